This is an optimization exercise on Yosys and OpenROAD, whose aim is small area, a short achievable clock period and few clock cycles, not a production implementation.
At most, simulation tests tie the RTL to the original design; equivalence was not proved.
Runs are listed by start time; runs that overlapped did not see each other's results, and the first one shown may already differ from the original design.
The series may have gaps, and a smaller design here may also do less where the tests do not look.
The RTL of runs 3 to 8 was laid out without a check of its function.
Power and IR drop assume default switching activity.

--- flow/run.sh ---
#!/bin/bash
# synth_recipe.tcl (not shown) runs the flow's synth.tcl, then flattens the netlist and writes it again
# the make line also repeats each setting of config.mk as NAME=value (left out here)
make -C /OpenROAD-flow-scripts/flow DESIGN_CONFIG=/design/flow/config.mk WORK_HOME=/design/flow/orfs CLKGATE_MAP_FILE= SYNTH_SCRIPT=/design/flow/synth_recipe.tcl finish
--- flow/config.mk ---
export PLATFORM = sky130hd
export DESIGN_NAME = procMonoc
export DESIGN_NICKNAME = procMonoc
export VERILOG_FILES = /design/flow/design.v
export SDC_FILE = /design/flow/constraint.sdc
export NUM_CORES = 4
export LEC_CHECK = 0
export CAP_MARGIN = 20
export CORE_MARGIN = 2
export CORE_UTILIZATION = 35
export SETUP_SLACK_MARGIN = 0.3
export SLEW_MARGIN = 20
--- flow/constraint.sdc ---
create_clock -name core_clock -period 12.5 [get_ports {clk}]
set_input_delay 2.5000 -clock core_clock [delete_from_list [all_inputs] [get_ports {clk}]]
set_output_delay 2.5000 -clock core_clock [all_outputs]
set_load 0.01 [all_outputs]
--- flow/design.v ---
module ALU(ASrc, BSrc, aluOp, alures);
  input logic [31:0] ASrc;
  input logic [31:0] BSrc;
  input logic [3:0] aluOp;
  output logic [31:0] alures;
  always @(*) begin
    case (aluOp)
      4'b0000: alures = ASrc + BSrc;  
      4'b1000: alures = ASrc - BSrc;  
      4'b0001: alures = ASrc << BSrc[4:0];  
      4'b0010: alures = {31'b0, $signed(ASrc) < $signed(BSrc)};  
      4'b0011: alures = {31'b0, ASrc < BSrc};  
      4'b0100: alures = ASrc ^ BSrc;  
      4'b0101: alures = ASrc >> BSrc[4:0];  
      4'b1101: alures = $unsigned($signed(ASrc) >>> BSrc[4:0]);  
      4'b0111: alures = ASrc & BSrc;  
      4'b0110: alures = ASrc | BSrc;  
      default: alures = ASrc + BSrc;
    endcase
  end
endmodule
module addInst(address, newAddress);
  input logic [31:0] address;
  output logic [31:0] newAddress;
  always @(*)
    newAddress = address + 32'h4;
endmodule
module branchUnit(brOp, Ru1, Ru2, nextPcSrc);
  input logic [4:0] brOp;
  input logic [31:0] Ru1;
  input logic [31:0] Ru2;
  output logic nextPcSrc;
  always @(*)begin
    nextPcSrc = 0;
    if (brOp[4] == 1)
      nextPcSrc = 1;
    else if (brOp[4:3] == 2'b01) begin
      case(brOp)
        5'b01000:
          if (Ru1 == Ru2)
            nextPcSrc = 1;
        5'b01001:
          if (Ru1 != Ru2)
            nextPcSrc = 1;
        5'b01100:
          if ($signed(Ru1) < $signed(Ru2))
            nextPcSrc = 1;
        5'b01101:
          if ($signed(Ru1) >= $signed(Ru2))
            nextPcSrc = 1;
        5'b01110:
          if (Ru1 < Ru2)
            nextPcSrc = 1;
        5'b01111:
          if (Ru1 >= Ru2)
            nextPcSrc = 1;
        default: nextPcSrc = 0;
      endcase
    end
  end
endmodule
module controlUnit(opCode, funct3, funct7, RUWr, ALUOp, IMMSrc,	ALUASrc, ALUBSrc, DMWr, DMCtrl, BrOp,RUDataWrSrc);
  input logic [6:0] opCode;
  input logic [2:0] funct3;
  input logic [6:0] funct7;
  output logic RUWr;
  output logic [3:0] ALUOp;
  output logic [2:0] IMMSrc;
  output logic [1:0] ALUASrc;
  output logic ALUBSrc;
  output logic DMWr;
  output logic [2:0] DMCtrl;
  output logic [4:0] BrOp;
  output logic [1:0] RUDataWrSrc;
  always @(*) begin
    RUWr = 0;
    ALUOp = 4'b0000;
    IMMSrc = 3'b000;
    ALUASrc = 2'b00;
    ALUBSrc = 0;
    DMWr = 0;
    DMCtrl = funct3;
    BrOp = 5'b00000;
    RUDataWrSrc = 2'b00;
    case(opCode)
        7'b0110011: begin   
          RUWr= 1;
          ALUOp= {funct7[5],funct3};
  		  ALUASrc= 2'b00;
  		  ALUBSrc= 0;
  		  DMWr= 0;
          BrOp= 5'b00000;
  		  RUDataWrSrc = 2'b00;
        end
        7'b0010011: begin   
          RUWr= 1;
          ALUOp= {(funct3 == 3'b101) ? funct7[5] : 1'b0, funct3};
  		  IMMSrc= 3'b000;
  		  ALUASrc= 2'b00;
  		  ALUBSrc= 1;
  		  DMWr= 0;
          BrOp= 5'b00000;
          RUDataWrSrc= 2'b00;
        end
        7'b0000011: begin   
          RUWr= 1;
          ALUOp= 4'b0;
  		  IMMSrc= 3'b000;
  		  ALUASrc= 2'b00;
  		  ALUBSrc= 1;
  		  DMWr= 0;
          DMCtrl= funct3;
          BrOp= 5'b00000;
          RUDataWrSrc= 2'b01;
        end
        7'b0100011:begin   
          RUWr= 0;
          ALUOp= 4'b0000;
  		  IMMSrc= 3'b001;
  		  ALUASrc= 2'b00;
  		  ALUBSrc= 1;
  		  DMWr= 1;
          DMCtrl= funct3;
          BrOp= 5'b00000;
        end
        7'b1100011: begin   
          RUWr= 0;
          ALUOp= 4'b0000;
  		  IMMSrc= 3'b101;
  		  ALUASrc= 2'b01;
  		  ALUBSrc= 1;
  		  DMWr= 0;
          BrOp= {2'b01, funct3};
        end
        7'b1101111: begin  
          RUWr= 1;
          ALUOp= 4'b0000;
  		  IMMSrc= 3'b110;
  		  ALUASrc= 2'b01;
  		  ALUBSrc= 1;
  		  DMWr= 0;
          BrOp= 5'b10000;
          RUDataWrSrc= 2'b10;
        end
      7'b1100111: begin  
          RUWr= 1;
          ALUOp= 4'b0000;
  		  IMMSrc= 3'b000;
  		  ALUASrc= 2'b00;
  		  ALUBSrc= 1;
  		  DMWr= 0;
          BrOp= 5'b10000;
          RUDataWrSrc= 2'b10;
        end
      7'b0110111: begin   
          RUWr= 1;
          ALUOp= 4'b0000;
  		  IMMSrc= 3'b010;
  		  ALUASrc= 2'b10;
  		  ALUBSrc= 1;
  		  DMWr= 0;
          BrOp= 5'b00000;
          RUDataWrSrc= 2'b00;
        end
      7'b0010111: begin   
          RUWr= 1;
          ALUOp= 4'b0000;
  		  IMMSrc= 3'b010;
  		  ALUASrc= 2'b01;
  		  ALUBSrc= 1;
  		  DMWr= 0;
          BrOp= 5'b00000;
          RUDataWrSrc= 2'b00;
        end
      default: begin
          RUWr= 0;
        end
      endcase
  end
endmodule
module ImmGen(immSrc, data, immExt);
  input logic [2:0] immSrc;
  input logic [24:0] data;
  output logic [31:0] immExt;
  always@(*) begin
    case(immSrc)
        3'b000:immExt= {{20{data[24]}}, data[24:13]};  
        3'b001:immExt= {{20{data[24]}}, data[24:18], data[4:0]};  
        3'b101:immExt= {{19{data[24]}}, data[24], data[0], data[23:18], data[4:1], 1'b0};  
        3'b010:immExt= {data[24:5], 12'b0};  
        3'b110:immExt= {{11{data[24]}}, data[24], data[12:5], data[13], data[23:14], 1'b0};  
        default:immExt= {{20{data[24]}}, data[24:13]};
      endcase
  end
endmodule
module Mux2t1(data0, data1, select, dataOut);
  input logic select;
  input logic [31:0] data0;
  input logic [31:0] data1;
  output logic [31:0] dataOut;
  always @(*) begin
    if (select == 1) dataOut = data1;
    else dataOut = data0;
  end
endmodule
module Mux3t1(data0, data1, data2, select, dataOut);
  input logic [1:0] select;
  input logic [31:0] data0;
  input logic [31:0] data1;
  input logic [31:0] data2;
  output logic [31:0] dataOut;
  always @(*) begin
    case(select)
      2'b00: dataOut = data0;
      2'b01: dataOut = data1;
      2'b10: dataOut = data2;
      default: dataOut = data0;
    endcase
  end
endmodule
module progCount(addressIn, addressOut, clk, rst);
  input logic clk;
  input logic rst;
  input logic [31:0] addressIn;
  output logic [31:0] addressOut;
  always @(posedge clk or posedge rst) begin
    if (rst)
      addressOut <= 32'b0;
    else
      addressOut <= addressIn;
  end
endmodule
module RegisterFile (
    input logic clk,            
    input logic rst,            
    input logic we,             
    input logic [4:0] wrAddr,   
    input logic [4:0] rdAddr1,  
    input logic [4:0] rdAddr2,  
    input logic [31:0] wrData,  
    output logic [31:0] rdData1,
    output logic [31:0] rdData2 
);
logic [31:0] regFile [31:0];
integer i;
always_ff @(posedge clk or posedge rst) begin
    if (rst) begin  
        for (i = 0; i < 32; i = i + 1)
            regFile[i] <= 32'b0;
    end
    else if (we && wrAddr != 5'b0)  
        regFile[wrAddr] <= wrData;
end
assign rdData1 = (rdAddr1 == 5'b0) ? 32'b0 : regFile[rdAddr1]; 
assign rdData2 = (rdAddr2 == 5'b0) ? 32'b0 : regFile[rdAddr2]; 
endmodule
module loadStoreUnit(dmCtrl, dmWr, address, dataWr, memRdata, memWdata, memWstrb, dataRd);
  input logic [2:0] dmCtrl;
  input logic dmWr;
  input logic [31:0] address;
  input logic [31:0] dataWr;
  input logic [31:0] memRdata;
  output logic [31:0] memWdata;
  output logic [3:0] memWstrb;
  output logic [31:0] dataRd;
  logic [7:0] byteRd;
  logic [15:0] halfRd;
  always @(*) begin
    case(address[1:0])
      2'b00: byteRd = memRdata[7:0];
      2'b01: byteRd = memRdata[15:8];
      2'b10: byteRd = memRdata[23:16];
      default: byteRd = memRdata[31:24];
    endcase
    halfRd = address[1] ? memRdata[31:16] : memRdata[15:0];
    case(dmCtrl)   
      3'b000: dataRd = {{24{byteRd[7]}}, byteRd};
      3'b001: dataRd = {{16{halfRd[15]}}, halfRd};
      3'b010: dataRd = memRdata;
      3'b100: dataRd = {24'h0, byteRd};
      3'b101: dataRd = {16'h0, halfRd};
      default: dataRd = memRdata;
    endcase
  end
  always @(*) begin
    memWdata = dataWr;
    memWstrb = 4'b0000;
    case(dmCtrl[1:0])   
      2'b00: begin
        memWdata = {4{dataWr[7:0]}};
        memWstrb = 4'b0001 << address[1:0];
      end
      2'b01: begin
        memWdata = {2{dataWr[15:0]}};
        memWstrb = address[1] ? 4'b1100 : 4'b0011;
      end
      default: begin
        memWdata = dataWr;
        memWstrb = 4'b1111;
      end
    endcase
    if (dmWr == 0)
      memWstrb = 4'b0000;
  end
endmodule
module procMonoc(
  input  logic        clk,
  input  logic        rst,
  output logic [31:0] imem_addr,
  input  logic [31:0] imem_rdata,
  output logic [31:0] dmem_addr,
  output logic [31:0] dmem_wdata,
  output logic [3:0]  dmem_wstrb,
  output logic        dmem_we,
  input  logic [31:0] dmem_rdata);
  wire [31:0] addrPC;
  wire [31:0] addrOutPC;
  wire [31:0] addrOutAdd;
  wire [31:0] inst;
  wire RuWr;
  wire [3:0] ALUOp;
  wire [2:0] IMMSrc;
  wire [1:0] ALUASrc;
  wire ALUBSrc;
  wire DMWr;
  wire [2:0] DMCtrl;
  wire [4:0] BrOp;
  wire [1:0] RUDataWrSrc;
  wire [31:0] DataRd;
  wire [31:0] RU1;
  wire [31:0] RU2;
  wire [31:0] immExt;
  wire [31:0] dataA;
  wire [31:0] dataB;
  wire [31:0] dataOutAlu;
  wire [31:0] dataWr;
  wire [31:0] nextPcTarget;
  wire NextPcSrc;
  progCount PC(.addressIn(addrPC), .addressOut(addrOutPC), .clk(clk), .rst(rst));
  assign imem_addr = addrOutPC;
  assign inst = imem_rdata;
  controlUnit CU(.opCode(inst[6:0]), .funct3(inst[14:12]), .funct7(inst[31:25]), .RUWr(RuWr), .ALUOp(ALUOp), .IMMSrc(IMMSrc), .ALUASrc(ALUASrc), .ALUBSrc(ALUBSrc), .DMWr(DMWr), .DMCtrl(DMCtrl), .BrOp(BrOp), .RUDataWrSrc(RUDataWrSrc));
  addInst adder(.address(addrOutPC), .newAddress(addrOutAdd));
  assign nextPcTarget = {dataOutAlu[31:1], 1'b0};
  Mux2t1 MUXNextPC(.data0(addrOutAdd), .data1(nextPcTarget), .select(NextPcSrc), .dataOut(addrPC));
  RegisterFile RU(.clk(clk), .rst(rst), .we(RuWr), .wrAddr(inst[11:7]), .rdAddr1(inst[19:15]), .rdAddr2(inst[24:20]), .wrData(dataWr), .rdData1(RU1), .rdData2(RU2));
  ALU ALU(.ASrc(dataA), .BSrc(dataB), .aluOp(ALUOp), .alures(dataOutAlu));
  ImmGen IG(.immSrc(IMMSrc), .data(inst[31:7]), .immExt(immExt));
  Mux3t1 MUXA(.data0(RU1), .data1(addrOutPC), .data2(32'b0), .select(ALUASrc), .dataOut(dataA));
  Mux2t1 MUXB(.data0(RU2), .data1(immExt), .select(ALUBSrc), .dataOut(dataB));
  branchUnit BU(.brOp(BrOp), .Ru1(RU1), .Ru2(RU2), .nextPcSrc(NextPcSrc));
  loadStoreUnit DM(.dmCtrl(DMCtrl), .dmWr(DMWr), .address(dataOutAlu), .dataWr(RU2), .memRdata(dmem_rdata), .memWdata(dmem_wdata), .memWstrb(dmem_wstrb), .dataRd(DataRd));
  assign dmem_addr = dataOutAlu;
  assign dmem_we = DMWr;
  Mux3t1 MUXWB(.data0(dataOutAlu), .data1(DataRd), .data2(addrOutAdd), .select(RUDataWrSrc), .dataOut(dataWr));
endmodule
==> results of run 1 <==
## cell usage after synthesis (15+ instances only)
cell and number:
o211ai_1 28, a22o_1 36, nand3_1 226, a21oi_1 353
buf_2 133, nand4_1 111, ha_1 135, xnor2_1 38
o22ai_1 289, nand3b_1 23, a21o_1 56, mux2_2 230
a2111oi_0 94, nor2_1 322, a22oi_2 15, nor2b_1 21
o41ai_1 36, o21ai_0 384, a222oi_1 26, nor3_1 102
nor4_1 47, a32oi_1 24, a31oi_1 406, o21a_1 17
and4_1 24, o21bai_1 19, and2_1 18, nand2_1 836
o31ai_1 164, clkbuf_1 600, a211oi_1 39, nand2b_1 37
a221oi_1 45, dfrtp_1 1023, mux2i_1 198, inv_1 163
and3_1 362, nand4b_1 16, a22oi_1 530, o31a_1 24
o2bb2ai_1 124, buf_4 26, buf_1 41
## logic make-up after synthesis
kind of cell             after synthesis
flip-flops                          1023
XOR/XNOR                              51
buffers and inverters                982
AND/OR/NAND/NOR                     2241
multiplexers                         440
adder cells (fa/ha/maj)              137
other                                  1
AO/OA/AOI/OAI                       2863
## path summary, 6_finish.rpt
check / startpoint / to
max in group asynchronous: rst / RU.regFile[21][29]$_DFFE_PP0P_
min in group asynchronous: rst / RU.regFile[1][26]$_DFFE_PP0P_
worst min-delay path: RU.regFile[18][31]$_DFFE_PP0P_ / RU.regFile[18][31]$_DFFE_PP0P_
worst max-delay path: imem_rdata[15] / dmem_wstrb[0]
worst min register to register: RU.regFile[18][31]$_DFFE_PP0P_ / RU.regFile[18][31]$_DFFE_PP0P_
worst max register to register: RU.regFile[15][0]$_DFFE_PP0P_ / RU.regFile[26][12]$_DFFE_PP0P_
## state kept, by name, summed over array words and instances, names as in the netlist
name,cells
PC.addressOut,31
RU.regFile,992
## where the power goes
group	switching, mW	internal [mW]	total, mW
logic	1.35	0.614	1.96
registers	0.285	3.47	3.76
clock network	1.66	2.10	3.76
total	3.29	6.19	9.49
## area by class of cell
type	instances	share of cell area, %
multi-input combinational	5733	49.2
antenna	39	0.123
clock buffer	163	4.32
tap	2526	3.99
timing repair buffer	772	8.39
sequential	1023	32.4
clock inverter	57	0.816
inverter	173	0.825
## stage by stage
| step | area, um2 | setup slack [ps] |
|---|---|---|
| floorplan | 67400 | -4100 |
| global placement | 74600 | 172 |
| detailed placement | 74700 | 71.3 |
| CTS | 78700 | 226 |
| global route | 79000 | 259 |
| finish | 79100 | 326 |
## timing repair
item                       in CTS  in global routing
pin swaps                       0                  4
setup buffers                   0                  5
setup endpoints to repair      12                 18
gates resized for setup         3                 47
## worst max-delay path, stage by stage
cell             delay (ps)
buf_4                   400
or3b_1                  550
nor2_2                  160
buf_4                   360
a2111oi_0               570
nand4_1                 190
o31a_1                  440
a22oi_4                 230
inv_1                   130
ha_1                    490
a21o_1                  160
a21o_1                  210
nor3_1                   60
o21a_1                  260
nor4_2                  370
buf_4                   170
and4b_1                 210
o31ai_1                 320
nor2_1                  210
a221o_1                 390
o21ai_0                 200
buf_4                   150
a21oi_1                  80
nor3_1                  190
clkdlybuf4s50_1         570
## metal layers
layer	share of wire [%]	global-route usage, %	wire length [um]	up-vias
li1	-	-	-	29800
met1	36	57.8	176000	38600
met2	39	66.3	193000	7291
met3	14	21.4	69800	2453
met4	11	39.5	52100	12
met5	0.038	0.269	185	-
==> impl_metrics.csv, run 1 <==
group,metric,value,unit
status,outcome,"complete, no violations",
global_routing,antenna_found_initial,37,
logic_synthesis,yosys_warnings,11,
critical_path,reg2reg_slack,4700,ps
pwr,pwr_density_cell,120,mW/mm2
logic_synthesis,syn_nets,7941,
global_routing,grt_pass1_vias,72700,
cells_and_area,layout_commonest_cell,"dfrtp_1",
place,dp.cells,10200,
floorplanning,coreArea,0.192,mm2
cells_and_area,multiInputGateArea,0.0389,mm2
timing,skew,64.2,ps
pwr,irDropWorstVdd,0.123,mV
timing,min_period,12170,ps
timing,max_freq,82.1,MHz
logic_synthesis,synthTopCellsByArea,"dfrtp_1, a22oi_1, nand2_1",
place,gp_congestion,1.08,
detailed_routing,drtAntennaViolNets,0,
logic_synthesis,syn_area,0.0674,mm2
logic_synthesis,postSynthAreaPerCell,8.71,um2
detailed_routing,via_per_inst,7.46,
global_routing,grt_pass1_wl,653000,um
cells_and_area,drive_gt1_share,17.0,%
logic_synthesis,yosysTopAreaCell,"dfrtp_1",
critical_path,r2r_cells,28,
logic_synthesis,ys_seq_elements,1023,
cells_and_area,seq_area,0.0256,mm2
timing,rsz0062_at_grt,"true",
clock_tree,clock_sink_count,1023,
cells_and_area,fin_nets,8026,
clock_tree,cts_max_level,3,
pwr,power,9.49,mW
logic_synthesis,async_flop_share,100,%
logic_synthesis,synthSimpleGateAreaFrac,16.3,%
detailed_routing,drtIter0Drc,13100,
timing,period_share,97.4,%
global_routing,grt_use_total,48.3,%
timing,drv_slew,0,
clock_tree,clk_latency,850,ps
global_routing,grt_max_degree,170,
cells_and_area,fin_cells,10500,
global_routing,grt-ovfl-total,0,
logic_synthesis,yosysSeqAreaShare,38.0,%
timing,slew_headroom,14.1,%
critical_path,cp.required,10000,ps
clock_tree,cts_buffers,120,
clock_tree,hold_buffers,0,
clock_tree,clockRootBuffer,"clkbuf_16",
floorplanning,die-area,0.196,mm2
floorplanning,die_x,443,um
logic_synthesis,synthMuxAreaShare,7.02,%
detailed_routing,routedWlPerCell,46.9,um
critical_path,cp-end-kind,"output pin",
logic_synthesis,synth.distinct_cells,114,
critical_path,crit_path_start_kind,"input port",
cells_and_area,area_delta_synth_final,17.4,%
critical_path,critPathKind,"in -> out",
clock_tree,cts.path.max_buffers,3,
logic_synthesis,synth_compound_area_share,29.5,%
logic_synthesis,synthAdderAreaFrac,2.57,%
timing,worst_pin_slew,1280,ps
detailed_routing,first_pass_iters,10,
logic_synthesis,synthCells,7738,
timing,setup_violations,0,
critical_path,critPathMaxFanout,35,
logic_synthesis,synthFlopType,"dfrtp_1",
cells_and_area,final_cell_mix,"dfrtp_1, nand2_1, buf_4, a22oi_1, a31oi_1",
floorplanning,rows,161,
detailed_routing,drc,0,
cells_and_area,fillCellCount,19300,
clock_tree,clkTransAtPathRegs,70,ps
hold_path,worstHoldPathCells,2,
timing,finalHoldViolations,0,
detailed_routing,vias,78200,
cells_and_area,utilization,41.2,%
logic_synthesis,synth_top_area_share,38.0,%
detailed_routing,totalWireLength,491000,um
floorplanning,start_util,35.1,%
place,portBuffers,165,
critical_path,crit_arrival,9670,ps
floorplanning,die_height,443,um
hold_path,hp-class,"reg -> reg",
place,dp_hpwl,346000,um
floorplanning,io-pin-count,167,
logic_synthesis,synth_xor_area_share,0.663,%
timing,timing.hold.ws,502,ps
clock_tree,cts_tree,"yes",
logic_synthesis,synth-edff-count,0,
run,maxCapViolCount,0,
timing,setup_tns,0,ps
pwr,p_leak,34.7,nW
logic_synthesis,synth_top_family_by_area,"compound AO/OA/AOI/OAI gates",
Testbench counts, summed over its fixed seeds: cycles 212,512.
==> run 2: changes to the inputs <==
==> flow/design.v (replaced) <==
module ALU(
  input  logic [31:0] a,
  input  logic [31:0] b,
  input  logic [3:0]  aluOp,
  output logic [31:0] sum,
  output logic        eq,
  output logic        lts,
  output logic        ltu,
  output logic [31:0] alures);
  logic [32:0] diff;
  logic [31:0] shr;
  assign sum  = a + b;
  assign diff = {1'b0, a} - {1'b0, b};
  assign eq   = a == b;
  assign ltu  = diff[32];
  assign lts  = (a[31] ^ b[31]) ? a[31] : diff[31];
  assign shr  = $unsigned($signed({aluOp[3] & a[31], a}) >>> b[4:0]);
  always_comb begin
    case (aluOp[2:0])
      3'b000: alures = aluOp[3] ? diff[31:0] : sum;
      3'b001: alures = a << b[4:0];
      3'b010: alures = {31'b0, lts};
      3'b011: alures = {31'b0, ltu};
      3'b100: alures = a ^ b;
      3'b101: alures = shr;
      3'b110: alures = a | b;
      default: alures = a & b;
    endcase
  end
endmodule
module addInst(address, newAddress);
  input logic [31:0] address;
  output logic [31:0] newAddress;
  always @(*)
    newAddress = address + 32'h4;
endmodule
module branchUnit(
  input  logic [2:0] funct3,
  input  logic       eq,
  input  logic       lts,
  input  logic       ltu,
  output logic       taken);
  always_comb begin
    case (funct3)
      3'b000:  taken = eq;
      3'b001:  taken = ~eq;
      3'b100:  taken = lts;
      3'b101:  taken = ~lts;
      3'b110:  taken = ltu;
      3'b111:  taken = ~ltu;
      default: taken = 1'b0;
    endcase
  end
endmodule
module controlUnit(
  input  logic [31:0] inst,
  output logic        regWr,      
  output logic        isLoad,
  output logic        isStore,
  output logic        isBranch,
  output logic        isJal,
  output logic        isJalr,
  output logic        useRs2,     
  output logic [3:0]  aluOp,      
  output logic [1:0]  resSel);    
  logic [6:0] op;
  logic [2:0] f3;
  logic isLui, isAuipc, isOpImm, isOp;
  assign op = inst[6:0];
  assign f3 = inst[14:12];
  assign isLui    = op == 7'b0110111;
  assign isAuipc  = op == 7'b0010111;
  assign isJal    = op == 7'b1101111;
  assign isJalr   = op == 7'b1100111;
  assign isBranch = op == 7'b1100011;
  assign isLoad   = op == 7'b0000011;
  assign isStore  = op == 7'b0100011;
  assign isOpImm  = op == 7'b0010011;
  assign isOp     = op == 7'b0110011;
  assign regWr  = (isLui | isAuipc | isJal | isJalr | isLoad | isOpImm | isOp) && inst[11:7] != 5'd0;
  assign useRs2 = isOp | isBranch;
  assign aluOp  = isOp    ? {inst[30], f3} :
                  isOpImm ? {(f3 == 3'b101) & inst[30], f3} : 4'b0000;
  assign resSel = isLui ? 2'd1 : isAuipc ? 2'd2 : (isJal | isJalr) ? 2'd3 : 2'd0;
endmodule
module ImmGen(
  input  logic [31:0] inst,
  output logic [31:0] immExt);
  logic [6:0] op;
  assign op = inst[6:0];
  always_comb begin
    case (op)
      7'b0100011: immExt = {{20{inst[31]}}, inst[31:25], inst[11:7]};                        
      7'b1100011: immExt = {{19{inst[31]}}, inst[31], inst[7], inst[30:25], inst[11:8], 1'b0};  
      7'b0110111,
      7'b0010111: immExt = {inst[31:12], 12'b0};                                                
      7'b1101111: immExt = {{11{inst[31]}}, inst[31], inst[19:12], inst[20], inst[30:21], 1'b0};  
      default:    immExt = {{20{inst[31]}}, inst[31:20]};                                       
    endcase
  end
endmodule
module Mux2t1(data0, data1, select, dataOut);
  input logic select;
  input logic [31:0] data0;
  input logic [31:0] data1;
  output logic [31:0] dataOut;
  always @(*) begin
    if (select == 1) dataOut = data1;
    else dataOut = data0;
  end
endmodule
module Mux3t1(data0, data1, data2, select, dataOut);
  input logic [1:0] select;
  input logic [31:0] data0;
  input logic [31:0] data1;
  input logic [31:0] data2;
  output logic [31:0] dataOut;
  always @(*) begin
    case(select)
      2'b00: dataOut = data0;
      2'b01: dataOut = data1;
      2'b10: dataOut = data2;
      default: dataOut = data0;
    endcase
  end
endmodule
module progCount(addressIn, addressOut, clk, rst);
  input logic clk;
  input logic rst;
  input logic [31:0] addressIn;
  output logic [31:0] addressOut;
  always @(posedge clk or posedge rst) begin
    if (rst)
      addressOut <= 32'b0;
    else
      addressOut <= addressIn;
  end
endmodule
module RegisterFile (
    input  logic        clk,
    input  logic        we,
    input  logic [4:0]  wrAddr,
    input  logic [31:0] wrData,
    input  logic [4:0]  rdAddr1,
    input  logic [4:0]  rdAddr2,
    output logic [31:0] rdData1,
    output logic [31:0] rdData2);
  logic [31:1][31:0] regs;
  genvar i;
  for (i = 1; i < 32; i = i + 1) begin : g_reg
    always_ff @(posedge clk)
      if (we && wrAddr == i) regs[i] <= wrData;
  end
  always_comb begin
    rdData1 = 32'b0;
    rdData2 = 32'b0;
    for (int k = 1; k < 32; k = k + 1) begin
      rdData1 = rdData1 | ({32{rdAddr1 == k}} & regs[k]);
      rdData2 = rdData2 | ({32{rdAddr2 == k}} & regs[k]);
    end
  end
endmodule
module loadStoreUnit(
  input  logic [2:0]  funct3,
  input  logic        store,
  input  logic [1:0]  addrLo,
  input  logic [31:0] dataWr,
  input  logic [31:0] memRdata,
  output logic [31:0] memWdata,
  output logic [3:0]  memWstrb,
  output logic [31:0] dataRd);
  logic [7:0]  byteRd;
  logic [15:0] halfRd;
  always_comb begin
    case (addrLo)
      2'b00:   byteRd = memRdata[7:0];
      2'b01:   byteRd = memRdata[15:8];
      2'b10:   byteRd = memRdata[23:16];
      default: byteRd = memRdata[31:24];
    endcase
    halfRd = addrLo[1] ? memRdata[31:16] : memRdata[15:0];
    case (funct3)
      3'b000:  dataRd = {{24{byteRd[7]}}, byteRd};
      3'b001:  dataRd = {{16{halfRd[15]}}, halfRd};
      3'b100:  dataRd = {24'h0, byteRd};
      3'b101:  dataRd = {16'h0, halfRd};
      default: dataRd = memRdata;
    endcase
  end
  always_comb begin
    case (funct3[1:0])
      2'b00: begin
        memWdata = {4{dataWr[7:0]}};
        memWstrb = 4'b0001 << addrLo;
      end
      2'b01: begin
        memWdata = {2{dataWr[15:0]}};
        memWstrb = addrLo[1] ? 4'b1100 : 4'b0011;
      end
      default: begin
        memWdata = dataWr;
        memWstrb = 4'b1111;
      end
    endcase
    if (!store) memWstrb = 4'b0000;
  end
endmodule
module procMonoc(
  input  logic        clk,
  input  logic        rst,
  output logic [31:0] imem_addr,
  input  logic [31:0] imem_rdata,
  output logic [31:0] dmem_addr,
  output logic [31:0] dmem_wdata,
  output logic [3:0]  dmem_wstrb,
  output logic        dmem_we,
  input  logic [31:0] dmem_rdata);
  logic [31:0] pcE;       
  logic [31:0] aE;        
  logic [31:0] bE;        
  logic [31:0] cE;        
  logic [4:0]  rdE;
  logic        wrE, ldE, stE, brE, jalE, jalrE;
  logic [2:0]  f3E;
  logic [3:0]  aluOpE;
  logic [1:0]  resSelE;
  logic [31:0] sum, aluRes, pc4, tgt, res, ldData, wbData, npc;
  logic        eq, lts, ltu, taken;
  ALU alu(.a(aE), .b(bE), .aluOp(aluOpE), .sum(sum), .eq(eq), .lts(lts), .ltu(ltu), .alures(aluRes));
  branchUnit bu(.funct3(f3E), .eq(eq), .lts(lts), .ltu(ltu), .taken(taken));
  assign pc4 = pcE + 32'd4;
  assign tgt = pcE + cE;
  always_comb begin
    if (jalrE)                    npc = {sum[31:1], 1'b0};
    else if (jalE | (brE & taken)) npc = tgt;
    else                          npc = pc4;
  end
  assign imem_addr = npc;
  always_comb begin
    case (resSelE)
      2'd0: res = aluRes;
      2'd1: res = bE;
      2'd2: res = tgt;
      default: res = pc4;
    endcase
  end
  loadStoreUnit lsu(.funct3(f3E), .store(stE), .addrLo(sum[1:0]), .dataWr(cE), .memRdata(dmem_rdata),
                    .memWdata(dmem_wdata), .memWstrb(dmem_wstrb), .dataRd(ldData));
  assign dmem_addr = sum;
  assign dmem_we   = stE;
  assign wbData = ldE ? ldData : res;
  logic [31:0] inst, imm, rd1, rd2, rs1v, rs2v;
  logic        regWr, isLoad, isStore, isBranch, isJal, isJalr, useRs2;
  logic [3:0]  aluOp;
  logic [1:0]  resSel;
  assign inst = imem_rdata;
  controlUnit cu(.inst(inst), .regWr(regWr), .isLoad(isLoad), .isStore(isStore), .isBranch(isBranch),
                 .isJal(isJal), .isJalr(isJalr), .useRs2(useRs2), .aluOp(aluOp), .resSel(resSel));
  ImmGen ig(.inst(inst), .immExt(imm));
  RegisterFile rf(.clk(clk), .we(wrE), .wrAddr(rdE), .wrData(wbData),
                  .rdAddr1(inst[19:15]), .rdAddr2(inst[24:20]), .rdData1(rd1), .rdData2(rd2));
  assign rs1v = (wrE && rdE == inst[19:15]) ? wbData : rd1;
  assign rs2v = (wrE && rdE == inst[24:20]) ? wbData : rd2;
  always_ff @(posedge clk or posedge rst) begin
    if (rst) begin
      pcE   <= 32'hFFFF_FFFC;    
      wrE   <= 1'b0;
      stE   <= 1'b0;
      brE   <= 1'b0;
      jalE  <= 1'b0;
      jalrE <= 1'b0;
    end else begin
      pcE   <= npc;
      wrE   <= regWr;
      stE   <= isStore;
      brE   <= isBranch;
      jalE  <= isJal;
      jalrE <= isJalr;
    end
  end
  always_ff @(posedge clk) begin
    aE      <= rs1v;
    bE      <= useRs2 ? rs2v : imm;
    cE      <= isStore ? rs2v : imm;
    rdE     <= inst[11:7];
    ldE     <= isLoad;
    f3E     <= inst[14:12];
    aluOpE  <= aluOp;
    resSelE <= resSel;
  end
endmodule
==> run 2 against run 1 <==
  * Still clean on timing, DRC and antenna
  * Non-clock buffer count is 408 lower
  * Via count fell by 27%
  * Clock power down 5%
==> impl_metrics.csv, run 2 <==
group,metric,value,unit
critical_path,crit_family,"compound AO/OA/AOI/OAI gates",
cells_and_area,fin_nets,5583,
floorplanning,die_height,420,um
global_routing,grt_pass1_vias,51800,
clock_tree,cts_setup_buffers,0,
critical_path,critPathKind,"reg -> out",
critical_path,crit_chain,"buf_4, clkinv_1, ha_1, nor3_1, nor2b_1, o21ai_1, a2111o_1, a21oi_1, nor4_1, o31ai_1, a21oi_1, nor2_1, nor2_1, fa_1, nand2_1, o31ai_1, nand2_1, o31ai_1, a31oi_1, nand2_1, o311ai_1, clkdlybuf4s50_1",
cells_and_area,layout_commonest_cell,"edfxtp_1",
timing,finalHoldViolations,0,
logic_synthesis,synth_top_family_by_area,"compound AO/OA/AOI/OAI gates",
timing,min_period,10700,ps
logic_synthesis,syn_area,0.0604,mm2
floorplanning,io-pin-count,167,
floorplanning,die-area,0.176,mm2
timing,setup_tns,0,ps
detailed_routing,drtAntennaViolNets,0,
critical_path,cp-end-kind,"output pin",
timing,worst_pin_slew,1340,ps
logic_synthesis,synth_common_cells,"edfxtp_1, a22oi_1, nor2_1",
global_routing,grt_pass1_wl,444000,um
critical_path,critPathMaxFanout,37,
logic_synthesis,synthMuxAreaShare,4.57,%
detailed_routing,via_per_inst,7.30,
floorplanning,coreArea,0.172,mm2
logic_synthesis,async_flop_share,3.25,%
detailed_routing,totalWireLength,335000,um
logic_synthesis,yosys_warnings,6,
critical_path,cp.required,10000,ps
cells_and_area,drive_gt1_share,12.0,%
place,placed_area,0.0657,mm2
timing,period_share,85.6,%
timing,rsz0062_at_grt,"false",
logic_synthesis,synth_compound_area_share,22.7,%
critical_path,crit_arrival,8200,ps
clock_tree,clkTransAtPathRegs,70,ps
floorplanning,rows,152,
cells_and_area,top_register,"rf.regs",
place,portBuffers,166,
critical_path,reg2reg_slack,4910,ps
place,gp_congestion,1.03,
global_routing,grt_use_total,36.7,%
detailed_routing,drtIter0Drc,13400,
logic_synthesis,synthAdderAreaFrac,2.80,%
clock_tree,cts_tree,"yes",
critical_path,startpoint,"bE[4]$_DFF_P_",
critical_path,r2r_start,"bE[4]$_DFF_P_",
clock_tree,hold_buffers,0,
logic_synthesis,synthTopCellsByArea,"edfxtp_1, a22oi_1, dfxtp_1",
logic_synthesis,synthFlopType,"edfxtp_1",
hold_path,hp-start,"pcE[0]$_DFF_PP0_",
cells_and_area,stdcell_area,0.0696,mm2
clock_tree,cts_resized,0,
hold_path,hp-class,"reg -> reg",
logic_synthesis,synthSimpleGateAreaFrac,9.92,%
timing,max_freq,93.5,MHz
floorplanning,die_x,420,um
logic_synthesis,ys_seq_elements,1140,
clock_tree,clock_sink_count,1140,
critical_path,crit_path_start_kind,"flop",
place,dp_hpwl,208000,um
cells_and_area,final_cell_mix,"edfxtp_1, a22oi_1, nand2_1, a21oi_1, nor2_1",
global_routing,grt-ovfl-total,0,
logic_synthesis,synth_xor_area_share,1.70,%
timing,setup_violations,0,
clock_tree,clockRootBuffer,"clkbuf_16",
global_routing,grt_max_degree,63,
pwr,pwr_density_cell,171,mW/mm2
status,outcome,"complete, no violations",
timing,drv_slew,0,
logic_synthesis,synth-edff-count,992,
timing,slew_headroom,10.7,%
pwr,p_leak,23.5,nW
critical_path,slowest_stage,"o311ai_1",
logic_synthesis,syn_nets,5506,
run,maxCapViolCount,0,
logic_synthesis,synth.distinct_cells,100,
detailed_routing,drc,0,
pwr,irDropWorstVdd,0.124,mV
cells_and_area,largest_reg_flops,992,
clock_tree,clk_latency,820,ps
logic_synthesis,yosysTopAreaCell,"edfxtp_1",
logic_synthesis,synthCells,5307,
logic_synthesis,yosysMostFrequentCell,"edfxtp_1",
clock_tree,cts.path.max_buffers,3,
logic_synthesis,yosysSeqAreaShare,54.6,%
timing,skew,90.5,ps
clock_tree,cts_max_level,3,
critical_path,max_stage_delay,710,ps
logic_synthesis,postSynthAreaPerCell,11.4,um2
critical_path,crit_buf_inv,3,
logic_synthesis,synth_top_area_share,49.3,%
cells_and_area,area_delta_synth_final,15.1,%
detailed_routing,vias,57000,
floorplanning,start_util,35.2,%
global_routing,antenna_found_initial,36,
clock_tree,cts_buffers,114,
detailed_routing,routedWlPerCell,42.9,um
detailed_routing,first_pass_iters,14,
run 2: changes by cell type after synthesis, moves of 272 or more:
cell	delta
clkbuf_1	-296
and3_1	-331
dfrtp_1	-1016
nand2_1	-499
a31oi_1	-367
o22ai_1	-272
edfxtp_1	+992
run 2: final cells by class:
class	count	area (um2)
Timing Repair Buffer	364	3200
Tap cell	2310	2890
Clock inverter	74	832
Multi-Input combinational cell	3611	26100
Fill cell	16300	102000
Clock buffer	135	2960
Antenna cell	31	77.6
Inverter	153	574
Sequential cell	1140	33000
run 2: per-layer routing:
layer | wire length [um] | GRT usage [%] | vias to the layer above | share of wire [%]
met5 | 259 | 0 | - | 0.077
met4 | 32400 | 26.9 | 36 | 9.7
met3 | 53800 | 15.1 | 1782 | 16
met2 | 137000 | 53.0 | 6275 | 41
met1 | 111000 | 43.7 | 27500 | 33
li1 | - | - | 21400 | -
run 2: worst register-to-register path, cell delays in order (launching register included):
cell and delay [ps]:
dfxtp_1 310, buf_4 350, clkinv_1 640, ha_1 660, nor3_1 660, nor2b_1 250
o21ai_1 120, a2111o_1 450, a21oi_1 330, nor4_1 160, o31ai_1 310, a21oi_1 110
nor2_1 100, nor2_1 70, fa_1 490, o31ai_1 120, a21oi_1 320, o211ai_1 140
a211oi_1 760, o211a_1 290, a31oi_2 110, buf_4 260, o21ai_0 240, buf_4 160
o21ai_0 70
run 2: cell families after synthesis:
group / Yosys count
buffers and inverters: 556
AOI/OAI and AO/OA: 1896
DFF: 1140
muxes: 199
adders and majority gates: 133
and+or+nand+nor: 1266
xor gates and xnor gates: 117
run 2: power by group:
part           total, mW  internal [mW]  switching [mW]  leakage, nW
combinational       3.42           1.04            2.38         11.4
sequential          4.87           4.68           0.187         10.3
clock               3.59           1.98            1.60         1.83
run 2: path summary, 6_finish.rpt:
path / endpoint / depth (start not counted)
worst max-delay path: imem_addr[28] / 22
worst min-delay path: pcE[0]$_DFF_PP0_ / 2
worst max register to register: cE[31]$_DFF_P_ / 24
worst min register to register: pcE[0]$_DFF_PP0_ / 2
max in group asynchronous: jalE$_DFF_PP0_ / 3
min in group asynchronous: pcE[1]$_DFF_PP0_ / 3
run 2: stage by stage:
step                      std cells  util [%]  setup WS (ps)  hold slack (ps)  power, mW
after global routing           7802      40.5           1440              662       12.1
final                          7818      40.6           1800              641       11.9
after global placement         7574      38.3           2740              631       8.21
after CTS                      7784      40.5           2010              628       11.7
after floorplan                5307         -           4990              599       6.60
after detailed placement       7575      38.3           2830              612       8.20
Testbench counts for the RTL of run 2, summed over its fixed seeds: cycles 212,704.
==> run 3: changes to the inputs <==
--- a/flow/design.v
+++ b/flow/design.v
@@ -8,21 +8,27 @@
   output logic        ltu,
   output logic [31:0] alures);
   logic [32:0] diff;
-  logic [31:0] shr;
   assign sum  = a + b;
   assign diff = {1'b0, a} - {1'b0, b};
   assign eq   = a == b;
   assign ltu  = diff[32];
   assign lts  = (a[31] ^ b[31]) ? a[31] : diff[31];
-  assign shr  = $unsigned($signed({aluOp[3] & a[31], a}) >>> b[4:0]);
+  logic        shl;
+  logic [31:0] shIn, shOut, shlOut;
+  assign shl = aluOp[2:0] == 3'b001;
+  always_comb
+    for (int k = 0; k < 32; k = k + 1) shIn[k] = shl ? a[31 - k] : a[k];
+  assign shOut = $unsigned($signed({aluOp[3] & a[31], shIn}) >>> b[4:0]);
+  always_comb
+    for (int k = 0; k < 32; k = k + 1) shlOut[k] = shOut[31 - k];
   always_comb begin
     case (aluOp[2:0])
       3'b000: alures = aluOp[3] ? diff[31:0] : sum;
-      3'b001: alures = a << b[4:0];
+      3'b001: alures = shlOut;
       3'b010: alures = {31'b0, lts};
       3'b011: alures = {31'b0, ltu};
       3'b100: alures = a ^ b;
-      3'b101: alures = shr;
+      3'b101: alures = shOut;
       3'b110: alures = a | b;
       default: alures = a & b;
     endcase
==> flow/flow/run.sh (new file) <==
#!/bin/bash
# Layout: the standard flow (standard.sh, unchanged synthesis), with the
# timing repair aiming at a shorter period than the clock constraint: the
# repair's setup margin (SETUP_SLACK_MARGIN) is set from flow/margin.txt.
set -euo pipefail
cd "$(dirname "$0")/.."
MARGIN=$(cat flow/margin.txt)
sed -E "s/\"\\\$\{@:-finish\}\"/SETUP_SLACK_MARGIN=$MARGIN \"\${@:-finish}\"/" standard.sh > flow_std.sh
grep -q "SETUP_SLACK_MARGIN=$MARGIN " flow_std.sh
bash flow_std.sh > flow_make.log 2>&1
==> flow/flow/margin.txt (new file) <==
8
==> flow/standard.sh (new file) <==
#!/bin/bash
# synth_recipe.tcl (not shown) runs the flow's synth.tcl, then flattens the netlist and writes it again
# the make line also repeats each setting of config.mk as NAME=value (left out here)
make -C /OpenROAD-flow-scripts/flow DESIGN_CONFIG=/design/flow/config.mk WORK_HOME=/design/flow/orfs CLKGATE_MAP_FILE= SYNTH_SCRIPT=/design/flow/synth_recipe.tcl "${@:-finish}"
--- a/flow/config.mk
+++ b/flow/config.mk
@@ -8,5 +8,4 @@
 export CAP_MARGIN = 20
 export CORE_MARGIN = 2
 export CORE_UTILIZATION = 35
-export SETUP_SLACK_MARGIN = 0.3
 export SLEW_MARGIN = 20
removed: flow/run.sh
==> run 3 against run 2 <==
  * Now fails the layout checks on capacitance limit, slew limit
  * Total power up 14%
  * Sequential power about the same
  * Die area fell by 0.28%
  * Critical endpoint is now imem_addr[14]
  * Largest power group unchanged
==> impl_metrics.csv, run 3 <==
group,metric,value,unit
status,outcome,"finished with violations",
status,violations,"capacitance limit, slew limit",
run,maxCapViolCount,2,
critical_path,max_stage_delay,430,ps
logic_synthesis,synth-edff-count,992,
timing,worst_pin_slew,1910,ps
global_routing,grt_pass1_vias,55000,
logic_synthesis,postSynthAreaPerCell,11.3,um2
cells_and_area,fillCellCount,15300,
hold_path,hp-class,"reg -> reg",
critical_path,critPathMaxFanout,5,
clock_tree,cts_tree,"yes",
clock_tree,cts_buffers,118,
logic_synthesis,yosysSeqAreaShare,54.7,%
logic_synthesis,synthTopCellsByArea,"edfxtp_1, a22oi_1, dfxtp_1",
clock_tree,clkTransAtPathRegs,60,ps
detailed_routing,routedWlPerCell,44.4,um
logic_synthesis,syn_nets,5525,
pwr,pwr_density_cell,171,mW/mm2
floorplanning,rows,152,
timing,min_period,7550,ps
logic_synthesis,async_flop_share,3.25,%
logic_synthesis,yosysMostFrequentCell,"edfxtp_1",
hold_path,hp-start,"pcE[0]$_DFF_PP0_",
timing,max_freq,132,MHz
global_routing,antenna_found_initial,29,
timing,finalHoldViolations,0,
timing,setup_violations,0,
logic_synthesis,yosysTopAreaCell,"edfxtp_1",
logic_synthesis,synthFlopType,"edfxtp_1",
clock_tree,clockRootBuffer,"clkbuf_16",
critical_path,r2r_cells,31,
cells_and_area,largest_reg_flops,992,
cells_and_area,utilization,46.2,%
clock_tree,cts.path.max_buffers,3,
floorplanning,die_height,419,um
critical_path,cp.required,10000,ps
timing,rsz0062_at_grt,"true",
cells_and_area,layout_commonest_cell,"edfxtp_1",
global_routing,grt-ovfl-total,0,
place,portBuffers,166,
critical_path,critPathKind,"reg -> out",
logic_synthesis,synthCells,5327,
timing,skew,101,ps
cells_and_area,area_delta_synth_final,31.4,%
timing,period_share,60.4,%
logic_synthesis,synth_common_cells,"edfxtp_1, a22oi_1, nand2_1",
timing,setup_tns,0,ps
cells_and_area,fin_nets,6060,
critical_path,crit_path_start_kind,"flop",
global_routing,grt_pass1_wl,474000,um
cells_and_area,top_register,"rf.regs",
global_routing,grt_use_total,39.5,%
place,dp_hpwl,212000,um
critical_path,crit_arrival,5050,ps
clock_tree,clock_sink_count,1140,
floorplanning,start_util,35.2,%
clock_tree,cts_max_level,3,
detailed_routing,vias,61200,
pwr,irDropWorstVdd,0.156,mV
timing,drv_slew,13,
critical_path,crit_chain,"buf_16, ha_4, fa_2, o21bai_4, o2111ai_4, a2111oi_4, buf_4, a2111oi_4, a211o_1, and2_4, o311a_4, o31ai_4, buf_6, buf_12, buf_16, mux2_4, o21ai_4, buf_6",
logic_synthesis,ys_seq_elements,1140,
detailed_routing,via_per_inst,7.38,
hold_path,hold_path_end,"pcE[0]$_DFF_PP0_",
timing,slew_headroom,-27.3,%
detailed_routing,drtIter0Drc,13800,
detailed_routing,first_pass_iters,14,
detailed_routing,drtAntennaViolNets,0,
logic_synthesis,synth_top_area_share,49.4,%
critical_path,r2r_start,"bE[0]$_DFF_P_",
logic_synthesis,yosys_warnings,6,
floorplanning,coreArea,0.171,mm2
cells_and_area,final_cell_mix,"edfxtp_1, a22oi_1, nand2_1, buf_4, nor2_1",
logic_synthesis,syn_area,0.0603,mm2
cells_and_area,drive_gt1_share,29.2,%
detailed_routing,drc,0,
hold_path,worstHoldPathCells,2,
floorplanning,die_x,419,um
logic_synthesis,synth.distinct_cells,101,
critical_path,slowest_stage,"fa_2",
floorplanning,io-pin-count,167,
critical_path,r2r_end,"rf.regs[637]$_DFFE_PP_",
detailed_routing,totalWireLength,368000,um
global_routing,grt_max_degree,60,
clock_tree,clk_latency,850,ps
floorplanning,die-area,0.176,mm2
critical_path,cp-end-kind,"output pin",
pwr,p_leak,27.5,nW
place,gp_congestion,1.04,
critical_path,reg2reg_slack,6830,ps
run 3: changes by cell type after synthesis, moves of 15 or more:
| cell | delta |
|---|---|
| nand2_1 | +97 |
| o21ai_0 | -67 |
| nor2_1 | -30 |
| inv_1 | -29 |
| a22oi_1 | +20 |
| nand3_1 | +19 |
| o21ai_1 | +19 |
| a22o_1 | -17 |
| mux4_2 | -16 |
| buf_2 | -15 |
run 3: logic make-up after synthesis:
group                      synth area share (%)
DFF                                        54.7
and+or+nand+nor                            10.7
AOI/OAI and AO/OA                          22.5
adders and majority gates                  2.79
xor gates and xnor gates                   1.64
buffers and inverters                      3.52
muxes                                      4.21
run 3: report_power, final:
part / total (mW) / leakage, nW / switching (mW) / internal [mW]
combinational: 4.85 / 15.2 / 3.06 / 1.79
sequential: 4.86 / 10.3 / 0.185 / 4.67
clock: 3.81 / 1.98 / 1.67 / 2.14
total: 13.5 / 27.5 / 4.91 / 8.61
run 3: through the flow:
| step | setup slack, ps | cells | hold WS (ps) | total power [mW] | cell area [um2] |
|---|---|---|---|---|---|
| global placement | 4300 | 7576 | 660 | 8.24 | 66000 |
| CTS | 5110 | 8048 | 671 | 12.6 | 75200 |
| detailed placement | 4340 | 7576 | 662 | 8.23 | 66000 |
| global route | 4890 | 8282 | 708 | 13.7 | 79100 |
| finish | 4950 | 8299 | 677 | 13.5 | 79200 |
| floorplan | 6080 | 5327 | 521 | 6.65 | 61200 |
run 3: worst max-delay path: cells and delay by family, from the launching register on:
family | cells | cell delay, ps
and+or+nand+nor | 1 | 190
adders and majority gates | 2 | 590
DFF | 1 | 370
muxes | 1 | 310
AOI/OAI and AO/OA | 8 | 1880
buffers and inverters | 6 | 870
run 3: worst max-delay path by stage:
stage / start / end
floorplan: bE[1]$_DFF_P_ / imem_addr[14]
global placement: bE[3]$_DFF_P_ / imem_addr[10]
detailed placement: bE[3]$_DFF_P_ / imem_addr[10]
CTS: bE[0]$_DFF_P_ / imem_addr[14]
global route: aE[23]$_DFF_P_ / imem_addr[27]
finish: bE[0]$_DFF_P_ / imem_addr[14]
run 3: final cells by class:
cell class / count / area (um2) / area share [%]
Sequential cell: 1140 / 33100 / 41.8
Multi-Input combinational cell: 3688 / 30300 / 38.2
Timing Repair Buffer: 780 / 8120 / 10.3
Clock buffer: 135 / 3060 / 3.86
Tap cell: 2310 / 2890 / 3.65
Clock inverter: 87 / 1040 / 1.31
Inverter: 128 / 607 / 0.766
Antenna cell: 25 / 62.6 / 0.0790
Timing Repair inverter: 6 / 47.5 / 0.0600
run 3: per-layer routing:
layer / global-route usage (%) / vias to the layer above / wire length, um
met2: 55.8 / 7003 / 146000
li1: - / 22500 / -
met4: 33.4 / 28 / 42200
met1: 44.8 / 29400 / 116000
met5: 0.111 / - / 893
met3: 18.6 / 2283 / 63000
run 3: repair_timing:
action / 4_1_cts / 5_1_grt
hold buffers: 0 / 0
hold endpoints to repair: 0 / 0
endpoints found under the setup margin: 1187 / 677
setup buffers: 223 / 187
pin swaps: 167 / 162
resized for setup: 1085 / 478
gates cloned: 27 / 38
==> run 4: changes to the inputs <==
--- a/flow/design.v
+++ b/flow/design.v
@@ -2,17 +2,13 @@
   input  logic [31:0] a,
   input  logic [31:0] b,
   input  logic [3:0]  aluOp,
-  output logic [31:0] sum,
-  output logic        eq,
-  output logic        lts,
-  output logic        ltu,
   output logic [31:0] alures);
-  logic [32:0] diff;
-  assign sum  = a + b;
-  assign diff = {1'b0, a} - {1'b0, b};
-  assign eq   = a == b;
-  assign ltu  = diff[32];
-  assign lts  = (a[31] ^ b[31]) ? a[31] : diff[31];
+  logic        sub, lts, ltu;
+  logic [32:0] sum;
+  assign sub = aluOp[3] | (aluOp[2:1] == 2'b01);
+  assign sum = {1'b0, a} + {1'b0, b ^ {32{sub}}} + {32'b0, sub};
+  assign ltu = ~sum[32];
+  assign lts = (a[31] ^ b[31]) ? a[31] : sum[31];
   logic        shl;
   logic [31:0] shIn, shOut, shlOut;
   assign shl = aluOp[2:0] == 3'b001;
@@ -23,7 +19,7 @@
     for (int k = 0; k < 32; k = k + 1) shlOut[k] = shOut[31 - k];
   always_comb begin
     case (aluOp[2:0])
-      3'b000: alures = aluOp[3] ? diff[31:0] : sum;
+      3'b000: alures = sum[31:0];
       3'b001: alures = shlOut;
       3'b010: alures = {31'b0, lts};
       3'b011: alures = {31'b0, ltu};
@@ -41,22 +37,28 @@
     newAddress = address + 32'h4;
 endmodule
 module branchUnit(
-  input  logic [2:0] funct3,
-  input  logic       eq,
-  input  logic       lts,
-  input  logic       ltu,
-  output logic       taken);
+  input  logic        isBranch,
+  input  logic        isJal,
+  input  logic [2:0]  funct3,
+  input  logic [31:0] rs1,
+  input  logic [31:0] rs2,
+  output logic        taken);
+  logic eq, lts, ltu, cond;
+  assign eq  = rs1 == rs2;
+  assign ltu = rs1 < rs2;
+  assign lts = $signed(rs1) < $signed(rs2);
   always_comb begin
     case (funct3)
-      3'b000:  taken = eq;
-      3'b001:  taken = ~eq;
-      3'b100:  taken = lts;
-      3'b101:  taken = ~lts;
-      3'b110:  taken = ltu;
-      3'b111:  taken = ~ltu;
-      default: taken = 1'b0;
+      3'b000:  cond = eq;
+      3'b001:  cond = ~eq;
+      3'b100:  cond = lts;
+      3'b101:  cond = ~lts;
+      3'b110:  cond = ltu;
+      3'b111:  cond = ~ltu;
+      default: cond = 1'b0;
     endcase
   end
+  assign taken = isJal | (isBranch & cond);
 endmodule
 module controlUnit(
   input  logic [31:0] inst,
@@ -66,12 +68,13 @@
   output logic        isBranch,
   output logic        isJal,
   output logic        isJalr,
+  output logic        isAuipc,
   output logic        useRs2,     
   output logic [3:0]  aluOp,      
-  output logic [1:0]  resSel);    
+  output logic        passB);     
   logic [6:0] op;
   logic [2:0] f3;
-  logic isLui, isAuipc, isOpImm, isOp;
+  logic isLui, isOpImm, isOp;
   assign op = inst[6:0];
   assign f3 = inst[14:12];
   assign isLui    = op == 7'b0110111;
@@ -87,7 +90,7 @@
   assign useRs2 = isOp | isBranch;
   assign aluOp  = isOp    ? {inst[30], f3} :
                   isOpImm ? {(f3 == 3'b101) & inst[30], f3} : 4'b0000;
-  assign resSel = isLui ? 2'd1 : isAuipc ? 2'd2 : (isJal | isJalr) ? 2'd3 : 2'd0;
+  assign passB  = isLui | isAuipc | isJal | isJalr;
 endmodule
 module ImmGen(
   input  logic [31:0] inst,
@@ -157,12 +160,31 @@
     always_ff @(posedge clk)
       if (we && wrAddr == i) regs[i] <= wrData;
   end
+  logic [31:0] sel1, sel2;
+  always_comb
+    for (int k = 0; k < 32; k = k + 1) begin
+      sel1[k] = rdAddr1 == k;
+      sel2[k] = rdAddr2 == k;
+    end
+  logic [10:0][31:0] g1, g2;
+  genvar j;
+  for (j = 0; j < 11; j = j + 1) begin : g_grp
+    always_comb begin
+      g1[j] = 32'b0;
+      g2[j] = 32'b0;
+      for (int m = 0; m < 3; m = m + 1)
+        if (3 * j + m >= 1 && 3 * j + m < 32) begin
+          g1[j] = g1[j] | ({32{sel1[3 * j + m]}} & regs[3 * j + m]);
+          g2[j] = g2[j] | ({32{sel2[3 * j + m]}} & regs[3 * j + m]);
+        end
+    end
+  end
   always_comb begin
     rdData1 = 32'b0;
     rdData2 = 32'b0;
-    for (int k = 1; k < 32; k = k + 1) begin
-      rdData1 = rdData1 | ({32{rdAddr1 == k}} & regs[k]);
-      rdData2 = rdData2 | ({32{rdAddr2 == k}} & regs[k]);
+    for (int k = 0; k < 11; k = k + 1) begin
+      rdData1 = rdData1 | g1[k];
+      rdData2 = rdData2 | g2[k];
     end
   end
 endmodule
@@ -221,77 +243,70 @@
   output logic [3:0]  dmem_wstrb,
   output logic        dmem_we,
   input  logic [31:0] dmem_rdata);
-  logic [31:0] pcE;       
   logic [31:0] aE;        
   logic [31:0] bE;        
   logic [31:0] cE;        
+  logic [31:0] addrE;     
+  logic [31:0] tgtE;      
+  logic [31:0] pc4E;      
   logic [4:0]  rdE;
-  logic        wrE, ldE, stE, brE, jalE, jalrE;
+  logic        wrE, ldE, stE, takenE, jalrE, passBE;
   logic [2:0]  f3E;
   logic [3:0]  aluOpE;
-  logic [1:0]  resSelE;
-  logic [31:0] sum, aluRes, pc4, tgt, res, ldData, wbData, npc;
-  logic        eq, lts, ltu, taken;
-  ALU alu(.a(aE), .b(bE), .aluOp(aluOpE), .sum(sum), .eq(eq), .lts(lts), .ltu(ltu), .alures(aluRes));
-  branchUnit bu(.funct3(f3E), .eq(eq), .lts(lts), .ltu(ltu), .taken(taken));
-  assign pc4 = pcE + 32'd4;
-  assign tgt = pcE + cE;
+  logic [31:0] aluRes, ldData, wbData, npc;
   always_comb begin
-    if (jalrE)                    npc = {sum[31:1], 1'b0};
-    else if (jalE | (brE & taken)) npc = tgt;
-    else                          npc = pc4;
+    if (jalrE)       npc = {addrE[31:1], 1'b0};
+    else if (takenE) npc = tgtE;
+    else             npc = pc4E;
   end
   assign imem_addr = npc;
-  always_comb begin
-    case (resSelE)
-      2'd0: res = aluRes;
-      2'd1: res = bE;
-      2'd2: res = tgt;
-      default: res = pc4;
-    endcase
-  end
-  loadStoreUnit lsu(.funct3(f3E), .store(stE), .addrLo(sum[1:0]), .dataWr(cE), .memRdata(dmem_rdata),
+  ALU alu(.a(aE), .b(bE), .aluOp(aluOpE), .alures(aluRes));
+  loadStoreUnit lsu(.funct3(f3E), .store(stE), .addrLo(addrE[1:0]), .dataWr(cE), .memRdata(dmem_rdata),
                     .memWdata(dmem_wdata), .memWstrb(dmem_wstrb), .dataRd(ldData));
-  assign dmem_addr = sum;
+  assign dmem_addr = addrE;
   assign dmem_we   = stE;
-  assign wbData = ldE ? ldData : res;
-  logic [31:0] inst, imm, rd1, rd2, rs1v, rs2v;
-  logic        regWr, isLoad, isStore, isBranch, isJal, isJalr, useRs2;
+  assign wbData = ldE ? ldData : passBE ? bE : aluRes;
+  logic [31:0] inst, imm, rd1, rd2, rs1v, rs2v, pc4, tgt, bOther;
+  logic        regWr, isLoad, isStore, isBranch, isJal, isJalr, isAuipc, useRs2, passB, taken;
   logic [3:0]  aluOp;
-  logic [1:0]  resSel;
   assign inst = imem_rdata;
   controlUnit cu(.inst(inst), .regWr(regWr), .isLoad(isLoad), .isStore(isStore), .isBranch(isBranch),
-                 .isJal(isJal), .isJalr(isJalr), .useRs2(useRs2), .aluOp(aluOp), .resSel(resSel));
+                 .isJal(isJal), .isJalr(isJalr), .isAuipc(isAuipc), .useRs2(useRs2), .aluOp(aluOp),
+                 .passB(passB));
   ImmGen ig(.inst(inst), .immExt(imm));
   RegisterFile rf(.clk(clk), .we(wrE), .wrAddr(rdE), .wrData(wbData),
                   .rdAddr1(inst[19:15]), .rdAddr2(inst[24:20]), .rdData1(rd1), .rdData2(rd2));
   assign rs1v = (wrE && rdE == inst[19:15]) ? wbData : rd1;
   assign rs2v = (wrE && rdE == inst[24:20]) ? wbData : rd2;
+  branchUnit bu(.isBranch(isBranch), .isJal(isJal), .funct3(inst[14:12]), .rs1(rs1v), .rs2(rs2v), .taken(taken));
+  assign pc4    = npc + 32'd4;
+  assign tgt    = npc + imm;
+  assign bOther = (isJal | isJalr) ? pc4 : isAuipc ? tgt : imm;
   always_ff @(posedge clk or posedge rst) begin
     if (rst) begin
-      pcE   <= 32'hFFFF_FFFC;    
-      wrE   <= 1'b0;
-      stE   <= 1'b0;
-      brE   <= 1'b0;
-      jalE  <= 1'b0;
-      jalrE <= 1'b0;
+      pc4E   <= 32'b0;    
+      takenE <= 1'b0;
+      jalrE  <= 1'b0;
+      wrE    <= 1'b0;
+      stE    <= 1'b0;
     end else begin
-      pcE   <= npc;
-      wrE   <= regWr;
-      stE   <= isStore;
-      brE   <= isBranch;
-      jalE  <= isJal;
-      jalrE <= isJalr;
+      pc4E   <= pc4;
+      takenE <= taken;
+      jalrE  <= isJalr;
+      wrE    <= regWr;
+      stE    <= isStore;
     end
   end
   always_ff @(posedge clk) begin
-    aE      <= rs1v;
-    bE      <= useRs2 ? rs2v : imm;
-    cE      <= isStore ? rs2v : imm;
-    rdE     <= inst[11:7];
-    ldE     <= isLoad;
-    f3E     <= inst[14:12];
-    aluOpE  <= aluOp;
-    resSelE <= resSel;
+    aE     <= rs1v;
+    bE     <= useRs2 ? rs2v : bOther;
+    cE     <= rs2v;
+    addrE  <= rs1v + imm;
+    tgtE   <= tgt;
+    rdE    <= inst[11:7];
+    ldE    <= isLoad;
+    f3E    <= inst[14:12];
+    aluOpE <= aluOp;
+    passBE <= passB;
   end
 endmodule
==> run 4 against run 3 <==
  * The run now finishes clean
  * Final cell count is 3.9% higher
  * Sequential share of layout area decreased by 1.3 points
  * Critical path type is now in -> reg
  * Largest cell class unchanged
  * Sequential cell count up 62
==> impl_metrics.csv, run 4 <==
group,metric,value,unit
global_routing,met2_usage,53.3,%
critical_path,r2r_end,"addrE[31]$_DFF_P_",
clock_tree,clk_latency,820,ps
critical_path,r2r_cells,25,
run,maxCapViolCount,0,
logic_synthesis,syn_area,0.0621,mm2
floorplanning,die_height,425,um
clock_tree,clock_sink_count,1202,
logic_synthesis,async_flop_share,3.00,%
detailed_routing,drtAntennaViolNets,0,
logic_synthesis,yosysTopAreaCell,"edfxtp_1",
critical_path,reg2reg_slack,6300,ps
global_routing,top_usage_layer,"met2",
status,outcome,"complete, no violations",
cells_and_area,area_delta_synth_final,36.1,%
pwr,pwr_density_cell,165,mW/mm2
logic_synthesis,synth-edff-count,992,
timing,max_freq,159,MHz
timing,finalHoldViolations,0,
timing,skew,59.6,ps
place,gp_congestion,1.01,
detailed_routing,via_per_inst,7.34,
clock_tree,cts.path.max_buffers,3,
critical_path,crit_path_start_kind,"input port",
hold_path,hold_path_end,"pc4E[20]$_DFF_PP0_",
logic_synthesis,synth_common_cells,"edfxtp_1, a22oi_1, nand2_1",
pwr,power_frac_clock,27.9,%
cells_and_area,fin_nets,6401,
pwr,p_leak,30.4,nW
global_routing,grt_pass1_wl,489000,um
critical_path,cp.required,13160,ps
critical_path,crit_chain,"buf_12, or3b_4, buf_6, nor2_4, buf_12, buf_16, a22o_1, a221oi_2, nand4_1, nor3_4, a21oi_4, ha_4, a21oi_4, o21ai_4, a221oi_4, o22ai_2, o21ai_2, a21boi_2, nor4b_4, o31ai_2, o41ai_2, xnor3_1",
logic_synthesis,yosys_warnings,6,
critical_path,r2r_start,"aluOpE[1]$_DFF_P_",
clock_tree,clockRootBuffer,"clkbuf_16",
detailed_routing,first_pass_iters,15,
hold_path,worstHoldPathCells,4,
global_routing,grt_pass1_vias,57400,
detailed_routing,drc,0,
global_routing,grt_max_degree,69,
logic_synthesis,postSynthAreaPerCell,11.6,um2
floorplanning,io-pin-count,167,
logic_synthesis,syn_nets,5622,
cells_and_area,largest_reg_flops,992,
pwr,netSwitchingFraction,35.1,%
pwr,combPwrFrac,35.1,%
global_routing,antenna_found_initial,29,
global_routing,met3_usage,22.5,%
hold_path,hp-start,"addrE[20]$_DFF_P_",
timing,worst_pin_slew,1260,ps
place,dp_hpwl,203000,um
clock_tree,hold_buffers,0,
critical_path,cp-end-kind,"flop",
logic_synthesis,ys_seq_elements,1202,
logic_synthesis,synthTopCellsByArea,"edfxtp_1, a22oi_1, dfxtp_1",
logic_synthesis,yosysMostFrequentCell,"edfxtp_1",
logic_synthesis,yosysSeqAreaShare,55.0,%
floorplanning,die_x,425,um
timing,period_share,50.4,%
clock_tree,cts_max_level,4,
critical_path,max_stage_delay,540,ps
clock_tree,clkTransAtPathRegs,60,ps
pwr,irDropWorstVdd,0.129,mV
timing,drv_slew,0,
floorplanning,coreArea,0.176,mm2
timing,min_period,6300,ps
floorplanning,start_util,35.2,%
timing,rsz0062_at_grt,"true",
logic_synthesis,synth_top_area_share,48.0,%
pwr,seqPwrFrac,37.0,%
global_routing,grt_use_met1,45.0,%
global_routing,grt_use_total,39.4,%
floorplanning,rows,154,
global_routing,grt-ovfl-total,0,
cells_and_area,top_register,"rf.regs",
logic_synthesis,synthCells,5362,
critical_path,crit_arrival,6960,ps
critical_path,critPathKind,"in -> reg",
timing,slew_headroom,15.9,%
pwr,intPower,9.08,mW
clock_tree,cts_tree,"yes",
place,portBuffers,166,
pwr,p_sw,4.91,mW
cells_and_area,drive_gt1_share,32.1,%
detailed_routing,vias,63300,
critical_path,critPathMaxFanout,6,
timing,setup_tns,0,ps
critical_path,slowest_stage,"nor3_4",
cells_and_area,final_cell_mix,"edfxtp_1, a22oi_1, buf_4, nand2_1, buf_6",
floorplanning,die-area,0.181,mm2
cells_and_area,layout_commonest_cell,"edfxtp_1",
hold_path,hp-class,"reg -> reg",
logic_synthesis,synth.distinct_cells,107,
detailed_routing,routedWlPerCell,43.3,um
clock_tree,cts_buffers,130,
detailed_routing,drtIter0Drc,14700,
pwr,power,14.0,mW
timing,setup_violations,0,
detailed_routing,totalWireLength,373000,um
logic_synthesis,synthFlopType,"edfxtp_1",
## run 4: kinds of logic (layout without fill, tap and decap cells)
logic type / count (synthesis) / after routing / synth area share (%)
AOI/OAI and AO/OA: 1847 / 1859 / 22.0
and+or+nand+nor: 1230 / 1237 / 9.56
DFF: 1202 / 1202 / 55.0
buffers and inverters: 558 / 1426 / 3.59
adders and majority gates: 194 / 194 / 3.95
muxes: 194 / 194 / 3.95
xor gates and xnor gates: 137 / 137 / 1.95
other: 0 / 30 / 0
## run 4: how the worst max path moves through the flow
stage / from / endpoint / slack [ps] / cells after the start
2_1_floorplan: dmem_rdata[24] / addrE[30]$_DFF_P_ / 6140 / 23
3_3_place_gp: imem_rdata[19] / addrE[31]$_DFF_P_ / 3180 / 21
3_5_place_dp: imem_rdata[19] / addrE[31]$_DFF_P_ / 3120 / 21
4_1_cts: imem_rdata[19] / addrE[31]$_DFF_P_ / 6460 / 22
5_1_grt: imem_rdata[18] / addrE[31]$_DFF_P_ / 6040 / 23
6_report: imem_rdata[17] / addrE[31]$_DFF_P_ / 6200 / 22
## run 4: power groups by stage
stage,logic (mW),registers [mW],clock network (mW)
6_report,4.90,5.17,3.91
2_1_floorplan,1.88,5.15,0
3_3_place_gp,3.16,5.23,0
5_1_grt,5.02,5.18,4.04
3_5_place_dp,3.18,5.24,0
4_1_cts,4.21,5.15,3.89
## run 4: repair_timing
action,4_1_cts,5_1_grt
pin swaps,322,187
setup endpoints to repair,1046,316
buffers inserted,502,114
gates cloned,51,5
resized for setup,1333,348
hold endpoints to repair,0,0
## run 4: worst max-delay path: cells and delay by family
kind | cells | cell delay, ps
xor+xnor | 1 | 290
compound gates | 11 | 2010
buf+inv | 4 | 540
fa+ha+maj | 1 | 210
simple gates | 5 | 1390
## run 4: layer usage
metal,vias up,share of wire [%]
met3,2443,18
met4,35,11
met5,-,0.50
met2,7154,38
met1,30500,33
li1,23100,-
## run 4: layout make-up
cell class	count	area, um2
Fill cell	15300	91800
Sequential cell	1202	34200
Multi-Input combinational cell	3621	31500
Timing Repair Buffer	1006	10800
Clock buffer	161	3440
Tap cell	2340	2930
Clock inverter	79	820
Inverter	176	692
Antenna cell	30	75.1
Timing Repair inverter	4	30.0
## run 4: stage by stage
stage                     instances  setup slack, ps  utilization (%)  hold slack (ps)  instance area [um2]
final                          8619             6200             47.9              728                84500
after global routing           8595             6040             47.9              739                84400
after CTS                      8470             6460             46.5              711                82000
after detailed placement       7677             3120             38.6              619                68000
after global placement         7677             3180             38.6              600                68000
after floorplan                5362             6140                -              523                63200
==> run 5: changes to the inputs <==
--- a/flow/design.v
+++ b/flow/design.v
@@ -87,7 +87,7 @@
   assign isOpImm  = op == 7'b0010011;
   assign isOp     = op == 7'b0110011;
   assign regWr  = (isLui | isAuipc | isJal | isJalr | isLoad | isOpImm | isOp) && inst[11:7] != 5'd0;
-  assign useRs2 = isOp | isBranch;
+  assign useRs2 = isOp | isBranch | isStore;
   assign aluOp  = isOp    ? {inst[30], f3} :
                   isOpImm ? {(f3 == 3'b101) & inst[30], f3} : 4'b0000;
   assign passB  = isLui | isAuipc | isJal | isJalr;
@@ -245,29 +245,28 @@
   input  logic [31:0] dmem_rdata);
   logic [31:0] aE;        
   logic [31:0] bE;        
-  logic [31:0] cE;        
   logic [31:0] addrE;     
   logic [31:0] tgtE;      
-  logic [31:0] pc4E;      
   logic [4:0]  rdE;
-  logic        wrE, ldE, stE, takenE, jalrE, passBE;
+  logic        wrE, ldE, stE, notTakenE, jalrE, passBE;
   logic [2:0]  f3E;
   logic [3:0]  aluOpE;
   logic [31:0] aluRes, ldData, wbData, npc;
   always_comb begin
-    if (jalrE)       npc = {addrE[31:1], 1'b0};
-    else if (takenE) npc = tgtE;
-    else             npc = pc4E;
+    if (jalrE)          npc = {addrE[31:1], 1'b0};
+    else if (notTakenE) npc = bE;
+    else                npc = tgtE;
   end
   assign imem_addr = npc;
   ALU alu(.a(aE), .b(bE), .aluOp(aluOpE), .alures(aluRes));
-  loadStoreUnit lsu(.funct3(f3E), .store(stE), .addrLo(addrE[1:0]), .dataWr(cE), .memRdata(dmem_rdata),
+  loadStoreUnit lsu(.funct3(f3E), .store(stE), .addrLo(addrE[1:0]), .dataWr(bE), .memRdata(dmem_rdata),
                     .memWdata(dmem_wdata), .memWstrb(dmem_wstrb), .dataRd(ldData));
   assign dmem_addr = addrE;
   assign dmem_we   = stE;
   assign wbData = ldE ? ldData : passBE ? bE : aluRes;
   logic [31:0] inst, imm, rd1, rd2, rs1v, rs2v, pc4, tgt, bOther;
   logic        regWr, isLoad, isStore, isBranch, isJal, isJalr, isAuipc, useRs2, passB, taken;
+  logic        useB;
   logic [3:0]  aluOp;
   assign inst = imem_rdata;
   controlUnit cu(.inst(inst), .regWr(regWr), .isLoad(isLoad), .isStore(isStore), .isBranch(isBranch),
@@ -281,28 +280,27 @@
   branchUnit bu(.isBranch(isBranch), .isJal(isJal), .funct3(inst[14:12]), .rs1(rs1v), .rs2(rs2v), .taken(taken));
   assign pc4    = npc + 32'd4;
   assign tgt    = npc + imm;
-  assign bOther = (isJal | isJalr) ? pc4 : isAuipc ? tgt : imm;
+  assign bOther = (isJal | isJalr | isBranch) ? pc4 : isAuipc ? tgt : imm;
+  assign useB   = useRs2 & ~isBranch;    
   always_ff @(posedge clk or posedge rst) begin
     if (rst) begin
-      pc4E   <= 32'b0;    
-      takenE <= 1'b0;
-      jalrE  <= 1'b0;
+      tgtE      <= 32'b0;    
+      notTakenE <= 1'b0;
+      jalrE     <= 1'b0;
       wrE    <= 1'b0;
       stE    <= 1'b0;
     end else begin
-      pc4E   <= pc4;
-      takenE <= taken;
-      jalrE  <= isJalr;
+      tgtE      <= (isJal | isBranch) ? tgt : pc4;
+      notTakenE <= isBranch & ~taken;
+      jalrE     <= isJalr;
       wrE    <= regWr;
       stE    <= isStore;
     end
   end
   always_ff @(posedge clk) begin
     aE     <= rs1v;
-    bE     <= useRs2 ? rs2v : bOther;
-    cE     <= rs2v;
+    bE     <= useB ? rs2v : bOther;
     addrE  <= rs1v + imm;
-    tgtE   <= tgt;
     rdE    <= inst[11:7];
     ldE    <= isLoad;
     f3E    <= inst[14:12];
==> flow/run.sh (new file) <==
#!/bin/bash
# synth_recipe.tcl (not shown) runs the flow's synth.tcl, then flattens the netlist and writes it again
# the make line also repeats each setting of config.mk as NAME=value (left out here)
make -C /OpenROAD-flow-scripts/flow DESIGN_CONFIG=/design/flow/config.mk WORK_HOME=/design/flow/orfs CLKGATE_MAP_FILE= SYNTH_SCRIPT=/design/flow/synth_recipe.tcl finish
--- a/flow/config.mk
+++ b/flow/config.mk
@@ -8,4 +8,5 @@
 export CAP_MARGIN = 20
 export CORE_MARGIN = 2
 export CORE_UTILIZATION = 35
+export SETUP_SLACK_MARGIN = 0.3
 export SLEW_MARGIN = 20
removed: flow/flow/run.sh
removed: flow/flow/margin.txt
removed: flow/standard.sh
==> run 5 against run 4 <==
  * Routed wire length is 15% lower
  * First-iteration DRC count is 12% lower
  * Area after synthesis is 2.8% lower
  * Non-clock buffer count is 623 lower
  * Total power is 17% lower
  * Die area is 2.8% lower
  * Clock skew is 22 ps higher
  * Via count is 11% lower
  * Count of clock-buffer cells in the layout is 29 lower
  * Sequential share of layout area is 6.7 points higher
  * Sequential power is 6.0% lower
  * Worst hold slack worse by 81 ps
  * Still clean
==> impl_metrics.csv, run 5 <==
group,metric,value,unit
clock_tree,hold_buffers,0,
critical_path,cp.required,13110,ps
floorplanning,rows,152,
global_routing,grt_pass1_wl,426000,um
clock_tree,cts_max_level,3,
global_routing,grt_pass1_vias,51300,
logic_synthesis,ys_seq_elements,1138,
logic_synthesis,yosysSeqAreaShare,54.5,%
logic_synthesis,yosys_warnings,6,
global_routing,met2_usage,48.9,%
clock_tree,clockRootBuffer,"clkbuf_16",
pwr,combPwrFrac,28.2,%
status,outcome,"complete, no violations",
timing,setup_violations,0,
global_routing,grt_max_degree,76,
clock_tree,cts_tree,"yes",
critical_path,crit_path_start_kind,"input port",
cells_and_area,fin_nets,5614,
clock_tree,clk_latency,800,ps
detailed_routing,first_pass_iters,13,
cells_and_area,area_delta_synth_final,15.6,%
pwr,pwr_density_cell,167,mW/mm2
floorplanning,start_util,35.2,%
clock_tree,cts_buffers,114,
logic_synthesis,synthFlopType,"edfxtp_1",
pwr,p_sw,3.94,mW
timing,drv_slew,0,
detailed_routing,routedWlPerCell,40.9,um
floorplanning,io-pin-count,167,
cells_and_area,top_register,"rf.regs",
logic_synthesis,synthTopCellsByArea,"edfxtp_1, a22oi_1, ha_1",
timing,min_period,9240,ps
run,maxCapViolCount,0,
cells_and_area,largest_reg_flops,992,
place,gp_congestion,1.01,
timing,worst_pin_slew,1300,ps
critical_path,cp-end-kind,"flop",
hold_path,hp-class,"reg -> reg",
cells_and_area,layout_commonest_cell,"edfxtp_1",
pwr,netSwitchingFraction,33.8,%
critical_path,crit_arrival,9850,ps
global_routing,met3_usage,14.6,%
clock_tree,cts.path.max_buffers,3,
floorplanning,coreArea,0.171,mm2
clock_tree,cts_resized,0,
timing,max_freq,108,MHz
critical_path,critPathMaxFanout,23,
clock_tree,clkTransAtPathRegs,60,ps
timing,setup_tns,0,ps
pwr,power,11.7,mW
detailed_routing,drtIter0Drc,12900,
logic_synthesis,postSynthAreaPerCell,11.5,um2
detailed_routing,totalWireLength,318000,um
critical_path,critPathKind,"in -> reg",
logic_synthesis,async_flop_share,3.16,%
detailed_routing,drtAntennaViolNets,0,
detailed_routing,vias,56100,
logic_synthesis,synth_top_area_share,49.4,%
global_routing,antenna_found_initial,16,
floorplanning,die-area,0.176,mm2
timing,period_share,73.9,%
timing,skew,81.9,ps
pwr,irDropWorstVdd,0.115,mV
global_routing,top_usage_layer,"met2",
detailed_routing,drc,0,
timing,rsz0062_at_grt,"false",
timing,finalHoldViolations,0,
global_routing,grt_use_met1,43.2,%
logic_synthesis,synth.distinct_cells,95,
floorplanning,die_x,419,um
place,dp_hpwl,197000,um
timing,slew_headroom,13.5,%
logic_synthesis,syn_nets,5488,
logic_synthesis,synth_common_cells,"edfxtp_1, a22oi_1, nor2_1",
logic_synthesis,yosysMostFrequentCell,"edfxtp_1",
cells_and_area,drive_gt1_share,11.1,%
global_routing,grt_use_total,34.9,%
logic_synthesis,synth-edff-count,992,
detailed_routing,via_per_inst,7.21,
logic_synthesis,yosysTopAreaCell,"edfxtp_1",
clock_tree,cts_setup_buffers,0,
clock_tree,clock_sink_count,1138,
logic_synthesis,syn_area,0.0603,mm2
global_routing,grt-ovfl-total,0,
pwr,intPower,7.73,mW
place,portBuffers,166,
floorplanning,die_height,419,um
logic_synthesis,synthCells,5228,
pwr,seqPwrFrac,41.7,%
cells_and_area,final_cell_mix,"edfxtp_1, a22oi_1, nand2_1, a221oi_1, nor2_1",
pwr,power_frac_clock,30.2,%
pwr,p_leak,23.7,nW
[run 5: path summary, 6_finish.rpt]
path                                       endpoint               from  slack [ps]  cells after the start
worst min register to register   tgtE[31]$_DFF_PP0_  addrE[31]$_DFF_P_         650                      2
worst min-delay path             tgtE[31]$_DFF_PP0_  addrE[31]$_DFF_P_         650                      2
worst max register to register    addrE[30]$_DFF_P_  aluOpE[1]$_DFF_P_        3870                     28
min in group asynchronous        tgtE[13]$_DFF_PP0_                rst        2270                      3
worst max-delay path              addrE[30]$_DFF_P_     imem_rdata[16]        3260                     22
max in group asynchronous       notTakenE$_DFF_PP0_                rst        9740                      3
[run 5: cells by family after synthesis]
family          share of synthesized area, %
xor+xnor                                2.08
flops                                   54.5
compound gates                          22.7
buf+inv                                 3.34
fa+ha+maj                               4.06
simple gates                            9.63
mux                                     3.70
[run 5: metal layers]
metal | wire [um] | up-vias
met5 | 474 | -
met3 | 51400 | 1805
li1 | - | 21400
met1 | 110000 | 26900
met2 | 127000 | 5996
met4 | 28600 | 26
[run 5: worst max-delay path, stage by stage]
cell	delay, ps
clkdlybuf4s50_1	720
nand2b_1	720
nor2_4	310
buf_4	420
a22o_1	310
a221oi_1	280
nand3_1	130
nor3_1	1020
nand2_1	120
o21a_1	180
ha_1	250
fa_1	440
a21o_1	180
a21oi_1	320
o21a_1	210
o2111ai_1	230
a41o_1	310
a21o_1	220
a221oi_1	480
nand4b_1	200
a21boi_0	110
xor2_1	150
[run 5: per-stage QoR]
stage               cell area, um2  util, %  hold WS [ps]  worst slack [ps]  cells
global route                 69700     40.7           692              3200   7765
floorplan                    60300        -           590              5400   5228
global placement             65900     38.4           667              3060   7547
detailed placement           65900     38.4           645              3060   7547
finish                       69800     40.7           647              3260   7777
CTS                          69700     40.7           662              3770   7760
[run 5: power groups by stage]
stage | clock network [mW] | logic, mW | registers (mW)
6_report | 3.52 | 3.29 | 4.86
5_1_grt | 3.68 | 3.47 | 4.86
4_1_cts | 3.54 | 3.16 | 4.85
3_5_place_dp | 0 | 3.15 | 4.93
3_3_place_gp | 0 | 3.12 | 4.93
2_1_floorplan | 0 | 1.80 | 4.88
[run 5: cell type report]
cell class | count | area, um2
clock inverters | 81 | 868
well taps | 2310 | 2890
multi-input cells | 3587 | 26300
inverters | 130 | 488
flip-flops and latches | 1138 | 32900
fillers | 16100 | 102000
diodes | 16 | 40.0
repair buffers | 383 | 3300
clock buffers | 132 | 2950
==> run 6: changes to the inputs <==
==> flow/flow/run.sh (new file) <==
#!/bin/bash
# Layout: the standard flow (standard.sh, unchanged synthesis), with the
# timing repair aiming at a shorter period than the clock constraint: the
# repair's setup margin (SETUP_SLACK_MARGIN) is set from flow/margin.txt.
set -euo pipefail
cd "$(dirname "$0")/.."
MARGIN=$(cat flow/margin.txt)
sed -E "s/\"\\\$\{@:-finish\}\"/SETUP_SLACK_MARGIN=$MARGIN \"\${@:-finish}\"/" standard.sh > flow_std.sh
grep -q "SETUP_SLACK_MARGIN=$MARGIN " flow_std.sh
bash flow_std.sh > flow_make.log 2>&1
==> flow/flow/margin.txt (new file) <==
8
==> flow/standard.sh (new file) <==
#!/bin/bash
# synth_recipe.tcl (not shown) runs the flow's synth.tcl, then flattens the netlist and writes it again
# the make line also repeats each setting of config.mk as NAME=value (left out here)
make -C /OpenROAD-flow-scripts/flow DESIGN_CONFIG=/design/flow/config.mk WORK_HOME=/design/flow/orfs CLKGATE_MAP_FILE= SYNTH_SCRIPT=/design/flow/synth_recipe.tcl "${@:-finish}"
--- a/flow/config.mk
+++ b/flow/config.mk
@@ -8,5 +8,5 @@
 export CAP_MARGIN = 20
 export CORE_MARGIN = 2
 export CORE_UTILIZATION = 35
-export SETUP_SLACK_MARGIN = 0.3
 export SLEW_MARGIN = 20
+export TNS_END_PERCENT = 0
removed: flow/run.sh
==> run 6 against run 5 <==
  * Still clean
  * Worst hold slack better by 32 ps
  * First-iteration DRC count increased by 16%
  * Sequential power about the same
  * Critical path type unchanged
  * Critical endpoint is now notTakenE$_DFF_PP0_
  * Largest cell class unchanged
  * Largest power group unchanged
==> impl_metrics.csv, run 6 <==
group,metric,value,unit
status,outcome,"complete, no violations",
global_routing,grt-ovfl-total,0,
detailed_routing,drc,0,
clock_tree,clk_latency,810,ps
logic_synthesis,synthAdderAreaFrac,4.06,%
clock_tree,cts.path.max_buffers,3,
global_routing,grt_pass1_vias,53000,
logic_synthesis,synthTopCellsByArea,"edfxtp_1, a22oi_1, ha_1",
floorplanning,die_x,419,um
critical_path,cp-end-kind,"flop",
timing,drv_slew,0,
detailed_routing,dr_wl_met3,62600,um
critical_path,crit_family,"simple AND/OR/NAND/NOR gates",
pwr,irDropWorstVdd,0.133,mV
global_routing,grt_use_total,37.1,%
logic_synthesis,yosysTopAreaCell,"edfxtp_1",
critical_path,critPathKind,"in -> reg",
floorplanning,die-area,0.176,mm2
cells_and_area,drive_gt1_share,18.3,%
pwr,pwr_density_cell,165,mW/mm2
global_routing,antenna_found_initial,18,
pwr,p_leak,25.4,nW
clock_tree,cts_tree,"yes",
clock_tree,clock_sink_count,1138,
hold_path,hp-class,"reg -> reg",
detailed_routing,via_per_inst,7.35,
cells_and_area,fillCellCount,15800,
logic_synthesis,synthMuxAreaShare,3.70,%
place,portBuffers,166,
logic_synthesis,postSynthAreaPerCell,11.5,um2
logic_synthesis,syn_area,0.0603,mm2
global_routing,grt_max_degree,76,
cells_and_area,layout_commonest_cell,"edfxtp_1",
timing,timing.hold.ws,679,ps
critical_path,cp.required,13110,ps
timing,rsz0062_at_grt,"true",
cells_and_area,final_cell_mix,"edfxtp_1, a22oi_1, buf_4, nand2_1, nor2_1",
floorplanning,coreArea,0.171,mm2
detailed_routing,top_layer,"met5",
detailed_routing,routedWlPerCell,42.5,um
detailed_routing,drtIter0Drc,15000,
run,maxCapViolCount,0,
floorplanning,io-pin-count,167,
floorplanning,rows,152,
clock_tree,clkTransAtPathRegs,70,ps
timing,skew,102,ps
critical_path,max_stage_delay,1110,ps
logic_synthesis,synthCells,5228,
clock_tree,cts_buffers,112,
timing,worst_pin_slew,1380,ps
critical_path,crit_buf_inv,4,
cells_and_area,fin_nets,5839,
logic_synthesis,synth_xor_area_share,2.08,%
timing,max_freq,150,MHz
detailed_routing,totalWireLength,340000,um
timing,finalHoldViolations,0,
timing,setup_violations,0,
detailed_routing,first_pass_iters,14,
logic_synthesis,synth-edff-count,992,
timing,setup_tns,0,ps
detailed_routing,wl_met2,130000,um
logic_synthesis,yosysSeqAreaShare,54.5,%
timing,min_period,6650,ps
logic_synthesis,synth_top_family_by_area,"compound AO/OA/AOI/OAI gates",
floorplanning,start_util,35.2,%
timing,slew_headroom,7.58,%
critical_path,critPathMaxFanout,11,
critical_path,slowest_stage,"nor3_1",
logic_synthesis,ys_seq_elements,1138,
detailed_routing,vias,58800,
detailed_routing,drtAntennaViolNets,0,
logic_synthesis,synth_top_area_share,49.4,%
logic_synthesis,async_flop_share,3.16,%
logic_synthesis,synthFlopType,"edfxtp_1",
critical_path,reg2reg_slack,6040,ps
logic_synthesis,syn_nets,5488,
logic_synthesis,yosysMostFrequentCell,"edfxtp_1",
logic_synthesis,synth_common_cells,"edfxtp_1, a22oi_1, nor2_1",
global_routing,grt_pass1_wl,449000,um
clock_tree,clockRootBuffer,"clkbuf_16",
place,gp_congestion,1.02,
detailed_routing,met1_length,113000,um
clock_tree,hold_buffers,0,
logic_synthesis,synth_compound_area_share,22.7,%
logic_synthesis,yosys_warnings,6,
timing,period_share,53.2,%
critical_path,crit_arrival,7260,ps
floorplanning,die_height,419,um
place,dp_hpwl,201000,um
cells_and_area,top_register,"rf.regs",
cells_and_area,largest_reg_flops,992,
logic_synthesis,synth.distinct_cells,95,
critical_path,crit_path_start_kind,"input port",
logic_synthesis,synthSimpleGateAreaFrac,9.63,%
cells_and_area,area_delta_synth_final,22.4,%
clock_tree,cts_max_level,3,
critical_path,crit_chain,"clkbuf_4, nand2b_4, buf_12, nor2_4, buf_4, buf_4, a22o_1, a221oi_1, nand4_1, nor3_1, nand2_1, o21ai_1, ha_1, nand2_1, or4_1, xor2_1, nor2_1, a31oi_1, o21a_1",
-- run 6: path summary, 6_finish.rpt --
path | startpoint | to | depth (start not counted)
max | imem_rdata[23] | notTakenE$_DFF_PP0_ | 19
min reg2reg | addrE[31]$_DFF_P_ | tgtE[31]$_DFF_PP0_ | 2
max in group asynchronous | rst | notTakenE$_DFF_PP0_ | 3
min in group asynchronous | rst | stE$_DFF_PP0_ | 3
max reg2reg | aluOpE[2]$_DFF_P_ | notTakenE$_DFF_PP0_ | 32
min | addrE[31]$_DFF_P_ | tgtE[31]$_DFF_PP0_ | 2
-- run 6: kinds of logic (layout without fill, tap and decap cells) --
family                   after synthesis  in the layout
AO/OA/AOI/OAI                       1853           1858
AND/OR/NAND/NOR                     1218           1221
flip-flops                          1138           1138
buffers and inverters                503            937
adder cells (fa/ha/maj)              194            194
multiplexers                         179            179
XOR/XNOR                             143            143
other                                  0             18
-- run 6: per-layer routing --
| metal | track usage (%) | vias up |
|---|---|---|
| met5 | 3.67 | - |
| met4 | 25.9 | 37 |
| met3 | 20.1 | 2075 |
| met2 | 50.1 | 6733 |
| met1 | 44.4 | 28100 |
| li1 | - | 21800 |
-- run 6: worst reg2reg max path: cells and delay by family (launching register included) --
kind,cells,cell delay (ps)
compound gates,9,1700
mux,2,500
simple gates,9,1660
xor+xnor,1,150
buf+inv,9,1300
fa+ha+maj,2,600
flops,1,370
-- run 6: report_power, final --
part / total [mW] / internal [mW] / switching [mW] / leakage (nW)
Sequential: 4.84 / 4.70 / 0.149 / 10.3
Combinational: 3.84 / 1.33 / 2.51 / 13.4
Clock: 3.52 / 1.93 / 1.59 / 1.79
Total: 12.2 / 7.96 / 4.24 / 25.4
-- run 6: area by class of cell --
cell class / count / area [um2] / share of cell area, %
antenna: 18 / 45.0 / 0.0610
clock buffer: 135 / 2940 / 3.98
clock inverter: 70 / 796 / 1.08
inverter: 130 / 488 / 0.661
multi-input combinational: 3595 / 28000 / 37.9
sequential: 1138 / 32900 / 44.6
tap: 2310 / 2890 / 3.91
timing repair buffer: 602 / 5800 / 7.85
-- run 6: repair_timing --
item / 4_1_cts / 5_1_grt
pin swaps: 88 / 36
gates cloned: 16 / 2
gates resized for setup: 425 / 78
buffers inserted: 163 / 19
endpoints found under the setup margin: 900 / 301
-- run 6: per-stage QoR --
step	worst slack (ps)	instance area, um2	instances	util, %	total power, mW
6_report	5850	73800	7998	43.1	12.2
5_1_grt	5870	73800	7987	43.1	12.5
4_1_cts	6150	73200	7956	42.7	11.9
3_5_place_dp	3420	66200	7572	38.6	8.11
3_3_place_gp	3370	66200	7572	38.6	8.09
2_1_floorplan	6260	60900	5228	-	6.71
==> run 7: changes to the inputs <==
--- a/flow/design.v
+++ b/flow/design.v
@@ -37,28 +37,20 @@
     newAddress = address + 32'h4;
 endmodule
 module branchUnit(
-  input  logic        isBranch,
-  input  logic        isJal,
   input  logic [2:0]  funct3,
   input  logic [31:0] rs1,
   input  logic [31:0] rs2,
-  output logic        taken);
-  logic eq, lts, ltu, cond;
-  assign eq  = rs1 == rs2;
-  assign ltu = rs1 < rs2;
-  assign lts = $signed(rs1) < $signed(rs2);
-  always_comb begin
-    case (funct3)
-      3'b000:  cond = eq;
-      3'b001:  cond = ~eq;
-      3'b100:  cond = lts;
-      3'b101:  cond = ~lts;
-      3'b110:  cond = ltu;
-      3'b111:  cond = ~ltu;
-      default: cond = 1'b0;
-    endcase
-  end
-  assign taken = isJal | (isBranch & cond);
+  output logic        p,
+  output logic        y,
+  output logic        z);
+  logic eqHi, eqLo, ltHi, ltLo;
+  assign eqHi = rs1[31:16] == rs2[31:16];
+  assign eqLo = rs1[15:0] == rs2[15:0];
+  assign ltLo = rs1[15:0] < rs2[15:0];
+  assign ltHi = {~funct3[1] ^ rs1[31], rs1[30:16]} < {~funct3[1] ^ rs2[31], rs2[30:16]};
+  assign p = funct3[2] & ltHi;
+  assign y = eqHi;
+  assign z = funct3[2] ? ltLo : eqLo;
 endmodule
 module controlUnit(
   input  logic [31:0] inst,
@@ -245,28 +237,43 @@
   input  logic [31:0] dmem_rdata);
   logic [31:0] aE;        
   logic [31:0] bE;        
-  logic [31:0] addrE;     
+  logic [11:0] addrLoE;   
+  logic        carryE;    
+  logic        negE;      
   logic [31:0] tgtE;      
   logic [4:0]  rdE;
-  logic        wrE, ldE, stE, notTakenE, jalrE, passBE;
+  logic        wrE, ldE, stE, brE, jalrE, passBE;
+  logic        pE, yE, zE;  
   logic [2:0]  f3E;
   logic [3:0]  aluOpE;
-  logic [31:0] aluRes, ldData, wbData, npc;
+  logic [31:0] aluRes, ldData, wbData, npc, addr;
+  logic [19:0] addrHi;
+  logic        taken;
+  always_comb begin
+    case ({carryE, negE})
+      2'b10:   addrHi = aE[31:12] + 20'd1;
+      2'b01:   addrHi = aE[31:12] - 20'd1;
+      default: addrHi = aE[31:12];
+    endcase
+  end
+  assign addr = {addrHi, addrLoE};
+  assign taken = f3E[0] ^ (pE | (yE & zE));
   always_comb begin
-    if (jalrE)          npc = {addrE[31:1], 1'b0};
-    else if (notTakenE) npc = bE;
-    else                npc = tgtE;
+    if (jalrE)              npc = {addr[31:1], 1'b0};
+    else if (brE & ~taken)  npc = bE;
+    else                    npc = tgtE;
   end
   assign imem_addr = npc;
   ALU alu(.a(aE), .b(bE), .aluOp(aluOpE), .alures(aluRes));
-  loadStoreUnit lsu(.funct3(f3E), .store(stE), .addrLo(addrE[1:0]), .dataWr(bE), .memRdata(dmem_rdata),
+  loadStoreUnit lsu(.funct3(f3E), .store(stE), .addrLo(addrLoE[1:0]), .dataWr(bE), .memRdata(dmem_rdata),
                     .memWdata(dmem_wdata), .memWstrb(dmem_wstrb), .dataRd(ldData));
-  assign dmem_addr = addrE;
+  assign dmem_addr = addr;
   assign dmem_we   = stE;
   assign wbData = ldE ? ldData : passBE ? bE : aluRes;
   logic [31:0] inst, imm, rd1, rd2, rs1v, rs2v, pc4, tgt, bOther;
-  logic        regWr, isLoad, isStore, isBranch, isJal, isJalr, isAuipc, useRs2, passB, taken;
-  logic        useB;
+  logic        regWr, isLoad, isStore, isBranch, isJal, isJalr, isAuipc, useRs2, passB;
+  logic        useB, p, y, z;
+  logic [12:0] addrLo;
   logic [3:0]  aluOp;
   assign inst = imem_rdata;
   controlUnit cu(.inst(inst), .regWr(regWr), .isLoad(isLoad), .isStore(isStore), .isBranch(isBranch),
@@ -277,34 +284,46 @@
                   .rdAddr1(inst[19:15]), .rdAddr2(inst[24:20]), .rdData1(rd1), .rdData2(rd2));
   assign rs1v = (wrE && rdE == inst[19:15]) ? wbData : rd1;
   assign rs2v = (wrE && rdE == inst[24:20]) ? wbData : rd2;
-  branchUnit bu(.isBranch(isBranch), .isJal(isJal), .funct3(inst[14:12]), .rs1(rs1v), .rs2(rs2v), .taken(taken));
+  branchUnit bu(.funct3(inst[14:12]), .rs1(rs1v), .rs2(rs2v), .p(p), .y(y), .z(z));
+  logic [11:0] imm12;
+  assign imm12  = {inst[31:25], (inst[5] & ~inst[6]) ? inst[11:7] : inst[24:20]};
+  assign addrLo = {1'b0, rs1v[11:0]} + {1'b0, imm12};
+  logic [31:0] tImm;
+  assign tImm = ~inst[2] ? {{19{inst[31]}}, inst[31], inst[7], inst[30:25], inst[11:8], 1'b0} :
+                 inst[3] ? {{11{inst[31]}}, inst[31], inst[19:12], inst[20], inst[30:21], 1'b0} :
+                           {inst[31:12], 12'b0};
   assign pc4    = npc + 32'd4;
-  assign tgt    = npc + imm;
+  assign tgt    = npc + tImm;
   assign bOther = (isJal | isJalr | isBranch) ? pc4 : isAuipc ? tgt : imm;
   assign useB   = useRs2 & ~isBranch;    
   always_ff @(posedge clk or posedge rst) begin
     if (rst) begin
-      tgtE      <= 32'b0;    
-      notTakenE <= 1'b0;
-      jalrE     <= 1'b0;
+      tgtE   <= 32'b0;    
+      brE    <= 1'b0;
+      jalrE  <= 1'b0;
       wrE    <= 1'b0;
       stE    <= 1'b0;
     end else begin
-      tgtE      <= (isJal | isBranch) ? tgt : pc4;
-      notTakenE <= isBranch & ~taken;
-      jalrE     <= isJalr;
+      tgtE   <= (isJal | isBranch) ? tgt : pc4;
+      brE    <= isBranch;
+      jalrE  <= isJalr;
       wrE    <= regWr;
       stE    <= isStore;
     end
   end
   always_ff @(posedge clk) begin
-    aE     <= rs1v;
-    bE     <= useB ? rs2v : bOther;
-    addrE  <= rs1v + imm;
-    rdE    <= inst[11:7];
-    ldE    <= isLoad;
-    f3E    <= inst[14:12];
-    aluOpE <= aluOp;
-    passBE <= passB;
+    aE      <= rs1v;
+    bE      <= useB ? rs2v : bOther;
+    addrLoE <= addrLo[11:0];
+    carryE  <= addrLo[12];
+    negE    <= inst[31];
+    pE      <= p;
+    yE      <= y;
+    zE      <= z;
+    rdE     <= inst[11:7];
+    ldE     <= isLoad;
+    f3E     <= inst[14:12];
+    aluOpE  <= aluOp;
+    passBE  <= passB;
   end
 endmodule
==> run 7 against run 6 <==
  * Register-to-register slack better by 160 ps
  * Worst hold slack improved by 30 ps
  * Sequential power decreased by 1%
  * Maximum frequency rose by 1.2%
  * Synthesized cell count rose by 0.55%
  * Routed wire length decreased by 2.6%
  * Area after synthesis shrank 0.76%
==> impl_metrics.csv, run 7 <==
group,metric,value,unit
status,outcome,"complete, no violations",
clock_tree,clockRootBuffer,"clkbuf_16",
cells_and_area,stdcell_area,0.0708,mm2
global_routing,grt_use_met1,43.8,%
detailed_routing,first_pass_iters,14,
cells_and_area,fin_cells,7779,
floorplanning,start_util,35.3,%
timing,min_period,6570,ps
cells_and_area,drive_gt1_share,14.8,%
timing,slew_headroom,11.8,%
critical_path,critPathMaxFanout,5,
hold_path,hp-class,"reg -> reg",
floorplanning,die-area,0.174,mm2
pwr,irDropWorstVdd,0.113,mV
clock_tree,cts_tree,"yes",
logic_synthesis,synthCells,5257,
global_routing,grt_use_total,36.5,%
critical_path,crit_arrival,4070,ps
cells_and_area,layout_commonest_cell,"edfxtp_1",
critical_path,cp-end-kind,"output pin",
detailed_routing,via_per_inst,7.32,
global_routing,grt_pass1_vias,52800,
pwr,netSwitchingFraction,34.8,%
logic_synthesis,postSynthAreaPerCell,11.4,um2
pwr,power,12.0,mW
critical_path,crit_path_start_kind,"flop",
clock_tree,cts.path.max_buffers,3,
logic_synthesis,syn_area,0.0599,mm2
logic_synthesis,yosysSeqAreaShare,54.4,%
pwr,combPwrFrac,30.9,%
detailed_routing,drtIter0Drc,13100,
hold_path,hp-start,"tgtE[0]$_DFF_PP0_",
detailed_routing,vias,57000,
logic_synthesis,synthFlopType,"edfxtp_1",
global_routing,antenna_found_initial,14,
timing,drv_slew,0,
pwr,p_sw,4.18,mW
timing,rsz0062_at_grt,"true",
floorplanning,coreArea,0.170,mm2
global_routing,grt_max_degree,54,
critical_path,startpoint,"carryE$_DFF_P_",
clock_tree,clk_latency,780,ps
logic_synthesis,ys_seq_elements,1123,
place,dp.cells,7483,
logic_synthesis,async_flop_share,3.21,%
cells_and_area,fin_nets,5713,
timing,period_share,52.5,%
logic_synthesis,yosys_warnings,5,
floorplanning,rows,151,
detailed_routing,drc,0,
place,portBuffers,166,
pwr,power_frac_clock,29.3,%
detailed_routing,totalWireLength,331000,um
floorplanning,die_height,418,um
pwr,intPower,7.82,mW
run,maxCapViolCount,0,
logic_synthesis,synthTopCellsByArea,"edfxtp_1, a22oi_1, ha_1",
logic_synthesis,synth_top_area_share,49.7,%
detailed_routing,routedWlPerCell,42.6,um
place,dp_slack,3970,ps
timing,skew,50.7,ps
logic_synthesis,yosysMostFrequentCell,"edfxtp_1",
clock_tree,clock_sink_count,1123,
detailed_routing,drtAntennaViolNets,0,
floorplanning,io-pin-count,167,
cells_and_area,final_cell_mix,"edfxtp_1, a22oi_1, nand2_1, nor2_1",
cells_and_area,area_delta_synth_final,18.2,%
logic_synthesis,syn_nets,5517,
global_routing,grt-ovfl-total,0,
cells_and_area,fillCellCount,15900,
place,gp_congestion,1.04,
clock_tree,cts_buffers,116,
critical_path,critPathKind,"reg -> out",
place,dp_hpwl,202000,um
logic_synthesis,synth_common_cells,"edfxtp_1, a22oi_1, nor2_1",
place,placed_area,0.0656,mm2
timing,setup_tns,0,ps
timing,finalHoldViolations,0,
global_routing,met3_usage,16.1,%
timing,fin_ws,5930,ps
clock_tree,clkTransAtPathRegs,70,ps
pwr,pwr_density_cell,170,mW/mm2
global_routing,grt_pass1_wl,443000,um
timing,setup_violations,0,
timing,max_freq,152,MHz
floorplanning,die_x,418,um
pwr,seqPwrFrac,39.8,%
critical_path,reg2reg_slack,6200,ps
logic_synthesis,synth-edff-count,992,
critical_path,cp.required,10000,ps
logic_synthesis,synth.distinct_cells,88,
clock_tree,cts_max_level,3,
cells_and_area,largest_reg_flops,992,
global_routing,top_usage_layer,"met2",
pwr,p_leak,24.3,nW
clock_tree,hold_buffers,0,
logic_synthesis,yosysTopAreaCell,"edfxtp_1",
cells_and_area,top_register,"rf.regs",
critical_path,r2r_start,"aluOpE[0]$_DFF_P_",
global_routing,met2_usage,52.0,%
timing,worst_pin_slew,1290,ps
-- run 7: cells by family after synthesis --
logic type               Yosys count  share of synthesized area (%)
buffers and inverters            528                           3.41
XOR/XNOR                         150                           2.19
AND/OR/NAND/NOR                 1220                           9.62
adder cells (fa/ha/maj)          194                           4.10
AO/OA/AOI/OAI                   1900                           23.0
flip-flops                      1123                           54.4
multiplexers                     142                           3.23
-- run 7: per-layer routing --
metal | up-vias | share of wire [%]
li1 | 21500 | -
met1 | 27400 | 34
met2 | 6117 | 40
met3 | 1860 | 16
met4 | 22 | 9.4
met5 | - | 0.15
-- run 7: power groups by stage --
stage / logic [mW] / clock network, mW / registers [mW]
finish: 3.71 / 3.51 / 4.78
floorplan: 1.90 / 0 / 4.82
global placement: 3.37 / 0 / 4.85
detailed placement: 3.38 / 0 / 4.85
global route: 3.89 / 3.65 / 4.78
CTS: 3.49 / 3.52 / 4.77
-- run 7: metrics by stage --
stage	hold WS (ps)	util, %
after floorplan	597	-
after global placement	643	38.7
after detailed placement	654	38.7
after CTS	669	41.3
after global routing	748	41.7
final	708	41.7
-- run 7: area by class of cell --
| class | instances | area, um2 | share of cell area (%) |
|---|---|---|---|
| Sequential cell | 1123 | 32600 | 46.1 |
| Inverter | 134 | 505 | 0.714 |
| Antenna cell | 8 | 20.0 | 0.0283 |
| Multi-Input combinational cell | 3608 | 27000 | 38.1 |
| Tap cell | 2218 | 2780 | 3.92 |
| Timing Repair Buffer | 470 | 4110 | 5.81 |
| Clock inverter | 76 | 762 | 1.08 |
| Clock buffer | 142 | 3020 | 4.27 |
-- run 7: critical path: stages, from the launching register on --
cell,delay (ps)
dfxtp_2,340
inv_2,50
ha_4,190
buf_12,150
ha_4,240
o21a_1,220
a211o_1,330
a211o_1,310
o211ai_1,310
a311oi_2,190
xnor2_1,190
or3_4,350
nand2_4,120
o21bai_4,70
inv_4,100
buf_6,110
-- run 7: final timing paths --
check,end,cells after the start
max,imem_addr[31],15
min,tgtE[0]$_DFF_PP0_,2
max reg2reg,carryE$_DFF_P_,25
max in group asynchronous,tgtE[10]$_DFF_PP0_,3
min reg2reg,tgtE[0]$_DFF_PP0_,2
min in group asynchronous,tgtE[25]$_DFF_PP0_,3
-- run 7: what timing repair did --
item | CTS | global route
endpoints found under the setup margin | 1188 | 1189
resized for setup | 144 | 129
cloned | 3 | 1
setup buffers | 35 | 31
pin swaps | 30 | 30
==> run 8: changes to the inputs <==
--- a/flow/design.v
+++ b/flow/design.v
@@ -30,11 +30,11 @@
     endcase
   end
 endmodule
-module addInst(address, newAddress);
-  input logic [31:0] address;
-  output logic [31:0] newAddress;
-  always @(*)
-    newAddress = address + 32'h4;
+module addInst(
+  input  logic [11:0] a,
+  input  logic [11:0] b,
+  output logic [12:0] sum);
+  assign sum = {1'b0, a} + {1'b0, b};
 endmodule
 module branchUnit(
   input  logic [2:0]  funct3,
@@ -100,28 +100,30 @@
     endcase
   end
 endmodule
-module Mux2t1(data0, data1, select, dataOut);
-  input logic select;
-  input logic [31:0] data0;
-  input logic [31:0] data1;
-  output logic [31:0] dataOut;
-  always @(*) begin
-    if (select == 1) dataOut = data1;
-    else dataOut = data0;
-  end
+module nextAddr(
+  input  logic [31:0] pc,
+  input  logic [31:0] imm,
+  output logic [31:0] pc4,
+  output logic [31:0] tgt);
+  assign pc4 = pc + 32'd4;
+  assign tgt = pc + imm;
 endmodule
-module Mux3t1(data0, data1, data2, select, dataOut);
-  input logic [1:0] select;
-  input logic [31:0] data0;
-  input logic [31:0] data1;
-  input logic [31:0] data2;
-  output logic [31:0] dataOut;
-  always @(*) begin
-    case(select)
-      2'b00: dataOut = data0;
-      2'b01: dataOut = data1;
-      2'b10: dataOut = data2;
-      default: dataOut = data0;
+module addrHigh(
+  input  logic [19:0] a,
+  input  logic        carry,
+  input  logic        neg,
+  output logic [19:0] hi);
+  logic [19:0] inc, dec;
+  always_comb
+    for (int k = 0; k < 20; k = k + 1) begin
+      inc[k] = a[k] ^ (k == 0 ? 1'b1 : &(a & ((20'd1 << k) - 20'd1)));
+      dec[k] = a[k] ^ (k == 0 ? 1'b1 : ~|(a & ((20'd1 << k) - 20'd1)));
+    end
+  always_comb begin
+    case ({carry, neg})
+      2'b10:   hi = inc;
+      2'b01:   hi = dec;
+      default: hi = a;
     endcase
   end
 endmodule
@@ -249,13 +251,7 @@
   logic [31:0] aluRes, ldData, wbData, npc, addr;
   logic [19:0] addrHi;
   logic        taken;
-  always_comb begin
-    case ({carryE, negE})
-      2'b10:   addrHi = aE[31:12] + 20'd1;
-      2'b01:   addrHi = aE[31:12] - 20'd1;
-      default: addrHi = aE[31:12];
-    endcase
-  end
+  addrHigh ah(.a(aE[31:12]), .carry(carryE), .neg(negE), .hi(addrHi));
   assign addr = {addrHi, addrLoE};
   assign taken = f3E[0] ^ (pE | (yE & zE));
   always_comb begin
@@ -287,13 +283,12 @@
   branchUnit bu(.funct3(inst[14:12]), .rs1(rs1v), .rs2(rs2v), .p(p), .y(y), .z(z));
   logic [11:0] imm12;
   assign imm12  = {inst[31:25], (inst[5] & ~inst[6]) ? inst[11:7] : inst[24:20]};
-  assign addrLo = {1'b0, rs1v[11:0]} + {1'b0, imm12};
+  addInst alo(.a(rs1v[11:0]), .b(imm12), .sum(addrLo));
   logic [31:0] tImm;
   assign tImm = ~inst[2] ? {{19{inst[31]}}, inst[31], inst[7], inst[30:25], inst[11:8], 1'b0} :
                  inst[3] ? {{11{inst[31]}}, inst[31], inst[19:12], inst[20], inst[30:21], 1'b0} :
                            {inst[31:12], 12'b0};
-  assign pc4    = npc + 32'd4;
-  assign tgt    = npc + tImm;
+  nextAddr na(.pc(npc), .imm(tImm), .pc4(pc4), .tgt(tgt));
   assign bOther = (isJal | isJalr | isBranch) ? pc4 : isAuipc ? tgt : imm;
   assign useB   = useRs2 & ~isBranch;    
   always_ff @(posedge clk or posedge rst) begin
--- a/flow/config.mk
+++ b/flow/config.mk
@@ -9,4 +9,5 @@
 export CORE_MARGIN = 2
 export CORE_UTILIZATION = 35
 export SLEW_MARGIN = 20
+export SYNTH_HIERARCHICAL = 1
 export TNS_END_PERCENT = 0
==> run 8 against run 7 <==
  * Still clean
  * Area after synthesis rose by 4.5%
  * Register-to-register slack improved by 550 ps
  * Design area rose by 9.0%
  * Clock skew rose by 40 ps
  * Utilization rose by 1.6 points
  * Worst hold slack improved by 74 ps
  * Sequential cell count did not move
  * Count of clock-buffer cells in the layout did not move
  * Clock power rose by 6.8%
==> impl_metrics.csv, run 8 <==
group,metric,value,unit
status,outcome,"complete, no violations",
floorplanning,io-pin-count,167,
logic_synthesis,postSynthAreaPerCell,11.5,um2
detailed_routing,routedWlPerCell,42.5,um
timing,period_share,47.0,%
critical_path,slowest_stage,"a2111oi_0",
place,gp_congestion,1.02,
global_routing,grt_max_degree,70,
timing,fin_ws,6620,ps
cells_and_area,area_delta_synth_final,23.2,%
logic_synthesis,ys_seq_elements,1123,
timing,skew,90.7,ps
hold_path,worstHoldPathCells,3,
cells_and_area,drive_gt1_share,22.3,%
critical_path,cp.required,13170,ps
floorplanning,rows,155,
logic_synthesis,synth_top_area_share,47.6,%
logic_synthesis,synthTopCellsByArea,"edfxtp_1, a22oi_1, ha_1",
clock_tree,hold_buffers,0,
critical_path,crit_chain,"clkbuf_4, clkbuf_16, and3_1, buf_4, and3_1, a2111oi_0, nand3_1, or4_1, mux2_2, ha_1, a221o_1, o21ai_0, o2111a_1",
pwr,combPwrFrac,32.3,%
pwr,irDropWorstVdd,0.121,mV
cells_and_area,utilization,43.3,%
logic_synthesis,synth-edff-count,992,
place,dp_hpwl,201000,um
critical_path,max_stage_delay,810,ps
pwr,power_frac_clock,29.7,%
detailed_routing,totalWireLength,349000,um
critical_path,crit_arrival,6540,ps
logic_synthesis,yosys_warnings,12,
pwr,pwr_density_cell,164,mW/mm2
critical_path,crit_family,"compound AO/OA/AOI/OAI gates",
critical_path,crit_buf_inv,3,
logic_synthesis,syn_area,0.0626,mm2
logic_synthesis,synthCells,5433,
global_routing,grt_pass1_vias,54800,
hold_path,hold_path_end,"aE[30]$_DFF_P_",
place,portBuffers,166,
clock_tree,cts.path.max_buffers,3,
critical_path,r2r_end,"addrLoE[11]$_DFF_P_",
logic_synthesis,async_flop_share,3.21,%
critical_path,crit_path_start_kind,"input port",
global_routing,grt_use_total,36.5,%
logic_synthesis,synth.distinct_cells,130,
detailed_routing,drtIter0Drc,12100,
timing,drv_slew,0,
detailed_routing,vias,59500,
critical_path,critPathKind,"in -> reg",
timing,slew_headroom,20.3,%
clock_tree,clock_sink_count,1123,
clock_tree,clkTransAtPathRegs,70,ps
critical_path,r2r_cells,20,
floorplanning,start_util,35.1,%
detailed_routing,first_pass_iters,10,
floorplanning,die_x,427,um
floorplanning,die-area,0.182,mm2
timing,finalHoldViolations,0,
pwr,netSwitchingFraction,34.6,%
hold_path,hp-start,"rf.regs[862]$_DFFE_PP_",
hold_path,hp-class,"reg -> reg",
floorplanning,coreArea,0.178,mm2
clock_tree,cts_buffers,114,
critical_path,reg2reg_slack,6750,ps
logic_synthesis,yosysTopAreaCell,"edfxtp_1",
cells_and_area,top_register,"rf.regs",
detailed_routing,via_per_inst,7.24,
global_routing,grt_pass1_wl,459000,um
cells_and_area,final_cell_mix,"edfxtp_1, a22oi_1, and3_1, nand2_1, buf_4",
floorplanning,die_height,427,um
critical_path,r2r_start,"aluOpE[1]$_DFF_P_",
logic_synthesis,yosysSeqAreaShare,52.1,%
detailed_routing,drtAntennaViolNets,0,
clock_tree,cts_max_level,3,
critical_path,critPathMaxFanout,12,
timing,rsz0062_at_grt,"true",
global_routing,antenna_found_initial,36,
timing,setup_violations,0,
timing,worst_pin_slew,1190,ps
timing,setup_tns,0,ps
critical_path,cp-end-kind,"flop",
clock_tree,cts_tree,"yes",
cells_and_area,fin_nets,5988,
pwr,seqPwrFrac,38.0,%
timing,min_period,5880,ps
pwr,p_leak,28.1,nW
logic_synthesis,synth_common_cells,"edfxtp_1, a22oi_1, and3_1",
logic_synthesis,synthFlopType,"edfxtp_1",
logic_synthesis,syn_nets,5680,
cells_and_area,largest_reg_flops,992,
critical_path,crit_path_frequent_cell,"and3_1",
detailed_routing,drc,0,
cells_and_area,layout_commonest_cell,"edfxtp_1",
pwr,p_sw,4.37,mW
global_routing,grt-ovfl-total,0,
timing,max_freq,170,MHz
logic_synthesis,yosysMostFrequentCell,"edfxtp_1",
run,maxCapViolCount,0,
pwr,intPower,8.26,mW
clock_tree,clockRootBuffer,"clkbuf_16",
clock_tree,clk_latency,810,ps
place,dp_slack,4680,ps
==> run 8: cell count changes after synthesis, sizes merged, moves of 51 or more <==
cell and change:
and3 +286, nor2 -177, or4 +67, a22oi +283
a221oi -242, o21ai -115, a2111oi +98, buf +60
a22o -214, nand3 +51, mux2 +119
==> run 8: logic make-up after synthesis <==
group | synth area share [%]
flip-flops | 52.1
buffers and inverters | 4.18
AND/OR/NAND/NOR | 13.3
adder cells (fa/ha/maj) | 3.66
AO/OA/AOI/OAI | 19.0
XOR/XNOR | 1.86
multiplexers | 5.96
other | 0.00599
==> run 8: worst max path at each step <==
| stage | depth (start not counted) | from | endpoint |
|---|---|---|---|
| floorplan | 16 | imem_rdata[17] | zE$_DFF_P_ |
| global placement | 16 | imem_rdata[22] | zE$_DFF_P_ |
| detailed placement | 16 | imem_rdata[22] | zE$_DFF_P_ |
| CTS | 13 | aE[13]$_DFF_P_ | imem_addr[30] |
| global route | 17 | imem_rdata[24] | pE$_DFF_P_ |
| finish | 13 | imem_rdata[19] | pE$_DFF_P_ |
==> run 8: worst reg2reg max path, cell delays in order, from the launching register on <==
cell and delay, ps:
dfxtp_4 380, buf_6 230, nor3b_4 310, buf_12 210, buf_16 200, mux2i_1 130
a21oi_1 500, o21ai_0 170, a21oi_1 430, a22oi_1 180, a21oi_1 430, mux2i_1 160
o21ai_2 210, buf_6 350, mux2_4 390, ha_4 260, and2_1 200, a21o_1 210
buf_4 140, a2111oi_2 320, o211ai_1 160
==> run 8: repair_timing <==
item | 4_1_cts | 5_1_grt
setup endpoints to repair | 1189 | 492
buffers inserted | 162 | 21
resized for setup | 673 | 117
pin swaps | 94 | 39
gates cloned | 32 | 8
==> run 8: final cells by class <==
class | instances | area, um2
clock inverter | 73 | 1000
multi-input combinational | 3737 | 29900
sequential | 1123 | 32600
tap | 2355 | 2950
clock buffer | 142 | 3050
timing repair buffer | 616 | 6900
fill | 16400 | 101000
antenna | 20 | 50.0
inverter | 149 | 577
==> run 8: power by group through the flow <==
stage / Combinational [mW] / Sequential (mW) / Clock [mW]
2_1_floorplan: 1.91 / 4.84 / 0
3_3_place_gp: 3.43 / 4.86 / 0
3_5_place_dp: 3.44 / 4.86 / 0
4_1_cts: 3.81 / 4.78 / 3.74
5_1_grt: 4.20 / 4.79 / 3.89
6_report: 4.08 / 4.79 / 3.75
==> run 8: through the flow <==
stage	hold slack [ps]	total power, mW	instances	instance area, um2
after floorplan	634	6.75	5433	63000
after global placement	756	8.29	7755	67700
after detailed placement	757	8.30	7756	67700
after CTS	732	12.3	8165	76200
after global routing	779	12.9	8196	77100
final	782	12.6	8215	77100
==> run 8: metal layers <==
layer / wire length [um] / part of all wire (%) / track usage (%) / vias to the layer above
li1: - / - / - / 22300
met1: 116000 / 33 / 42.9 / 28900
met2: 142000 / 41 / 52.7 / 6315
met3: 57600 / 16 / 16.5 / 1881
met4: 33700 / 9.6 / 26.0 / 34
met5: 300 / 0.086 / 0.238 / -
==> run 8: Yosys stat by module, one instance, submodules excluded, excerpt <==
module	times used	area (um2)	flops+latches	cells
nextAddr	1	2200	0	312
loadStoreUnit	1	1180	0	178
addrHigh	1	641	0	101
procMonoc	1	7090	131	723
branchUnit	1	825	0	115
RegisterFile	1	42700	992	2947
==> run 9: changes to the inputs <==
--- a/flow/design.v
+++ b/flow/design.v
@@ -1,34 +1,30 @@
 module ALU(
   input  logic [31:0] a,
   input  logic [31:0] b,
-  input  logic [3:0]  aluOp,
+  input  logic        sub,       
+  input  logic        sra,       
+  input  logic        shl,       
+  input  logic        rAdd, rSlt, rSltu, rXor, rOr, rAnd, rShr, rShl, rB,
   output logic [31:0] alures);
-  logic        sub, lts, ltu;
+  logic        lts, ltu;
   logic [32:0] sum;
-  assign sub = aluOp[3] | (aluOp[2:1] == 2'b01);
   assign sum = {1'b0, a} + {1'b0, b ^ {32{sub}}} + {32'b0, sub};
   assign ltu = ~sum[32];
   assign lts = (a[31] ^ b[31]) ? a[31] : sum[31];
-  logic        shl;
   logic [31:0] shIn, shOut, shlOut;
-  assign shl = aluOp[2:0] == 3'b001;
   always_comb
     for (int k = 0; k < 32; k = k + 1) shIn[k] = shl ? a[31 - k] : a[k];
-  assign shOut = $unsigned($signed({aluOp[3] & a[31], shIn}) >>> b[4:0]);
+  assign shOut = $unsigned($signed({sra & a[31], shIn}) >>> b[4:0]);
   always_comb
     for (int k = 0; k < 32; k = k + 1) shlOut[k] = shOut[31 - k];
-  always_comb begin
-    case (aluOp[2:0])
-      3'b000: alures = sum[31:0];
-      3'b001: alures = shlOut;
-      3'b010: alures = {31'b0, lts};
-      3'b011: alures = {31'b0, ltu};
-      3'b100: alures = a ^ b;
-      3'b101: alures = shOut;
-      3'b110: alures = a | b;
-      default: alures = a & b;
-    endcase
-  end
+  assign alures = ({32{rAdd}} & sum[31:0]) |
+                  ({32{rXor}} & (a ^ b)) |
+                  ({32{rOr}}  & (a | b)) |
+                  ({32{rAnd}} & (a & b)) |
+                  ({32{rShr}} & shOut) |
+                  ({32{rShl}} & shlOut) |
+                  ({32{rB}}   & b) |
+                  {31'b0, (rSlt & lts) | (rSltu & ltu)};
 endmodule
 module addInst(
   input  logic [11:0] a,
@@ -244,10 +240,10 @@
   logic        negE;      
   logic [31:0] tgtE;      
   logic [4:0]  rdE;
-  logic        wrE, ldE, stE, brE, jalrE, passBE;
+  logic        wrE, ldE, stE, brE, jalrE;
+  logic        subE, sraE, shlE, rAddE, rSltE, rSltuE, rXorE, rOrE, rAndE, rShrE, rShlE, rBE;
   logic        pE, yE, zE;  
   logic [2:0]  f3E;
-  logic [3:0]  aluOpE;
   logic [31:0] aluRes, ldData, wbData, npc, addr;
   logic [19:0] addrHi;
   logic        taken;
@@ -260,12 +256,13 @@
     else                    npc = tgtE;
   end
   assign imem_addr = npc;
-  ALU alu(.a(aE), .b(bE), .aluOp(aluOpE), .alures(aluRes));
+  ALU alu(.a(aE), .b(bE), .sub(subE), .sra(sraE), .shl(shlE), .rAdd(rAddE), .rSlt(rSltE), .rSltu(rSltuE),
+          .rXor(rXorE), .rOr(rOrE), .rAnd(rAndE), .rShr(rShrE), .rShl(rShlE), .rB(rBE), .alures(aluRes));
   loadStoreUnit lsu(.funct3(f3E), .store(stE), .addrLo(addrLoE[1:0]), .dataWr(bE), .memRdata(dmem_rdata),
                     .memWdata(dmem_wdata), .memWstrb(dmem_wstrb), .dataRd(ldData));
   assign dmem_addr = addr;
   assign dmem_we   = stE;
-  assign wbData = ldE ? ldData : passBE ? bE : aluRes;
+  assign wbData = ({32{ldE}} & ldData) | aluRes;
   logic [31:0] inst, imm, rd1, rd2, rs1v, rs2v, pc4, tgt, bOther;
   logic        regWr, isLoad, isStore, isBranch, isJal, isJalr, isAuipc, useRs2, passB;
   logic        useB, p, y, z;
@@ -318,7 +315,17 @@
     rdE     <= inst[11:7];
     ldE     <= isLoad;
     f3E     <= inst[14:12];
-    aluOpE  <= aluOp;
-    passBE  <= passB;
+    subE    <= aluOp[3] | (aluOp[2:1] == 2'b01);
+    sraE    <= aluOp[3];
+    shlE    <= aluOp[2:0] == 3'b001;
+    rAddE   <= ~passB & ~isLoad & aluOp[2:0] == 3'b000;
+    rSltE   <= aluOp[2:0] == 3'b010;
+    rSltuE  <= aluOp[2:0] == 3'b011;
+    rXorE   <= aluOp[2:0] == 3'b100;
+    rShrE   <= aluOp[2:0] == 3'b101;
+    rOrE    <= aluOp[2:0] == 3'b110;
+    rAndE   <= aluOp[2:0] == 3'b111;
+    rShlE   <= aluOp[2:0] == 3'b001;
+    rBE     <= passB;
   end
 endmodule
==> run 9 against run 8 <==
  * Worst hold slack gained 60 ps
  * Largest cell class unchanged
  * Count of clock-buffer cells in the layout shrank 3
  * Still clean
  * Critical endpoint is now zE$_DFF_P_
  * Setup slack gained 62 ps
==> impl_metrics.csv, run 9 <==
group,metric,value,unit
status,outcome,"complete, no violations",
cells_and_area,fin_cells,8251,
detailed_routing,vias,59800,
timing,min_period,5820,ps
logic_synthesis,async_flop_share,3.19,%
clock_tree,clk_latency,800,ps
global_routing,grt_use_total,36.4,%
place,dp_hpwl,199000,um
floorplanning,die_x,427,um
floorplanning,start_util,35.1,%
logic_synthesis,yosysMostFrequentCell,"edfxtp_1",
logic_synthesis,synth.distinct_cells,119,
clock_tree,cts_max_level,3,
global_routing,met2_usage,51.9,%
floorplanning,io-pin-count,167,
timing,worst_pin_slew,1160,ps
timing,drv_slew,0,
pwr,pwr_density_cell,166,mW/mm2
cells_and_area,area_delta_synth_final,21.3,%
detailed_routing,drtAntennaViolNets,0,
cells_and_area,fillCellCount,16600,
cells_and_area,layout_commonest_cell,"edfxtp_1",
detailed_routing,totalWireLength,345000,um
critical_path,critPathKind,"in -> reg",
cells_and_area,final_cell_mix,"edfxtp_1, a22oi_1, nand2_1, and3_1, buf_4",
logic_synthesis,yosys_warnings,12,
critical_path,crit_path_frequent_cell,"buf_12",
timing,finalHoldViolations,0,
cells_and_area,top_register,"rf.regs",
pwr,p_leak,27.4,nW
clock_tree,clock_sink_count,1129,
critical_path,slowest_stage,"or4_4",
floorplanning,die-area,0.182,mm2
run,maxCapViolCount,0,
clock_tree,hold_buffers,0,
timing,rsz0062_at_grt,"true",
logic_synthesis,synthFlopType,"edfxtp_1",
global_routing,grt_pass1_vias,54600,
global_routing,grt_max_degree,70,
detailed_routing,first_pass_iters,10,
logic_synthesis,synthTopCellsByArea,"edfxtp_1, a22oi_1, ha_1",
timing,period_share,46.5,%
logic_synthesis,synth_top_area_share,47.6,%
global_routing,antenna_found_initial,39,
critical_path,critPathMaxFanout,28,
global_routing,grt-ovfl-total,0,
cells_and_area,largest_reg_flops,992,
critical_path,cp-end-kind,"flop",
logic_synthesis,synth_common_cells,"edfxtp_1, a22oi_1, nand2_1",
pwr,netSwitchingFraction,36.2,%
detailed_routing,drc,0,
timing,slew_headroom,22.3,%
clock_tree,clkTransAtPathRegs,60,ps
global_routing,met3_usage,17.0,%
critical_path,crit_arrival,6490,ps
place,portBuffers,166,
detailed_routing,drtIter0Drc,12800,
critical_path,crit_path_start_kind,"input port",
pwr,p_sw,4.57,mW
pwr,combPwrFrac,33.0,%
logic_synthesis,syn_area,0.0625,mm2
timing,timing.hold.ws,842,ps
timing,setup_tns,0,ps
clock_tree,cts_tree,"yes",
floorplanning,coreArea,0.178,mm2
place,dp.cells,7756,
hold_path,hp-class,"reg -> reg",
critical_path,max_stage_delay,660,ps
pwr,intPower,8.06,mW
clock_tree,cts.path.max_buffers,3,
detailed_routing,routedWlPerCell,41.8,um
logic_synthesis,postSynthAreaPerCell,11.4,um2
logic_synthesis,ys_seq_elements,1129,
detailed_routing,via_per_inst,7.24,
logic_synthesis,syn_nets,5752,
clock_tree,clockRootBuffer,"clkbuf_16",
place,gp_congestion,1.03,
global_routing,grt_pass1_wl,458000,um
cells_and_area,fin_nets,6015,
logic_synthesis,yosysTopAreaCell,"edfxtp_1",
floorplanning,rows,155,
global_routing,grt_use_met1,43.7,%
timing,skew,76.8,ps
pwr,power,12.6,mW
critical_path,cp.required,13180,ps
pwr,irDropWorstVdd,0.135,mV
floorplanning,die_height,427,um
critical_path,crit_chain,"buf_2, buf_12, nor2b_4, buf_12, and2_4, buf_12, a222oi_1, nand3_1, or4_4, o21ai_2, o21ai_0, inv_1, ha_1, a21oi_1, a2111oi_2, or4b_1, o21ai_1",
clock_tree,cts_buffers,114,
global_routing,top_usage_layer,"met2",
timing,setup_violations,0,
timing,max_freq,172,MHz
logic_synthesis,synth-edff-count,992,
cells_and_area,drive_gt1_share,20.5,%
pwr,seqPwrFrac,38.5,%
pwr,power_frac_clock,28.4,%
logic_synthesis,synthCells,5498,
logic_synthesis,yosysSeqAreaShare,52.3,%
==> run 9: cell types whose count changed after synthesis, sizes merged, moves of 23 or more <==
cell	change
a221o	-23
o221ai	+34
a221oi	+23
mux2i	-29
xor2	+31
o211ai	+42
inv	+30
nand2	+46
nor2	-41
o21ai	+57
a21oi	-23
xnor2	-34
a211oi	-38
==> run 9: power by group through the flow <==
stage | logic (mW) | registers (mW) | clock network [mW]
2_1_floorplan | 1.88 | 4.84 | 0
3_3_place_gp | 3.25 | 4.95 | 0
3_5_place_dp | 3.26 | 4.95 | 0
4_1_cts | 3.85 | 4.85 | 3.56
5_1_grt | 4.26 | 4.86 | 3.72
6_report | 4.17 | 4.86 | 3.59
==> run 9: final timing paths <==
| check | startpoint | endpoint | depth (start not counted) | slack [ps] |
|---|---|---|---|---|
| worst max-delay path | imem_rdata[20] | zE$_DFF_P_ | 17 | 6680 |
| worst min-delay path | tgtE[2]$_DFF_PP0_ | tgtE[2]$_DFF_PP0_ | 4 | 840 |
| worst max register to register | bE[1]$_DFF_P_ | zE$_DFF_P_ | 16 | 6820 |
| worst min register to register | tgtE[2]$_DFF_PP0_ | tgtE[2]$_DFF_PP0_ | 4 | 840 |
| max in group asynchronous | rst | jalrE$_DFF_PP0_ | 3 | 9850 |
| min in group asynchronous | rst | tgtE[30]$_DFF_PP0_ | 3 | 2200 |
==> run 9: final cells by class <==
type	instances	area [um2]	area share (%)
Clock inverter	73	831	1.10
Timing Repair Buffer	544	5800	7.65
Timing Repair inverter	31	155	0.205
Clock buffer	139	2980	3.93
Tap cell	2355	2950	3.89
Inverter	180	792	1.04
Multi-Input combinational cell	3761	29500	38.9
Antenna cell	39	97.6	0.129
Sequential cell	1129	32800	43.2
==> run 9: critical path: cells and delay by family <==
kind	cells	cell delay (ps)
fa+ha+maj	1	260
compound gates	6	1130
simple gates	5	1690
buf+inv	5	800
==> run 9: per-layer routing <==
layer / part of all wire (%) / vias to the layer above
met3: 17 / 1825
met2: 40 / 6464
met5: 0.073 / -
li1: - / 22400
met4: 8.8 / 30
met1: 34 / 29000
==> run 9: per-stage QoR <==
stage / instance area (um2) / utilization, % / setup slack (ps)
after floorplan: 62900 / - / 6870
after global placement: 67100 / 37.7 / 4680
after detailed placement: 67100 / 37.7 / 4720
after CTS: 75200 / 42.2 / 6850
after global routing: 75800 / 42.6 / 6730
final: 75800 / 42.6 / 6680
==> run 9: logic make-up (layout without fill, tap and decap cells) <==
kind of cell	after synthesis	after routing	share of synthesized area (%)
adders and majority gates	188	188	3.80
buffers and inverters	615	967	4.30
other	1	40	0.00600
AOI/OAI and AO/OA	1656	1656	19.3
and+or+nand+nor	1535	1540	13.5
DFF	1129	1129	52.3
xor gates and xnor gates	129	129	1.81
muxes	245	247	4.96
==> run 9: Yosys stat by module (local to each module, per instance) <==
module | flip-flops and latches | copies in the design
nextAddr | 0 | 1
addrHigh | 0 | 1
controlUnit | 0 | 1
RegisterFile | 992 | 1
loadStoreUnit | 0 | 1
addInst | 0 | 1
ALU | 0 | 1
ImmGen | 0 | 1
branchUnit | 0 | 1
procMonoc | 137 | 1
==> run 9: repair_timing <==
action,4_1_cts,5_1_grt
pin swaps,63,21
setup endpoints to repair,1187,918
gates resized for setup,647,72
setup buffers,159,28
gates cloned,56,1
Testbench counts for the RTL of run 9, summed over its fixed seeds: cycles 212,704.
==> run 10: changes to the inputs <==
--- a/flow/design.v
+++ b/flow/design.v
@@ -1,6 +1,7 @@
 module ALU(
   input  logic [31:0] a,
   input  logic [31:0] b,
+  input  logic [4:0]  shamt,     
   input  logic        sub,       
   input  logic        sra,       
   input  logic        shl,       
@@ -14,7 +15,7 @@
   logic [31:0] shIn, shOut, shlOut;
   always_comb
     for (int k = 0; k < 32; k = k + 1) shIn[k] = shl ? a[31 - k] : a[k];
-  assign shOut = $unsigned($signed({sra & a[31], shIn}) >>> b[4:0]);
+  assign shOut = $unsigned($signed({sra & a[31], shIn}) >>> shamt);
   always_comb
     for (int k = 0; k < 32; k = k + 1) shlOut[k] = shOut[31 - k];
   assign alures = ({32{rAdd}} & sum[31:0]) |
@@ -106,22 +107,13 @@
 endmodule
 module addrHigh(
   input  logic [19:0] a,
-  input  logic        carry,
-  input  logic        neg,
-  output logic [19:0] hi);
-  logic [19:0] inc, dec;
+  output logic [19:0] inc,
+  output logic [19:0] dec);
   always_comb
     for (int k = 0; k < 20; k = k + 1) begin
       inc[k] = a[k] ^ (k == 0 ? 1'b1 : &(a & ((20'd1 << k) - 20'd1)));
       dec[k] = a[k] ^ (k == 0 ? 1'b1 : ~|(a & ((20'd1 << k) - 20'd1)));
     end
-  always_comb begin
-    case ({carry, neg})
-      2'b10:   hi = inc;
-      2'b01:   hi = dec;
-      default: hi = a;
-    endcase
-  end
 endmodule
 module progCount(addressIn, addressOut, clk, rst);
   input logic clk;
@@ -234,10 +226,13 @@
   output logic        dmem_we,
   input  logic [31:0] dmem_rdata);
   logic [31:0] aE;        
+  logic [4:0]  shamtE;    
   logic [31:0] bE;        
   logic [11:0] addrLoE;   
   logic        carryE;    
   logic        negE;      
+  logic [19:0] hiIncE;    
+  logic [19:0] hiDecE;    
   logic [31:0] tgtE;      
   logic [4:0]  rdE;
   logic        wrE, ldE, stE, brE, jalrE;
@@ -247,7 +242,13 @@
   logic [31:0] aluRes, ldData, wbData, npc, addr;
   logic [19:0] addrHi;
   logic        taken;
-  addrHigh ah(.a(aE[31:12]), .carry(carryE), .neg(negE), .hi(addrHi));
+  always_comb begin
+    case ({carryE, negE})
+      2'b10:   addrHi = hiIncE;
+      2'b01:   addrHi = hiDecE;
+      default: addrHi = aE[31:12];
+    endcase
+  end
   assign addr = {addrHi, addrLoE};
   assign taken = f3E[0] ^ (pE | (yE & zE));
   always_comb begin
@@ -256,7 +257,7 @@
     else                    npc = tgtE;
   end
   assign imem_addr = npc;
-  ALU alu(.a(aE), .b(bE), .sub(subE), .sra(sraE), .shl(shlE), .rAdd(rAddE), .rSlt(rSltE), .rSltu(rSltuE),
+  ALU alu(.a(aE), .b(bE), .shamt(shamtE), .sub(subE), .sra(sraE), .shl(shlE), .rAdd(rAddE), .rSlt(rSltE), .rSltu(rSltuE),
           .rXor(rXorE), .rOr(rOrE), .rAnd(rAndE), .rShr(rShrE), .rShl(rShlE), .rB(rBE), .alures(aluRes));
   loadStoreUnit lsu(.funct3(f3E), .store(stE), .addrLo(addrLoE[1:0]), .dataWr(bE), .memRdata(dmem_rdata),
                     .memWdata(dmem_wdata), .memWstrb(dmem_wstrb), .dataRd(ldData));
@@ -281,6 +282,8 @@
   logic [11:0] imm12;
   assign imm12  = {inst[31:25], (inst[5] & ~inst[6]) ? inst[11:7] : inst[24:20]};
   addInst alo(.a(rs1v[11:0]), .b(imm12), .sum(addrLo));
+  logic [19:0] hiInc, hiDec;
+  addrHigh ah(.a(rs1v[31:12]), .inc(hiInc), .dec(hiDec));
   logic [31:0] tImm;
   assign tImm = ~inst[2] ? {{19{inst[31]}}, inst[31], inst[7], inst[30:25], inst[11:8], 1'b0} :
                  inst[3] ? {{11{inst[31]}}, inst[31], inst[19:12], inst[20], inst[30:21], 1'b0} :
@@ -306,9 +309,12 @@
   always_ff @(posedge clk) begin
     aE      <= rs1v;
     bE      <= useB ? rs2v : bOther;
+    shamtE  <= (aluOp[1:0] == 2'b01) ? (useB ? rs2v[4:0] : bOther[4:0]) : 5'b0;
     addrLoE <= addrLo[11:0];
     carryE  <= addrLo[12];
     negE    <= inst[31];
+    hiIncE  <= hiInc;
+    hiDecE  <= hiDec;
     pE      <= p;
     yE      <= y;
     zE      <= z;
==> run 10 against run 9 <==
  * Worst hold slack improved by 21 ps
  * Largest power group unchanged
  * Maximum frequency increased by 1.9%
  * Via count increased by 3.7%
  * Critical endpoint is now pE$_DFF_P_
  * Highest routed layer unchanged
  * Clock power increased by 7.2%
==> impl_metrics.csv, run 10 <==
group,metric,value,unit
status,outcome,"complete, no violations",
timing,setup_tns,0,ps
detailed_routing,vias,62000,
hold_path,hp-class,"reg -> reg",
logic_synthesis,synth.distinct_cells,124,
logic_synthesis,synthCells,5698,
cells_and_area,fin_nets,6301,
critical_path,critPathMaxFanout,15,
pwr,irDropWorstVdd,0.151,mV
clock_tree,clk_latency,820,ps
critical_path,cp.required,13230,ps
global_routing,grt_pass1_wl,481000,um
floorplanning,coreArea,0.184,mm2
critical_path,critPathKind,"in -> reg",
floorplanning,die_x,434,um
run,maxCapViolCount,0,
cells_and_area,multiInputGateArea,0.0304,mm2
cells_and_area,final_cell_mix,"edfxtp_1, a22oi_1, buf_4, nand2_1, and3_1",
cells_and_area,top_register,"rf.regs",
critical_path,crit_path_start_kind,"input port",
timing,setup_violations,0,
hold_path,hp-start,"rf.regs[804]$_DFFE_PP_",
floorplanning,die-area,0.189,mm2
logic_synthesis,yosysTopAreaCell,"edfxtp_1",
critical_path,cp-end-kind,"flop",
clock_tree,cts_buffers,130,
critical_path,startpoint,"imem_rdata[17]",
critical_path,r2r_cells,14,
floorplanning,rows,157,
cells_and_area,drive_gt1_share,21.7,%
timing,finalHoldViolations,0,
pwr,p_leak,28.9,nW
timing,drv_slew,0,
pwr,pwr_density_cell,164,mW/mm2
timing,worst_pin_slew,1290,ps
clock_tree,clock_sink_count,1174,
clock_tree,cts_tree,"yes",
place,dp_hpwl,213000,um
floorplanning,die_height,434,um
logic_synthesis,postSynthAreaPerCell,11.4,um2
cells_and_area,seq_area,0.0337,mm2
timing,skew,53.5,ps
global_routing,grt_max_degree,75,
floorplanning,io-pin-count,167,
cells_and_area,layout_commonest_cell,"edfxtp_1",
logic_synthesis,synth_common_cells,"edfxtp_1, a22oi_1, nand2_1",
global_routing,grt_pass1_vias,57000,
global_routing,grt_use_total,37.2,%
detailed_routing,routedWlPerCell,41.9,um
logic_synthesis,yosys_warnings,12,
logic_synthesis,synthTopCellsByArea,"edfxtp_1, a22oi_1, dfxtp_1",
logic_synthesis,yosysSeqAreaShare,51.8,%
floorplanning,start_util,35.3,%
place,portBuffers,166,
detailed_routing,drtIter0Drc,13500,
place,dp.cells,8084,
detailed_routing,first_pass_iters,13,
logic_synthesis,synth-edff-count,992,
critical_path,reg2reg_slack,6880,ps
cells_and_area,largest_reg_flops,992,
detailed_routing,drtAntennaViolNets,0,
clock_tree,cts_max_level,4,
clock_tree,cts.path.max_buffers,3,
global_routing,antenna_found_initial,37,
logic_synthesis,async_flop_share,3.07,%
logic_synthesis,yosysMostFrequentCell,"edfxtp_1",
detailed_routing,drc,0,
cells_and_area,fin_cells,8638,
critical_path,crit_end,"pE$_DFF_P_",
critical_path,crit_arrival,6440,ps
logic_synthesis,ys_seq_elements,1174,
critical_path,r2r_end,"pE$_DFF_P_",
place,gp_congestion,1.03,
logic_synthesis,syn_nets,5952,
detailed_routing,totalWireLength,362000,um
logic_synthesis,syn_area,0.0648,mm2
timing,slew_headroom,12.9,%
timing,min_period,5710,ps
clock_tree,clkTransAtPathRegs,60,ps
logic_synthesis,synthFlopType,"edfxtp_1",
critical_path,r2r_start,"shamtE[4]$_SDFF_PP0_",
cells_and_area,area_delta_synth_final,23.1,%
clock_tree,hold_buffers,0,
detailed_routing,via_per_inst,7.18,
global_routing,grt-ovfl-total,0,
timing,max_freq,175,MHz
timing,period_share,45.7,%
clock_tree,clockRootBuffer,"clkbuf_16",
cells_and_area,fillCellCount,16900,
timing,rsz0062_at_grt,"true",
logic_synthesis,synth_top_area_share,45.9,%
-- run 10: changes by cell type in the layout (fill, tap and decap cells not counted), sizes merged, moves of 37 or more --
cell / delta
o221ai: -37
o311ai: +55
dfxtp: +45
inv: +49
a21oi: -65
buf: +116
-- run 10: worst max-delay path: stages --
cell       delay [ps]
buf_4             150
buf_12            150
nor3b_1           830
and2_4            380
bufbuf_16         410
a22oi_1           120
nand4_1           150
or4_1             120
mux2_2            390
ha_1              330
nand3_1           100
nor2_1             80
a221o_1           330
o21ai_1           170
o2111a_1          190
-- run 10: repair_timing --
item | 4_1_cts | 5_1_grt
buffers inserted | 218 | 15
resized for setup | 683 | 63
endpoints found under the setup margin | 1108 | 635
pin swaps | 90 | 28
gates cloned | 61 | 1
-- run 10: cell type report --
cell class / count / area share [%]
Clock inverter: 74 / 0.855
Timing Repair inverter: 26 / 0.163
Tap cell: 2464 / 3.86
Clock buffer: 160 / 4.34
Multi-Input combinational cell: 3829 / 38.2
Inverter: 218 / 1.15
Timing Repair Buffer: 668 / 9.22
Antenna cell: 25 / 0.0784
Sequential cell: 1174 / 42.2
-- run 10: stage by stage --
step | utilization (%) | instance area, um2 | setup WS [ps] | power, mW | hold slack [ps]
after floorplan | - | 65200 | 6880 | 6.84 | 679
after global placement | 38.0 | 69800 | 4840 | 8.45 | 843
after detailed placement | 38.0 | 69900 | 4810 | 8.48 | 840
after CTS | 43.2 | 79300 | 7030 | 12.8 | 815
after global routing | 43.4 | 79700 | 6740 | 13.3 | 882
final | 43.4 | 79800 | 6790 | 13.1 | 863
-- run 10: metal layers --
metal  global-route usage [%]  share of wire, %  up-vias  routed length (um)
li1                         -                 -    23400                   -
met1                     44.3                34    30200              123000
met2                     52.2                40     6417              145000
met3                     16.3                16     1947               56600
met4                     28.6                10       36               36300
met5                    0.615              0.14        -                 508
-- run 10: logic make-up after synthesis --
family / synth area share [%]
AND/OR/NAND/NOR: 13.1
other: 0.00578
multiplexers: 5.64
XOR/XNOR: 1.93
buffers and inverters: 4.67
adder cells (fa/ha/maj): 3.66
AO/OA/AOI/OAI: 19.2
flip-flops: 51.8
-- run 10: how the worst min path moves through the flow --
stage / depth (start not counted) / slack, ps / end
after CTS: 4 / 820 / aE[4]$_DFF_P_
after global routing: 4 / 880 / aE[4]$_DFF_P_
after global placement: 4 / 840 / aE[4]$_DFF_P_
after detailed placement: 4 / 840 / hiIncE[4]$_DFF_P_
after floorplan: 3 / 680 / aE[30]$_DFF_P_
final: 4 / 860 / aE[4]$_DFF_P_
-- run 10: power by group --
group	switching, mW	internal (mW)
sequential	0.157	4.86
clock	1.73	2.12
combinational	2.79	1.44
-- run 10: Yosys stat by module, one instance, submodules excluded --
module / cells inside / cell area, um2 / copies in the design
procMonoc: 913 / 8530 / 1
addInst: 82 / 626 / 1
RegisterFile: 2947 / 42700 / 1
controlUnit: 27 / 183 / 1
addrHigh: 70 / 499 / 1
branchUnit: 115 / 825 / 1
ALU: 1004 / 7720 / 1
ImmGen: 50 / 393 / 1
loadStoreUnit: 178 / 1180 / 1
nextAddr: 312 / 2200 / 1
Testbench counts for the RTL of run 10, summed over its fixed seeds: cycles 212,704.
==> run 11: changes to the inputs <==
--- a/flow/config.mk
+++ b/flow/config.mk
@@ -7,7 +7,7 @@
 export LEC_CHECK = 0
 export CAP_MARGIN = 20
 export CORE_MARGIN = 2
-export CORE_UTILIZATION = 35
+export CORE_UTILIZATION = 55
 export SLEW_MARGIN = 20
 export SYNTH_HIERARCHICAL = 1
 export TNS_END_PERCENT = 0
==> run 11 against run 10 <==
  * Setup slack got worse by 45 ps
  * Die area fell by 36%
  * Final cell count fell by 12%
  * Design area fell by 2.7%
  * Sequential power barely moved
  * Worst hold slack got worse by 49 ps
  * Clock power fell by 5.2%
==> impl_metrics.csv, run 11 <==
group,metric,value,unit
detailed_routing,first_pass_iters,14,
floorplanning,rows,125,
global_routing,grt_pass1_vias,57400,
clock_tree,hold_buffers,0,
timing,rsz0062_at_grt,"true",
cells_and_area,largest_reg_flops,992,
timing,setup_tns,0,ps
cells_and_area,fin_nets,6244,
logic_synthesis,synthFlopType,"edfxtp_1",
global_routing,antenna_found_initial,38,
timing,worst_pin_slew,1340,ps
cells_and_area,fin_cells,7644,
clock_tree,cts_max_level,3,
floorplanning,die_height,347,um
timing,max_freq,174,MHz
logic_synthesis,ys_seq_elements,1174,
critical_path,startpoint,"imem_rdata[22]",
logic_synthesis,synth.distinct_cells,124,
global_routing,grt_pass1_wl,454000,um
clock_tree,clkTransAtPathRegs,70,ps
timing,timing.hold.ws,814,ps
critical_path,crit_path_start_kind,"input port",
global_routing,grt_use_total,54.2,%
timing,finalHoldViolations,0,
detailed_routing,routedWlPerCell,44.3,um
detailed_routing,drtAntennaViolNets,0,
pwr,power,12.8,mW
place,dp_slack,4850,ps
clock_tree,clk_latency,760,ps
logic_synthesis,yosys_warnings,12,
timing,min_period,5750,ps
run,maxCapViolCount,0,
critical_path,critPathKind,"in -> reg",
timing,setup_violations,0,
critical_path,r2r_cells,15,
pwr,p_leak,28.4,nW
logic_synthesis,synth_common_cells,"edfxtp_1, a22oi_1, nand2_1",
floorplanning,io-pin-count,167,
cells_and_area,layout_commonest_cell,"edfxtp_1",
logic_synthesis,postSynthAreaPerCell,11.4,um2
critical_path,reg2reg_slack,6830,ps
logic_synthesis,synth-edff-count,992,
clock_tree,clock_sink_count,1174,
floorplanning,die-area,0.121,mm2
detailed_routing,drtIter0Drc,14600,
critical_path,crit_arrival,6420,ps
timing,skew,84.1,ps
critical_path,r2r_end,"hiDecE[18]$_DFF_P_",
critical_path,cp-end-kind,"flop",
cells_and_area,top_register,"rf.regs",
clock_tree,cts_tree,"yes",
critical_path,r2r_start,"rShlE$_DFF_P_",
cells_and_area,area_delta_synth_final,19.8,%
place,dp_hpwl,192000,um
global_routing,grt_max_degree,95,
detailed_routing,drc,0,
status,outcome,"complete, no violations",
detailed_routing,via_per_inst,8.20,
timing,drv_slew,0,
global_routing,grt-ovfl-total,0,
pwr,irDropWorstVdd,0.161,mV
timing,period_share,46.0,%
detailed_routing,totalWireLength,339000,um
critical_path,critPathMaxFanout,12,
place,dp.cells,7131,
cells_and_area,final_cell_mix,"edfxtp_1, a22oi_1, nand2_1, buf_4, and3_1",
place,portBuffers,166,
floorplanning,start_util,55.6,%
hold_path,hp-class,"reg -> reg",
place,gp_congestion,1.05,
logic_synthesis,synth_top_area_share,45.9,%
logic_synthesis,syn_nets,5952,
logic_synthesis,syn_area,0.0648,mm2
floorplanning,coreArea,0.117,mm2
logic_synthesis,synthTopCellsByArea,"edfxtp_1, a22oi_1, dfxtp_1",
timing,fin_ws,6750,ps
pwr,pwr_density_cell,165,mW/mm2
timing,slew_headroom,9.89,%
clock_tree,cts_buffers,118,
detailed_routing,vias,62700,
logic_synthesis,yosysSeqAreaShare,51.8,%
floorplanning,die_x,347,um
clock_tree,cts.path.max_buffers,3,
critical_path,crit_end,"zE$_DFF_P_",
logic_synthesis,yosysTopAreaCell,"edfxtp_1",
cells_and_area,drive_gt1_share,21.3,%
logic_synthesis,synthCells,5698,
critical_path,cp.required,13170,ps
clock_tree,clockRootBuffer,"clkbuf_16",
logic_synthesis,yosysMostFrequentCell,"edfxtp_1",
logic_synthesis,async_flop_share,3.07,%
-- run 11: worst min path at each step --
stage,start,depth (start not counted),to,slack [ps]
2_1_floorplan,rf.regs[862]$_DFFE_PP_,3,aE[30]$_DFF_P_,680
3_3_place_gp,rf.regs[166]$_DFFE_PP_,4,aE[6]$_DFF_P_,850
3_5_place_dp,rf.regs[166]$_DFFE_PP_,4,aE[6]$_DFF_P_,840
4_1_cts,rf.regs[845]$_DFFE_PP_,4,hiIncE[1]$_DFF_P_,800
5_1_grt,rf.regs[845]$_DFFE_PP_,4,hiIncE[1]$_DFF_P_,840
6_report,rf.regs[847]$_DFFE_PP_,4,aE[15]$_DFF_P_,810
-- run 11: stage by stage --
| stage | instance area, um2 | utilization (%) |
|---|---|---|
| 4_1_cts | 77000 | 66.1 |
| 3_3_place_gp | 68600 | 58.8 |
| 3_5_place_dp | 68600 | 58.8 |
| 2_1_floorplan | 65200 | - |
| 6_report | 77700 | 66.6 |
| 5_1_grt | 77600 | 66.6 |
-- run 11: worst max-delay path, cell delays in order --
cell       delay (ps)
buf_2             200
buf_12            200
nor3b_4           480
buf_8             290
and2_4            280
buf_4             370
a22oi_1           150
nand4_1           100
or4_4             250
o21ai_0           110
o21ai_0           200
inv_1              90
ha_1              320
nand4_1           160
a2111oi_1          70
or4b_1            470
o21ai_1           140
-- run 11: report_power, final --
part / leakage, nW / switching [mW] / total, mW / internal (mW)
Combinational: 15.9 / 2.73 / 4.11 / 1.38
Sequential: 10.6 / 0.173 / 5.03 / 4.86
Clock: 1.91 / 1.60 / 3.65 / 2.04
Total: 28.4 / 4.50 / 12.8 / 8.28
-- run 11: logic make-up after synthesis --
group	Yosys count	synth area share, %
AO/OA/AOI/OAI	1673	19.2
XOR/XNOR	143	1.93
adder cells (fa/ha/maj)	188	3.66
buffers and inverters	700	4.67
flip-flops	1174	51.8
multiplexers	282	5.64
other	1	0.00578
AND/OR/NAND/NOR	1537	13.1
-- run 11: repair_timing --
item,4_1_cts,5_1_grt
setup buffers,172,23
gates cloned,66,2
gates resized for setup,607,82
hold endpoints to repair,0,0
endpoints found under the setup margin,1070,788
pin swaps,81,26
-- run 11: routing by layer --
metal | vias to the layer above | routed length, um | global-route usage, %
met3 | 2320 | 59200 | 24.4
met1 | 29700 | 108000 | 64.8
met2 | 7329 | 132000 | 74.1
li1 | 23300 | - | -
met4 | 30 | 38900 | 46.5
met5 | - | 364 | 0.720
-- run 11: final cells by class --
cell class | instances | area (um2)
Tap cell | 1524 | 1910
Sequential cell | 1174 | 33600
Clock inverter | 66 | 702
Timing Repair inverter | 28 | 140
Clock buffer | 151 | 3240
Antenna cell | 33 | 82.6
Inverter | 218 | 927
Multi-Input combinational cell | 3835 | 30400
Timing Repair Buffer | 615 | 6630
Fill cell | 8800 | 38900
-- run 11: per-module statistics from Yosys (local to each module, per instance) --
module         copies in the design  cells  flip-flops and latches
controlUnit                       1     27                       0
nextAddr                          1    312                       0
addInst                           1     82                       0
branchUnit                        1    115                       0
addrHigh                          1     70                       0
ALU                               1   1004                       0
loadStoreUnit                     1    178                       0
RegisterFile                      1   2947                     992
ImmGen                            1     50                       0
procMonoc                         1    913                     182
==> run 12: changes to the inputs <==
==> flow/design.v: back to that of run 9 <==
==> flow/flow/run.sh (replaced) <==
#!/bin/bash
# Layout: the standard flow (standard.sh, unchanged synthesis), with
#  - the timing repair aiming at a shorter period than the clock constraint:
#    the repair's setup margin (SETUP_SLACK_MARGIN) is set from flow/margin.txt;
#  - the port buffers (still one on every input and output) made from
#    sky130_fd_sc_hd__buf_4 instead of the delay-buffer cell buffer_ports
#    picks by default.
# make's full output goes to flow_make.log; ORFS writes each step's log under
# orfs/logs/.
set -euo pipefail
cd "$(dirname "$0")/.."
MARGIN=$(cat flow/margin.txt)
EXTRA="SETUP_SLACK_MARGIN=$MARGIN BUFFER_PORTS_ARGS='-buffer_cell sky130_fd_sc_hd__buf_4'"
sed -E "s/\"\\\$\{@:-finish\}\"/$EXTRA \"\${@:-finish}\"/" standard.sh > flow_std.sh
grep -q "BUFFER_PORTS_ARGS='-buffer_cell sky130_fd_sc_hd__buf_4' " flow_std.sh
bash flow_std.sh > flow_make.log 2>&1
--- a/flow/config.mk
+++ b/flow/config.mk
@@ -7,7 +7,7 @@
 export LEC_CHECK = 0
 export CAP_MARGIN = 20
 export CORE_MARGIN = 2
-export CORE_UTILIZATION = 55
+export CORE_UTILIZATION = 35
 export SLEW_MARGIN = 20
 export SYNTH_HIERARCHICAL = 1
 export TNS_END_PERCENT = 0
==> run 12 against run 11 <==
  * First-iteration DRC count is 19% lower
  * Count of clock-buffer cells in the layout is 6 lower
  * Total power is 1.6% lower
==> impl_metrics.csv, run 12 <==
group,metric,value,unit
global_routing,antenna_found_initial,29,
place,portBuffers,166,
floorplanning,start_util,35.1,%
timing,rsz0062_at_grt,"true",
place,dp_slack,5190,ps
cells_and_area,fin_cells,8259,
timing,worst_pin_slew,1210,ps
floorplanning,io-pin-count,167,
floorplanning,die-area,0.182,mm2
logic_synthesis,syn_area,0.0625,mm2
pwr,intPower,8.03,mW
timing,slew_headroom,19.2,%
detailed_routing,first_pass_iters,13,
timing,max_freq,177,MHz
global_routing,grt_use_total,35.3,%
floorplanning,die_height,427,um
clock_tree,hold_buffers,0,
critical_path,max_stage_delay,730,ps
pwr,p_sw,4.55,mW
timing,setup_violations,0,
logic_synthesis,syn_nets,5752,
logic_synthesis,yosysTopAreaCell,"edfxtp_1",
floorplanning,rows,155,
clock_tree,clk_latency,790,ps
critical_path,slowest_stage,"or4_1",
clock_tree,clock_sink_count,1129,
place,dp.cells,7760,
cells_and_area,largest_reg_flops,992,
pwr,pwr_density_cell,166,mW/mm2
logic_synthesis,synthTopCellsByArea,"edfxtp_1, a22oi_1, ha_1",
detailed_routing,totalWireLength,345000,um
logic_synthesis,yosys_warnings,12,
logic_synthesis,synth.distinct_cells,119,
cells_and_area,top_register,"rf.regs",
floorplanning,coreArea,0.178,mm2
logic_synthesis,ys_seq_elements,1129,
timing,skew,93.4,ps
clock_tree,clockRootBuffer,"clkbuf_16",
cells_and_area,drive_gt1_share,24.2,%
critical_path,crit_arrival,6300,ps
global_routing,grt_pass1_vias,53900,
clock_tree,clkTransAtPathRegs,60,ps
global_routing,grt-ovfl-total,0,
pwr,power_frac_clock,28.8,%
cells_and_area,area_delta_synth_final,21.3,%
clock_tree,cts_tree,"yes",
run,maxCapViolCount,0,
critical_path,crit_path_start_kind,"input port",
timing,period_share,45.1,%
pwr,irDropWorstVdd,0.129,mV
detailed_routing,routedWlPerCell,41.8,um
logic_synthesis,synthFlopType,"edfxtp_1",
global_routing,grt_pass1_wl,445000,um
detailed_routing,drtIter0Drc,11800,
pwr,power,12.6,mW
logic_synthesis,async_flop_share,3.19,%
timing,fin_ws,6860,ps
timing,drv_slew,0,
cells_and_area,layout_commonest_cell,"edfxtp_1",
logic_synthesis,postSynthAreaPerCell,11.4,um2
pwr,seqPwrFrac,38.7,%
detailed_routing,via_per_inst,7.17,
critical_path,crit_path_frequent_cell,"buf_8",
timing,setup_tns,0,ps
critical_path,reg2reg_slack,6910,ps
detailed_routing,vias,59200,
cells_and_area,final_cell_mix,"edfxtp_1, a22oi_1, buf_4, nand2_1, and3_1",
timing,min_period,5640,ps
place,dp_hpwl,203000,um
critical_path,cp-end-kind,"flop",
logic_synthesis,synth_top_area_share,47.6,%
cells_and_area,fin_nets,6033,
critical_path,crit_chain,"buf_8, nor3b_2, buf_8, and2_4, a2111oi_0, nand3_1, or4_1, o21ai_2, o21ai_0, inv_1, ha_1, a21oi_1, nand2_1, a211oi_1, o2111a_1",
place,gp_congestion,1.04,
pwr,p_leak,27.6,nW
pwr,combPwrFrac,32.5,%
clock_tree,cts_buffers,116,
timing,finalHoldViolations,0,
logic_synthesis,yosysSeqAreaShare,52.3,%
logic_synthesis,synth_common_cells,"edfxtp_1, a22oi_1, nand2_1",
clock_tree,cts.path.max_buffers,3,
detailed_routing,drc,0,
critical_path,cp.required,13150,ps
pwr,netSwitchingFraction,36.2,%
timing,timing.hold.ws,822,ps
logic_synthesis,synthCells,5498,
clock_tree,cts_max_level,3,
floorplanning,die_x,427,um
detailed_routing,drtAntennaViolNets,0,
critical_path,critPathKind,"in -> reg",
global_routing,grt_max_degree,71,
hold_path,hp-class,"reg -> reg",
status,outcome,"complete, no violations",
logic_synthesis,yosysMostFrequentCell,"edfxtp_1",
critical_path,critPathMaxFanout,23,
logic_synthesis,synth-edff-count,992,
run 12: cell type report:
type,count,area (um2)
Timing Repair Buffer,567,5710
Sequential cell,1129,32800
Clock inverter,73,808
Multi-Input combinational cell,3758,29600
Tap cell,2355,2950
Antenna cell,25,62.6
Timing Repair inverter,27,135
Clock buffer,145,3050
Inverter,180,781
Fill cell,16700,102000
run 12: worst paths after layout:
kind / from / to / cells past startpoint
min in group asynchronous: rst / stE$_DFF_PP0_ / 3
max reg2reg: bE[1]$_DFF_P_ / addrLoE[11]$_DFF_P_ / 17
max in group asynchronous: rst / jalrE$_DFF_PP0_ / 3
max: imem_rdata[22] / pE$_DFF_P_ / 15
min reg2reg: addrLoE[2]$_DFF_P_ / tgtE[2]$_DFF_PP0_ / 4
min: addrLoE[2]$_DFF_P_ / tgtE[2]$_DFF_PP0_ / 4
run 12: cells by family (layout without fill, tap and decap cells):
| logic type | Yosys count | count (layout) | share of synthesized area (%) |
|---|---|---|---|
| AO/OA/AOI/OAI | 1656 | 1656 | 19.3 |
| AND/OR/NAND/NOR | 1535 | 1538 | 13.5 |
| flip-flops | 1129 | 1129 | 52.3 |
| buffers and inverters | 615 | 992 | 4.30 |
| multiplexers | 245 | 246 | 4.96 |
| adder cells (fa/ha/maj) | 188 | 188 | 3.80 |
| XOR/XNOR | 129 | 129 | 1.81 |
| other | 1 | 26 | 0.00600 |
run 12: critical path: cells and delay by family:
kind            cells  cell delay, ps
compound gates      6            1520
simple gates        5            1480
buf+inv             3             420
fa+ha+maj           1             260
run 12: per-stage QoR:
step,cell area (um2),utilization (%)
after detailed placement,66700,37.5
final,75800,42.6
after global placement,66700,37.5
after floorplan,62900,-
after CTS,73100,41.1
after global routing,75800,42.6
run 12: per-module statistics from Yosys, one instance, submodules excluded, a selection:
module         times used  flops+latches
addInst                 1              0
addrHigh                1              0
RegisterFile            1            992
controlUnit             1              0
loadStoreUnit           1              0
ImmGen                  1              0
run 12: repair_timing:
item | in CTS | in global routing
endpoints found under the setup margin | 1012 | 598
resized for setup | 429 | 265
buffers inserted | 84 | 115
pin swaps | 35 | 72
gates cloned | 30 | 27
hold endpoints to repair | 0 | 0
run 12: power by group through the flow:
stage	combinational (mW)	clock [mW]	sequential, mW
2_1_floorplan	1.88	0	4.84
3_3_place_gp	3.24	0	4.94
3_5_place_dp	3.26	0	4.94
4_1_cts	3.65	3.62	4.85
5_1_grt	4.19	3.77	4.86
6_report	4.09	3.63	4.86
run 12: per-layer routing:
| layer | part of all wire (%) | up-vias | routed length [um] | GRT usage [%] |
|---|---|---|---|---|
| met4 | 8.9 | 40 | 30800 | 22.4 |
| met2 | 41 | 6115 | 142000 | 51.8 |
| met1 | 34 | 28900 | 117000 | 42.6 |
| met5 | 0.26 | - | 891 | 0.423 |
| li1 | - | 22400 | - | - |
| met3 | 16 | 1733 | 54500 | 14.7 |
Testbench counts for the RTL of run 12, summed over its fixed seeds: cycles 212,704.
==> run 13: changes to the inputs <==
--- a/flow/config.mk
+++ b/flow/config.mk
@@ -7,7 +7,7 @@
 export LEC_CHECK = 0
 export CAP_MARGIN = 20
 export CORE_MARGIN = 2
-export CORE_UTILIZATION = 35
+export CORE_UTILIZATION = 55
 export SLEW_MARGIN = 20
 export SYNTH_HIERARCHICAL = 1
 export TNS_END_PERCENT = 0
==> run 13 against run 12 <==
  * Still clean on timing, DRC and antenna
  * Clock skew down 44 ps
  * Routed wire length down 5.7%
  * Setup slack worse by 100 ps
  * Sequential cell count unchanged
  * Design area down 3.8%
  * Maximum frequency down 1.8%
  * Sequential power about the same
  * Register-to-register slack better by 40 ps
  * Clock power down 4%
  * First-iteration DRC count up 15%
  * Non-clock buffer count down 101
  * Critical endpoint is now zE$_DFF_P_
  * Largest cell class unchanged
  * Largest power group unchanged
  * Highest routed layer unchanged
==> impl_metrics.csv, run 13 <==
group,metric,value,unit
detailed_routing,vias,59300,
logic_synthesis,yosys_warnings,12,
logic_synthesis,synth.distinct_cells,119,
floorplanning,die_height,341,um
floorplanning,io-pin-count,167,
logic_synthesis,synth_top_area_share,47.6,%
logic_synthesis,syn_nets,5752,
global_routing,grt_pass1_wl,433000,um
detailed_routing,drc,0,
detailed_routing,via_per_inst,8.13,
logic_synthesis,ys_seq_elements,1129,
global_routing,antenna_found_initial,18,
timing,rsz0062_at_grt,"true",
critical_path,cp.required,13180,ps
pwr,power_frac_clock,28.4,%
critical_path,critPathMaxFanout,32,
cells_and_area,area_delta_synth_final,16.7,%
logic_synthesis,synthFlopType,"edfxtp_1",
status,outcome,"complete, no violations",
detailed_routing,routedWlPerCell,44.6,um
hold_path,hp-start,"rf.regs[820]$_DFFE_PP_",
timing,worst_pin_slew,1150,ps
global_routing,grt_use_total,53.7,%
clock_tree,clockRootBuffer,"clkbuf_16",
logic_synthesis,postSynthAreaPerCell,11.4,um2
pwr,p_sw,4.41,mW
clock_tree,cts_max_level,3,
logic_synthesis,synth_common_cells,"edfxtp_1, a22oi_1, nand2_1",
floorplanning,coreArea,0.113,mm2
place,portBuffers,166,
timing,setup_tns,0,ps
timing,slew_headroom,23.1,%
critical_path,crit_arrival,6420,ps
pwr,p_leak,26.8,nW
critical_path,cp-end-kind,"flop",
cells_and_area,final_cell_mix,"edfxtp_1, a22oi_1, buf_4, nand2_1, and3_1",
timing,drv_slew,0,
place,dp_hpwl,186000,um
clock_tree,hold_buffers,0,
pwr,seqPwrFrac,39.3,%
floorplanning,start_util,55.5,%
clock_tree,clock_sink_count,1129,
cells_and_area,stdcell_area,0.0730,mm2
cells_and_area,drive_gt1_share,21.5,%
pwr,irDropWorstVdd,0.153,mV
floorplanning,die-area,0.116,mm2
pwr,netSwitchingFraction,35.9,%
place,placed_area,0.0657,mm2
critical_path,critPathKind,"in -> reg",
logic_synthesis,async_flop_share,3.19,%
clock_tree,clk_latency,770,ps
cells_and_area,top_register,"rf.regs",
global_routing,grt_max_degree,90,
timing,setup_violations,0,
pwr,combPwrFrac,32.2,%
global_routing,grt-ovfl-total,0,
timing,max_freq,174,MHz
detailed_routing,drtIter0Drc,13600,
run,maxCapViolCount,0,
global_routing,grt_pass1_vias,54500,
clock_tree,cts_tree,"yes",
timing,skew,49.5,ps
logic_synthesis,yosysMostFrequentCell,"edfxtp_1",
critical_path,r2r_start,"bE[14]$_DFF_P_",
clock_tree,cts_buffers,112,
timing,finalHoldViolations,0,
logic_synthesis,yosysTopAreaCell,"edfxtp_1",
floorplanning,die_x,341,um
clock_tree,clkTransAtPathRegs,70,ps
pwr,pwr_density_cell,168,mW/mm2
detailed_routing,drtAntennaViolNets,0,
timing,min_period,5740,ps
cells_and_area,fin_nets,5931,
cells_and_area,layout_commonest_cell,"edfxtp_1",
logic_synthesis,synthCells,5498,
hold_path,hp-class,"reg -> reg",
logic_synthesis,synth-edff-count,992,
floorplanning,rows,123,
detailed_routing,totalWireLength,326000,um
logic_synthesis,synthTopCellsByArea,"edfxtp_1, a22oi_1, ha_1",
critical_path,startpoint,"imem_rdata[23]",
timing,period_share,46.0,%
cells_and_area,largest_reg_flops,992,
critical_path,crit_path_start_kind,"input port",
clock_tree,cts.path.max_buffers,3,
pwr,intPower,7.87,mW
logic_synthesis,yosysSeqAreaShare,52.3,%
logic_synthesis,syn_area,0.0625,mm2
place,gp_congestion,1.03,
detailed_routing,first_pass_iters,13,
-- run 13: cell counts after synthesis --
No cell type changed its count.
-- run 13: per-layer routing --
layer  up-vias  global-route usage, %  routed length, um  part of all wire (%)
met3      2148                   26.9              58300                    18
met5         -                  0.654                363                  0.11
met4        20                   44.1              36600                    11
met1     28200                   62.7             102000                    31
li1      22200                      -                  -                     -
met2      6750                   73.8             128000                    39
-- run 13: cells by family (layout without fill, tap and decap cells) --
group	Yosys count	after routing	synth area share, %
xor gates and xnor gates	129	129	1.81
buffers and inverters	615	887	4.30
AOI/OAI and AO/OA	1656	1656	19.3
other	1	21	0.00600
adders and majority gates	188	188	3.80
and+or+nand+nor	1535	1539	13.5
muxes	245	245	4.96
DFF	1129	1129	52.3
-- run 13: per-module statistics from Yosys (local to each module, per instance), a selection --
| module | cells inside | flops+latches | times used | cell area [um2] |
|---|---|---|---|---|
| RegisterFile | 2947 | 992 | 1 | 42700 |
| nextAddr | 312 | 0 | 1 | 2200 |
| addInst | 82 | 0 | 1 | 626 |
| controlUnit | 27 | 0 | 1 | 183 |
| loadStoreUnit | 178 | 0 | 1 | 1180 |
| ALU | 947 | 0 | 1 | 7110 |
| procMonoc | 739 | 137 | 1 | 6690 |
-- run 13: critical path, cell delays in order --
cell	delay, ps
buf_8	180
and3b_1	210
buf_6	220
and2_2	570
a222oi_1	400
nand3_1	150
or4_4	640
o21ai_1	160
o21ai_0	110
inv_1	90
ha_1	240
nand4_1	170
a2111oi_1	80
or4b_1	470
o21ai_1	140
-- run 13: final timing paths --
check | endpoint | slack, ps | cells past startpoint
worst max-delay path | zE$_DFF_P_ | 6760 | 15
worst min-delay path | aE[20]$_DFF_P_ | 770 | 4
worst max register to register | carryE$_DFF_P_ | 6950 | 20
worst min register to register | aE[20]$_DFF_P_ | 770 | 4
max in group asynchronous | jalrE$_DFF_PP0_ | 10130 | 3
min in group asynchronous | tgtE[6]$_DFF_PP0_ | 1930 | 3
-- run 13: what timing repair did --
item / 4_1_cts / 5_1_grt
endpoints found under the hold margin: 0 / 0
gates resized for setup: 403 / 167
setup endpoints to repair: 1070 / 778
pin swaps: 27 / 32
gates cloned: 35 / 10
buffers inserted: 65 / 42
-- run 13: stage by stage --
stage | hold slack (ps) | cells | utilization [%] | power [mW] | worst slack (ps)
6_report | 773 | 7294 | 64.8 | 12.3 | 6760
5_1_grt | 828 | 7277 | 64.7 | 12.5 | 6810
4_1_cts | 779 | 7222 | 63.7 | 11.9 | 6930
3_5_place_dp | 749 | 6911 | 58.3 | 8.12 | 5160
3_3_place_gp | 751 | 6911 | 58.3 | 8.11 | 5240
2_1_floorplan | 601 | 5498 | - | 6.73 | 6870
-- run 13: final cells by class --
| type | instances | area, um2 |
|---|---|---|
| well taps | 1500 | 1880 |
| inverters | 180 | 791 |
| fillers | 8786 | 39700 |
| flip-flops and latches | 1129 | 32700 |
| repair buffers | 466 | 4490 |
| repair inverters | 30 | 150 |
| clock buffers | 145 | 3030 |
| diodes | 20 | 50.0 |
| clock inverters | 66 | 693 |
| multi-input cells | 3758 | 29100 |
-- run 13: power by group through the flow --
stage	Clock (mW)	Combinational (mW)	Sequential, mW
finish	3.49	3.96	4.83
global route	3.60	4.04	4.83
CTS	3.45	3.59	4.82
detailed placement	0	3.21	4.91
global placement	0	3.20	4.91
floorplan	0	1.88	4.84
==> run 14: changes to the inputs <==
--- a/flow/design.v
+++ b/flow/design.v
@@ -112,7 +112,7 @@
   logic [19:0] inc, dec;
   always_comb
     for (int k = 0; k < 20; k = k + 1) begin
-      inc[k] = a[k] ^ (k == 0 ? 1'b1 : &(a & ((20'd1 << k) - 20'd1)));
+      inc[k] = a[k] ^ (k == 0 ? 1'b1 : &(a | ~((20'd1 << k) - 20'd1)));
       dec[k] = a[k] ^ (k == 0 ? 1'b1 : ~|(a & ((20'd1 << k) - 20'd1)));
     end
   always_comb begin
--- a/flow/config.mk
+++ b/flow/config.mk
@@ -7,7 +7,7 @@
 export LEC_CHECK = 0
 export CAP_MARGIN = 20
 export CORE_MARGIN = 2
-export CORE_UTILIZATION = 55
+export CORE_UTILIZATION = 35
 export SLEW_MARGIN = 20
 export SYNTH_HIERARCHICAL = 1
 export TNS_END_PERCENT = 0
==> run 14 against run 13 <==
  * Clock power increased by 5%
  * Still clean on timing, DRC and antenna
  * Global-route usage decreased by 18 points
  * First-iteration DRC count decreased by 16%
  * Largest cell class unchanged
  * Clock skew increased by 20 ps
  * Sequential cell count unchanged
  * Critical path depth decreased by 1
  * Critical endpoint is now addrLoE[9]$_DFF_P_
==> impl_metrics.csv, run 14 <==
group,metric,value,unit
pwr,irDropWorstVdd,0.128,mV
detailed_routing,drtAntennaViolNets,0,
cells_and_area,area_delta_synth_final,16.4,%
place,dp_hpwl,206000,um
logic_synthesis,synth_common_cells,"edfxtp_1, a22oi_1, nand2_1",
logic_synthesis,yosys_warnings,12,
logic_synthesis,async_flop_share,3.19,%
pwr,combPwrFrac,30.9,%
detailed_routing,routedWlPerCell,42.0,um
logic_synthesis,synthTopCellsByArea,"edfxtp_1, a22oi_1, ha_1",
clock_tree,clk_latency,800,ps
logic_synthesis,synth.distinct_cells,119,
critical_path,cp-end-kind,"flop",
clock_tree,clkTransAtPathRegs,60,ps
critical_path,critPathMaxFanout,30,
pwr,p_leak,26.4,nW
logic_synthesis,syn_area,0.0626,mm2
timing,worst_pin_slew,1190,ps
detailed_routing,drc,0,
detailed_routing,totalWireLength,340000,um
cells_and_area,fillCellCount,17000,
logic_synthesis,yosysMostFrequentCell,"edfxtp_1",
logic_synthesis,synthCells,5495,
critical_path,crit_arrival,6590,ps
global_routing,grt_use_total,35.8,%
detailed_routing,drtIter0Drc,11400,
timing,min_period,5950,ps
cells_and_area,layout_commonest_cell,"edfxtp_1",
critical_path,slowest_stage,"or4_4",
cells_and_area,fin_nets,5881,
status,outcome,"complete, no violations",
timing,drv_slew,0,
timing,timing.hold.ws,838,ps
global_routing,grt_pass1_wl,449000,um
place,gp_congestion,1.04,
pwr,p_sw,4.43,mW
cells_and_area,largest_reg_flops,992,
floorplanning,die_x,427,um
hold_path,hp-class,"reg -> reg",
logic_synthesis,ys_seq_elements,1129,
global_routing,grt-ovfl-total,0,
global_routing,grt_max_degree,64,
floorplanning,start_util,35.2,%
pwr,pwr_density_cell,170,mW/mm2
logic_synthesis,synth-edff-count,992,
logic_synthesis,synth_top_area_share,47.6,%
detailed_routing,via_per_inst,7.18,
timing,setup_violations,0,
floorplanning,rows,155,
pwr,power_frac_clock,29.7,%
timing,setup_tns,0,ps
global_routing,grt_pass1_vias,53900,
cells_and_area,top_register,"rf.regs",
detailed_routing,vias,58200,
floorplanning,die_height,427,um
timing,period_share,47.6,%
critical_path,max_stage_delay,620,ps
clock_tree,cts_tree,"yes",
critical_path,crit_path_frequent_cell,"buf_6",
logic_synthesis,syn_nets,5743,
logic_synthesis,yosysSeqAreaShare,52.3,%
timing,rsz0062_at_grt,"true",
timing,slew_headroom,20.9,%
pwr,seqPwrFrac,39.5,%
timing,fin_ws,6550,ps
critical_path,critPathKind,"in -> reg",
global_routing,antenna_found_initial,28,
critical_path,crit_chain,"buf_6, nor3b_2, buf_6, and2_4, buf_4, a22oi_2, nand4_1, or4_4, mux2_4, ha_4, a21o_1, a41o_1, or4_1, o311ai_1",
pwr,power,12.3,mW
logic_synthesis,postSynthAreaPerCell,11.4,um2
critical_path,crit_family,"simple AND/OR/NAND/NOR gates",
timing,max_freq,168,MHz
cells_and_area,drive_gt1_share,19.7,%
pwr,intPower,7.91,mW
clock_tree,cts.path.max_buffers,3,
clock_tree,cts_buffers,115,
cells_and_area,final_cell_mix,"edfxtp_1, a22oi_1, buf_4, nand2_1, and3_1",
timing,skew,69.9,ps
clock_tree,clockRootBuffer,"clkbuf_16",
floorplanning,coreArea,0.178,mm2
floorplanning,die-area,0.182,mm2
run,maxCapViolCount,0,
critical_path,cp.required,13140,ps
detailed_routing,first_pass_iters,12,
timing,finalHoldViolations,0,
clock_tree,clock_sink_count,1129,
logic_synthesis,synthFlopType,"edfxtp_1",
pwr,netSwitchingFraction,35.9,%
place,dp_slack,5100,ps
logic_synthesis,yosysTopAreaCell,"edfxtp_1",
critical_path,crit_buf_inv,3,
place,portBuffers,166,
cells_and_area,utilization,40.9,%
clock_tree,cts_max_level,3,
floorplanning,io-pin-count,167,
critical_path,crit_path_start_kind,"input port",
## run 14: changes by cell type after synthesis, sizes merged, moves of 9 or more
cell	before	now
xnor2	58	67
o21ai	180	169
nand2	351	333
xor2	71	83
## run 14: cell families after synthesis
| family | after synthesis | synth area share, % |
|---|---|---|
| AOI/OAI and AO/OA | 1649 | 19.3 |
| and+or+nand+nor | 1533 | 13.5 |
| DFF | 1129 | 52.3 |
| buffers and inverters | 612 | 4.29 |
| muxes | 239 | 4.86 |
| adders and majority gates | 182 | 3.67 |
| xor gates and xnor gates | 150 | 2.10 |
| other | 1 | 0.00599 |
## run 14: worst reg2reg max path: stages (launching register included)
cell	delay (ps)
dfxtp_1	830
xor2_1	480
ha_1	400
a21o_1	200
o31ai_1	320
o211ai_1	310
a41o_1	430
or3_1	340
a31o_2	280
a21oi_4	220
clkinvlp_4	110
buf_4	180
mux2_1	520
ha_1	380
nand2_1	80
nor2_1	70
a221o_1	280
o21ai_0	150
o2111a_1	190
## run 14: routing by layer
| metal | share of wire (%) | global-route usage (%) | vias up |
|---|---|---|---|
| met4 | 8.7 | 24.3 | 33 |
| li1 | - | - | 22100 |
| met5 | 0.17 | 1.80 | - |
| met3 | 16 | 15.2 | 1619 |
| met2 | 41 | 51.9 | 5906 |
| met1 | 34 | 42.8 | 28500 |
## run 14: path summary, 6_finish.rpt
| check | start | to | slack (ps) | depth (start not counted) |
|---|---|---|---|---|
| min in group asynchronous | rst | tgtE[23]$_DFF_PP0_ | 1890 | 3 |
| setup reg to reg | bE[11]$_DFF_P_ | pE$_DFF_P_ | 6690 | 18 |
| hold reg to reg | rf.regs[180]$_DFFE_PP_ | aE[20]$_DFF_P_ | 840 | 4 |
| setup / recovery | imem_rdata[18] | addrLoE[9]$_DFF_P_ | 6550 | 14 |
| max in group asynchronous | rst | jalrE$_DFF_PP0_ | 10140 | 3 |
| hold / removal | rf.regs[180]$_DFFE_PP_ | aE[20]$_DFF_P_ | 840 | 4 |
## run 14: Yosys stat by module (local to each module, per instance)
module | copies in the design | cell area [um2] | cells inside | flip-flops and latches
loadStoreUnit | 1 | 1180 | 178 | 0
addrHigh | 1 | 694 | 98 | 0
RegisterFile | 1 | 42700 | 2947 | 992
branchUnit | 1 | 825 | 115 | 0
controlUnit | 1 | 183 | 27 | 0
addInst | 1 | 626 | 82 | 0
nextAddr | 1 | 2200 | 312 | 0
procMonoc | 1 | 6690 | 739 | 137
ALU | 1 | 7110 | 947 | 0
ImmGen | 1 | 393 | 50 | 0
## run 14: repair_timing
| item | CTS | global route |
|---|---|---|
| gates resized for setup | 234 | 96 |
| hold buffers | 0 | 0 |
| endpoints found under the hold margin | 0 | 0 |
| setup endpoints to repair | 1140 | 851 |
| cloned | 25 | 5 |
| setup buffers | 55 | 35 |
| pin swaps | 15 | 14 |
## run 14: cell type report
type                            count  area (um2)  share of cell area, %
Sequential cell                  1129       32700                   45.0
Multi-Input combinational cell   3757       28700                   39.4
Clock inverter                     83         971                   1.33
Inverter                          174         756                   1.04
Tap cell                         2355        2950                   4.05
Timing Repair Buffer              429        3600                   4.94
Antenna cell                       17        42.5                 0.0584
Timing Repair inverter             27         135                  0.186
Clock buffer                      131        2940                   4.03
## run 14: per-stage QoR
| stage | cells | cell area (um2) |
|---|---|---|
| 2_1_floorplan | 5495 | 63000 |
| 3_3_place_gp | 7750 | 66700 |
| 3_5_place_dp | 7750 | 66700 |
| 4_1_cts | 8044 | 72100 |
| 5_1_grt | 8087 | 72800 |
| 6_report | 8102 | 72800 |
## run 14: power groups by stage
stage | registers, mW | clock network [mW] | logic [mW]
6_report | 4.87 | 3.66 | 3.81
2_1_floorplan | 4.84 | 0 | 1.86
4_1_cts | 4.86 | 3.65 | 3.53
3_3_place_gp | 4.95 | 0 | 3.18
3_5_place_dp | 4.95 | 0 | 3.20
5_1_grt | 4.87 | 3.79 | 3.93
Testbench counts for the RTL of run 14, summed over its fixed seeds: cycles 212,704.
==> run 15: changes to the inputs <==
--- a/flow/config.mk
+++ b/flow/config.mk
@@ -7,7 +7,7 @@
 export LEC_CHECK = 0
 export CAP_MARGIN = 20
 export CORE_MARGIN = 2
-export CORE_UTILIZATION = 35
+export CORE_UTILIZATION = 55
 export SLEW_MARGIN = 20
 export SYNTH_HIERARCHICAL = 1
 export TNS_END_PERCENT = 0
==> run 15 against run 14 <==
  * Still clean on timing, DRC and antenna
  * Die area is 36% lower
  * Routed wire length is 7.6% lower
  * Worst hold slack worse by 49 ps
  * Critical endpoint is now pE$_DFF_P_
  * Largest cell class unchanged
  * Largest power group unchanged
  * Highest routed layer unchanged
==> impl_metrics.csv, run 15 <==
group,metric,value,unit
critical_path,r2r_cells,21,
logic_synthesis,synth_top_family_by_area,"compound AO/OA/AOI/OAI gates",
logic_synthesis,synthTopCellsByArea,"edfxtp_1, a22oi_1, ha_1",
critical_path,crit_family,"simple AND/OR/NAND/NOR gates",
logic_synthesis,syn_nets,5743,
critical_path,timing.critical_path.depth,17,
clock_tree,cts_buffers,114,
detailed_routing,drc,0,
cells_and_area,largest_reg_flops,992,
critical_path,crit_path_start_kind,"input port",
logic_synthesis,postSynthAreaPerCell,11.4,um2
timing,slew_headroom,23.1,%
place,dp_hpwl,185000,um
pwr,p_sw,4.29,mW
global_routing,grt_use_total,52.3,%
logic_synthesis,synth_common_cells,"edfxtp_1, a22oi_1, nand2_1",
hold_path,hp-class,"reg -> reg",
logic_synthesis,synth-edff-count,992,
critical_path,cp-end-kind,"flop",
timing,worst_pin_slew,1150,ps
logic_synthesis,synthAdderAreaFrac,3.67,%
global_routing,grt_pass1_wl,424000,um
cells_and_area,seq_area,0.0327,mm2
critical_path,crit_buf_inv,4,
pwr,netSwitchingFraction,35.7,%
logic_synthesis,synth_top_area_share,47.6,%
cells_and_area,fillCellCount,8895,
critical_path,crit_chain,"buf_4, nor2b_4, buf_4, and2_1, buf_4, a22oi_1, nand4_1, or4_1, o21ai_0, o21ai_0, inv_1, ha_1, nand3_1, nor2_1, a221o_1, o21ai_0, o2111a_1",
place,portBuffers,166,
timing,skew,51.2,ps
cells_and_area,drive_gt1_share,19.0,%
floorplanning,io-pin-count,167,
pwr,power_frac_clock,29.0,%
clock_tree,clkTransAtPathRegs,70,ps
run,maxCapViolCount,0,
pwr,pwr_density_cell,169,mW/mm2
pwr,irDropWorstVdd,0.145,mV
logic_synthesis,synth.distinct_cells,119,
pwr,seqPwrFrac,40.2,%
critical_path,r2r_end,"pE$_DFF_P_",
clock_tree,clock_sink_count,1129,
cells_and_area,area_delta_synth_final,13.8,%
logic_synthesis,synth_compound_area_share,19.3,%
global_routing,grt-ovfl-total,0,
cells_and_area,multiInputGateArea,0.0286,mm2
timing,drv_slew,0,
logic_synthesis,syn_area,0.0626,mm2
clock_tree,clockRootBuffer,"clkbuf_16",
clock_tree,clk_latency,770,ps
timing,rsz0062_at_grt,"true",
status,outcome,"complete, no violations",
hold_path,hp-start,"rf.regs[816]$_DFFE_PP_",
critical_path,critPathKind,"in -> reg",
timing,min_period,5990,ps
timing,period_share,47.9,%
timing,max_freq,167,MHz
global_routing,grt_max_degree,69,
critical_path,r2r_start,"bE[4]$_DFF_P_",
logic_synthesis,yosysSeqAreaShare,52.3,%
logic_synthesis,synth_xor_area_share,2.10,%
cells_and_area,fin_cells,7227,
detailed_routing,totalWireLength,314000,um
pwr,combPwrFrac,30.8,%
detailed_routing,via_per_inst,8.04,
cells_and_area,final_cell_mix,"edfxtp_1, a22oi_1, buf_4, nand2_1, and3_1",
critical_path,crit_arrival,6710,ps
logic_synthesis,yosysMostFrequentCell,"edfxtp_1",
floorplanning,die_height,341,um
global_routing,antenna_found_initial,22,
detailed_routing,first_pass_iters,13,
timing,setup_tns,0,ps
logic_synthesis,async_flop_share,3.19,%
detailed_routing,routedWlPerCell,43.5,um
critical_path,max_stage_delay,850,ps
critical_path,slowest_stage,"and2_1",
logic_synthesis,yosysTopAreaCell,"edfxtp_1",
floorplanning,rows,123,
logic_synthesis,synthFlopType,"edfxtp_1",
critical_path,critPathMaxFanout,20,
clock_tree,cts_tree,"yes",
floorplanning,coreArea,0.113,mm2
pwr,intPower,7.75,mW
detailed_routing,drtAntennaViolNets,0,
critical_path,reg2reg_slack,6560,ps
cells_and_area,fin_nets,5862,
cells_and_area,layout_commonest_cell,"edfxtp_1",
floorplanning,start_util,55.6,%
critical_path,crit_end,"pE$_DFF_P_",
logic_synthesis,synthCells,5495,
timing,finalHoldViolations,0,
global_routing,grt_pass1_vias,54000,
logic_synthesis,synthSimpleGateAreaFrac,13.5,%
floorplanning,die_x,341,um
pwr,p_leak,26.1,nW
critical_path,cp.required,13210,ps
place,dp.cells,6897,
critical_path,startpoint,"imem_rdata[20]",
timing,setup_violations,0,
logic_synthesis,yosys_warnings,12,
floorplanning,die-area,0.116,mm2
clock_tree,cts.path.max_buffers,3,
logic_synthesis,ys_seq_elements,1129,
logic_synthesis,synthMuxAreaShare,4.86,%
detailed_routing,vias,58100,
cells_and_area,top_register,"rf.regs",
clock_tree,cts_max_level,3,
place,gp_congestion,1.03,
detailed_routing,drtIter0Drc,12600,
run 15: cell count changes in the layout (fill, tap and decap cells not counted), moves of 6 or more:
| cell | change |
|---|---|
| bufinv_16 | -8 |
| buf_6 | -6 |
| dfxtp_1 | +10 |
| and2_4 | -12 |
| dfxtp_2 | -10 |
| clkbuf_1 | +9 |
run 15: worst reg2reg max path, delay by kind of cell (launching register included):
family                   cells  cell delay (ps)
AO/OA/AOI/OAI                9             2530
buffers and inverters        4              930
adder cells (fa/ha/maj)      2              710
AND/OR/NAND/NOR              4              670
flip-flops                   1              570
multiplexers                 1              380
XOR/XNOR                     1              130
run 15: worst min path at each step:
stage               depth (start not counted)        endpoint  slack (ps)
floorplan                                   2  bE[30]$_DFF_P_         600
global placement                            4  aE[16]$_DFF_P_         760
detailed placement                          4  aE[16]$_DFF_P_         750
CTS                                         4  aE[16]$_DFF_P_         770
global route                                4  aE[16]$_DFF_P_         800
finish                                      4  aE[16]$_DFF_P_         790
run 15: cell families after synthesis:
| kind of cell | count (synthesis) |
|---|---|
| flip-flops | 1129 |
| buffers and inverters | 612 |
| XOR/XNOR | 150 |
| AND/OR/NAND/NOR | 1533 |
| AO/OA/AOI/OAI | 1649 |
| other | 1 |
| multiplexers | 239 |
| adder cells (fa/ha/maj) | 182 |
run 15: what timing repair did:
action	in CTS	in global routing
pin swaps	10	9
setup endpoints to repair	1172	1115
setup buffers	41	30
gates resized for setup	218	62
hold buffers	0	0
gates cloned	27	3
run 15: area by class of cell:
cell class	count	area share, %
Tap cell	1500	2.64
Inverter	174	1.07
Clock buffer	145	4.29
Timing Repair inverter	28	0.197
Clock inverter	66	0.924
Sequential cell	1129	46.0
Antenna cell	18	0.0633
Multi-Input combinational cell	3756	40.1
Timing Repair Buffer	411	4.71
run 15: Yosys stat by module (local to each module, per instance):
module	cell area, um2	flip-flops and latches	cells inside
addrHigh	694	0	98
ALU	7110	0	947
procMonoc	6690	137	739
branchUnit	825	0	115
addInst	626	0	82
loadStoreUnit	1180	0	178
nextAddr	2200	0	312
ImmGen	393	0	50
RegisterFile	42700	992	2947
controlUnit	183	0	27
run 15: power by group through the flow:
stage,Combinational [mW],Sequential [mW],Clock [mW]
3_3_place_gp,3.09,4.92,0
5_1_grt,3.80,4.84,3.60
3_5_place_dp,3.11,4.92,0
4_1_cts,3.41,4.84,3.45
6_report,3.71,4.85,3.49
2_1_floorplan,1.86,4.84,0
run 15: metal layers:
metal | track usage (%) | wire length [um] | part of all wire, %
met1 | 61.7 | 100000 | 32
met2 | 73.3 | 126000 | 40
met3 | 24.5 | 55200 | 18
met4 | 41.3 | 32400 | 10
met5 | 0.940 | 370 | 0.12
run 15: stage by stage:
step	hold WS, ps	utilization, %	setup slack (ps)	power, mW	area [um2]
2_1_floorplan	601	-	6870	6.71	63000
3_5_place_dp	752	58.3	5110	8.03	65700
3_3_place_gp	761	58.3	5130	8.01	65700
4_1_cts	771	62.8	6660	11.7	70700
5_1_grt	795	63.2	6550	12.2	71200
6_report	789	63.2	6510	12.0	71200

## port drivers added, routing unchanged
Ports are ideal in the flow. The routed layouts listed here were re-timed in OpenROAD. Step 1 (the two cells are an assumption about what drives the block):
set clk [get_ports {clk}]
set_driving_cell -lib_cell sky130_fd_sc_hd__clkbuf_16 $clk
set_driving_cell -lib_cell sky130_fd_sc_hd__buf_2 [delete_from_list [all_inputs] $clk]
Step 2 times the ports against the registers' clock, not the clock port: input delays grow and output delays shrink by t, the midpoint of the rising clock arrivals with the driver on. Three values: no drivers, after step 1, after step 2; two values: the first two.
run	t (ns)	setup slack, ns	worst setup path after step 2	worst register clock-pin slew, ns	pins driven straight from the clock port
run 1	0.907	0.326 / 0.298 / 0.298	input to output	0.07 / 0.07	1
run 2	0.852	1.800 / 1.721 / 2.573	register to output	0.08 / 0.08	1
run 3	0.886	4.951 / 4.865 / 5.751	register to output	0.08 / 0.08	1
run 4	0.871	6.201 / 6.124 / 5.253	input to register	0.07 / 0.07	1
run 5	0.838	3.260 / 3.228 / 2.390	input to register	0.07 / 0.07	1
run 6	0.842	5.851 / 5.761 / 4.919	input to register	0.08 / 0.08	1
run 7	0.832	5.932 / 5.858 / 5.058	input to register	0.07 / 0.07	1
run 8	0.842	6.622 / 6.674 / 5.833	input to register	0.07 / 0.07	1
run 9	0.839	6.684 / 6.702 / 5.887	input to register	0.07 / 0.07	1
run 10	0.874	6.793 / 6.785 / 5.911	input to register	0.08 / 0.08	1
run 11	0.791	6.748 / 6.801 / 6.010	input to register	0.07 / 0.07	1
run 12	0.831	6.857 / 6.667 / 5.836	input to register	0.07 / 0.07	1
run 13	0.815	6.756 / 6.694 / 5.879	input to register	0.07 / 0.07	1
run 14	0.841	6.546 / 6.576 / 5.744	input to register	0.08 / 0.08	1
run 15	0.814	6.506 / 6.533 / 5.736	input to register	0.07 / 0.07	1
The setup slack of run 12, which loses most, moves by -0.190 ns with the drivers and by -1.021 ns with both steps.
